What follows belongs to an exercise in optimizing a design on an open flow for small area; a production flow would make more cautious choices.
Where RTL was checked, it was by simulation tests only, not by an equivalence proof against the original.
Order is by start time. A run may have started before the one above it ended, and the first run may already hold edits.
Some runs may be left out. An edit can pass the tests and still lose a function that they never use.
The RTL of runs 1 to 5 and 10 to 13 was laid out without a check of its function.
Power figures rest on the tool's default switching activity, not on a simulated workload.

==> run.sh <==
#!/bin/bash
# synth_recipe.tcl (not shown) runs the flow's synth.tcl, then flattens the netlist and writes it again
# the make line also repeats each setting of config.mk as NAME=value (left out here)
make -C /OpenROAD-flow-scripts/flow DESIGN_CONFIG=/design/flow/config.mk WORK_HOME=/design/flow/orfs CLKGATE_MAP_FILE= SYNTH_SCRIPT=/design/flow/synth_recipe.tcl finish
==> design.v <==
`timescale 1ns/1ps
module ram_single_port(
    input clk,
    input write_en,
    input reset,
    input [6:0] addr,
    input [7:0] data_in,
    output reg [7:0] data_out    
);
integer i;
reg [7:0] memory [63:0];
reg [7:0] temp;
reg [7:0] op_buff;
always@(posedge clk) 
begin
    if (reset == 1'b1)
    begin
        for (i=0;i<64;i=i+1) 
            memory[i] <= 8'h00;
        temp<=8'h00;
    end
    else
    begin
        if (write_en == 1)
        begin
            temp <= data_in;
            memory[addr[5:0]] <= data_in;
        end
        else
        begin
            temp <= memory[addr[5:0]];
            data_out <= memory[addr[5:0]];
        end
    end  
end
endmodule
==> config.mk <==
export PLATFORM = sky130hd
export DESIGN_NAME = ram_single_port
export DESIGN_NICKNAME = ram_single_port
export VERILOG_FILES = /design/flow/design.v
export SDC_FILE = /design/flow/constraint.sdc
export NUM_CORES = 4
export LEC_CHECK = 0
export CAP_MARGIN = 20
export CORE_MARGIN = 2
export CORE_UTILIZATION = 45
export SLEW_MARGIN = 20
==> constraint.sdc <==
create_clock -name core_clock -period 5.0 [get_ports {clk}]
set_input_delay 1.0000 -clock core_clock [delete_from_list [all_inputs] [get_ports {clk}]]
set_output_delay 1.0000 -clock core_clock [all_outputs]
set_load 0.01 [all_outputs]
==> impl_metrics.csv, run 1 <==
group,metric,value,unit
status,outcome,"no timing/DRC/antenna violations",
synth,synth_compound_area_share,8.60,%
timing,fin_tns_setup,0,ps
global_route,grt_pass1_vias,15363,
pwr,power.total,9.72,mW
place,dp_slack,995,ps
worst_setup_path,worst_setup_path_end_kind,"flop",
pwr,power_per_cell_area,362,nW/um2
floorplan,die-area,55900,um2
worst_setup_path,startpoint_type,"primary input",
floorplan,die_w,236,um
synth,yosys.area_share.simple,19.5,%
timing,max_clock_freq,285,MHz
timing,hold_viol_final,0,
floorplan,core_area,53600,um2
detailed_routing,drc,0,
cts,cts_sinks,520,
cts,cts_buffers,54,
floorplan,start_util,45.4,%
worst_setup_path,reg2reg_from,"memory[54][1]",
place,placed_area,25200,um2
detailed_routing,drtPass1Iterations,5,
hold_path,hold_path_end,"data_out[0]",
cts,hold_buffers,0,
timing,rsz0062_at_grt,"no",
timing,maxSlewHeadroom,18.8,%
worst_setup_path,slowest_delay,710,ps
synth,yosysWarningCount,1,
worst_setup_path,critPathMaxFanout,9,
detailed_routing,viasPerCell,6.02,
cts,htree_num_levels,2,
layout,synthToLayoutAreaGrowth,10.5,%
cts,cts_tree,"yes",
synth,ys_seq_area_share,64.2,%
cts,clk_latency,610,ps
synth,ys_async_sr_fraction,0,%
run,maxCapViolations,0,
pwr,leakagePower,9.30,nW
timing,setup_viol,0,
detailed_routing,dr.first_iter.drc_count,1695,
layout,drive_gt1_share,14.5,%
synth,synth_seq_cells,520,
worst_setup_path,r2r_slack,2740,ps
timing,worst_slew_pin_slew,1220,ps
timing,skew,16.3,ps
cts,clk_pin_slew,60,ps
hold_path,worstHoldStart,"memory[10][0]",
layout,fill_cells,4700,
synth,synth_top_family_by_area,"simple AND/OR/NAND/NOR gates",
worst_setup_path,worstPathCellList,"clkdlybuf4s50_1 -> nor3b_1 -> nand2_1 -> nor2_1 -> or2_2",
global_route,grt_max_degree,67,
detailed_routing,wl_per_cell,27.7,um
global_route,grt_overflow_total,0,
layout,fin_util,50.1,%
detailed_routing,num_vias,15359,
synth,synth_edf_count,520,
timing,holdWs,854,ps
timing,final_max_slew_viol_count,0,
place,io_buffer_count,24,
synth,synth_nets,1849,
timing,setup_ws,1490,ps
timing,period_needed,3510,ps
cts,cts_root_buf,"clkbuf_16",
place,hpwl,44700,um
hold_path,hold_depth,4,
global_route,antenna_found_initial,4,
worst_setup_path,criticalPathCategory,"in2reg",
synth,synthXorXnorAreaFrac,0,%
synth,muxShareOfSynthArea,4.96,%
worst_setup_path,crit_path_top_delay_cell,"nor2_1",
synth,synth_cell_types,60,
timing,period_share,70.2,%
cts,clock_path_buffers,3,
synth,avgSynthCellArea,13.3,um2
layout,antenna_cells,0,
detailed_routing,wl,70800,um
floorplan,rows,85,
floorplan,io_pins,26,
worst_setup_path,r2r_cells,5,
layout,nets,1834,
layout,finalNonFillerCells,2553,
worst_setup_path,critPathRequiredTime,5290,ps
synth,ys.flop_type,"edfxtp_1",
global_route,grt_pass1_wl,104000,um
hold_path,hold_path_class,"reg2reg",
cts,cts_resized,0,
global_route,grt_usage,25.4,%
layout,fin_area,26900,um2
worst_setup_path,cp.arrival,3800,ps
detailed_routing,final_antenna_net_count,0,
cts,cts_setup_buffers,0,
synth,postSynthCellCount,1831,
synth,synthAdderAreaFrac,0,%
worst_setup_path,r2r-end,"data_out[1]",
synth,netlist_area,24300,um2
pwr,vdd_drop_max,0.254,mV
place,routabilityCongestion,0.869,
floorplan,die_h,236,um
place,dp.cells,2456,
## cell type report
cell class / instances / area (um2) / share of cell area, %
inverter: 5 / 18.8 / 0.0698
multi-input combinational: 1153 / 8060 / 30.0
clock inverter: 26 / 186 / 0.694
clock buffer: 71 / 1480 / 5.50
timing repair buffer: 82 / 642 / 2.39
sequential: 520 / 15600 / 58.1
tap: 696 / 871 / 3.24
## layer usage
metal	GRT usage, %	part of all wire, %	vias to the layer above
met1	35.0	42	7841
li1	-	-	6756
met3	4.48	7.8	130
met5	0	0.025	-
met2	40.8	47	628
met4	8.55	3.1	4
## worst max-delay path by stage
stage	from	endpoint	slack (ps)	cells past startpoint
after global placement	addr[2]	memory[13][3]	1020	7
after global routing	addr[2]	memory[61][1]	1460	7
after detailed placement	addr[2]	memory[13][3]	990	7
after floorplan	addr[4]	memory[12][0]	2090	7
final	write_en	memory[19][1]	1490	5
after CTS	addr[2]	memory[13][5]	1650	7
## flip-flops by register name, indices dropped and copies added (netlist names)
signal,cells
data_out,8
memory,512
## Yosys cell counts, types with 9 or more instances
cell / instances / share of area (%)
a21oi_1: 25 / 0.51
a221o_1: 16 / 0.66
or2_2: 68 / 1.7
buf_1: 18 / 0.28
nand3_1: 16 / 0.33
nand2_1: 28 / 0.43
mux2i_1: 44 / 1.8
o221ai_1: 18 / 0.65
or3b_2: 9 / 0.32
o21ai_0: 15 / 0.31
mux4_2: 21 / 1.9
buf_2: 47 / 0.97
nand3b_1: 14 / 0.43
o22ai_1: 15 / 0.39
a221oi_1: 55 / 2.0
nor2_1: 74 / 1.1
a22o_1: 11 / 0.40
and3_1: 11 / 0.28
edfxtp_1: 520 / 64
a22oi_1: 62 / 1.9
clkbuf_1: 84 / 1.3
nor3b_1: 10 / 0.31
and2_1: 516 / 13
nand2b_1: 13 / 0.33
mux2_2: 26 / 1.2
## power breakdown
part / switching, mW / leakage, nW / internal, mW / total (mW)
clock: 1.67 / 0.816 / 2.21 / 3.89
combinational: 0.516 / 3.55 / 0.227 / 0.743
sequential: 0.0749 / 4.94 / 5.02 / 5.09
total: 2.26 / 9.30 / 7.46 / 9.72
## cells in the final DEF (no fill, tap or decap), types with 18 or more instances in the layout
cell and instances:
mux2_2 26, mux4_2 21, or2_2 68, edfxtp_1 520
a21oi_1 25, buf_4 60, a221oi_1 55, and2_1 516
mux2i_1 44, o221ai_1 18, a22oi_1 62, nor2_1 72
clkbuf_16 57, nand2_1 28
## worst max-delay path, delay by kind of cell
family        cells  cell delay [ps]
buf+inv           1              570
simple gates      4             2220
## cell families after synthesis
kind of cell | Yosys count
AO/OA/AOI/OAI | 270
buffers and inverters | 158
flip-flops | 520
multiplexers | 91
AND/OR/NAND/NOR | 792
==> inputs of run 2 (changes only) <==
==> design.v (replaced) <==
`timescale 1ns/1ps
module ram_single_port(
    input clk,
    input write_en,
    input reset,
    input [6:0] addr,
    input [7:0] data_in,
    output reg [7:0] data_out
);
reg [7:0] memory [63:0];
wire [2:0] lo = addr[2:0];
wire [2:0] hi = addr[5:3];
wire [7:0] wdata = data_in & {8{~reset}};
wire [7:0] col = 8'd1 << lo;               
wire [7:0] wcol = reset ? 8'hff : (write_en ? col : 8'h00);
wire [7:0] row = reset ? 8'hff : (8'd1 << hi);
integer i;
always @(posedge clk) begin
    for (i = 0; i < 64; i = i + 1)
        if (wcol[i % 8] & row[i / 8])
            memory[i] <= wdata;
end
wire [7:0] rdata;
genvar b, h;
generate
    for (b = 0; b < 8; b = b + 1) begin : bitg
        wire [7:0] rowbit;
        for (h = 0; h < 8; h = h + 1) begin : rowg
            ram_ao8 u_col (
                .d({memory[8*h+7][b], memory[8*h+6][b], memory[8*h+5][b], memory[8*h+4][b],
                    memory[8*h+3][b], memory[8*h+2][b], memory[8*h+1][b], memory[8*h+0][b]}),
                .s(col), .y(rowbit[h]));
        end
        ram_ao8 u_row (.d(rowbit), .s(row), .y(rdata[b]));
    end
endgenerate
always @(posedge clk) begin
    if (!reset && !write_en)
        data_out <= rdata;
end
endmodule
module ram_ao8(
    input [7:0] d,
    input [7:0] s,
    output y
);
assign y = |(d & s);
endmodule
--- a/config.mk
+++ b/config.mk
@@ -11 +11,3 @@
 export SLEW_MARGIN = 20
+export SYNTH_HIERARCHICAL = 1
+export SYNTH_MINIMUM_KEEP_SIZE = 0
==> impl_metrics.csv, run 2 <==
group,metric,value,unit
pwr,power.total,9.48,mW
worst_setup_path,worst_setup_path_end_kind,"flop",
place,hpwl,27300,um
synth,yosysWarningCount,8,
synth,synth_top_cell_by_area,"edfxtp_1",
cts,clock_path_buffers,3,
cts,htree_num_levels,2,
synth,synth_edf_count,520,
global_route,antenna_found_initial,0,
hold_path,hold_path_end,"data_out[7]",
detailed_routing,drc,0,
hold_path,hold_path_class,"reg2reg",
worst_setup_path,reg2reg_from,"memory[26][0]",
detailed_routing,drtPass1Iterations,6,
pwr,vdd_drop_max,0.276,mV
synth,synth_nets,1025,
layout,largestRegisters,"memory x512, data_out x8",
place,io_buffer_count,24,
synth,synth_cell_types,28,
cts,cts_root_buf,"clkbuf_16",
layout,antenna_cells,0,
timing,hold_viol_final,0,
place,placed_area,20500,um2
global_route,grt_max_degree,65,
cts,clk_pin_slew,60,ps
layout,drive_gt1_share,14.8,%
timing,period_needed,3650,ps
synth,synthXorXnorAreaFrac,0,%
synth,ys_seq_area_share,82.3,%
timing,skew,18.2,ps
detailed_routing,num_vias,10488,
detailed_routing,dr.first_iter.drc_count,1271,
layout,regMostFlops,"memory",
global_route,grt_pass1_wl,67600,um
global_route,grt_usage,21.0,%
synth,netlist_area,19000,um2
timing,maxSlewHeadroom,28.2,%
detailed_routing,final_antenna_net_count,0,
timing,max_clock_freq,274,MHz
place,routabilityCongestion,0.870,
worst_setup_path,criticalPathCategory,"in2reg",
timing,period_share,73.0,%
global_route,grt_overflow_total,0,
worst_setup_path,critPathMaxFanout,50,
synth,synthAdderAreaFrac,0,%
global_route,grt_pass1_vias,10195,
timing,rsz0062_at_grt,"no",
timing,final_max_slew_viol_count,0,
layout,largest_register_ffs,512,
synth,synth_seq_cells,520,
floorplan,die_w,209,um
run,maxCapViolations,0,
floorplan,die-area,43800,um2
place,dp.cells,1626,
synth,synth_compound_area_share,13.3,%
layout,final_cell_mix,"520 x edfxtp_1, 288 x a22oi_1, 74 x buf_4",
cts,clk_latency,570,ps
layout,nets,1156,
worst_setup_path,r2r_cells,4,
timing,worst_slew_pin_slew,1080,ps
timing,holdWs,788,ps
floorplan,core_area,41800,um2
detailed_routing,wl_per_cell,26.6,um
synth,synthTopCellsByCount,"520 x edfxtp_1, 288 x a22oi_1, 72 x nand4_1",
synth,ys_async_sr_fraction,0,%
synth,muxShareOfSynthArea,0,%
detailed_routing,wl,45800,um
cts,cts_resized,0,
worst_setup_path,startpoint_type,"primary input",
hold_path,worstHoldStart,"memory[52][7]",
layout,layout_commonest_cell,"edfxtp_1",
cts,cts_sinks,520,
cts,cts_tree,"yes",
floorplan,io_pins,26,
synth,synth_top_family_by_area,"compound AO/OA/AOI/OAI gates",
synth,avgSynthCellArea,18.8,um2
cts,hold_buffers,0,
detailed_routing,viasPerCell,6.10,
synth,yosys.area_share.simple,3.79,%
layout,synthToLayoutAreaGrowth,16.2,%
worst_setup_path,critPathRequiredTime,5410,ps
pwr,leakagePower,7.02,nW
synth,ys.flop_type,"edfxtp_1",
timing,setup_viol,0,
pwr,power_per_cell_area,430,nW/um2
layout,finalNonFillerCells,1718,
synth,post-synth-top-count-cell,"edfxtp_1",
timing,fin_tns_setup,0,ps
cts,cts_setup_buffers,0,
status,outcome,"no timing/DRC/antenna violations",
hold_path,hold_depth,4,
layout,fin_area,22000,um2
worst_setup_path,cp.arrival,4060,ps
worst_setup_path,r2r_slack,3110,ps
floorplan,start_util,45.4,%
floorplan,die_h,209,um
floorplan,rows,75,
synth,postSynthCellCount,1007,
synth,synthTopCellsByArea,"edfxtp_1 82%, a22oi_1 11%, nand4_1 2.4%",
synth,yosysTopAreaCellShare,82.3,%
worst_setup_path,r2r-end,"data_out[0]",
cts,cts_buffers,49,
-- run 2: changes by cell type after synthesis, moves of 44 or more --
cell / before / now
and2_1: 516 / 0
mux2i_1: 44 / 0
nand4_1: 5 / 72
a221oi_1: 55 / 0
clkbuf_1: 84 / 7
or2_2: 68 / 0
a22oi_1: 62 / 288
nor2_1: 74 / 3
-- run 2: where the power goes --
part           internal, mW  total [mW]  switching (mW)  leakage (nW)
registers              5.20        5.29          0.0896          4.91
logic                 0.178       0.627           0.449          1.34
clock network          2.02        3.56            1.54         0.770
total                  7.40        9.48            2.07          7.02
-- run 2: cells by family (layout without fill, tap and decap cells) --
kind of cell,after synthesis,count (layout)
DFF,520,520
AOI/OAI and AO/OA,353,353
and+or+nand+nor,112,112
buffers and inverters,22,194
-- run 2: how the worst max path moves through the flow --
stage               startpoint     endpoint  depth (start not counted)
finish                 addr[2]  data_out[3]                          8
global route           addr[2]  data_out[0]                          8
CTS                    addr[2]  data_out[3]                          8
detailed placement     addr[2]  data_out[3]                          8
global placement       addr[2]  data_out[0]                          8
floorplan              addr[2]  data_out[0]                          7
-- run 2: modules after synthesis, one instance, submodules excluded --
module,cells,times used,area [um2]
ram_single_port,647,1,16400
ram_ao8,5,72,36.3
-- run 2: area by class of cell --
class	count	area, um2
Fill cell	3274	19700
Sequential cell	520	15600
Tap cell	539	674
Inverter	2	7.51
Multi-Input combinational cell	465	3370
Timing Repair Buffer	100	836
Clock buffer	62	1320
Clock inverter	30	221
-- run 2: layer usage --
layer | wire length (um) | share of wire [%] | global-route usage, % | up-vias
met2 | 21600 | 47 | 32.7 | 409
met4 | 1350 | 3.0 | 7.39 | 0
met5 | 0 | 0 | 0 | -
met3 | 3260 | 7.1 | 4.00 | 81
li1 | - | - | - | 4676
met1 | 19600 | 43 | 29.8 | 5322
-- run 2: through the flow --
stage	setup WS, ps	util, %
after floorplan	1160	-
after global placement	885	49.1
after detailed placement	888	49.1
after CTS	1470	52.8
after global routing	1250	52.8
final	1350	52.8
-- run 2: critical path, stage by stage --
cell	delay, ps
clkdlybuf4s50_1	580
buf_4	270
nor3b_4	720
buf_4	680
a22oi_1	140
nand4_1	200
a22oi_1	210
nand4_1	210
==> inputs of run 3 (changes only) <==
--- a/config.mk
+++ b/config.mk
@@ -9,3 +9,4 @@
 export CORE_MARGIN = 2
-export CORE_UTILIZATION = 45
+export CORE_UTILIZATION = 70
+export CTS_BUF_LIST = sky130_fd_sc_hd__clkbuf_4
 export SLEW_MARGIN = 20
==> impl_metrics.csv, run 3 <==
group,metric,value,unit
detailed_routing,drtPass1Iterations,8,
detailed_routing,drc,0,
synth,synthAdderAreaFrac,0,%
worst_setup_path,startpoint_type,"primary input",
run,maxCapViolations,0,
layout,synthToLayoutAreaGrowth,15.2,%
worst_setup_path,crit_path_top_delay_cell,"clkdlybuf4s50_1",
timing,rsz0062_at_grt,"no",
timing,setup_viol,0,
synth,avgSynthCellArea,18.8,um2
global_route,grt_max_degree,65,
floorplan,die_w,169,um
layout,final_cell_mix,"520 x edfxtp_1, 288 x a22oi_1, 180 x clkbuf_4",
cts,cts_resized,0,
synth,yosysTopAreaCellShare,82.3,%
synth,netlist_area,19000,um2
worst_setup_path,critPathRequiredTime,5610,ps
floorplan,die_h,169,um
synth,muxShareOfSynthArea,0,%
worst_setup_path,worstPathCellList,"clkdlybuf4s50_1 -> and3b_4 -> buf_4 -> a22oi_1 -> nand4_1 -> a22oi_1 -> nand4_1",
cts,cts_root_buf,"clkbuf_4",
synth,synth_cell_types,28,
synth,ys_seq_area_share,82.3,%
timing,setup_ws,1730,ps
synth,yosysWarningCount,8,
synth,synthTopCellsByArea,"edfxtp_1 82%, a22oi_1 11%, nand4_1 2.4%",
synth,ys_async_sr_fraction,0,%
layout,regMostFlops,"memory",
synth,yosys.area_share.simple,3.79,%
synth,postSynthCellCount,1007,
cts,clk_pin_slew,70,ps
pwr,vdd_drop_max,0.312,mV
place,hpwl,26000,um
cts,clk_latency,770,ps
place,io_buffer_count,24,
status,outcome,"no timing/DRC/antenna violations",
worst_setup_path,critPathTopFamily,"buffers and inverters",
cts,htree_num_levels,3,
worst_setup_path,worst_setup_path_end_kind,"flop",
worst_setup_path,criticalPathCategory,"in2reg",
detailed_routing,num_vias,11365,
cts,clock_path_buffers,3,
place,dp_slack,1030,ps
place,routabilityCongestion,0.875,
hold_path,hold_path_class,"reg2reg",
layout,largestRegisters,"memory x512, data_out x8",
timing,hold_viol_final,0,
layout,layout_commonest_cell,"edfxtp_1",
synth,ys.flop_type,"edfxtp_1",
synth,synth_nets,1025,
global_route,grt_pass1_vias,11265,
global_route,grt_usage,33.3,%
global_route,grt_pass1_wl,68100,um
pwr,power_per_cell_area,419,nW/um2
cts,cts_sinks,520,
timing,worst_slew_pin_slew,1090,ps
timing,holdWs,722,ps
timing,final_max_slew_viol_count,0,
floorplan,io_pins,26,
worst_setup_path,crit_buf_inv,2,
worst_setup_path,cp.arrival,3880,ps
layout,nets,1233,
floorplan,rows,60,
detailed_routing,final_antenna_net_count,0,
layout,largest_register_ffs,512,
timing,maxSlewHeadroom,26.9,%
synth,synthTopCellsByCount,"520 x edfxtp_1, 288 x a22oi_1, 72 x nand4_1",
worst_setup_path,critPathMaxFanout,39,
floorplan,start_util,70.8,%
detailed_routing,viasPerCell,6.87,
timing,max_clock_freq,306,MHz
global_route,grt_overflow_total,0,
detailed_routing,wl_per_cell,27.9,um
synth,synth_compound_area_share,13.3,%
timing,period_share,65.5,%
layout,drive_gt1_share,22.8,%
cts,cts_setup_buffers,0,
cts,hold_buffers,0,
worst_setup_path,slowest_delay,940,ps
floorplan,die-area,28400,um2
synth,post-synth-top-count-cell,"edfxtp_1",
cts,cts_tree,"yes",
timing,skew,47.5,ps
synth,synth_edf_count,520,
cts,cts_buffers,117,
global_route,antenna_found_initial,1,
synth,synth_top_family_by_area,"compound AO/OA/AOI/OAI gates",
synth,synth_seq_cells,520,
detailed_routing,wl,46200,um
timing,fin_tns_setup,0,ps
detailed_routing,dr.first_iter.drc_count,2040,
synth,synth_top_cell_by_area,"edfxtp_1",
synth,synthXorXnorAreaFrac,0,%
pwr,leakagePower,7.20,nW
floorplan,core_area,26800,um2
timing,period_needed,3270,ps
[run 3: worst paths after layout]
check | start | end | depth (start not counted) | slack [ps]
setup / recovery | addr[1] | data_out[7] | 7 | 1730
hold / removal | memory[22][1] | data_out[1] | 4 | 720
setup reg to reg | memory[11][1] | data_out[1] | 4 | 3320
hold reg to reg | memory[22][1] | data_out[1] | 4 | 720
[run 3: report_power, final]
part           internal, mW  leakage (nW)  switching (mW)
logic                 0.187          1.38           0.452
clock network          1.65         0.908            1.58
registers              5.20          4.91          0.0974
[run 3: logic make-up (layout without fill, tap and decap cells)]
family	count (synthesis)	count (layout)
AO/OA/AOI/OAI	353	353
AND/OR/NAND/NOR	112	112
flip-flops	520	520
other	0	1
buffers and inverters	22	328
[run 3: cell type report]
class,count,area [um2]
diodes,1,2.50
clock buffers,180,1350
clock inverters,37,165
fillers,1388,4940
inverters,2,7.51
multi-input cells,465,3370
flip-flops and latches,520,15600
well taps,341,427
repair buffers,109,916
[run 3: through the flow]
stage | util, % | std cells | instance area (um2) | power (mW)
global route | 81.6 | 1655 | 21900 | 9.48
global placement | 75.8 | 1436 | 20300 | 5.98
finish | 81.6 | 1655 | 21900 | 9.17
floorplan | - | 1007 | 19000 | 5.69
CTS | 81.5 | 1653 | 21800 | 9.19
detailed placement | 75.8 | 1436 | 20300 | 6.02
[run 3: per-module statistics from Yosys (local to each module, per instance)]
module	flops+latches	times used
ram_single_port	520	1
ram_ao8	0	72
[run 3: tightest hold or removal path, cell delays in order (launching register included)]
cell and delay [ps]:
edfxtp_1 320, a22oi_1 60, nand4_1 70, a22oi_1 80
nand4_1 80
[run 3: layer usage]
| metal | GRT usage, % | part of all wire [%] |
|---|---|---|
| met1 | 46.5 | 37 |
| met2 | 51.9 | 48 |
| met3 | 8.28 | 12 |
| met4 | 13.5 | 3.2 |
| met5 | 0 | 0 |
==> inputs of run 4 (changes only) <==
--- a/design.v
+++ b/design.v
@@ -10,8 +10,9 @@
 reg [7:0] memory [63:0];
-wire [2:0] lo = addr[2:0];
-wire [2:0] hi = addr[5:3];
-wire [7:0] wdata = data_in & {8{~reset}};
-wire [7:0] col = 8'd1 << lo;               
-wire [7:0] wcol = reset ? 8'hff : (write_en ? col : 8'h00);
-wire [7:0] row = reset ? 8'hff : (8'd1 << hi);
+wire [63:0] s, sn;
+wire [7:0] wd, col, row;
+wire rd;
+ram_ctrl u_ctrl (
+    .write_en(write_en), .reset(reset), .addr(addr[5:0]), .data_in(data_in),
+    .s(s), .sn(sn), .wd(wd), .col(col), .row(row), .rd(rd)
+);
 integer i;
@@ -19,4 +20,3 @@
     for (i = 0; i < 64; i = i + 1)
-        if (wcol[i % 8] & row[i / 8])
-            memory[i] <= wdata;
+        memory[i] <= (memory[i] & {8{sn[i]}}) | (wd & {8{s[i]}});
 end
@@ -37,5 +37,31 @@
 always @(posedge clk) begin
-    if (!reset && !write_en)
+    if (rd)
         data_out <= rdata;
 end
+endmodule
+module ram_ctrl(
+    input write_en,
+    input reset,
+    input [5:0] addr,
+    input [7:0] data_in,
+    output [63:0] s,
+    output [63:0] sn,
+    output [7:0] wd,
+    output [7:0] col,
+    output [7:0] row,
+    output rd
+);
+wire [7:0] wcol;
+assign col = 8'd1 << addr[2:0];
+assign wcol = reset ? 8'hff : (write_en ? col : 8'h00);
+assign row = reset ? 8'hff : (8'd1 << addr[5:3]);
+genvar w;
+generate
+    for (w = 0; w < 64; w = w + 1) begin : wg
+        assign s[w] = wcol[w % 8] & row[w / 8];
+    end
+endgenerate
+assign sn = ~s;
+assign wd = data_in & {8{~reset}};
+assign rd = ~reset & ~write_en;
 endmodule
@@ -46,3 +72,14 @@
 );
-assign y = |(d & s);
+wire y0, y1, y2;
+ram_ao3n u0 (.d(d[2:0]), .s(s[2:0]), .y(y0));
+ram_ao3n u1 (.d(d[5:3]), .s(s[5:3]), .y(y1));
+assign y2 = ~((d[6] & s[6]) | (d[7] & s[7]));
+assign y = ~(y0 & y1 & y2);
 endmodule
+module ram_ao3n(
+    input [2:0] d,
+    input [2:0] s,
+    output y
+);
+assign y = ~|(d & s);
+endmodule
==> impl_metrics.csv, run 4 <==
group,metric,value,unit
timing,setup_viol,0,
layout,finalNonFillerCells,2185,
place,io_buffer_count,24,
timing,hold_viol_final,0,
worst_setup_path,r2r_cells,4,
timing,period_needed,3380,ps
pwr,vdd_drop_max,0.320,mV
cts,htree_num_levels,4,
cts,clk_latency,830,ps
detailed_routing,dr.first_iter.drc_count,2637,
hold_path,hold_path_class,"reg2reg",
synth,synth_edf_count,8,
global_route,grt_usage,41.1,%
synth,synthTopCellsByArea,"dfxtp_1 52%, a22o_1 23%, a222oi_1 7.3%",
synth,yosysWarningCount,8,
layout,synthToLayoutAreaGrowth,8.43,%
global_route,grt_max_degree,76,
layout,largest_register_ffs,512,
worst_setup_path,critPathMaxFanout,33,
synth,synth_seq_cells,520,
synth,ys_async_sr_fraction,0,%
synth,yosysTopAreaCellShare,51.9,%
timing,rsz0062_at_grt,"no",
worst_setup_path,critPathRequiredTime,5500,ps
place,hpwl,36600,um
cts,clock_path_buffers,3,
layout,largestRegisters,"memory x512, data_out x8",
detailed_routing,drc,0,
worst_setup_path,cp.arrival,3880,ps
cts,cts_root_buf,"clkbuf_4",
detailed_routing,final_antenna_net_count,0,
synth,synthTopCellsByCount,"512 x a22o_1, 512 x dfxtp_1, 144 x a222oi_1",
floorplan,rows,61,
layout,nets,1740,
pwr,leakagePower,8.64,nW
worst_setup_path,r2r_slack,3050,ps
global_route,use_met2,61.0,%
cts,cts_sinks,520,
place,routabilityCongestion,0.914,
cts,cts_setup_buffers,0,
timing,period_share,67.6,%
synth,postSynthCellCount,1729,
layout,regMostFlops,"memory",
synth,ys_seq_area_share,53.1,%
detailed_routing,wl_per_cell,28.1,um
global_route,grt_most_used_layer,"met2",
worst_setup_path,worst_setup_path_end_kind,"flop",
timing,max_clock_freq,296,MHz
place,dp.cells,1966,
detailed_routing,viasPerCell,7.63,
status,outcome,"no timing/DRC/antenna violations",
cts,cts_buffers,131,
pwr,power.total,9.43,mW
detailed_routing,num_vias,16667,
synth,avgSynthCellArea,11.4,um2
global_route,grt_overflow_total,0,
layout,final_cell_mix,"512 x a22o_1, 512 x dfxtp_1, 178 x clkbuf_4",
synth,synth_cell_types,42,
global_route,grt_pass1_vias,15904,
synth,ys.flop_type,"dfxtp_1",
floorplan,io_pins,26,
run,maxCapViolations,0,
global_route,grtUsageMet3,11.2,%
worst_setup_path,criticalPathCategory,"in2reg",
floorplan,core_area,27800,um2
worst_setup_path,reg2reg_from,"memory[32][7]",
floorplan,start_util,71.1,%
layout,drive_gt1_share,15.8,%
cts,hold_buffers,0,
floorplan,die_h,172,um
timing,fin_tns_setup,0,ps
timing,maxSlewHeadroom,22.2,%
timing,final_max_slew_viol_count,0,
pwr,power_per_cell_area,440,nW/um2
detailed_routing,wl,61400,um
global_route,antenna_found_initial,1,
worst_setup_path,r2r-end,"data_out[7]",
cts,clk_pin_slew,60,ps
worst_setup_path,crit_end,"data_out[6]",
cts,cts_tree,"yes",
synth,netlist_area,19800,um2
timing,worst_slew_pin_slew,1160,ps
global_route,grt_pass1_wl,93000,um
synth,synth_nets,1747,
floorplan,die_w,172,um
timing,skew,58.0,ps
cts,cts_resized,0,
worst_setup_path,startpoint_type,"primary input",
global_route,grt_use_met1,54.2,%
detailed_routing,drtPass1Iterations,10,
synth,synth_top_cell_by_area,"dfxtp_1",
floorplan,die-area,29600,um2
worst_setup_path,cp-startpoint,"addr[2]",
[run 4: how the worst min path moves through the flow]
stage,startpoint,endpoint,slack (ps),depth (start not counted)
5_1_grt,memory[8][3],memory[8][3],480,1
4_1_cts,memory[43][1],memory[43][1],470,1
2_1_floorplan,memory[11][7],memory[11][7],440,1
3_3_place_gp,memory[48][7],memory[48][7],450,1
3_5_place_dp,memory[27][3],memory[27][3],450,1
6_report,memory[27][1],memory[27][1],470,1
[run 4: stage by stage]
step | setup slack (ps) | instance area [um2] | hold slack (ps) | util, %
after global placement | 1010 | 19800 | 451 | 71.1
after CTS | 1760 | 21400 | 473 | 77.0
final | 1620 | 21400 | 469 | 77.1
after floorplan | 1000 | 19800 | 439 | -
after global routing | 1590 | 21400 | 479 | 77.1
after detailed placement | 914 | 19800 | 452 | 71.1
[run 4: cell type report]
class,instances,area [um2]
antenna,3,7.51
clock buffer,178,1340
clock inverter,37,298
fill,1939,6360
inverter,2,7.51
multi-input combinational,984,8080
sequential,520,10500
tap,378,473
timing repair buffer,83,736
[run 4: logic make-up (layout without fill, tap and decap cells)]
family	after synthesis	after routing	share of synthesized area, %
DFF	520	520	53.1
buffers and inverters	225	300	6.72
other	0	3	0
AOI/OAI and AO/OA	857	857	36.1
and+or+nand+nor	127	127	4.07
[run 4: power by group]
group | leakage (nW) | switching [mW] | internal (mW)
combinational | 3.36 | 0.619 | 0.434
clock | 0.949 | 1.71 | 1.90
sequential | 4.33 | 0.219 | 4.55
total | 8.64 | 2.55 | 6.89
[run 4: worst max-delay path: stages]
cell and delay (ps):
clkdlybuf4s50_1 710, and3b_2 540, buf_4 390, a222oi_1 430, nand3_1 230, a22oi_1 430
nand3_1 120
[run 4: layer usage]
metal | part of all wire, % | routed length, um
met1 | 38 | 23600
met2 | 43 | 26500
met3 | 12 | 7660
met4 | 6.0 | 3660
met5 | 0 | 0
[run 4: Yosys stat by module (local to each module, per instance)]
module	cells inside	cell area, um2
ram_ctrl	225	1340
ram_ao3n	1	10.0
ram_single_port	1216	16100
ram_ao8	2	12.5
==> inputs of run 5 (changes only) <==
--- a/design.v
+++ b/design.v
@@ -11,3 +11,3 @@
 wire [63:0] s, sn;
-wire [7:0] wd, col, row;
+wire [7:0] wd, col, row, wcol, wcoln, wrow, wrown;
 wire rd;
@@ -15,4 +15,11 @@
     .write_en(write_en), .reset(reset), .addr(addr[5:0]), .data_in(data_in),
-    .s(s), .sn(sn), .wd(wd), .col(col), .row(row), .rd(rd)
+    .wcol(wcol), .wcoln(wcoln), .wrow(wrow), .wrown(wrown), .wd(wd), .col(col), .row(row), .rd(rd)
 );
+genvar w;
+generate
+    for (w = 0; w < 64; w = w + 1) begin : wordg
+        ram_wsel u_wsel (.col(wcol[w % 8]), .coln(wcoln[w % 8]), .row(wrow[w / 8]), .rown(wrown[w / 8]),
+                         .s(s[w]), .sn(sn[w]));
+    end
+endgenerate
 integer i;
@@ -46,4 +53,6 @@
     input [7:0] data_in,
-    output [63:0] s,
-    output [63:0] sn,
+    output [7:0] wcol,
+    output [7:0] wcoln,
+    output [7:0] wrow,
+    output [7:0] wrown,
     output [7:0] wd,
@@ -53,15 +62,21 @@
 );
-wire [7:0] wcol;
 assign col = 8'd1 << addr[2:0];
+assign row = 8'd1 << addr[5:3];
 assign wcol = reset ? 8'hff : (write_en ? col : 8'h00);
-assign row = reset ? 8'hff : (8'd1 << addr[5:3]);
-genvar w;
-generate
-    for (w = 0; w < 64; w = w + 1) begin : wg
-        assign s[w] = wcol[w % 8] & row[w / 8];
-    end
-endgenerate
-assign sn = ~s;
+assign wcoln = ~wcol;
+assign wrow = reset ? 8'hff : row;
+assign wrown = ~wrow;
 assign wd = data_in & {8{~reset}};
 assign rd = ~reset & ~write_en;
+endmodule
+module ram_wsel(
+    input col,
+    input coln,
+    input row,
+    input rown,
+    output s,
+    output sn
+);
+assign s = ~(coln | rown);
+assign sn = ~(col & row);
 endmodule
==> flow/run.sh (new file) <==
#!/bin/bash
# Standard ORFS layout (standard.sh) with two changes:
# - clock tree: no dummy loads, clkbuf_4/clkbuf_8 buffers, larger sink clusters
# - port buffers: buf_1 instead of the default choice
# ORFS writes each step's log under orfs/logs/; make's own output goes to
# standard.log here.
set -euo pipefail
export CTS_ARGS="-sink_clustering_enable -repair_clock_nets -dont_use_dummy_load -buf_list {sky130_fd_sc_hd__clkbuf_4 sky130_fd_sc_hd__clkbuf_8} -sink_clustering_size 20 -sink_clustering_max_diameter 60"
export BUFFER_PORTS_ARGS="-buffer_cell sky130_fd_sc_hd__buf_1"
bash standard.sh > standard.log 2>&1
==> standard.sh (new file) <==
#!/bin/bash
# synth_recipe.tcl (not shown) runs the flow's synth.tcl, then flattens the netlist and writes it again
# the make line also repeats each setting of config.mk as NAME=value (left out here)
make -C /OpenROAD-flow-scripts/flow DESIGN_CONFIG=/design/flow/config.mk WORK_HOME=/design/flow/orfs CLKGATE_MAP_FILE= SYNTH_SCRIPT=/design/flow/synth_recipe.tcl "${@:-finish}"
--- a/config.mk
+++ b/config.mk
@@ -9,4 +9,3 @@
 export CORE_MARGIN = 2
-export CORE_UTILIZATION = 70
-export CTS_BUF_LIST = sky130_fd_sc_hd__clkbuf_4
+export CORE_UTILIZATION = 55
 export SLEW_MARGIN = 20
removed: run.sh
==> impl_metrics.csv, run 5 <==
group,metric,value,unit
synth,synth_edf_count,8,
cts,cts_buffers,37,
pwr,leakagePower,7.96,nW
synth,synthAdderAreaFrac,0,%
run,maxCapViolations,0,
worst_setup_path,reg2reg_from,"memory[3][6]",
pwr,vdd_drop_max,0.303,mV
worst_setup_path,crit_path_top_delay_cell,"and2_2",
pwr,p_comb_share,14.1,%
timing,hold_viol_final,0,
timing,rsz0062_at_grt,"no",
detailed_routing,final_antenna_net_count,0,
detailed_routing,wl,59300,um
pwr,clock_power_share,24.4,%
floorplan,start_util,55.9,%
timing,fin_tns_setup,0,ps
worst_setup_path,startpoint_type,"primary input",
synth,yosysWarningCount,8,
synth,synthTopCellsByCount,"512 x a22o_1, 512 x dfxtp_1, 144 x a222oi_1",
floorplan,core_area,34600,um2
pwr,power_frac_seq,61.5,%
detailed_routing,drc,0,
timing,setup_viol,0,
place,dp.cells,2029,
global_route,grt_overflow_total,0,
detailed_routing,viasPerCell,7.30,
synth,avgSynthCellArea,11.4,um2
pwr,switching_share,27.6,%
synth,synthTopCellsByArea,"dfxtp_1 53%, a22o_1 23%, a222oi_1 7.4%",
synth,netlist_area,19400,um2
synth,muxShareOfSynthArea,0,%
timing,period_share,72.3,%
global_route,antenna_found_initial,0,
place,hpwl,36900,um
pwr,internal_power,5.80,mW
place,routabilityCongestion,0.853,
layout,synthToLayoutAreaGrowth,2.48,%
detailed_routing,dr.first_iter.drc_count,2242,
synth,postSynthCellCount,1703,
hold_path,hold_path_class,"reg2reg",
cts,clk_latency,650,ps
layout,largestRegisters,"memory x512, data_out x8",
synth,synth_cell_types,31,
timing,final_max_slew_viol_count,0,
global_route,grt_usage,32.0,%
cts,clock_path_buffers,3,
timing,worst_slew_pin_slew,1160,ps
synth,yosysTopAreaCellShare,52.9,%
floorplan,rows,68,
layout,final_cell_mix,"512 x a22o_1, 512 x dfxtp_1, 144 x a222oi_1",
cts,clk_pin_slew,90,ps
worst_setup_path,slowest_delay,580,ps
synth,ys_seq_area_share,54.2,%
worst_setup_path,worst_setup_path_end_kind,"flop",
cts,cts_tree,"yes",
layout,largest_register_ffs,512,
global_route,grt_pass1_vias,14060,
synth,synth_seq_cells,520,
global_route,grt_max_degree,65,
pwr,power_per_cell_area,403,nW/um2
cts,cts_root_buf,"clkbuf_8",
worst_setup_path,critPathTopFamily,"simple AND/OR/NAND/NOR gates",
timing,maxSlewHeadroom,23.0,%
detailed_routing,wl_per_cell,28.7,um
cts,htree_num_levels,2,
cts,hold_buffers,0,
detailed_routing,drtPass1Iterations,9,
worst_setup_path,critPathMaxFanout,47,
synth,yosys.area_share.simple,5.88,%
timing,max_clock_freq,277,MHz
cts,cts_resized,0,
cts,cts_sinks,520,
floorplan,die-area,36700,um2
status,outcome,"no timing/DRC/antenna violations",
worst_setup_path,cp.arrival,3970,ps
timing,period_needed,3610,ps
layout,finalNonFillerCells,2067,
worst_setup_path,crit_buf_inv,2,
hold_path,worstHoldStart,"memory[9][7]",
cts,cts_setup_buffers,0,
layout,regMostFlops,"memory",
synth,synth_top_family_by_area,"compound AO/OA/AOI/OAI gates",
global_route,grt_pass1_wl,88900,um
synth,synthXorXnorAreaFrac,0,%
detailed_routing,num_vias,15093,
timing,holdWs,473,ps
worst_setup_path,criticalPathCategory,"in2reg",
worst_setup_path,critPathRequiredTime,5350,ps
floorplan,io_pins,26,
pwr,power_switching,2.21,mW
timing,skew,84.9,ps
synth,ys_async_sr_fraction,0,%
place,io_buffer_count,24,
floorplan,die_w,192,um
floorplan,die_h,192,um
synth,synth_compound_area_share,33.9,%
synth,synth_nets,1721,
worst_setup_path,cp-startpoint,"addr[1]",
layout,drive_gt1_share,6.83,%
worst_setup_path,worstPathCellList,"buf_1 -> nor2b_2 -> and2_2 -> buf_4 -> a222oi_1 -> nand3_1 -> a222oi_1 -> nand3_1",
synth,synth_top_cell_by_area,"dfxtp_1",
layout,nets,1631,
synth,ys.flop_type,"dfxtp_1",
run 5: Yosys stat by module (local to each module, per instance):
module	cells inside	times used
ram_single_port	1216	1
ram_ao3n	1	144
ram_wsel	2	64
ram_ctrl	71	1
ram_ao8	2	72
run 5: logic make-up after synthesis:
logic type             Yosys count
AO/OA/AOI/OAI                  743
flip-flops                     520
AND/OR/NAND/NOR                246
buffers and inverters          194
run 5: layer usage:
layer	track usage [%]	vias up	wire, um
li1	-	6639	-
met1	47.5	7489	25900
met2	44.8	835	25000
met3	7.14	130	6110
met4	12.3	0	2220
met5	0	-	0
run 5: layout make-up:
class,instances,area (um2)
Fill cell,2905,14800
Sequential cell,520,10500
Timing Repair Buffer,64,437
Inverter,1,3.75
Tap cell,455,569
Antenna cell,1,2.50
Clock buffer,37,509
Multi-Input combinational cell,989,7840
run 5: stage by stage:
stage	power, mW	setup slack [ps]	utilization, %	cell area [um2]
5_1_grt	8.34	1280	57.3	19800
3_5_place_dp	6.11	816	55.8	19300
2_1_floorplan	5.78	822	-	19400
6_report	8.00	1390	57.3	19900
3_3_place_gp	6.08	887	55.8	19300
4_1_cts	8.03	1520	57.3	19800
run 5: power groups by stage:
stage | logic (mW) | clock network, mW | registers, mW
2_1_floorplan | 0.849 | 0 | 4.93
3_3_place_gp | 1.08 | 0 | 5.00
3_5_place_dp | 1.11 | 0 | 5.00
4_1_cts | 1.11 | 2.00 | 4.91
5_1_grt | 1.21 | 2.15 | 4.98
6_report | 1.13 | 1.95 | 4.92
run 5: worst paths after layout:
check                      end  slack, ps  cells after the start
setup reg to reg   data_out[6]       2890                      4
hold / removal    memory[9][7]        470                      1
setup / recovery   data_out[7]       1390                      8
hold reg to reg   memory[9][7]        470                      1
==> inputs of run 6 (changes only) <==
--- a/design.v
+++ b/design.v
@@ -11,7 +11,8 @@
 wire [63:0] s, sn;
-wire [7:0] wd, col, row, wcol, wcoln, wrow, wrown;
-wire rd;
+wire [7:0] wd, col, wcol, wcoln, wrow, wrown;
+wire rd, rdn;
 ram_ctrl u_ctrl (
     .write_en(write_en), .reset(reset), .addr(addr[5:0]), .data_in(data_in),
-    .wcol(wcol), .wcoln(wcoln), .wrow(wrow), .wrown(wrown), .wd(wd), .col(col), .row(row), .rd(rd)
+    .wcol(wcol), .wcoln(wcoln), .wrow(wrow), .wrown(wrown), .wd(wd), .col(col),
+    .rd(rd), .rdn(rdn)
 );
@@ -35,8 +36,8 @@
         for (h = 0; h < 8; h = h + 1) begin : rowg
-            ram_ao8 u_col (
+            ram_rowsel u_row (
                 .d({memory[8*h+7][b], memory[8*h+6][b], memory[8*h+5][b], memory[8*h+4][b],
                     memory[8*h+3][b], memory[8*h+2][b], memory[8*h+1][b], memory[8*h+0][b]}),
-                .s(col), .y(rowbit[h]));
+                .col(col), .rown(wrown[h]), .y(rowbit[h]));
         end
-        ram_ao8 u_row (.d(rowbit), .s(row), .y(rdata[b]));
+        ram_or8 u_or (.d(rowbit), .y(rdata[b]));
     end
@@ -44,4 +45,3 @@
 always @(posedge clk) begin
-    if (rd)
-        data_out <= rdata;
+    data_out <= (data_out & {8{rdn}}) | (rdata & {8{rd}});
 end
@@ -59,10 +59,9 @@
     output [7:0] col,
-    output [7:0] row,
-    output rd
+    output rd,
+    output rdn
 );
 assign col = 8'd1 << addr[2:0];
-assign row = 8'd1 << addr[5:3];
 assign wcol = reset ? 8'hff : (write_en ? col : 8'h00);
 assign wcoln = ~wcol;
-assign wrow = reset ? 8'hff : row;
+assign wrow = reset ? 8'hff : (8'd1 << addr[5:3]);
 assign wrown = ~wrow;
@@ -70,2 +69,3 @@
 assign rd = ~reset & ~write_en;
+assign rdn = reset | write_en;
 endmodule
@@ -82,5 +82,6 @@
 endmodule
-module ram_ao8(
+module ram_rowsel(
     input [7:0] d,
-    input [7:0] s,
+    input [7:0] col,
+    input rown,
     output y
@@ -88,6 +89,6 @@
 wire y0, y1, y2;
-ram_ao3n u0 (.d(d[2:0]), .s(s[2:0]), .y(y0));
-ram_ao3n u1 (.d(d[5:3]), .s(s[5:3]), .y(y1));
-assign y2 = ~((d[6] & s[6]) | (d[7] & s[7]));
-assign y = ~(y0 & y1 & y2);
+ram_ao3n u0 (.d(d[2:0]), .s(col[2:0]), .y(y0));
+ram_ao3n u1 (.d(d[5:3]), .s(col[5:3]), .y(y1));
+assign y2 = ~((d[6] & col[6]) | (d[7] & col[7]));
+assign y = ~((y0 & y1 & y2) | rown);
 endmodule
@@ -100 +101,7 @@
 endmodule
+module ram_or8(
+    input [7:0] d,
+    output y
+);
+assign y = |d;
+endmodule
==> flow/run.sh (replaced) <==
#!/bin/bash
# Standard ORFS layout (standard.sh) with two changes:
# - clock tree: no dummy loads, clkbuf_8 buffers, sink clusters of up to 16
#   flip-flops within 60 um
# - port buffers: buf_1 instead of the default choice
# ORFS writes each step's log under orfs/logs/; make's own output goes to
# standard.log here.
set -euo pipefail
export CTS_ARGS="-sink_clustering_enable -repair_clock_nets -dont_use_dummy_load -buf_list sky130_fd_sc_hd__clkbuf_8 -sink_clustering_size 16 -sink_clustering_max_diameter 60"
export BUFFER_PORTS_ARGS="-buffer_cell sky130_fd_sc_hd__buf_1"
bash standard.sh > standard.log 2>&1
==> impl_metrics.csv, run 6 <==
group,metric,value,unit
global_route,grt_max_degree,65,
worst_setup_path,r2r-end,"data_out[5]",
timing,skew,45.4,ps
pwr,power_per_cell_area,414,nW/um2
detailed_routing,drtPass1Iterations,11,
global_route,use_met2,47.5,%
layout,drive_gt1_share,7.01,%
synth,synth_top_cell_by_area,"dfxtp_1",
timing,rsz0062_at_grt,"no",
global_route,antenna_found_initial,1,
synth,synth_edf_count,0,
synth,synthTopCellsByArea,"dfxtp_1 54%, a22o_1 24%, a222oi_1 6.6%",
worst_setup_path,slowest_delay,750,ps
cts,cts_resized,0,
worst_setup_path,critPathTopFamily,"simple AND/OR/NAND/NOR gates",
detailed_routing,drc,0,
status,outcome,"no timing/DRC/antenna violations",
floorplan,rows,68,
global_route,grt_pass1_vias,14352,
global_route,grt_most_used_layer,"met1",
layout,fill_cells,2967,
timing,setup_viol,0,
worst_setup_path,critPathRequiredTime,5530,ps
timing,hold_viol_final,0,
floorplan,start_util,55.8,%
worst_setup_path,startpoint_type,"primary input",
layout,final_cell_mix,"520 x a22o_1, 520 x dfxtp_1, 128 x a222oi_1",
cts,cts_setup_buffers,0,
worst_setup_path,r2r_slack,2840,ps
place,hpwl,37000,um
hold_path,worstHoldStart,"memory[27][1]",
cts,htree_num_levels,2,
global_route,grt_usage,33.6,%
pwr,leakagePower,7.71,nW
synth,ys_seq_area_share,53.8,%
timing,maxSlewHeadroom,22.2,%
timing,holdWs,476,ps
place,routabilityCongestion,0.868,
global_route,grt_overflow_total,0,
layout,largest_register_ffs,512,
layout,regArea,10400,um2
timing,period_needed,3620,ps
cts,hold_buffers,0,
worst_setup_path,cp.arrival,4150,ps
cts,clock_path_buffers,3,
synth,synth_nets,1725,
synth,yosysTopAreaCellShare,53.8,%
cts,clk_pin_slew,100,ps
synth,avgSynthCellArea,11.3,um2
worst_setup_path,criticalPathCategory,"in2reg",
worst_setup_path,reg2reg_from,"memory[11][5]",
cts,cts_tree,"yes",
global_route,grt_use_met1,50.0,%
synth,postSynthCellCount,1707,
worst_setup_path,r2r_cells,5,
hold_path,hold_path_class,"reg2reg",
floorplan,io_pins,26,
cts,cts_buffers,39,
detailed_routing,wl_per_cell,30.2,um
detailed_routing,viasPerCell,7.42,
timing,max_clock_freq,276,MHz
global_route,grt_pass1_wl,92600,um
floorplan,core_area,34600,um2
detailed_routing,wl,62500,um
hold_path,hold_path_end,"memory[27][1]",
layout,nets,1632,
floorplan,die-area,36700,um2
worst_setup_path,worstPathCellList,"buf_1 -> and2b_4 -> a222oi_1 -> a31oi_1 -> nor4_1 -> nand2_1 -> a22o_1",
timing,fin_tns_setup,0,ps
worst_setup_path,critPathMaxFanout,64,
detailed_routing,final_antenna_net_count,0,
synth,synth_cell_types,30,
worst_setup_path,crit_buf_inv,1,
worst_setup_path,crit_path_top_delay_cell,"buf_1",
layout,synthToLayoutAreaGrowth,2.28,%
synth,ys_async_sr_fraction,0,%
synth,yosysWarningCount,8,
synth,ys.flop_type,"dfxtp_1",
cts,cts_root_buf,"clkbuf_8",
floorplan,die_h,192,um
timing,period_share,72.5,%
synth,netlist_area,19300,um2
place,io_buffer_count,24,
cts,clk_latency,630,ps
synth,synth_seq_cells,520,
pwr,vdd_drop_max,0.299,mV
detailed_routing,dr.first_iter.drc_count,2039,
timing,final_max_slew_viol_count,0,
run,maxCapViolations,0,
synth,synthTopCellsByCount,"520 x a22o_1, 520 x dfxtp_1, 128 x a222oi_1",
detailed_routing,num_vias,15343,
layout,regMostFlops,"memory",
layout,largestRegisters,"memory x512, data_out x8",
worst_setup_path,path_depth,7,
floorplan,die_w,192,um
cts,cts_sinks,520,
layout,multi_input_area,7850,um2
global_route,grtUsageMet3,6.70,%
timing,worst_slew_pin_slew,1170,ps
hold_path,hold_depth,1,
worst_setup_path,worst_setup_path_end_kind,"flop",
==> run 6: cell count changes after synthesis, sizes merged, moves of 9 or more <==
cell / delta
nor4: +16
a31oi: +66
nand3: -72
a222oi: -16
nand2: +9
==> run 6: modules after synthesis (local to each module, per instance) <==
module | cell area [um2] | flops+latches | cells | times used
ram_ao3n | 10.0 | 0 | 1 | 128
ram_ctrl | 488 | 0 | 73 | 1
ram_or8 | 16.3 | 0 | 3 | 8
ram_rowsel | 13.8 | 0 | 2 | 64
ram_single_port | 16100 | 520 | 1226 | 1
ram_wsel | 7.51 | 0 | 2 | 64
==> run 6: report_power, final <==
group | switching [mW] | total (mW) | internal, mW
logic | 0.715 | 1.21 | 0.498
registers | 0.293 | 4.95 | 4.65
clock network | 1.32 | 2.02 | 0.704
total | 2.32 | 8.18 | 5.86
==> run 6: metal layers <==
layer	vias to the layer above	routed length [um]	part of all wire, %
li1	6674	-	-
met1	7673	27200	44
met2	870	26500	42
met3	126	6490	10
met4	0	2290	3.7
met5	-	0	0
==> run 6: logic make-up after synthesis <==
kind of cell | synth area share, %
AO/OA/AOI/OAI | 35.7
flip-flops | 53.8
AND/OR/NAND/NOR | 4.15
buffers and inverters | 6.30
==> run 6: worst max path at each step <==
stage / slack, ps / end / start
floorplan: 920 / data_out[0] / addr[1]
global placement: 990 / data_out[5] / addr[0]
detailed placement: 940 / data_out[5] / addr[0]
CTS: 1630 / data_out[5] / addr[0]
global route: 1310 / data_out[6] / addr[0]
finish: 1380 / data_out[0] / addr[0]
==> run 6: worst register-to-register path, cell delays in order, from the launching register on <==
cell      delay [ps]
dfxtp_1          330
a222oi_1         480
a31oi_1          320
nor4_1           660
nand2_1          110
a22o_1           190
==> run 6: layout make-up <==
class / count / share of cell area [%]
Tap cell: 455 / 2.88
Sequential cell: 520 / 52.6
Timing Repair Buffer: 63 / 2.01
Multi-Input combinational cell: 985 / 39.7
Inverter: 5 / 0.0949
Clock buffer: 39 / 2.71
Antenna cell: 2 / 0.0253
==> run 6: stage by stage <==
stage / cells / setup slack [ps] / instance area (um2) / util [%] / total power [mW]
after CTS: 2067 / 1630 / 19800 / 57.1 / 8.18
after global placement: 2028 / 988 / 19200 / 55.5 / 6.18
final: 2069 / 1380 / 19800 / 57.1 / 8.18
after global routing: 2067 / 1310 / 19800 / 57.1 / 8.49
after detailed placement: 2028 / 945 / 19200 / 55.5 / 6.21
after floorplan: 1707 / 923 / 19300 / - / 5.83
==> inputs of run 7 (changes only) <==
==> run.sh (new file) <==
#!/bin/bash
# synth_recipe.tcl (not shown) runs the flow's synth.tcl, then flattens the netlist and writes it again
# the make line also repeats each setting of config.mk as NAME=value (left out here)
make -C /OpenROAD-flow-scripts/flow DESIGN_CONFIG=/design/flow/config.mk WORK_HOME=/design/flow/orfs CLKGATE_MAP_FILE= SYNTH_SCRIPT=/design/flow/synth_recipe.tcl finish
--- a/config.mk
+++ b/config.mk
@@ -10,2 +10,5 @@
 export CORE_UTILIZATION = 55
+export CTS_BUF_LIST = sky130_fd_sc_hd__clkbuf_8
+export CTS_CLUSTER_DIAMETER = 60
+export CTS_CLUSTER_SIZE = 16
 export SLEW_MARGIN = 20
removed: flow/run.sh
removed: standard.sh
==> impl_metrics.csv, run 7 <==
group,metric,value,unit
detailed_routing,final_antenna_net_count,0,
cts,clock_path_buffers,3,
cts,htree_num_levels,2,
timing,period_needed,3800,ps
detailed_routing,dr_wl_met2,26300,um
cts,cts_setup_buffers,0,
global_route,grt_pass1_wl,91300,um
run,maxCapViolations,0,
detailed_routing,top_layer,"met4",
worst_setup_path,critPathMaxFanout,64,
timing,skew,20.9,ps
synth,ys_seq_area_share,53.8,%
pwr,vdd_drop_max,0.298,mV
floorplan,io_pins,26,
timing,fin_tns_setup,0,ps
synth,postSynthCellCount,1707,
detailed_routing,viasPerCell,7.34,
hold_path,hold_path_class,"reg2reg",
detailed_routing,drtPass1Iterations,11,
layout,finalNonFillerCells,2085,
global_route,antenna_found_initial,0,
synth,synth_seq_cells,520,
pwr,power_per_cell_area,420,nW/um2
layout,antenna_cells,0,
detailed_routing,wl,61300,um
cts,hold_buffers,0,
layout,regMostFlops,"memory",
layout,nets,1635,
synth,netlist_area,19300,um2
detailed_routing,dr.first_iter.drc_count,2131,
synth,synth_edf_count,0,
timing,period_share,76.0,%
timing,final_max_slew_viol_count,0,
layout,drive_gt1_share,7.42,%
synth,ys_async_sr_fraction,0,%
cts,clk_pin_slew,100,ps
detailed_routing,drc,0,
cts,cts_resized,0,
synth,synth_cell_types,30,
status,outcome,"no timing/DRC/antenna violations",
floorplan,die_w,192,um
place,routabilityCongestion,0.848,
worst_setup_path,critPathRequiredTime,5490,ps
synth,avgSynthCellArea,11.3,um2
synth,synthTopCellsByArea,"dfxtp_1 54%, a22o_1 24%, a222oi_1 6.6%",
synth,yosysTopAreaCellShare,53.8,%
synth,synth_top_cell_by_area,"dfxtp_1",
timing,setup_viol,0,
worst_setup_path,startpoint_type,"primary input",
pwr,leakagePower,7.90,nW
detailed_routing,num_vias,15313,
place,dp.cells,2029,
worst_setup_path,criticalPathCategory,"in2reg",
floorplan,start_util,55.8,%
layout,synthToLayoutAreaGrowth,4.18,%
timing,maxSlewHeadroom,26.8,%
detailed_routing,met3_length,5500,um
cts,cts_root_buf,"clkbuf_8",
detailed_routing,wl_per_cell,29.4,um
synth,synth_nets,1725,
synth,yosysWarningCount,8,
place,io_buffer_count,24,
layout,largest_register_ffs,512,
floorplan,die_h,192,um
cts,clk_latency,600,ps
timing,worst_slew_pin_slew,1100,ps
layout,final_cell_mix,"520 x a22o_1, 520 x dfxtp_1, 128 x a222oi_1",
global_route,grt_max_degree,65,
synth,ys.flop_type,"dfxtp_1",
place,hpwl,37300,um
cts,cts_tree,"yes",
global_route,grt_pass1_vias,14351,
floorplan,die-area,36700,um2
detailed_routing,met1Wirelength,27200,um
floorplan,rows,68,
layout,largestRegisters,"memory x512, data_out x8",
cts,cts_buffers,41,
worst_setup_path,r2r_slack,2850,ps
global_route,grt_usage,32.9,%
timing,rsz0062_at_grt,"no",
timing,max_clock_freq,263,MHz
synth,synthTopCellsByCount,"520 x a22o_1, 520 x dfxtp_1, 128 x a222oi_1",
timing,hold_viol_final,0,
worst_setup_path,cp.arrival,4290,ps
worst_setup_path,worst_setup_path_end_kind,"flop",
cts,cts_sinks,520,
floorplan,core_area,34600,um2
global_route,grt_overflow_total,0,
[run 7: worst paths after layout]
check	from	endpoint	cells after the start
hold / removal	memory[59][0]	memory[59][0]	1
setup / recovery	addr[0]	data_out[3]	7
hold reg to reg	memory[59][0]	memory[59][0]	1
setup reg to reg	memory[3][3]	data_out[3]	5
[run 7: final cells by class]
class | count | area [um2]
repair buffers | 64 | 611
well taps | 455 | 569
flip-flops and latches | 520 | 10400
clock buffers | 44 | 606
fillers | 2918 | 14500
inverters | 5 | 18.8
multi-input cells | 985 | 7810
clock inverters | 12 | 128
[run 7: power by group]
part	leakage, nW	internal [mW]	switching (mW)
clock network	0.390	0.922	1.37
registers	4.32	4.65	0.290
logic	3.19	0.531	0.703
total	7.90	6.11	2.36
[run 7: metrics by stage]
| stage | power [mW] | cell area [um2] | setup slack [ps] | util, % | hold slack (ps) |
|---|---|---|---|---|---|
| after floorplan | 5.83 | 19300 | 923 | - | 439 |
| after CTS | 8.47 | 20100 | 1350 | 58.2 | 480 |
| after detailed placement | 6.23 | 19400 | 723 | 56.1 | 452 |
| after global placement | 6.21 | 19400 | 730 | 56.1 | 451 |
| final | 8.46 | 20100 | 1200 | 58.2 | 479 |
| after global routing | 8.78 | 20100 | 1160 | 58.2 | 487 |
[run 7: cells by family after synthesis]
logic type / Yosys count / synth area share [%]
AND/OR/NAND/NOR: 181 / 4.15
AO/OA/AOI/OAI: 804 / 35.7
flip-flops: 520 / 53.8
buffers and inverters: 202 / 6.30
[run 7: per-module statistics from Yosys (local to each module, per instance)]
module	cells	cell area (um2)
ram_rowsel	2	13.8
ram_ctrl	73	488
ram_ao3n	1	10.0
ram_single_port	1226	16100
ram_or8	3	16.3
ram_wsel	2	7.51
[run 7: worst max-delay path, stage by stage]
cell and delay, ps:
clkdlybuf4s50_1 960, and2b_4 570, a222oi_1 550, a31oi_1 240, nor4_1 630, nand2_1 120, a22o_1 190
[run 7: metal layers]
metal	vias up	global-route usage, %
met5	-	0
met4	0	12.0
met3	142	5.29
met2	816	48.9
met1	7657	48.0
li1	6698	-
==> inputs of run 8 (changes only) <==
==> flow/run.sh (new file) <==
#!/bin/bash
# Standard ORFS layout (standard.sh) with two changes:
# - clock tree: no dummy loads, clkbuf_8 buffers, sink clusters of up to 16
#   flip-flops within 60 um
# - port buffers: buf_1 instead of the default choice
# ORFS writes each step's log under orfs/logs/; make's own output goes to
# standard.log here.
set -euo pipefail
export CTS_ARGS="-sink_clustering_enable -repair_clock_nets -dont_use_dummy_load -buf_list sky130_fd_sc_hd__clkbuf_8 -sink_clustering_size 16 -sink_clustering_max_diameter 60"
export BUFFER_PORTS_ARGS="-buffer_cell sky130_fd_sc_hd__buf_1"
bash standard.sh > standard.log 2>&1
==> standard.sh (new file) <==
#!/bin/bash
# synth_recipe.tcl (not shown) runs the flow's synth.tcl, then flattens the netlist and writes it again
# the make line also repeats each setting of config.mk as NAME=value (left out here)
make -C /OpenROAD-flow-scripts/flow DESIGN_CONFIG=/design/flow/config.mk WORK_HOME=/design/flow/orfs CLKGATE_MAP_FILE= SYNTH_SCRIPT=/design/flow/synth_recipe.tcl "${@:-finish}"
--- a/config.mk
+++ b/config.mk
@@ -10,5 +10,3 @@
 export CORE_UTILIZATION = 55
-export CTS_BUF_LIST = sky130_fd_sc_hd__clkbuf_8
-export CTS_CLUSTER_DIAMETER = 60
-export CTS_CLUSTER_SIZE = 16
+export GPL_TIMING_DRIVEN = 0
 export SLEW_MARGIN = 20
removed: run.sh
==> impl_metrics.csv, run 8 <==
group,metric,value,unit
worst_setup_path,crit_path_top_delay_cell,"nor4_1",
worst_setup_path,critPathTopFamily,"buffers and inverters",
worst_setup_path,slowest_delay,850,ps
cts,clock_path_buffers,3,
pwr,leakagePower,8.20,nW
timing,setup_viol,0,
synth,yosysTopAreaCellShare,53.8,%
worst_setup_path,crit_buf_inv,5,
timing,fin_tns_setup,0,ps
worst_setup_path,critPathRequiredTime,5530,ps
floorplan,die_w,192,um
worst_setup_path,path_depth,11,
layout,fin_util,60.8,%
layout,nets,1809,
synth,synth_nets,1725,
worst_setup_path,startpoint_type,"primary input",
cts,cts_resized,0,
global_route,grt_pass1_vias,14938,
detailed_routing,wl,64000,um
pwr,power_per_cell_area,394,nW/um2
cts,cts_buffers,40,
timing,final_max_slew_viol_count,0,
synth,netlist_area,19300,um2
timing,max_clock_freq,269,MHz
synth,synthAdderAreaFrac,0,%
layout,fill_cells,2899,
worst_setup_path,critPathMaxFanout,17,
cts,clk_latency,630,ps
place,io_buffer_count,18,
worst_setup_path,worstPathCellList,"buf_1 -> buf_4 -> nor3_4 -> buf_8 -> buf_8 -> buf_16 -> a222oi_1 -> a31oi_1 -> nor4_1 -> nand2_1 -> a22o_1",
layout,largestRegisters,"memory x512, data_out x8",
floorplan,die-area,36700,um2
synth,synth_compound_area_share,35.7,%
synth,muxShareOfSynthArea,0,%
cts,clk_pin_slew,100,ps
place,placed_area,20500,um2
synth,synth_seq_cells,520,
layout,regMostFlops,"memory",
layout,fin_area,21000,um2
layout,synthToLayoutAreaGrowth,8.83,%
worst_setup_path,cp.arrival,4250,ps
worst_setup_path,critical_path.most_common_cell,"buf_8",
global_route,grt_max_degree,41,
synth,synth_top_cell_by_area,"dfxtp_1",
detailed_routing,final_antenna_net_count,0,
timing,period_needed,3720,ps
synth,postSynthCellCount,1707,
detailed_routing,num_vias,15914,
detailed_routing,dr.first_iter.drc_count,2608,
place,routabilityCongestion,0.859,
timing,setup_ws,1280,ps
synth,synth_cell_types,30,
worst_setup_path,criticalPathCategory,"in2reg",
layout,drive_gt1_share,9.33,%
timing,skew,33.8,ps
synth,avgSynthCellArea,11.3,um2
worst_setup_path,r2r_slack,2540,ps
cts,cts_sinks,520,
place,dp_slack,739,ps
floorplan,io_pins,26,
floorplan,die_h,192,um
global_route,grt_overflow_total,0,
hold_path,hold_depth,1,
floorplan,rows,68,
synth,synthTopCellsByArea,"dfxtp_1 54%, a22o_1 24%, a222oi_1 6.6%",
global_route,grt_pass1_wl,94300,um
synth,synth_top_family_by_area,"compound AO/OA/AOI/OAI gates",
synth,ys.flop_type,"dfxtp_1",
synth,ys_async_sr_fraction,0,%
layout,final_cell_mix,"520 x a22o_1, 520 x dfxtp_1, 130 x buf_1",
synth,ys_seq_area_share,53.8,%
synth,yosys.area_share.simple,4.15,%
floorplan,core_area,34600,um2
pwr,vdd_drop_max,0.316,mV
run,maxCapViolations,0,
synth,synth_edf_count,0,
timing,maxSlewHeadroom,32.6,%
global_route,grt_usage,34.3,%
cts,hold_buffers,0,
detailed_routing,drc,0,
synth,yosysWarningCount,8,
worst_setup_path,worst_setup_path_end_kind,"flop",
detailed_routing,drtPass1Iterations,9,
cts,cts_setup_buffers,0,
timing,hold_viol_final,0,
layout,largest_register_ffs,512,
cts,cts_root_buf,"clkbuf_8",
synth,synthTopCellsByCount,"520 x a22o_1, 520 x dfxtp_1, 128 x a222oi_1",
floorplan,start_util,55.8,%
timing,worst_slew_pin_slew,1000,ps
hold_path,hold_path_class,"reg2reg",
detailed_routing,wl_per_cell,28.5,um
timing,rsz0062_at_grt,"no",
global_route,antenna_found_initial,1,
synth,synthXorXnorAreaFrac,0,%
cts,cts_tree,"yes",
status,outcome,"no timing/DRC/antenna violations",
timing,period_share,74.4,%
worst_setup_path,r2r_cells,5,
place,hpwl,41500,um
detailed_routing,viasPerCell,7.09,
cts,htree_num_levels,2,
## run 8: cell types whose count changed in the layout (fill, tap and decap cells not counted), moves of 18 or more
| cell | before | now |
|---|---|---|
| buf_1 | 0 | 130 |
| buf_6 | 0 | 68 |
| buf_4 | 34 | 3 |
| clkdlybuf4s50_1 | 23 | 0 |
| clkbuf_1 | 0 | 18 |
## run 8: worst paths after layout
kind / startpoint / endpoint
setup / recovery: addr[0] / data_out[1]
hold / removal: memory[17][2] / memory[17][2]
setup reg to reg: memory[0][2] / data_out[2]
hold reg to reg: memory[17][2] / memory[17][2]
## run 8: power breakdown
group | switching (mW) | total, mW | leakage (nW) | internal, mW
clock network | 1.32 | 2.04 | 0.288 | 0.721
registers | 0.280 | 4.93 | 4.32 | 4.65
logic | 0.755 | 1.33 | 3.59 | 0.576
total | 2.35 | 8.30 | 8.20 | 5.95
## run 8: final cells by class
cell class | count | area, um2 | share of cell area [%]
Inverter | 5 | 18.8 | 0.0892
Timing Repair Buffer | 42 | 467 | 2.22
Tap cell | 455 | 569 | 2.70
Sequential cell | 520 | 10400 | 49.5
Antenna cell | 1 | 2.50 | 0.0119
Clock buffer | 40 | 551 | 2.62
Multi-Input combinational cell | 985 | 7830 | 37.2
Buffer | 197 | 1200 | 5.70
## run 8: routing by layer
| layer | up-vias | track usage, % | wire length [um] |
|---|---|---|---|
| met1 | 7894 | 49.5 | 27600 |
| met5 | - | 0 | 0 |
| li1 | 7027 | - | - |
| met4 | 0 | 13.5 | 2580 |
| met2 | 849 | 49.8 | 27400 |
| met3 | 144 | 7.45 | 6390 |
## run 8: logic make-up (layout without fill, tap and decap cells)
logic type | count (synthesis) | in the layout
flops | 520 | 520
other cells | 0 | 1
simple gates | 181 | 181
compound gates | 804 | 804
buf+inv | 202 | 284
## run 8: worst register-to-register path, cell delays in order, from the launching register on
cell      delay (ps)
dfxtp_1          330
a222oi_1         540
a31oi_1          200
nor4_1           890
nand2_1          190
a22o_1           220
## run 8: stage by stage
stage                     std cells  hold WS, ps  total power, mW
after floorplan                1707          439             5.83
after global placement         2180          451             6.25
after detailed placement       2204          453             6.31
after CTS                      2244          475             8.30
after global routing           2244          488             8.60
final                          2245          474             8.30
## run 8: Yosys stat by module, one instance, submodules excluded
module | area (um2) | copies in the design
ram_or8 | 16.3 | 8
ram_rowsel | 13.8 | 64
ram_wsel | 7.51 | 64
ram_ctrl | 488 | 1
ram_ao3n | 10.0 | 128
ram_single_port | 16100 | 1
==> inputs of run 9 (changes only) <==
--- a/config.mk
+++ b/config.mk
@@ -9,4 +9,3 @@
 export CORE_MARGIN = 2
-export CORE_UTILIZATION = 55
-export GPL_TIMING_DRIVEN = 0
+export CORE_UTILIZATION = 65
 export SLEW_MARGIN = 20
==> impl_metrics.csv, run 9 <==
group,metric,value,unit
timing,fin_tns_setup,0,ps
worst_setup_path,cp.arrival,3880,ps
place,dp.cells,1955,
cts,cts_setup_buffers,0,
cts,cts_buffers,39,
pwr,internal_power,5.85,mW
detailed_routing,drtPass1Iterations,13,
pwr,p_comb_share,14.7,%
synth,netlist_area,19300,um2
floorplan,die_w,176,um
place,routabilityCongestion,0.940,
synth,ys_seq_area_share,53.8,%
floorplan,die_h,176,um
detailed_routing,viasPerCell,7.70,
layout,regMostFlops,"memory",
worst_setup_path,startpoint_type,"primary input",
cts,hold_buffers,0,
cts,clk_pin_slew,100,ps
synth,synth_nets,1725,
worst_setup_path,critPathRequiredTime,5480,ps
pwr,power_switching,2.24,mW
cts,cts_sinks,520,
timing,rsz0062_at_grt,"no",
worst_setup_path,r2r-end,"data_out[4]",
synth,ys.flop_type,"dfxtp_1",
timing,final_max_slew_viol_count,0,
worst_setup_path,cp-startpoint,"addr[2]",
worst_setup_path,crit_end,"data_out[3]",
place,placed_area,19200,um2
cts,cts_resized,0,
worst_setup_path,criticalPathCategory,"in2reg",
worst_setup_path,r2r_cells,5,
worst_setup_path,worst_setup_path_end_kind,"flop",
global_route,antenna_found_initial,0,
floorplan,io_pins,26,
layout,final_cell_mix,"520 x a22o_1, 520 x dfxtp_1, 128 x a222oi_1",
layout,largestRegisters,"memory x512, data_out x8",
timing,holdWs,471,ps
timing,period_share,68.1,%
layout,nets,1624,
pwr,vdd_drop_max,0.282,mV
synth,synthTopCellsByArea,"dfxtp_1 54%, a22o_1 24%, a222oi_1 6.6%",
global_route,grt_pass1_vias,14284,
timing,maxSlewHeadroom,22.3,%
global_route,grt_pass1_wl,87500,um
floorplan,start_util,65.6,%
timing,max_clock_freq,294,MHz
pwr,power_frac_seq,61.1,%
detailed_routing,num_vias,15351,
floorplan,rows,63,
cts,clk_latency,570,ps
global_route,grt_overflow_total,0,
worst_setup_path,reg2reg_from,"memory[24][4]",
layout,antenna_cells,0,
pwr,switching_share,27.7,%
cts,clock_path_buffers,3,
synth,synth_edf_count,0,
pwr,clock_power_share,24.2,%
detailed_routing,wl,58500,um
cts,cts_tree,"yes",
floorplan,core_area,29500,um2
detailed_routing,drc,0,
run,maxCapViolations,0,
layout,fill_cells,2364,
timing,period_needed,3400,ps
synth,synth_cell_types,30,
detailed_routing,wl_per_cell,29.3,um
layout,largest_register_ffs,512,
synth,synthTopCellsByCount,"520 x a22o_1, 520 x dfxtp_1, 128 x a222oi_1",
global_route,grt_usage,36.5,%
status,outcome,"no timing/DRC/antenna violations",
detailed_routing,final_antenna_net_count,0,
detailed_routing,dr.first_iter.drc_count,2194,
global_route,grt_max_degree,65,
synth,yosysWarningCount,8,
pwr,leakagePower,7.69,nW
place,io_buffer_count,24,
timing,hold_viol_final,0,
timing,worst_slew_pin_slew,1160,ps
hold_path,hold_path_class,"reg2reg",
place,hpwl,35300,um
cts,cts_root_buf,"clkbuf_8",
synth,yosysTopAreaCellShare,53.8,%
cts,htree_num_levels,2,
timing,skew,51.4,ps
layout,synthToLayoutAreaGrowth,1.85,%
timing,setup_viol,0,
synth,ys_async_sr_fraction,0,%
worst_setup_path,r2r_slack,2950,ps
synth,synth_seq_cells,520,
synth,synth_top_cell_by_area,"dfxtp_1",
pwr,power_per_cell_area,411,nW/um2
layout,fin_area,19700,um2
synth,avgSynthCellArea,11.3,um2
synth,postSynthCellCount,1707,
floorplan,die-area,31100,um2
layout,drive_gt1_share,6.48,%
worst_setup_path,critPathMaxFanout,48,
layout,finalNonFillerCells,1994,
[run 9: cell counts after synthesis]
No cell type changed its count.
[run 9: kinds of logic after synthesis]
logic type             Yosys count  synth area share, %
AOI/OAI and AO/OA              804                 35.7
buffers and inverters          202                 6.30
DFF                            520                 53.8
and+or+nand+nor                181                 4.15
[run 9: final cells by class]
class	instances	area (um2)	share of cell area, %
inverter	5	18.8	0.0953
sequential	520	10400	52.8
timing repair buffer	55	412	2.09
multi-input combinational	985	7830	39.8
clock buffer	39	537	2.73
tap	390	488	2.48
[run 9: worst max-delay path: stages]
cell	delay (ps)
buf_1	450
nor2b_4	130
and2_2	380
buf_12	250
a222oi_1	610
a31oi_1	240
nor4_1	480
nand2_1	100
a22o_1	190
[run 9: metal layers]
layer	up-vias	track usage [%]	wire length, um
met5	-	0	0
met4	0	18.4	3240
met3	187	6.24	5870
met2	956	53.7	25600
met1	7565	52.0	23700
li1	6643	-	-
[run 9: through the flow]
stage / setup WS [ps] / total power, mW / util, %
floorplan: 923 / 5.83 / -
global placement: 1190 / 6.14 / 65.0
detailed placement: 1130 / 6.18 / 65.0
CTS: 1740 / 8.09 / 66.8
global route: 1570 / 8.40 / 66.8
finish: 1600 / 8.09 / 66.8
[run 9: worst min-delay path by stage]
stage / startpoint / to / cells after the start
finish: memory[33][1] / memory[33][1] / 1
global route: memory[33][0] / memory[33][0] / 1
CTS: memory[33][1] / memory[33][1] / 1
detailed placement: memory[19][0] / memory[19][0] / 1
global placement: memory[32][5] / memory[32][5] / 1
floorplan: memory[11][7] / memory[11][7] / 1
[run 9: per-module statistics from Yosys (local to each module, per instance)]
module	copies in the design	area (um2)	flip-flops and latches	cells
ram_single_port	1	16100	520	1226
ram_ctrl	1	488	0	73
ram_or8	8	16.3	0	3
ram_rowsel	64	13.8	0	2
ram_ao3n	128	10.0	0	1
ram_wsel	64	7.51	0	2
[run 9: power groups by stage]
stage | Clock (mW) | Sequential [mW] | Combinational, mW
2_1_floorplan | 0 | 4.95 | 0.880
3_3_place_gp | 0 | 5.01 | 1.13
3_5_place_dp | 0 | 5.02 | 1.16
4_1_cts | 2.00 | 4.93 | 1.16
5_1_grt | 2.15 | 4.99 | 1.26
6_report | 1.96 | 4.94 | 1.19
==> inputs of run 10 (changes only) <==
--- a/design.v
+++ b/design.v
@@ -11,9 +11,14 @@
 wire [63:0] s, sn;
-wire [7:0] wd, col, wcol, wcoln, wrow, wrown;
+wire [7:0] wcol, wcoln, wrow, wrown;
+wire [7:0] col_lo, col_hi, wd_lo, wd_hi;
 wire rd, rdn;
 ram_ctrl u_ctrl (
-    .write_en(write_en), .reset(reset), .addr(addr[5:0]), .data_in(data_in),
-    .wcol(wcol), .wcoln(wcoln), .wrow(wrow), .wrown(wrown), .wd(wd), .col(col),
+    .write_en(write_en), .reset(reset), .addr(addr[5:0]),
+    .wcol(wcol), .wcoln(wcoln), .wrow(wrow), .wrown(wrown),
     .rd(rd), .rdn(rdn)
 );
+ram_coldec u_col_lo (.addr(addr[2:0]), .col(col_lo));
+ram_coldec u_col_hi (.addr(addr[2:0]), .col(col_hi));
+ram_wdata u_wd_lo (.reset(reset), .data_in(data_in), .wd(wd_lo));
+ram_wdata u_wd_hi (.reset(reset), .data_in(data_in), .wd(wd_hi));
 genvar w;
@@ -28,3 +33,3 @@
     for (i = 0; i < 64; i = i + 1)
-        memory[i] <= (memory[i] & {8{sn[i]}}) | (wd & {8{s[i]}});
+        memory[i] <= (memory[i] & {8{sn[i]}}) | ((i < 32 ? wd_lo : wd_hi) & {8{s[i]}});
 end
@@ -39,3 +44,3 @@
                     memory[8*h+3][b], memory[8*h+2][b], memory[8*h+1][b], memory[8*h+0][b]}),
-                .col(col), .rown(wrown[h]), .y(rowbit[h]));
+                .col(b < 4 ? col_lo : col_hi), .rown(wrown[h]), .y(rowbit[h]));
         end
@@ -52,3 +57,2 @@
     input [5:0] addr,
-    input [7:0] data_in,
     output [7:0] wcol,
@@ -57,4 +61,2 @@
     output [7:0] wrown,
-    output [7:0] wd,
-    output [7:0] col,
     output rd,
@@ -62,3 +64,3 @@
 );
-assign col = 8'd1 << addr[2:0];
+wire [7:0] col = 8'd1 << addr[2:0];
 assign wcol = reset ? 8'hff : (write_en ? col : 8'h00);
@@ -67,5 +69,17 @@
 assign wrown = ~wrow;
-assign wd = data_in & {8{~reset}};
 assign rd = ~reset & ~write_en;
 assign rdn = reset | write_en;
+endmodule
+module ram_coldec(
+    input [2:0] addr,
+    output [7:0] col
+);
+assign col = 8'd1 << addr;
+endmodule
+module ram_wdata(
+    input reset,
+    input [7:0] data_in,
+    output [7:0] wd
+);
+assign wd = data_in & {8{~reset}};
 endmodule
--- a/config.mk
+++ b/config.mk
@@ -9,3 +9,3 @@
 export CORE_MARGIN = 2
-export CORE_UTILIZATION = 65
+export CORE_UTILIZATION = 55
 export SLEW_MARGIN = 20
==> impl_metrics.csv, run 10 <==
group,metric,value,unit
synth,yosysWarningCount,8,
detailed_routing,final_antenna_net_count,0,
cts,cts_tree,"yes",
layout,regMostFlops,"memory",
worst_setup_path,critPathMaxFanout,32,
floorplan,core_area,34600,um2
timing,maxSlewHeadroom,20.0,%
global_route,grt_overflow_total,0,
layout,largestRegisters,"memory x512, data_out x8",
synth,synth_edf_count,0,
hold_path,hold_path_class,"reg2reg",
place,io_buffer_count,24,
pwr,vdd_drop_max,0.254,mV
worst_setup_path,worst_setup_path_end_kind,"flop",
global_route,grt_use_met1,46.0,%
floorplan,die_w,192,um
worst_setup_path,crit_buf_inv,1,
synth,avgSynthCellArea,11.3,um2
pwr,leakagePower,7.73,nW
worst_setup_path,critPathRequiredTime,5520,ps
synth,synth_seq_cells,520,
place,dp_slack,685,ps
detailed_routing,num_vias,15123,
layout,synthToLayoutAreaGrowth,2.54,%
cts,clk_pin_slew,100,ps
cts,cts_resized,0,
timing,hold_viol_final,0,
global_route,antenna_found_initial,0,
place,hpwl,38000,um
timing,fin_tns_setup,0,ps
worst_setup_path,slowest_delay,780,ps
pwr,power.total,8.16,mW
timing,setup_ws,1340,ps
floorplan,rows,68,
synth,synthTopCellsByArea,"dfxtp_1 54%, a22o_1 23%, a222oi_1 6.6%",
global_route,grt_pass1_wl,89800,um
worst_setup_path,worstPathCellList,"buf_1 -> and3b_2 -> a222oi_1 -> a31oi_1 -> nor4_1 -> nand2_1 -> a22o_1",
layout,fin_area,19900,um2
synth,post-synth-top-count-cell,"dfxtp_1",
timing,setup_viol,0,
worst_setup_path,critPathTopFamily,"simple AND/OR/NAND/NOR gates",
layout,largest_register_ffs,512,
timing,period_needed,3660,ps
synth,ys_async_sr_fraction,0,%
synth,ys_seq_area_share,53.7,%
worst_setup_path,crit_path_top_delay_cell,"nor4_1",
status,outcome,"no timing/DRC/antenna violations",
worst_setup_path,startpoint_type,"primary input",
global_route,grt_usage,32.5,%
synth,synthTopCellsByCount,"520 x dfxtp_1, 516 x a22o_1, 128 x a222oi_1",
synth,synth_nets,1727,
detailed_routing,viasPerCell,7.27,
synth,synth_top_cell_by_area,"dfxtp_1",
timing,final_max_slew_viol_count,0,
timing,skew,71.7,ps
timing,worst_slew_pin_slew,1200,ps
cts,cts_setup_buffers,0,
floorplan,die-area,36700,um2
layout,antenna_cells,0,
place,routabilityCongestion,0.860,
place,placed_area,19300,um2
layout,layout_commonest_cell,"dfxtp_1",
layout,nets,1644,
worst_setup_path,criticalPathCategory,"in2reg",
global_route,use_met2,48.5,%
cts,clock_path_buffers,3,
run,maxCapViolations,0,
detailed_routing,drtPass1Iterations,6,
cts,cts_buffers,40,
timing,period_share,73.2,%
synth,postSynthCellCount,1709,
synth,yosysTopAreaCellShare,53.7,%
floorplan,start_util,55.9,%
synth,netlist_area,19400,um2
detailed_routing,drc,0,
detailed_routing,wl_per_cell,29.1,um
timing,rsz0062_at_grt,"no",
cts,clk_latency,610,ps
global_route,grt_most_used_layer,"met2",
layout,drive_gt1_share,7.94,%
cts,cts_root_buf,"clkbuf_8",
cts,cts_sinks,520,
global_route,grt_max_degree,33,
synth,ys.flop_type,"dfxtp_1",
cts,hold_buffers,0,
detailed_routing,dr.first_iter.drc_count,2031,
detailed_routing,wl,60500,um
cts,htree_num_levels,2,
floorplan,die_h,192,um
pwr,power_per_cell_area,411,nW/um2
floorplan,io_pins,26,
layout,final_cell_mix,"520 x dfxtp_1, 516 x a22o_1, 128 x a222oi_1",
timing,max_clock_freq,273,MHz
synth,synth_cell_types,31,
worst_setup_path,cp.arrival,4180,ps
global_route,grtUsageMet3,6.05,%
global_route,grt_pass1_vias,14056,
[run 10: cell type report]
class / instances / area (um2)
sequential: 520 / 10400
fill: 2998 / 14800
multi-input combinational: 1000 / 7960
inverter: 4 / 15.0
timing repair buffer: 60 / 363
tap: 455 / 569
clock buffer: 40 / 551
[run 10: where the power goes]
| part | leakage (nW) | total [mW] | switching (mW) | internal (mW) |
|---|---|---|---|---|
| sequential | 4.32 | 4.95 | 0.299 | 4.65 |
| clock | 0.288 | 2.02 | 1.30 | 0.721 |
| combinational | 3.12 | 1.19 | 0.690 | 0.497 |
| total | 7.73 | 8.16 | 2.29 | 5.87 |
[run 10: cell families after synthesis]
kind of cell / count (synthesis) / share of synthesized area, %
flip-flops: 520 / 53.7
AO/OA/AOI/OAI: 804 / 35.7
AND/OR/NAND/NOR: 196 / 4.82
buffers and inverters: 189 / 5.77
[run 10: worst paths after layout]
path                                    start           end  slack [ps]  cells after the start
worst max-delay path                  addr[1]   data_out[2]        1340                      7
worst min-delay path             memory[8][4]  memory[8][4]         470                      1
worst max register to register  memory[56][2]   data_out[2]        2740                      5
worst min register to register   memory[8][4]  memory[8][4]         470                      1
[run 10: worst reg2reg max path, delay by kind of cell (launching register included)]
family / cells / cell delay (ps)
and+or+nand+nor: 2 / 880
DFF: 1 / 330
AOI/OAI and AO/OA: 3 / 940
[run 10: stage by stage]
stage | util (%) | std cells | hold slack (ps)
floorplan | - | 1709 | 439
global placement | 55.8 | 2039 | 451
detailed placement | 55.8 | 2039 | 453
CTS | 57.4 | 2079 | 474
global route | 57.4 | 2079 | 483
finish | 57.4 | 2079 | 473
[run 10: Yosys stat by module, one instance, submodules excluded]
module,cells inside,flip-flops and latches
ram_wdata,8,0
ram_rowsel,2,0
ram_coldec,8,0
ram_single_port,1218,520
ram_ctrl,51,0
ram_or8,3,0
ram_ao3n,1,0
ram_wsel,2,0
[run 10: routing by layer]
| layer | wire [um] | vias to the layer above |
|---|---|---|
| met2 | 26100 | 730 |
| met5 | 0 | - |
| met4 | 2710 | 0 |
| met1 | 26800 | 7538 |
| met3 | 4860 | 145 |
| li1 | - | 6710 |
==> inputs of run 11 (changes only) <==
==> design.v (replaced) <==
`timescale 1ns/1ps
module ram_single_port(
    input clk,
    input write_en,
    input reset,
    input [6:0] addr,
    input [7:0] data_in,
    output reg [7:0] data_out
);
reg [7:0] memory [63:0];
wire [31:0] wcol;
wire [1:0] whalf;
wire [7:0] wdh [1:0];
wire [63:0] sn;
wire [7:0] col, rown;
wire rd, rdn;
ram_ctrl u_ctrl (
    .write_en(write_en), .reset(reset), .addr(addr[5:0]), .data_in(data_in),
    .wcol(wcol), .whalf(whalf), .wdh0(wdh[0]), .wdh1(wdh[1]),
    .col(col), .rown(rown), .rd(rd), .rdn(rdn)
);
genvar w;
generate
    for (w = 0; w < 64; w = w + 1) begin : wordg
        ram_hold u_hold (.col(wcol[w % 32]), .half(whalf[w / 32]), .sn(sn[w]));
    end
endgenerate
integer i;
always @(posedge clk) begin
    for (i = 0; i < 64; i = i + 1)
        memory[i] <= (memory[i] & {8{sn[i]}}) | (wdh[i / 32] & {8{wcol[i % 32]}});
end
wire [7:0] rdata;
genvar b, r;
generate
    for (b = 0; b < 8; b = b + 1) begin : bitg
        wire [7:0] rowbit;
        for (r = 0; r < 8; r = r + 1) begin : rowg
            ram_rowsel u_row (
                .d({memory[8*r+7][b], memory[8*r+6][b], memory[8*r+5][b], memory[8*r+4][b],
                    memory[8*r+3][b], memory[8*r+2][b], memory[8*r+1][b], memory[8*r+0][b]}),
                .col(col), .rown(rown[r]), .y(rowbit[r]));
        end
        ram_or8 u_or (.d(rowbit), .y(rdata[b]));
    end
endgenerate
always @(posedge clk) begin
    data_out <= (data_out & {8{rdn}}) | (rdata & {8{rd}});
end
endmodule
module ram_ctrl(
    input write_en,
    input reset,
    input [5:0] addr,
    input [7:0] data_in,
    output [31:0] wcol,
    output [1:0] whalf,
    output [7:0] wdh0,
    output [7:0] wdh1,
    output [7:0] col,
    output [7:0] rown,
    output rd,
    output rdn
);
wire [3:0] plon = ~(reset ? 4'hf : (write_en ? (4'd1 << addr[1:0]) : 4'd0));
wire [7:0] phin = ~(reset ? 8'hff : (8'd1 << addr[4:2]));
genvar c;
generate
    for (c = 0; c < 32; c = c + 1) begin : colg
        ram_nor2 u_col (.a(plon[c % 4]), .b(phin[c / 4]), .y(wcol[c]));
    end
endgenerate
assign whalf = reset ? 2'b11 : (2'd1 << addr[5]);
assign wdh0 = data_in & {8{~reset & ~addr[5]}};
assign wdh1 = data_in & {8{~reset & addr[5]}};
assign col = 8'd1 << addr[2:0];
assign rown = ~(8'd1 << addr[5:3]);
assign rd = ~reset & ~write_en;
assign rdn = reset | write_en;
endmodule
module ram_nor2(
    input a,
    input b,
    output y
);
assign y = ~(a | b);
endmodule
module ram_hold(
    input col,
    input half,
    output sn
);
assign sn = ~(col & half);
endmodule
module ram_rowsel(
    input [7:0] d,
    input [7:0] col,
    input rown,
    output y
);
wire y0, y1, y2;
ram_ao3n u0 (.d(d[2:0]), .s(col[2:0]), .y(y0));
ram_ao3n u1 (.d(d[5:3]), .s(col[5:3]), .y(y1));
assign y2 = ~((d[6] & col[6]) | (d[7] & col[7]));
assign y = ~((y0 & y1 & y2) | rown);
endmodule
module ram_ao3n(
    input [2:0] d,
    input [2:0] s,
    output y
);
assign y = ~|(d & s);
endmodule
module ram_or8(
    input [7:0] d,
    output y
);
assign y = |d;
endmodule
==> impl_metrics.csv, run 11 <==
group,metric,value,unit
status,outcome,"no timing/DRC/antenna violations",
global_route,grt_usage,29.8,%
cts,clock_path_buffers,3,
detailed_routing,drtPass1Iterations,10,
synth,ys_seq_area_share,53.4,%
synth,ys.flop_type,"dfxtp_1",
layout,drive_gt1_share,7.83,%
floorplan,rows,68,
pwr,clock_power_share,25.5,%
layout,multi_input_area,7600,um2
timing,period_share,75.5,%
synth,synthTopCellsByArea,"dfxtp_1 53%, a22o_1 23%, a222oi_1 6.6%",
worst_setup_path,criticalPathCategory,"in2reg",
pwr,p_comb_share,12.8,%
layout,layout_commonest_cell,"dfxtp_1",
place,io_buffer_count,24,
global_route,grt_overflow_total,0,
timing,maxSlewHeadroom,28.1,%
layout,largest_register_ffs,512,
hold_path,worstHoldStart,"memory[35][2]",
timing,hold_viol_final,0,
floorplan,die_h,192,um
hold_path,hold_path_class,"reg2reg",
layout,regMostFlops,"memory",
timing,rsz0062_at_grt,"no",
synth,synthXorXnorAreaFrac,0,%
pwr,power_per_cell_area,396,nW/um2
synth,synth_top_cell_by_area,"dfxtp_1",
worst_setup_path,cp.arrival,4280,ps
layout,fin_util,57.2,%
detailed_routing,wl,56000,um
synth,synth_compound_area_share,34.8,%
layout,nets,1629,
worst_setup_path,r2r_cells,5,
cts,clk_latency,600,ps
floorplan,start_util,56.2,%
layout,final_cell_mix,"520 x dfxtp_1, 518 x a22o_1, 128 x a222oi_1",
worst_setup_path,critPathRequiredTime,5500,ps
floorplan,die_w,192,um
synth,synth_edf_count,0,
detailed_routing,dr.first_iter.drc_count,1841,
worst_setup_path,critPathMaxFanout,49,
cts,cts_tree,"yes",
cts,cts_setup_buffers,0,
detailed_routing,wl_per_cell,27.1,um
worst_setup_path,r2r-end,"data_out[6]",
cts,htree_num_levels,2,
synth,synth_cell_types,25,
cts,cts_root_buf,"clkbuf_8",
synth,muxShareOfSynthArea,0,%
layout,synthToLayoutAreaGrowth,1.91,%
detailed_routing,num_vias,14674,
synth,synth_top_family_by_area,"compound AO/OA/AOI/OAI gates",
floorplan,io_pins,26,
layout,regArea,10400,um2
synth,synthAdderAreaFrac,0,%
pwr,leakagePower,7.56,nW
floorplan,core_area,34700,um2
worst_setup_path,worst_setup_path_end_kind,"flop",
global_route,grt_pass1_wl,84700,um
timing,worst_slew_pin_slew,1070,ps
timing,skew,49.1,ps
global_route,grt_pass1_vias,13663,
global_route,grt_max_degree,65,
synth,synthTopCellsByCount,"520 x dfxtp_1, 518 x a22o_1, 128 x a222oi_1",
timing,fin_tns_setup,0,ps
synth,ys_async_sr_fraction,0,%
pwr,vdd_drop_max,0.297,mV
cts,clk_pin_slew,100,ps
pwr,power_switching,2.10,mW
global_route,antenna_found_initial,0,
layout,largestRegisters,"memory x512, data_out x8",
synth,post-synth-top-count-cell,"dfxtp_1",
synth,postSynthCellCount,1656,
worst_setup_path,cp-startpoint,"addr[0]",
timing,setup_viol,0,
pwr,power_frac_seq,61.7,%
layout,fill_cells,2953,
floorplan,die-area,37000,um2
synth,avgSynthCellArea,11.8,um2
timing,final_max_slew_viol_count,0,
detailed_routing,final_antenna_net_count,0,
cts,cts_sinks,520,
synth,synth_seq_cells,520,
synth,yosys.area_share.simple,3.75,%
cts,hold_buffers,0,
pwr,internal_power,5.76,mW
place,routabilityCongestion,0.967,
detailed_routing,drc,0,
place,hpwl,36300,um
worst_setup_path,reg2reg_from,"memory[0][6]",
synth,netlist_area,19500,um2
worst_setup_path,r2r_slack,2470,ps
timing,max_clock_freq,265,MHz
cts,cts_resized,0,
timing,period_needed,3770,ps
synth,yosysTopAreaCellShare,53.4,%
cts,cts_buffers,40,
pwr,switching_share,26.7,%
synth,synth_nets,1674,
synth,yosysWarningCount,9,
run,maxCapViolations,0,
layout,antenna_cells,0,
detailed_routing,viasPerCell,7.11,
worst_setup_path,crit_end,"data_out[7]",
worst_setup_path,startpoint_type,"primary input",
## run 11: cell types whose count changed after synthesis, sizes merged, moves of 4 or more
cell | before | now
nor3b | 6 | 0
and3b | 6 | 0
a31o | 4 | 0
a21o | 8 | 0
nor2 | 67 | 36
nor2b | 20 | 3
and2 | 0 | 16
## run 11: Yosys stat by module, one instance, submodules excluded
module           cells  cell area (um2)
ram_rowsel           2             13.8
ram_ao3n             1             10.0
ram_single_port   1218            16500
ram_nor2             1             3.75
ram_hold             1             3.75
ram_or8              3             16.3
ram_ctrl            62              363
## run 11: power by group through the flow
stage / clock network (mW) / registers [mW] / logic (mW)
2_1_floorplan: 0 / 4.87 / 0.811
3_3_place_gp: 0 / 4.93 / 0.969
3_5_place_dp: 0 / 4.93 / 0.992
4_1_cts: 2.07 / 4.85 / 0.993
5_1_grt: 2.19 / 4.90 / 1.09
6_report: 2.01 / 4.85 / 1.01
## run 11: stage by stage
| step | worst slack, ps | instances | area, um2 | hold WS, ps | power (mW) |
|---|---|---|---|---|---|
| 6_report | 1230 | 2064 | 19900 | 474 | 7.87 |
| 5_1_grt | 1340 | 2064 | 19900 | 488 | 8.18 |
| 4_1_cts | 1590 | 2064 | 19900 | 475 | 7.91 |
| 3_5_place_dp | 969 | 2024 | 19300 | 453 | 5.92 |
| 3_3_place_gp | 994 | 2024 | 19300 | 451 | 5.90 |
| 2_1_floorplan | 888 | 1656 | 19500 | 439 | 5.68 |
## run 11: how the worst min path moves through the flow
stage,to,slack (ps),cells after the start
detailed placement,memory[35][1],450,1
finish,memory[35][2],470,1
floorplan,memory[32][0],440,1
global route,memory[54][2],490,1
CTS,memory[8][5],480,1
global placement,memory[11][7],450,1
## run 11: metal layers
layer	global-route usage [%]	routed length, um	vias up
li1	-	-	6613
met2	41.3	22800	703
met5	0	0	-
met1	45.7	26000	7240
met4	11.7	2340	0
met3	5.16	4820	118
## run 11: cell type report
type,instances,area share [%]
well taps,455,2.86
clock buffers,40,2.77
multi-input cells,947,38.3
flip-flops and latches,520,52.4
inverters,6,0.113
repair buffers,96,3.61
## run 11: critical path: stages
cell      delay (ps)
buf_1            520
nor3_4           240
buf_4            390
a222oi_1         530
a31oi_1          280
nor4_1           930
nand2_1          120
a22o_1           210
## run 11: cells by family (layout without fill, tap and decap cells)
group,count (synthesis),count (layout)
AND/OR/NAND/NOR,159,159
buffers and inverters,189,142
flip-flops,520,520
AO/OA/AOI/OAI,788,788
==> inputs of run 12 (changes only) <==
--- a/design.v
+++ b/design.v
@@ -64,8 +64,10 @@
 );
-wire [3:0] plon = ~(reset ? 4'hf : (write_en ? (4'd1 << addr[1:0]) : 4'd0));
-wire [7:0] phin = ~(reset ? 8'hff : (8'd1 << addr[4:2]));
-genvar c;
+wire [3:0] plo = reset ? 4'hf : (write_en ? (4'd1 << addr[1:0]) : 4'd0);
+wire [7:0] phi = reset ? 8'hff : (8'd1 << addr[4:2]);
+genvar c, b;
 generate
     for (c = 0; c < 32; c = c + 1) begin : colg
-        ram_nor2 u_col (.a(plon[c % 4]), .b(phin[c / 4]), .y(wcol[c]));
+        wire n;
+        ram_nand2 u_nand (.a(plo[c % 4]), .b(phi[c / 4]), .y(n));
+        ram_inv u_inv (.a(n), .y(wcol[c]));
     end
@@ -73,4 +75,12 @@
 assign whalf = reset ? 2'b11 : (2'd1 << addr[5]);
-assign wdh0 = data_in & {8{~reset & ~addr[5]}};
-assign wdh1 = data_in & {8{~reset & addr[5]}};
+wire [1:0] hsel = reset ? 2'b00 : (2'd1 << addr[5]);
+generate
+    for (b = 0; b < 8; b = b + 1) begin : wdg
+        wire n0, n1;
+        ram_nand2 u_nand0 (.a(data_in[b]), .b(hsel[0]), .y(n0));
+        ram_inv u_inv0 (.a(n0), .y(wdh0[b]));
+        ram_nand2 u_nand1 (.a(data_in[b]), .b(hsel[1]), .y(n1));
+        ram_inv u_inv1 (.a(n1), .y(wdh1[b]));
+    end
+endgenerate
 assign col = 8'd1 << addr[2:0];
@@ -80,3 +90,3 @@
 endmodule
-module ram_nor2(
+module ram_nand2(
     input a,
@@ -85,3 +95,9 @@
 );
-assign y = ~(a | b);
+assign y = ~(a & b);
+endmodule
+module ram_inv(
+    input a,
+    output y
+);
+assign y = ~a;
 endmodule
==> impl_metrics.csv, run 12 <==
group,metric,value,unit
status,outcome,"no timing/DRC/antenna violations",
floorplan,core_area,35400,um2
cts,clock_path_buffers,3,
synth,postSynthCellCount,1702,
cts,cts_resized,0,
cts,cts_buffers,41,
timing,skew,33.3,ps
pwr,leakagePower,7.85,nW
worst_setup_path,crit_end,"data_out[3]",
timing,hold_viol_final,0,
floorplan,io_pins,26,
worst_setup_path,critPathRequiredTime,5530,ps
synth,synth_top_cell_by_area,"dfxtp_1",
timing,fin_tns_setup,0,ps
worst_setup_path,r2r_slack,2630,ps
layout,nets,1655,
layout,regMostFlops,"memory",
floorplan,die_w,193,um
place,io_buffer_count,24,
floorplan,rows,69,
synth,synth_cell_types,27,
layout,finalNonFillerCells,2097,
hold_path,hold_depth,1,
detailed_routing,final_antenna_net_count,0,
global_route,grt_pass1_vias,13894,
synth,netlist_area,19700,um2
place,dp.cells,2054,
hold_path,hold_path_class,"reg2reg",
timing,setup_ws,1230,ps
worst_setup_path,worst_setup_path_end_kind,"flop",
cts,cts_setup_buffers,0,
detailed_routing,wl_per_cell,28.5,um
run,maxCapViolations,0,
layout,largest_register_ffs,512,
timing,max_clock_freq,266,MHz
worst_setup_path,startpoint_type,"primary input",
floorplan,start_util,55.5,%
floorplan,die_h,193,um
cts,cts_tree,"yes",
worst_setup_path,criticalPathCategory,"in2reg",
timing,setup_viol,0,
worst_setup_path,cp-startpoint,"addr[0]",
worst_setup_path,r2r-end,"data_out[3]",
cts,clk_latency,630,ps
pwr,power_per_cell_area,399,nW/um2
detailed_routing,viasPerCell,7.17,
cts,cts_sinks,520,
timing,maxSlewHeadroom,21.9,%
detailed_routing,wl,59700,um
synth,ys.flop_type,"dfxtp_1",
global_route,grt_pass1_wl,88600,um
layout,drive_gt1_share,6.67,%
timing,worst_slew_pin_slew,1170,ps
detailed_routing,drc,0,
synth,post-synth-top-count-cell,"dfxtp_1",
timing,final_max_slew_viol_count,0,
synth,yosysTopAreaCellShare,53.0,%
place,hpwl,37800,um
synth,synthTopCellsByArea,"dfxtp_1 53%, a22o_1 23%, a222oi_1 6.5%",
worst_setup_path,critPathMaxFanout,26,
global_route,grt_overflow_total,0,
timing,rsz0062_at_grt,"no",
synth,yosysWarningCount,9,
synth,synth_edf_count,0,
global_route,grt_usage,31.6,%
layout,fin_area,19800,um2
worst_setup_path,cp.arrival,4300,ps
cts,cts_root_buf,"clkbuf_8",
place,routabilityCongestion,0.876,
synth,ys_seq_area_share,53.0,%
detailed_routing,dr.first_iter.drc_count,2339,
detailed_routing,drtPass1Iterations,10,
layout,layout_commonest_cell,"dfxtp_1",
floorplan,die-area,37300,um2
timing,period_needed,3770,ps
place,dp_slack,760,ps
synth,avgSynthCellArea,11.5,um2
synth,synth_seq_cells,520,
timing,period_share,75.3,%
place,placed_area,19300,um2
synth,synthTopCellsByCount,"520 x dfxtp_1, 518 x a22o_1, 128 x a222oi_1",
synth,synth_nets,1720,
global_route,antenna_found_initial,4,
worst_setup_path,r2r_cells,5,
cts,clk_pin_slew,100,ps
layout,synthToLayoutAreaGrowth,1.01,%
synth,ys_async_sr_fraction,0,%
detailed_routing,num_vias,15034,
cts,hold_buffers,0,
pwr,vdd_drop_max,0.273,mV
worst_setup_path,reg2reg_from,"memory[51][3]",
global_route,grt_max_degree,41,
layout,final_cell_mix,"520 x dfxtp_1, 518 x a22o_1, 128 x a222oi_1",
cts,htree_num_levels,2,
layout,largestRegisters,"memory x512, data_out x8",
==> run 12: where the power goes <==
part | total, mW | internal [mW] | switching, mW | leakage, nW
clock | 2.06 | 0.738 | 1.32 | 0.295
sequential | 4.85 | 4.60 | 0.252 | 4.28
combinational | 1.01 | 0.424 | 0.590 | 3.27
==> run 12: metal layers <==
layer	vias up	routed length, um	track usage, %
li1	6665	-	-
met1	7493	27200	47.6
met2	764	24900	44.5
met3	106	5730	7.00
met4	6	1830	10.3
met5	-	43	0
==> run 12: worst min path at each step <==
stage	endpoint	start	slack [ps]
2_1_floorplan	memory[32][0]	memory[32][0]	440
3_3_place_gp	memory[35][2]	memory[35][2]	450
3_5_place_dp	memory[11][7]	memory[11][7]	450
4_1_cts	memory[46][4]	memory[46][4]	480
5_1_grt	memory[54][5]	memory[54][5]	480
6_report	memory[46][4]	memory[46][4]	470
==> run 12: cells by family after synthesis <==
logic type,Yosys count,share of synthesized area (%)
AOI/OAI and AO/OA,788,34.7
DFF,520,53.0
buffers and inverters,235,8.86
and+or+nand+nor,159,3.49
==> run 12: final cells by class <==
type                       instances  area, um2
multi-input combinational        947       7590
antenna                            1       2.50
fill                            3088      15500
clock buffer                      41        564
sequential                       520      10400
timing repair buffer              73        503
tap                              461        577
inverter                          54        203
==> run 12: worst max-delay path: stages <==
cell	delay [ps]
buf_1	260
inv_1	400
nor3_4	90
buf_4	260
buf_4	280
a222oi_1	480
a31oi_1	240
nor4_1	930
nand2_1	100
a22o_1	220
==> run 12: per-module statistics from Yosys, one instance, submodules excluded <==
module / cell area [um2] / cells inside
ram_ctrl: 274 / 44
ram_hold: 3.75 / 1
ram_inv: 3.75 / 1
ram_rowsel: 13.8 / 2
ram_or8: 16.3 / 3
ram_nand2: 3.75 / 1
ram_ao3n: 10.0 / 1
ram_single_port: 16500 / 1218
==> run 12: stage by stage <==
| step | hold slack [ps] | power, mW | util (%) |
|---|---|---|---|
| after CTS | 476 | 7.93 | 56.0 |
| after global routing | 485 | 8.23 | 56.1 |
| final | 472 | 7.92 | 56.1 |
| after detailed placement | 453 | 5.92 | 54.4 |
| after global placement | 451 | 5.90 | 54.4 |
| after floorplan | 439 | 5.69 | - |
==> inputs of run 13 (changes only) <==
==> design.v (replaced) <==
`timescale 1ns/1ps
module ram_single_port(
    input clk,
    input write_en,
    input reset,
    input [6:0] addr,
    input [7:0] data_in,
    output reg [7:0] data_out
);
reg [7:0] memory [63:0];
wire [63:0] s, sn;
wire [7:0] wd, col, wcol, wcoln, wrow, wrown;
wire rd, rdn;
ram_ctrl u_ctrl (
    .write_en(write_en), .reset(reset), .addr(addr[5:0]), .data_in(data_in),
    .wcol(wcol), .wcoln(wcoln), .wrow(wrow), .wrown(wrown), .wd(wd), .col(col),
    .rd(rd), .rdn(rdn)
);
genvar w;
generate
    for (w = 0; w < 64; w = w + 1) begin : wordg
        ram_wsel u_wsel (.col(wcol[w % 8]), .coln(wcoln[w % 8]), .row(wrow[w / 8]), .rown(wrown[w / 8]),
                         .s(s[w]), .sn(sn[w]));
    end
endgenerate
integer i;
always @(posedge clk) begin
    for (i = 0; i < 64; i = i + 1)
        memory[i] <= (memory[i] & {8{sn[i]}}) | (wd & {8{s[i]}});
end
wire [7:0] rdata;
genvar b, h;
generate
    for (b = 0; b < 8; b = b + 1) begin : bitg
        wire [7:0] rowbit;
        for (h = 0; h < 8; h = h + 1) begin : rowg
            ram_rowsel u_row (
                .d({memory[8*h+7][b], memory[8*h+6][b], memory[8*h+5][b], memory[8*h+4][b],
                    memory[8*h+3][b], memory[8*h+2][b], memory[8*h+1][b], memory[8*h+0][b]}),
                .col(col), .rown(wrown[h]), .y(rowbit[h]));
        end
        ram_or8 u_or (.d(rowbit), .y(rdata[b]));
    end
endgenerate
always @(posedge clk) begin
    data_out <= (data_out & {8{rdn}}) | (rdata & {8{rd}});
end
endmodule
module ram_ctrl(
    input write_en,
    input reset,
    input [5:0] addr,
    input [7:0] data_in,
    output [7:0] wcol,
    output [7:0] wcoln,
    output [7:0] wrow,
    output [7:0] wrown,
    output [7:0] wd,
    output [7:0] col,
    output rd,
    output rdn
);
wire [2:0] an = ~addr[2:0];
genvar l, b;
generate
    for (l = 0; l < 8; l = l + 1) begin : rcolg
        wire n;
        ram_nand3 u_nand (.a(l & 1 ? addr[0] : an[0]), .b(l & 2 ? addr[1] : an[1]),
                          .c(l & 4 ? addr[2] : an[2]), .y(n));
        ram_inv u_inv (.a(n), .y(col[l]));
    end
    for (b = 0; b < 8; b = b + 1) begin : wdg
        wire n;
        ram_nand2 u_nand (.a(data_in[b]), .b(~reset), .y(n));
        ram_inv u_inv (.a(n), .y(wd[b]));
    end
endgenerate
assign wcol = reset ? 8'hff : (write_en ? (8'd1 << addr[2:0]) : 8'h00);
assign wcoln = ~wcol;
assign wrow = reset ? 8'hff : (8'd1 << addr[5:3]);
assign wrown = ~wrow;
assign rd = ~reset & ~write_en;
assign rdn = reset | write_en;
endmodule
module ram_wsel(
    input col,
    input coln,
    input row,
    input rown,
    output s,
    output sn
);
assign s = ~(coln | rown);
assign sn = ~(col & row);
endmodule
module ram_nand2(
    input a,
    input b,
    output y
);
assign y = ~(a & b);
endmodule
module ram_nand3(
    input a,
    input b,
    input c,
    output y
);
assign y = ~(a & b & c);
endmodule
module ram_inv(
    input a,
    output y
);
assign y = ~a;
endmodule
module ram_rowsel(
    input [7:0] d,
    input [7:0] col,
    input rown,
    output y
);
wire y0, y1, y2;
ram_ao3n u0 (.d(d[2:0]), .s(col[2:0]), .y(y0));
ram_ao3n u1 (.d(d[5:3]), .s(col[5:3]), .y(y1));
assign y2 = ~((d[6] & col[6]) | (d[7] & col[7]));
assign y = ~((y0 & y1 & y2) | rown);
endmodule
module ram_ao3n(
    input [2:0] d,
    input [2:0] s,
    output y
);
assign y = ~|(d & s);
endmodule
module ram_or8(
    input [7:0] d,
    output y
);
assign y = |d;
endmodule
--- a/flow/run.sh
+++ b/flow/run.sh
@@ -1,3 +1,5 @@
 #!/bin/bash
-# Standard ORFS layout (standard.sh) with two changes:
+# Standard ORFS layout (standard.sh) with three changes:
+# - before global placement, flow/upsize.tcl removes the synthesis buffers
+#   and gives high-fanout drivers a stronger size of the same cell family
 # - clock tree: no dummy loads, clkbuf_8 buffers, sink clusters of up to 16
@@ -8,2 +10,3 @@
 set -euo pipefail
+export PRE_GLOBAL_PLACE_TCL="$PWD/flow/upsize.tcl"
 export CTS_ARGS="-sink_clustering_enable -repair_clock_nets -dont_use_dummy_load -buf_list sky130_fd_sc_hd__clkbuf_8 -sink_clustering_size 16 -sink_clustering_max_diameter 60"
==> flow/upsize.tcl (new file) <==
# Before global placement: remove synthesis buffers (as the standard step
# does next anyway), then give each high-fanout combinational driver the
# smallest drive strength of its family that can carry its estimated load,
# so that placement's repair does not have to split the net with buffers.
remove_buffers
set per_load 0.0075
set margin 1.3
array set maxcap {inv_1 0.1813 inv_2 0.3314 inv_4 0.5631 inv_6 0.7828 inv_8 1.0355 and2_1 0.1584 and2_2 0.3030 and2_4 0.5393 and3_1 0.1575 and3_2 0.3095 and3_4 0.5328 and4_1 0.1611 and4_2 0.3003 and4_4 0.5319 nand2_1 0.1666 nand2_2 0.2957 nand2_4 0.5301 nand2_8 0.9338 nand3_1 0.1465 nand3_2 0.2600 nand3_4 0.4697 nor2_1 0.0861 nor2_2 0.1419 nor2_4 0.2518 nor2_8 0.4331 nor3_1 0.0522 nor3_2 0.0925 nor3_4 0.1538 or2_1 0.1648 or2_2 0.2994 or2_4 0.5145 or3_1 0.1676 or3_2 0.3104 or3_4 0.5319}
set block [ord::get_db_block]
set n_resized 0
foreach inst [$block getInsts] {
  set mname [[$inst getMaster] getName]
  if { ![regexp {^sky130_fd_sc_hd__([a-z0-9]+)_(\d+)$} $mname -> fam size] } {
    continue
  }
  if { ![info exists maxcap(${fam}_$size)] } { continue }
  set net ""
  foreach it [$inst getITerms] {
    if { [$it isOutputSignal] } { set net [$it getNet] }
  }
  if { $net == "" || $net == "NULL" } { continue }
  set fanout 0
  foreach it [$net getITerms] {
    if { [$it isInputSignal] } { incr fanout }
  }
  if { $fanout < 12 } { continue }
  set need [expr { $fanout * $per_load * $margin }]
  if { $maxcap(${fam}_$size) >= $need } { continue }
  foreach s {1 2 4 6 8} {
    if { $s <= $size || ![info exists maxcap(${fam}_$s)] } { continue }
    if { $maxcap(${fam}_$s) >= $need } {
      puts "upsize [$inst getName] $mname -> sky130_fd_sc_hd__${fam}_$s (fanout $fanout)"
      replace_cell [$inst getName] sky130_fd_sc_hd__${fam}_$s
      incr n_resized
      break
    }
  }
}
puts "upsized $n_resized drivers"
==> impl_metrics.csv, run 13 <==
group,metric,value,unit
detailed_routing,drc,0,
timing,hold_viol_final,0,
synth,synthTopCellsByCount,"520 x a22o_1, 520 x dfxtp_1, 128 x a222oi_1",
global_route,grtUsageMet3,7.99,%
layout,largestRegisters,"memory x512, data_out x8",
global_route,grt_overflow_total,0,
synth,synth_nets,1740,
timing,worst_slew_pin_slew,1170,ps
hold_path,hold_path_class,"reg2reg",
timing,period_needed,3260,ps
pwr,vdd_drop_max,0.332,mV
layout,final_cell_mix,"520 x a22o_1, 520 x dfxtp_1, 128 x a222oi_1",
worst_setup_path,criticalPathCategory,"in2reg",
worst_setup_path,cp.arrival,3750,ps
timing,rsz0062_at_grt,"no",
place,io_buffer_count,24,
layout,nets,1624,
detailed_routing,viasPerCell,7.41,
floorplan,die-area,36700,um2
synth,synthTopCellsByArea,"dfxtp_1 54%, a22o_1 24%, a222oi_1 6.6%",
layout,fin_area,19600,um2
cts,cts_buffers,40,
global_route,use_met2,48.5,%
timing,period_share,65.2,%
global_route,grt_pass1_wl,91100,um
place,routabilityCongestion,0.806,
synth,ys_seq_area_share,53.8,%
floorplan,die_h,191,um
detailed_routing,wl,61400,um
timing,skew,72.6,ps
floorplan,core_area,34500,um2
worst_setup_path,critPathRequiredTime,5490,ps
worst_setup_path,worst_setup_path_end_kind,"flop",
pwr,leakagePower,7.58,nW
detailed_routing,drtPass1Iterations,9,
synth,ys_async_sr_fraction,0,%
hold_path,worstHoldStart,"memory[52][2]",
cts,cts_sinks,520,
floorplan,start_util,56.0,%
cts,hold_buffers,0,
detailed_routing,dr.first_iter.drc_count,2075,
synth,yosysWarningCount,8,
floorplan,die_w,191,um
timing,maxSlewHeadroom,21.5,%
status,outcome,"no timing/DRC/antenna violations",
place,hpwl,34700,um
global_route,grt_use_met1,47.5,%
cts,clk_latency,610,ps
detailed_routing,final_antenna_net_count,0,
cts,cts_root_buf,"clkbuf_8",
global_route,grt_usage,33.0,%
layout,largest_register_ffs,512,
global_route,grt_pass1_vias,14278,
timing,setup_viol,0,
layout,regMostFlops,"memory",
run,maxCapViolations,0,
worst_setup_path,reg2reg_from,"memory[59][1]",
worst_setup_path,startpoint_type,"primary input",
global_route,grt_most_used_layer,"met2",
floorplan,rows,68,
synth,postSynthCellCount,1722,
detailed_routing,wl_per_cell,29.8,um
synth,synth_edf_count,0,
cts,clk_pin_slew,100,ps
cts,cts_tree,"yes",
synth,ys.flop_type,"dfxtp_1",
pwr,power_per_cell_area,416,nW/um2
layout,fin_util,56.7,%
cts,clock_path_buffers,3,
synth,yosysTopAreaCellShare,53.8,%
cts,htree_num_levels,2,
floorplan,io_pins,26,
synth,synth_top_cell_by_area,"dfxtp_1",
synth,synth_seq_cells,520,
global_route,grt_max_degree,65,
synth,avgSynthCellArea,11.2,um2
synth,synth_cell_types,30,
place,placed_area,19000,um2
detailed_routing,num_vias,15256,
worst_setup_path,cp-startpoint,"addr[1]",
layout,drive_gt1_share,5.36,%
timing,final_max_slew_viol_count,0,
layout,synthToLayoutAreaGrowth,1.31,%
synth,netlist_area,19300,um2
timing,max_clock_freq,307,MHz
worst_setup_path,critPathMaxFanout,64,
timing,fin_tns_setup,0,ps
cts,cts_setup_buffers,0,
global_route,antenna_found_initial,1,
cts,cts_resized,0,
layout,antenna_cells,0,
-- run 13: cell count changes in the layout (fill, tap and decap cells not counted), sizes merged, moves of 2 or more --
| cell | change |
|---|---|
| o21bai | -2 |
| a31oi | +6 |
| nand2 | -43 |
| inv | -30 |
| nor2 | +66 |
| buf | -38 |
| o21ai | +3 |
| nand3 | +7 |
| nor3 | -7 |
| a21oi | +8 |
-- run 13: modules after synthesis, one instance, submodules excluded --
module / flip-flops and latches / cell area, um2 / cells
ram_ctrl: 0 / 350 / 56
ram_wsel: 0 / 7.51 / 2
ram_single_port: 520 / 16100 / 1226
ram_or8: 0 / 16.3 / 3
ram_rowsel: 0 / 13.8 / 2
ram_nand3: 0 / 5.00 / 1
ram_inv: 0 / 3.75 / 1
ram_ao3n: 0 / 10.0 / 1
ram_nand2: 0 / 3.75 / 1
-- run 13: logic make-up (layout without fill, tap and decap cells) --
logic type      count (synthesis)  after routing  synth area share, %
simple gates                  181            181                 3.97
flops                         520            520                 53.8
buf+inv                       217             99                 6.49
compound gates                804            804                 35.7
-- run 13: path summary, 6_finish.rpt --
kind / endpoint / slack [ps] / cells after the start
max: data_out[1] / 1740 / 9
min: memory[52][2] / 470 / 1
max reg2reg: data_out[1] / 2850 / 5
min reg2reg: memory[52][2] / 470 / 1
-- run 13: final cells by class --
| cell class | count | area [um2] |
|---|---|---|
| Timing Repair Buffer | 35 | 173 |
| Tap cell | 455 | 569 |
| Multi-Input combinational cell | 985 | 7710 |
| Clock buffer | 40 | 551 |
| Sequential cell | 520 | 10400 |
| Inverter | 24 | 170 |
| Fill cell | 2976 | 15000 |
-- run 13: critical path: stages --
cell and delay, ps:
buf_1 380, inv_1 170, nand3_1 180, inv_6 220, a222oi_1 480, a31oi_1 300, nor4_1 670, nand2_1 100
a22o_1 200
-- run 13: through the flow --
| step | cells | setup slack (ps) | power, mW | hold WS (ps) |
|---|---|---|---|---|
| 2_1_floorplan | 1722 | 1980 | 5.82 | 439 |
| 3_3_place_gp | 2019 | 1230 | 6.15 | 452 |
| 3_5_place_dp | 2019 | 1210 | 6.18 | 453 |
| 4_1_cts | 2059 | 1850 | 8.15 | 478 |
| 5_1_grt | 2059 | 1610 | 8.46 | 484 |
| 6_report | 2059 | 1740 | 8.15 | 473 |
-- run 13: layer usage --
metal	wire (um)	up-vias
met5	13	-
met4	2000	2
met3	6770	132
met2	26400	872
met1	26200	7589
li1	-	6661
-- run 13: report_power, final --
part / switching [mW] / total, mW / internal [mW]
combinational: 0.706 / 1.19 / 0.480
clock: 1.31 / 2.03 / 0.720
sequential: 0.285 / 4.94 / 4.65
total: 2.30 / 8.15 / 5.85
==> inputs of run 14 (changes only) <==
==> design.v (replaced) <==
`timescale 1ns/1ps
module ram_single_port(
    input clk,
    input write_en,
    input reset,
    input [6:0] addr,
    input [7:0] data_in,
    output reg [7:0] data_out
);
reg [7:0] memory [63:0];
wire [31:0] wcol;
wire [1:0] whalf;
wire [7:0] wdh [1:0];
wire [63:0] sn;
wire [7:0] col, rown;
wire rd, rdn;
ram_ctrl u_ctrl (
    .write_en(write_en), .reset(reset), .addr(addr[5:0]), .data_in(data_in),
    .wcol(wcol), .whalf(whalf), .wdh0(wdh[0]), .wdh1(wdh[1]),
    .col(col), .rown(rown), .rd(rd), .rdn(rdn)
);
genvar w;
generate
    for (w = 0; w < 64; w = w + 1) begin : wordg
        ram_hold u_hold (.col(wcol[w % 32]), .half(whalf[w / 32]), .sn(sn[w]));
    end
endgenerate
integer i;
always @(posedge clk) begin
    for (i = 0; i < 64; i = i + 1)
        memory[i] <= (memory[i] & {8{sn[i]}}) | (wdh[i / 32] & {8{wcol[i % 32]}});
end
wire [7:0] rdata;
genvar b, r;
generate
    for (b = 0; b < 8; b = b + 1) begin : bitg
        wire [7:0] rowbit;
        for (r = 0; r < 8; r = r + 1) begin : rowg
            ram_rowsel u_row (
                .d({memory[8*r+7][b], memory[8*r+6][b], memory[8*r+5][b], memory[8*r+4][b],
                    memory[8*r+3][b], memory[8*r+2][b], memory[8*r+1][b], memory[8*r+0][b]}),
                .col(col), .rown(rown[r]), .y(rowbit[r]));
        end
        ram_or8 u_or (.d(rowbit), .y(rdata[b]));
    end
endgenerate
always @(posedge clk) begin
    data_out <= (data_out & {8{rdn}}) | (rdata & {8{rd}});
end
endmodule
module ram_ctrl(
    input write_en,
    input reset,
    input [5:0] addr,
    input [7:0] data_in,
    output [31:0] wcol,
    output [1:0] whalf,
    output [7:0] wdh0,
    output [7:0] wdh1,
    output [7:0] col,
    output [7:0] rown,
    output rd,
    output rdn
);
wire [3:0] plo = reset ? 4'hf : (write_en ? (4'd1 << addr[1:0]) : 4'd0);
wire [7:0] phi = reset ? 8'hff : (8'd1 << addr[4:2]);
genvar c, b;
generate
    for (c = 0; c < 32; c = c + 1) begin : colg
        wire n;
        ram_nand2 u_nand (.a(plo[c % 4]), .b(phi[c / 4]), .y(n));
        ram_inv u_inv (.a(n), .y(wcol[c]));
    end
endgenerate
assign whalf = reset ? 2'b11 : (2'd1 << addr[5]);
wire [1:0] hsel = reset ? 2'b00 : (2'd1 << addr[5]);
generate
    for (b = 0; b < 8; b = b + 1) begin : wdg
        wire n0, n1;
        ram_nand2 u_nand0 (.a(data_in[b]), .b(hsel[0]), .y(n0));
        ram_inv u_inv0 (.a(n0), .y(wdh0[b]));
        ram_nand2 u_nand1 (.a(data_in[b]), .b(hsel[1]), .y(n1));
        ram_inv u_inv1 (.a(n1), .y(wdh1[b]));
    end
endgenerate
wire [2:0] an = ~addr[2:0];
genvar l;
generate
    for (l = 0; l < 8; l = l + 1) begin : rcolg
        wire n;
        ram_nand3 u_nand (.a(l & 1 ? addr[0] : an[0]), .b(l & 2 ? addr[1] : an[1]),
                          .c(l & 4 ? addr[2] : an[2]), .y(n));
        ram_inv u_inv (.a(n), .y(col[l]));
    end
endgenerate
assign rown = ~(8'd1 << addr[5:3]);
assign rd = ~reset & ~write_en;
assign rdn = reset | write_en;
endmodule
module ram_nand2(
    input a,
    input b,
    output y
);
assign y = ~(a & b);
endmodule
module ram_nand3(
    input a,
    input b,
    input c,
    output y
);
assign y = ~(a & b & c);
endmodule
module ram_inv(
    input a,
    output y
);
assign y = ~a;
endmodule
module ram_hold(
    input col,
    input half,
    output sn
);
assign sn = ~(col & half);
endmodule
module ram_rowsel(
    input [7:0] d,
    input [7:0] col,
    input rown,
    output y
);
wire y0, y1, y2;
ram_ao3n u0 (.d(d[2:0]), .s(col[2:0]), .y(y0));
ram_ao3n u1 (.d(d[5:3]), .s(col[5:3]), .y(y1));
assign y2 = ~((d[6] & col[6]) | (d[7] & col[7]));
assign y = ~((y0 & y1 & y2) | rown);
endmodule
module ram_ao3n(
    input [2:0] d,
    input [2:0] s,
    output y
);
assign y = ~|(d & s);
endmodule
module ram_or8(
    input [7:0] d,
    output y
);
assign y = |d;
endmodule
==> impl_metrics.csv, run 14 <==
group,metric,value,unit
status,outcome,"no timing/DRC/antenna violations",
timing,period_share,66.7,%
worst_setup_path,criticalPathCategory,"in2reg",
worst_setup_path,slowest_delay,750,ps
pwr,leakagePower,7.64,nW
layout,nets,1627,
layout,regMostFlops,"memory",
cts,cts_sinks,520,
floorplan,die_h,193,um
layout,fin_area,19500,um2
layout,layout_commonest_cell,"dfxtp_1",
pwr,power.total,7.90,mW
synth,netlist_area,19700,um2
floorplan,io_pins,26,
layout,drive_gt1_share,5.35,%
floorplan,die-area,37300,um2
synth,yosysTopAreaCellShare,52.9,%
synth,synth_nets,1728,
global_route,grtUsageMet3,6.97,%
worst_setup_path,worstPathCellList,"buf_1 -> inv_1 -> nand3_1 -> inv_6 -> a222oi_1 -> a31oi_1 -> nor4_1 -> nand2_1 -> a22o_1",
cts,cts_buffers,41,
global_route,antenna_found_initial,3,
place,io_buffer_count,24,
place,routabilityCongestion,0.872,
worst_setup_path,startpoint_type,"primary input",
timing,setup_ws,1670,ps
synth,postSynthCellCount,1710,
place,hpwl,34400,um
global_route,grt_usage,31.3,%
synth,ys.flop_type,"dfxtp_1",
cts,clk_pin_slew,100,ps
synth,ys_seq_area_share,52.9,%
place,dp_slack,1210,ps
timing,hold_viol_final,0,
detailed_routing,wl_per_cell,28.9,um
detailed_routing,num_vias,15003,
worst_setup_path,critPathRequiredTime,5530,ps
cts,cts_resized,0,
detailed_routing,final_antenna_net_count,0,
worst_setup_path,crit_path_top_delay_cell,"nor4_1",
synth,synth_seq_cells,520,
floorplan,core_area,35400,um2
detailed_routing,dr.first_iter.drc_count,1770,
cts,cts_root_buf,"clkbuf_8",
layout,largestRegisters,"memory x512, data_out x8",
layout,fill_cells,3088,
timing,setup_viol,0,
timing,fin_tns_setup,0,ps
global_route,use_met2,45.6,%
run,maxCapViolations,0,
timing,rsz0062_at_grt,"no",
global_route,grt_pass1_vias,13561,
timing,max_clock_freq,300,MHz
layout,synthToLayoutAreaGrowth,-0.846,%
pwr,power_per_cell_area,405,nW/um2
timing,worst_slew_pin_slew,1010,ps
layout,largest_register_ffs,512,
cts,cts_tree,"yes",
global_route,grt_overflow_total,0,
floorplan,start_util,55.6,%
floorplan,rows,69,
cts,clk_latency,630,ps
timing,maxSlewHeadroom,32.6,%
synth,synth_edf_count,0,
global_route,grt_most_used_layer,"met1",
synth,synth_cell_types,25,
detailed_routing,wl,59800,um
hold_path,hold_path_class,"reg2reg",
detailed_routing,drc,0,
worst_setup_path,worst_setup_path_end_kind,"flop",
layout,final_cell_mix,"520 x dfxtp_1, 518 x a22o_1, 128 x a222oi_1",
place,placed_area,18900,um2
timing,holdWs,473,ps
synth,synthTopCellsByArea,"dfxtp_1 53%, a22o_1 23%, a222oi_1 6.5%",
global_route,grt_pass1_wl,87700,um
synth,ys_async_sr_fraction,0,%
global_route,grt_max_degree,65,
timing,period_needed,3330,ps
synth,yosysWarningCount,9,
cts,cts_setup_buffers,0,
cts,htree_num_levels,2,
synth,synthTopCellsByCount,"520 x dfxtp_1, 518 x a22o_1, 128 x a222oi_1",
detailed_routing,viasPerCell,7.25,
timing,skew,48.0,ps
worst_setup_path,cp.arrival,3860,ps
timing,final_max_slew_viol_count,0,
cts,hold_buffers,0,
synth,synth_top_cell_by_area,"dfxtp_1",
cts,clock_path_buffers,3,
worst_setup_path,r2r_slack,2750,ps
worst_setup_path,critPathMaxFanout,64,
detailed_routing,drtPass1Iterations,9,
synth,post-synth-top-count-cell,"dfxtp_1",
synth,avgSynthCellArea,11.5,um2
global_route,grt_use_met1,46.1,%
floorplan,die_w,193,um
pwr,vdd_drop_max,0.257,mV
run 14: cell types whose count changed in the layout (fill, tap and decap cells not counted), moves of 3 or more:
cell and change:
a21o_1 +3, nor2_1 -65, a21o_2 -3, inv_2 +17, a31oi_2 -4, a21oi_1 -5, inv_1 +29, a21oi_2 -3
nand2_1 +44, o21bai_1 +4, inv_6 -8
run 14: per-module statistics from Yosys (local to each module, per instance):
module / flip-flops and latches / times used
ram_ao3n: 0 / 128
ram_ctrl: 0 / 1
ram_hold: 0 / 64
ram_inv: 0 / 56
ram_nand2: 0 / 48
ram_nand3: 0 / 8
ram_or8: 0 / 8
ram_rowsel: 0 / 64
ram_single_port: 520 / 1
run 14: cells by family after synthesis:
kind of cell	synth area share (%)
AOI/OAI and AO/OA	34.6
DFF	52.9
buffers and inverters	8.97
and+or+nand+nor	3.50
run 14: power by group:
part	internal, mW	switching (mW)
Sequential	4.60	0.253
Combinational	0.408	0.584
Clock	0.738	1.31
run 14: through the flow:
stage,utilization [%],instances
6_report,55.1,2069
5_1_grt,55.1,2068
4_1_cts,55.1,2068
3_5_place_dp,53.5,2027
3_3_place_gp,53.5,2027
2_1_floorplan,-,1710
run 14: area by class of cell:
class	count	area (um2)	area share, %
antenna	1	2.50	0.0128
clock buffer	41	564	2.89
inverter	62	273	1.40
multi-input combinational	948	7500	38.5
sequential	520	10400	53.4
tap	461	577	2.96
timing repair buffer	36	180	0.923
run 14: path summary, 6_finish.rpt:
| kind | cells after the start | startpoint | to |
|---|---|---|---|
| min reg2reg | 1 | memory[32][5] | memory[32][5] |
| max reg2reg | 5 | memory[11][2] | data_out[2] |
| min | 1 | memory[32][5] | memory[32][5] |
| max | 9 | addr[0] | data_out[6] |
run 14: routing by layer:
metal	part of all wire [%]	vias to the layer above
met5	0.043	-
met4	2.6	4
met3	9.4	95
met2	43	740
met1	45	7550
li1	-	6614
run 14: critical path, delay by kind of cell:
family	cells	cell delay, ps
AND/OR/NAND/NOR	3	1080
AO/OA/AOI/OAI	3	1010
buffers and inverters	3	760
==> inputs of run 15 (changes only) <==
--- a/flow/upsize.tcl
+++ b/flow/upsize.tcl
@@ -4,2 +4,3 @@
 # so that placement's repair does not have to split the net with buffers.
+# An inv_1 driving 8 or more loads becomes at least an inv_2 (same area).
 remove_buffers
@@ -25,4 +26,10 @@
   }
-  if { $fanout < 12 } { continue }
-  set need [expr { $fanout * $per_load * $margin }]
+  if { $mname == "sky130_fd_sc_hd__inv_1" && $fanout >= 8 } {
+    # inv_2 has the same area as inv_1
+    set need [expr { max($fanout * $per_load * $margin, 0.2) }]
+  } elseif { $fanout < 12 } {
+    continue
+  } else {
+    set need [expr { $fanout * $per_load * $margin }]
+  }
   if { $maxcap(${fam}_$size) >= $need } { continue }
==> impl_metrics.csv, run 15 <==
group,metric,value,unit
status,outcome,"no timing/DRC/antenna violations",
timing,period_needed,3470,ps
timing,worst_slew_pin_slew,1140,ps
worst_setup_path,critPathRequiredTime,5500,ps
cts,cts_buffers,40,
synth,synth_cell_types,25,
floorplan,core_area,35400,um2
global_route,grt_pass1_vias,13672,
timing,setup_viol,0,
worst_setup_path,slowest_delay,880,ps
floorplan,die_w,193,um
place,dp.cells,2015,
cts,hold_buffers,0,
synth,yosysTopAreaCellShare,52.9,%
detailed_routing,wl,58900,um
place,routabilityCongestion,0.866,
synth,synthTopCellsByCount,"520 x dfxtp_1, 518 x a22o_1, 128 x a222oi_1",
timing,skew,31.1,ps
synth,synthTopCellsByArea,"dfxtp_1 53%, a22o_1 23%, a222oi_1 6.5%",
cts,cts_setup_buffers,0,
timing,maxSlewHeadroom,23.7,%
layout,largest_register_ffs,512,
detailed_routing,dr.first_iter.drc_count,1597,
timing,fin_tns_setup,0,ps
global_route,grt_pass1_wl,86800,um
worst_setup_path,r2r_cells,5,
layout,largestRegisters,"memory x512, data_out x8",
worst_setup_path,cp.arrival,3970,ps
floorplan,die_h,193,um
timing,period_share,69.4,%
cts,clk_pin_slew,80,ps
global_route,antenna_found_initial,8,
cts,htree_num_levels,2,
hold_path,hold_path_class,"reg2reg",
floorplan,die-area,37300,um2
hold_path,hold_depth,1,
worst_setup_path,startpoint_type,"primary input",
cts,cts_resized,0,
timing,final_max_slew_viol_count,0,
worst_setup_path,crit_buf_inv,3,
timing,setup_ws,1530,ps
synth,ys.flop_type,"dfxtp_1",
worst_setup_path,criticalPathCategory,"in2reg",
synth,postSynthCellCount,1710,
hold_path,hold_path_end,"memory[51][3]",
layout,regMostFlops,"memory",
detailed_routing,drtPass1Iterations,9,
detailed_routing,viasPerCell,7.24,
floorplan,start_util,55.6,%
synth,synth_top_cell_by_area,"dfxtp_1",
synth,synth_edf_count,0,
synth,yosysWarningCount,9,
layout,nets,1614,
hold_path,worstHoldStart,"memory[51][3]",
timing,hold_viol_final,0,
layout,fill_cells,3128,
place,io_buffer_count,24,
synth,netlist_area,19700,um2
worst_setup_path,critPathTopFamily,"simple AND/OR/NAND/NOR gates",
detailed_routing,drc,0,
pwr,power_per_cell_area,404,nW/um2
worst_setup_path,r2r-end,"data_out[2]",
pwr,leakagePower,7.51,nW
layout,layout_commonest_cell,"dfxtp_1",
worst_setup_path,worst_setup_path_end_kind,"flop",
timing,max_clock_freq,288,MHz
global_route,grt_usage,31.0,%
place,dp_slack,1090,ps
cts,cts_root_buf,"clkbuf_8",
cts,clock_path_buffers,3,
pwr,vdd_drop_max,0.259,mV
cts,cts_sinks,520,
detailed_routing,final_antenna_net_count,0,
synth,avgSynthCellArea,11.5,um2
place,hpwl,34200,um
worst_setup_path,crit_path_top_delay_cell,"nor4_1",
detailed_routing,num_vias,14927,
worst_setup_path,worstPathCellList,"buf_1 -> inv_2 -> nand3_1 -> inv_6 -> a222oi_1 -> a31oi_1 -> nor4_1 -> nand2_1 -> a22o_1",
detailed_routing,wl_per_cell,28.6,um
layout,drive_gt1_share,6.78,%
synth,post-synth-top-count-cell,"dfxtp_1",
layout,synthToLayoutAreaGrowth,-1.31,%
worst_setup_path,critPathMaxFanout,64,
worst_setup_path,r2r_slack,2640,ps
cts,cts_tree,"yes",
synth,synth_nets,1728,
synth,synth_seq_cells,520,
cts,clk_latency,630,ps
run,maxCapViolations,0,
pwr,power.total,7.85,mW
floorplan,rows,69,
layout,final_cell_mix,"520 x dfxtp_1, 518 x a22o_1, 128 x a222oi_1",
timing,rsz0062_at_grt,"no",
layout,finalNonFillerCells,2061,
worst_setup_path,reg2reg_from,"memory[0][2]",
global_route,grt_max_degree,65,
global_route,grt_overflow_total,0,
floorplan,io_pins,26,
synth,ys_async_sr_fraction,0,%
synth,ys_seq_area_share,52.9,%
run 15: metrics by stage:
step           utilization (%)  cell area (um2)  hold slack [ps]
3_3_place_gp              53.3            18900              452
6_report                  54.9            19400              475
3_5_place_dp              53.3            18900              453
4_1_cts                   54.8            19400              478
2_1_floorplan                -            19700              439
5_1_grt                   54.8            19400              488
run 15: cells by family after synthesis:
family / synth area share, %
DFF: 52.9
and+or+nand+nor: 3.50
buffers and inverters: 8.97
AOI/OAI and AO/OA: 34.6
run 15: power breakdown:
group / switching (mW) / internal, mW
Combinational: 0.579 / 0.401
Clock: 1.30 / 0.721
Sequential: 0.252 / 4.60
run 15: Yosys stat by module (local to each module, per instance):
module,area [um2],times used
ram_nand3,5.00,8
ram_inv,3.75,56
ram_nand2,3.75,48
ram_rowsel,13.8,64
ram_or8,16.3,8
ram_hold,3.75,64
ram_single_port,16500,1
ram_ao3n,10.0,128
ram_ctrl,230,1
run 15: layer usage:
metal	wire [um]	share of wire [%]	GRT usage, %	vias to the layer above
met5	30	0.051	0	-
met4	2040	3.5	12.0	4
met3	5630	9.5	6.66	111
met2	25300	43	45.0	762
met1	25900	44	44.9	7470
li1	-	-	-	6580
run 15: layout make-up:
type / count / area (um2) / area share (%)
flip-flops and latches: 520 / 10400 / 53.6
multi-input cells: 948 / 7500 / 38.6
well taps: 461 / 577 / 2.97
clock buffers: 40 / 551 / 2.84
inverters: 62 / 273 / 1.40
repair buffers: 24 / 90.1 / 0.464
diodes: 6 / 15.0 / 0.0773
run 15: how the worst max path moves through the flow:
stage            start          end  slack, ps  depth (start not counted)
2_1_floorplan  addr[2]  data_out[0]       2110                          8
3_3_place_gp   addr[2]  data_out[2]       1070                          9
3_5_place_dp   addr[2]  data_out[2]       1090                          9
4_1_cts        addr[2]  data_out[2]       1720                          9
5_1_grt        addr[2]  data_out[2]       1380                          9
6_report       addr[2]  data_out[2]       1530                          9
==> inputs of run 16 (changes only) <==
--- a/flow/run.sh
+++ b/flow/run.sh
@@ -5,3 +5,3 @@
 # - clock tree: no dummy loads, clkbuf_8 buffers, sink clusters of up to 16
-#   flip-flops within 60 um
+#   flip-flops within 80 um
 # - port buffers: buf_1 instead of the default choice
@@ -11,3 +11,3 @@
 export PRE_GLOBAL_PLACE_TCL="$PWD/flow/upsize.tcl"
-export CTS_ARGS="-sink_clustering_enable -repair_clock_nets -dont_use_dummy_load -buf_list sky130_fd_sc_hd__clkbuf_8 -sink_clustering_size 16 -sink_clustering_max_diameter 60"
+export CTS_ARGS="-sink_clustering_enable -repair_clock_nets -dont_use_dummy_load -buf_list sky130_fd_sc_hd__clkbuf_8 -sink_clustering_size 16 -sink_clustering_max_diameter 80"
 export BUFFER_PORTS_ARGS="-buffer_cell sky130_fd_sc_hd__buf_1"
==> impl_metrics.csv, run 16 <==
group,metric,value,unit
timing,period_needed,3530,ps
timing,final_max_slew_viol_count,0,
global_route,grt_pass1_vias,13616,
detailed_routing,wl_per_cell,28.7,um
detailed_routing,dr.first_iter.drc_count,1651,
layout,layout_commonest_cell,"dfxtp_1",
place,routabilityCongestion,0.866,
place,io_buffer_count,24,
cts,clock_path_buffers,3,
global_route,grt_pass1_wl,86600,um
synth,synthTopCellsByArea,"dfxtp_1 53%, a22o_1 23%, a222oi_1 6.5%",
synth,yosysWarningCount,9,
synth,ys_seq_area_share,52.9,%
worst_setup_path,r2r_slack,2610,ps
synth,post-synth-top-count-cell,"dfxtp_1",
layout,drive_gt1_share,6.66,%
synth,ys_async_sr_fraction,0,%
cts,cts_root_buf,"clkbuf_8",
synth,synth_edf_count,0,
layout,final_cell_mix,"520 x dfxtp_1, 518 x a22o_1, 128 x a222oi_1",
floorplan,die_h,193,um
global_route,grt_overflow_total,0,
global_route,grt_usage,30.8,%
synth,synth_cell_types,25,
layout,regMostFlops,"memory",
pwr,power_per_cell_area,403,nW/um2
synth,avgSynthCellArea,11.5,um2
synth,synthTopCellsByCount,"520 x dfxtp_1, 518 x a22o_1, 128 x a222oi_1",
cts,clk_pin_slew,110,ps
place,placed_area,18900,um2
hold_path,hold_path_class,"reg2reg",
cts,cts_sinks,520,
floorplan,rows,69,
cts,hold_buffers,0,
detailed_routing,drtPass1Iterations,9,
place,hpwl,34200,um
synth,netlist_area,19700,um2
cts,htree_num_levels,2,
layout,fin_area,19400,um2
status,outcome,"no timing/DRC/antenna violations",
worst_setup_path,criticalPathCategory,"in2reg",
detailed_routing,final_antenna_net_count,0,
run,maxCapViolations,0,
timing,setup_viol,0,
synth,synth_nets,1728,
timing,max_clock_freq,283,MHz
worst_setup_path,critPathMaxFanout,64,
cts,cts_resized,0,
global_route,grt_max_degree,65,
timing,period_share,70.6,%
cts,clk_latency,600,ps
floorplan,die-area,37300,um2
synth,postSynthCellCount,1710,
worst_setup_path,critPathRequiredTime,5510,ps
floorplan,start_util,55.6,%
layout,nets,1612,
synth,synth_top_cell_by_area,"dfxtp_1",
synth,synth_seq_cells,520,
floorplan,core_area,35400,um2
layout,largestRegisters,"memory x512, data_out x8",
layout,fill_cells,3135,
layout,finalNonFillerCells,2058,
pwr,leakagePower,7.50,nW
timing,fin_tns_setup,0,ps
cts,cts_buffers,38,
detailed_routing,num_vias,14783,
timing,rsz0062_at_grt,"no",
layout,synthToLayoutAreaGrowth,-1.46,%
global_route,antenna_found_initial,7,
synth,ys.flop_type,"dfxtp_1",
layout,largest_register_ffs,512,
timing,worst_slew_pin_slew,1120,ps
floorplan,die_w,193,um
cts,cts_tree,"yes",
detailed_routing,viasPerCell,7.18,
worst_setup_path,cp.arrival,4040,ps
timing,maxSlewHeadroom,24.9,%
detailed_routing,drc,0,
detailed_routing,wl,59100,um
timing,hold_viol_final,0,
timing,holdWs,475,ps
worst_setup_path,worst_setup_path_end_kind,"flop",
synth,yosysTopAreaCellShare,52.9,%
place,dp.cells,2015,
floorplan,io_pins,26,
timing,skew,38.9,ps
pwr,vdd_drop_max,0.264,mV
worst_setup_path,startpoint_type,"primary input",
cts,cts_setup_buffers,0,
-- run 16: cell counts after synthesis --
No cell type changed its count.
-- run 16: cell type report --
type / instances / area, um2 / share of cell area (%)
flip-flops and latches: 520 / 10400 / 53.7
multi-input cells: 948 / 7500 / 38.7
well taps: 461 / 577 / 2.97
clock buffers: 38 / 523 / 2.70
inverters: 62 / 273 / 1.41
repair buffers: 24 / 90.1 / 0.465
diodes: 5 / 12.5 / 0.0645
-- run 16: final timing paths --
path | endpoint | start | depth (start not counted)
setup / recovery | data_out[2] | addr[2] | 9
hold / removal | memory[36][0] | memory[36][0] | 1
setup reg to reg | data_out[2] | memory[0][2] | 5
hold reg to reg | memory[36][0] | memory[36][0] | 1
-- run 16: worst max-delay path, stage by stage --
cell and delay, ps:
buf_1 350, inv_2 170, nand3_1 200, inv_6 230, a222oi_1 520, a31oi_1 260, nor4_1 940, nand2_1 120
a22o_1 200
-- run 16: per-layer routing --
metal	track usage, %	wire, um
met3	6.75	6030
met5	0	27
met1	45.0	25800
met2	45.0	25400
met4	10.1	1810
-- run 16: cell families (layout without fill, tap and decap cells) --
| group | after synthesis | count (layout) | share of synthesized area, % |
|---|---|---|---|
| other cells | 0 | 5 | 0 |
| buf+inv | 242 | 124 | 8.97 |
| simple gates | 160 | 160 | 3.50 |
| compound gates | 788 | 788 | 34.6 |
| flops | 520 | 520 | 52.9 |
-- run 16: per-module statistics from Yosys (local to each module, per instance), a selection --
module,cells,flops+latches
ram_inv,1,0
ram_nand2,1,0
ram_hold,1,0
ram_rowsel,2,0
ram_single_port,1218,520
ram_nand3,1,0
ram_ao3n,1,0
ram_or8,3,0
-- run 16: per-stage QoR --
step / util (%) / power (mW) / worst slack [ps]
final: 54.8 / 7.81 / 1470
after global routing: 54.7 / 8.11 / 1390
after CTS: 54.7 / 7.82 / 1710
after detailed placement: 53.3 / 5.90 / 1090
after global placement: 53.3 / 5.87 / 1070
after floorplan: - / 5.69 / 2110
-- run 16: power breakdown --
group	internal, mW	total, mW	switching, mW
Clock	0.688	1.97	1.28
Sequential	4.60	4.85	0.253
Combinational	0.401	0.981	0.580
Total	5.69	7.81	2.12
==> inputs of run 17 (changes only) <==
==> design.v (replaced) <==
`timescale 1ns/1ps
module ram_single_port(
    input clk,
    input write_en,
    input reset,
    input [6:0] addr,
    input [7:0] data_in,
    output reg [7:0] data_out
);
reg [7:0] memory [63:0];
wire [31:0] wcol;
wire [1:0] whalf, rhalf;
wire [7:0] wdh [1:0];
wire [63:0] sn;
wire rd, rdn;
ram_ctrl u_ctrl (
    .write_en(write_en), .reset(reset), .addr(addr[5:0]), .data_in(data_in),
    .wcol(wcol), .whalf(whalf), .wdh0(wdh[0]), .wdh1(wdh[1]),
    .rhalf(rhalf), .rd(rd), .rdn(rdn)
);
genvar w;
generate
    for (w = 0; w < 64; w = w + 1) begin : wordg
        ram_nand2 u_hold (.a(wcol[w % 32]), .b(whalf[w / 32]), .y(sn[w]));
    end
endgenerate
integer i;
always @(posedge clk) begin
    for (i = 0; i < 64; i = i + 1)
        memory[i] <= (memory[i] & {8{sn[i]}}) | (wdh[i / 32] & {8{wcol[i % 32]}});
end
wire [7:0] rdata;
genvar b, h, k;
generate
    for (b = 0; b < 8; b = b + 1) begin : bitg
        wire [2:0] hp [1:0];
        for (h = 0; h < 2; h = h + 1) begin : halfg
            wire [31:0] d;
            for (k = 0; k < 32; k = k + 1) begin : dg
                assign d[k] = memory[32*h+k][b];
            end
            ram_half u_half (.d(d), .col(wcol), .p(hp[h]));
        end
        ram_out u_out (.p0(hp[0]), .p1(hp[1]), .sel(rhalf), .y(rdata[b]));
    end
endgenerate
always @(posedge clk) begin
    data_out <= (data_out & {8{rdn}}) | (rdata & {8{rd}});
end
endmodule
module ram_ctrl(
    input write_en,
    input reset,
    input [5:0] addr,
    input [7:0] data_in,
    output [31:0] wcol,
    output [1:0] whalf,
    output [7:0] wdh0,
    output [7:0] wdh1,
    output [1:0] rhalf,
    output rd,
    output rdn
);
wire [3:0] plo = reset ? 4'hf : (4'd1 << addr[1:0]);
wire [7:0] phi = reset ? 8'hff : (8'd1 << addr[4:2]);
genvar c, b;
generate
    for (c = 0; c < 32; c = c + 1) begin : colg
        wire n;
        ram_nand2 u_nand (.a(plo[c % 4]), .b(phi[c / 4]), .y(n));
        ram_inv u_inv (.a(n), .y(wcol[c]));
    end
endgenerate
assign whalf = reset ? 2'b11 : (write_en ? (2'd1 << addr[5]) : 2'b00);
assign rhalf = 2'd1 << addr[5];
wire [1:0] hsel = (reset | ~write_en) ? 2'b00 : (2'd1 << addr[5]);
generate
    for (b = 0; b < 8; b = b + 1) begin : wdg
        wire n0, n1;
        ram_nand2 u_nand0 (.a(data_in[b]), .b(hsel[0]), .y(n0));
        ram_inv u_inv0 (.a(n0), .y(wdh0[b]));
        ram_nand2 u_nand1 (.a(data_in[b]), .b(hsel[1]), .y(n1));
        ram_inv u_inv1 (.a(n1), .y(wdh1[b]));
    end
endgenerate
assign rd = ~reset & ~write_en;
assign rdn = reset | write_en;
endmodule
module ram_half(
    input [31:0] d,
    input [31:0] col,
    output [2:0] p
);
wire [9:0] z;
genvar g;
generate
    for (g = 0; g < 10; g = g + 1) begin : g3
        ram_ao3n u_ao (.d(d[3*g+2:3*g]), .s(col[3*g+2:3*g]), .y(z[g]));
    end
endgenerate
ram_nand4 u_p0 (.a(z[3:0]), .y(p[0]));
ram_nand4 u_p1 (.a(z[7:4]), .y(p[1]));
ram_tail u_p2 (.z(z[9:8]), .d(d[31:30]), .s(col[31:30]), .y(p[2]));
endmodule
module ram_tail(
    input [1:0] z,
    input [1:0] d,
    input [1:0] s,
    output y
);
assign y = ~(z[0] & z[1] & ~|(d & s));
endmodule
module ram_out(
    input [2:0] p0,
    input [2:0] p1,
    input [1:0] sel,
    output y
);
assign y = (|p0 & sel[0]) | (|p1 & sel[1]);
endmodule
module ram_nand4(
    input [3:0] a,
    output y
);
assign y = ~&a;
endmodule
module ram_nand2(
    input a,
    input b,
    output y
);
assign y = ~(a & b);
endmodule
module ram_inv(
    input a,
    output y
);
assign y = ~a;
endmodule
module ram_ao3n(
    input [2:0] d,
    input [2:0] s,
    output y
);
assign y = ~|(d & s);
endmodule
==> impl_metrics.csv, run 17 <==
group,metric,value,unit
status,outcome,"no timing/DRC/antenna violations",
cts,cts_tree,"yes",
pwr,leakagePower,7.54,nW
place,dp_slack,964,ps
floorplan,die-area,36800,um2
layout,regArea,10400,um2
place,io_buffer_count,24,
global_route,grtUsageMet3,4.57,%
synth,yosysTopAreaCellShare,53.6,%
detailed_routing,dr.first_iter.drc_count,1654,
detailed_routing,drc,0,
layout,synthToLayoutAreaGrowth,-1.28,%
cts,cts_setup_buffers,0,
timing,period_share,71.7,%
global_route,grt_most_used_layer,"met1",
layout,largest_register_ffs,512,
layout,fill_cells,2964,
cts,cts_buffers,38,
hold_path,worstHoldStart,"memory[41][4]",
synth,ys_async_sr_fraction,0,%
worst_setup_path,cp-startpoint,"reset",
detailed_routing,wl,51100,um
global_route,grt_pass1_wl,78500,um
cts,clk_pin_slew,100,ps
timing,period_needed,3590,ps
detailed_routing,viasPerCell,6.96,
synth,yosysWarningCount,9,
global_route,grt_pass1_vias,12690,
timing,max_clock_freq,279,MHz
global_route,grt_max_degree,35,
global_route,grt_usage,27.5,%
synth,ys.flop_type,"dfxtp_1",
synth,synth_cell_types,24,
worst_setup_path,startpoint_type,"primary input",
worst_setup_path,critPathMaxFanout,34,
timing,setup_ws,1410,ps
floorplan,core_area,34600,um2
pwr,vdd_drop_max,0.250,mV
layout,finalNonFillerCells,1995,
global_route,use_met2,38.7,%
synth,synth_nets,1673,
synth,post-synth-top-count-cell,"dfxtp_1",
pwr,power_per_cell_area,405,nW/um2
floorplan,die_w,192,um
layout,layout_commonest_cell,"dfxtp_1",
layout,nets,1559,
synth,synth_seq_cells,520,
layout,regMostFlops,"memory",
floorplan,start_util,56.1,%
synth,ys_seq_area_share,53.6,%
floorplan,die_h,192,um
synth,synthTopCellsByCount,"520 x dfxtp_1, 518 x a22o_1, 160 x a222oi_1",
synth,synthTopCellsByArea,"dfxtp_1 54%, a22o_1 23%, a222oi_1 8.3%",
place,routabilityCongestion,0.851,
timing,setup_viol,0,
synth,synth_top_cell_by_area,"dfxtp_1",
detailed_routing,num_vias,13882,
place,hpwl,31800,um
synth,postSynthCellCount,1655,
worst_setup_path,r2r_slack,2750,ps
timing,maxSlewHeadroom,30.1,%
cts,clock_path_buffers,3,
place,dp.cells,1956,
hold_path,hold_path_class,"reg2reg",
timing,fin_tns_setup,0,ps
floorplan,rows,68,
cts,clk_latency,570,ps
synth,synth_edf_count,0,
layout,largestRegisters,"memory x512, data_out x8",
synth,netlist_area,19400,um2
timing,skew,25.6,ps
timing,final_max_slew_viol_count,0,
hold_path,hold_depth,1,
worst_setup_path,criticalPathCategory,"in2reg",
global_route,antenna_found_initial,2,
detailed_routing,final_antenna_net_count,0,
detailed_routing,wl_per_cell,25.6,um
timing,worst_slew_pin_slew,1040,ps
cts,cts_sinks,520,
worst_setup_path,cp.arrival,4060,ps
synth,avgSynthCellArea,11.7,um2
timing,rsz0062_at_grt,"no",
worst_setup_path,r2r-end,"data_out[1]",
cts,cts_resized,0,
timing,hold_viol_final,0,
worst_setup_path,critPathRequiredTime,5480,ps
hold_path,hold_path_end,"memory[41][4]",
floorplan,io_pins,26,
run,maxCapViolations,0,
worst_setup_path,r2r_cells,5,
cts,cts_root_buf,"clkbuf_8",
cts,hold_buffers,0,
cts,htree_num_levels,2,
layout,final_cell_mix,"520 x dfxtp_1, 518 x a22o_1, 160 x a222oi_1",
detailed_routing,drtPass1Iterations,7,
global_route,grt_overflow_total,0,
timing,holdWs,478,ps
worst_setup_path,reg2reg_from,"memory[50][1]",
global_route,grt_use_met1,43.1,%
layout,multi_input_area,7270,um2
worst_setup_path,worst_setup_path_end_kind,"flop",
layout,drive_gt1_share,6.30,%
## run 17: per-stage QoR
stage | cell area [um2] | total power, mW | utilization, %
after floorplan | 19400 | 5.58 | -
after global placement | 18600 | 5.86 | 53.8
after detailed placement | 18600 | 5.88 | 53.8
after CTS | 19200 | 7.81 | 55.3
after global routing | 19200 | 8.11 | 55.3
final | 19200 | 7.76 | 55.3
## run 17: per-layer routing
layer	up-vias	share of wire, %
li1	6391	-
met1	6910	49
met4	2	2.2
met3	65	7.3
met5	-	0.025
met2	514	41
## run 17: layout make-up
class / instances / share of cell area, %
inverters: 54 / 1.48
flip-flops and latches: 520 / 54.3
multi-input cells: 901 / 37.9
well taps: 455 / 2.97
diodes: 1 / 0.0131
clock buffers: 38 / 2.73
repair buffers: 26 / 0.548
## run 17: where the power goes
group          total (mW)  switching, mW  leakage (nW)  internal, mW
sequential           4.69          0.196          4.25          4.50
combinational        1.11          0.702          3.02         0.413
clock                1.96           1.27         0.273         0.688
total                7.76           2.17          7.54          5.60
## run 17: logic make-up (layout without fill, tap and decap cells)
family | after synthesis | count (layout) | synth area share [%]
other | 0 | 1 | 0
buffers and inverters | 234 | 118 | 8.95
AOI/OAI and AO/OA | 723 | 723 | 33.4
and+or+nand+nor | 178 | 178 | 4.00
DFF | 520 | 520 | 53.6
## run 17: how the worst max path moves through the flow
stage,end,depth (start not counted)
after global placement,data_out[1],10
after global routing,data_out[1],10
final,data_out[1],10
after detailed placement,data_out[1],10
after floorplan,data_out[0],10
after CTS,data_out[1],10
## run 17: per-module statistics from Yosys (local to each module, per instance), a selection
module,cell area (um2),flops+latches
ram_out,18.8,0
ram_tail,12.5,0
ram_single_port,16500,520
ram_ctrl,174,0
ram_ao3n,10.0,0
ram_nand2,3.75,0
## run 17: critical path, cell delays in order
cell and delay (ps):
buf_1 180, inv_2 200, o21ai_0 400, nand2_1 260, inv_4 180, a222oi_1 580, nand4_1 230, o31ai_1 640
nand2_1 170, a22o_1 200
==> inputs of run 18 (changes only) <==
--- a/flow/upsize.tcl
+++ b/flow/upsize.tcl
@@ -7,3 +7,3 @@
 set per_load 0.0075
-set margin 1.3
+set margin 1.2
 array set maxcap {inv_1 0.1813 inv_2 0.3314 inv_4 0.5631 inv_6 0.7828 inv_8 1.0355 and2_1 0.1584 and2_2 0.3030 and2_4 0.5393 and3_1 0.1575 and3_2 0.3095 and3_4 0.5328 and4_1 0.1611 and4_2 0.3003 and4_4 0.5319 nand2_1 0.1666 nand2_2 0.2957 nand2_4 0.5301 nand2_8 0.9338 nand3_1 0.1465 nand3_2 0.2600 nand3_4 0.4697 nor2_1 0.0861 nor2_2 0.1419 nor2_4 0.2518 nor2_8 0.4331 nor3_1 0.0522 nor3_2 0.0925 nor3_4 0.1538 or2_1 0.1648 or2_2 0.2994 or2_4 0.5145 or3_1 0.1676 or3_2 0.3104 or3_4 0.5319}
==> impl_metrics.csv, run 18 <==
group,metric,value,unit
global_route,antenna_found_initial,0,
timing,period_share,73.4,%
worst_setup_path,worst_setup_path_end_kind,"flop",
floorplan,core_area,34600,um2
layout,regMostFlops,"memory",
cts,cts_buffers,38,
timing,rsz0062_at_grt,"no",
synth,ys_seq_area_share,53.6,%
timing,setup_ws,1330,ps
timing,holdWs,474,ps
pwr,leakagePower,7.53,nW
run,maxCapViolations,0,
pwr,power_per_cell_area,405,nW/um2
timing,maxSlewHeadroom,26.6,%
detailed_routing,final_antenna_net_count,0,
worst_setup_path,crit_buf_inv,3,
layout,final_cell_mix,"520 x dfxtp_1, 518 x a22o_1, 160 x a222oi_1",
hold_path,hold_path_class,"reg2reg",
synth,yosysTopAreaCellShare,53.6,%
cts,cts_tree,"yes",
synth,postSynthCellCount,1655,
cts,cts_root_buf,"clkbuf_8",
synth,post-synth-top-count-cell,"dfxtp_1",
global_route,grt_overflow_total,0,
synth,avgSynthCellArea,11.7,um2
worst_setup_path,crit_path_top_delay_cell,"o31ai_1",
detailed_routing,wl,49900,um
layout,largestRegisters,"memory x512, data_out x8",
detailed_routing,viasPerCell,6.89,
timing,worst_slew_pin_slew,1090,ps
cts,cts_setup_buffers,0,
worst_setup_path,r2r_slack,2710,ps
global_route,grt_pass1_vias,12580,
synth,synthTopCellsByCount,"520 x dfxtp_1, 518 x a22o_1, 160 x a222oi_1",
worst_setup_path,slowest_delay,680,ps
place,io_buffer_count,24,
place,hpwl,30900,um
place,placed_area,18500,um2
worst_setup_path,criticalPathCategory,"in2reg",
timing,hold_viol_final,0,
synth,synth_nets,1673,
cts,clk_latency,600,ps
cts,clock_path_buffers,3,
cts,htree_num_levels,2,
floorplan,die_h,192,um
floorplan,die_w,192,um
synth,ys.flop_type,"dfxtp_1",
synth,yosysWarningCount,9,
timing,period_needed,3670,ps
synth,synthTopCellsByArea,"dfxtp_1 54%, a22o_1 23%, a222oi_1 8.3%",
layout,fin_util,55.1,%
layout,nets,1558,
detailed_routing,drtPass1Iterations,10,
layout,synthToLayoutAreaGrowth,-1.77,%
synth,netlist_area,19400,um2
detailed_routing,dr.first_iter.drc_count,1957,
layout,largest_register_ffs,512,
worst_setup_path,critPathTopFamily,"compound AO/OA/AOI/OAI gates",
floorplan,io_pins,26,
layout,layout_commonest_cell,"dfxtp_1",
cts,cts_resized,0,
worst_setup_path,startpoint_type,"primary input",
layout,antenna_cells,0,
cts,hold_buffers,0,
timing,setup_viol,0,
global_route,grt_usage,27.0,%
floorplan,die-area,36800,um2
detailed_routing,num_vias,13741,
timing,fin_tns_setup,0,ps
place,dp_slack,860,ps
detailed_routing,drc,0,
synth,synth_seq_cells,520,
place,dp.cells,1955,
synth,synth_edf_count,0,
layout,drive_gt1_share,6.24,%
detailed_routing,wl_per_cell,25.0,um
synth,ys_async_sr_fraction,0,%
cts,clk_pin_slew,100,ps
global_route,grt_max_degree,35,
floorplan,rows,68,
global_route,grt_pass1_wl,77200,um
timing,final_max_slew_viol_count,0,
layout,fill_cells,2970,
timing,max_clock_freq,273,MHz
place,routabilityCongestion,0.918,
synth,synth_cell_types,24,
layout,fin_area,19100,um2
pwr,vdd_drop_max,0.229,mV
cts,cts_sinks,520,
floorplan,start_util,56.1,%
pwr,power.total,7.73,mW
timing,skew,24.0,ps
status,outcome,"no timing/DRC/antenna violations",
worst_setup_path,worstPathCellList,"buf_1 -> inv_2 -> o21ai_0 -> nand2_1 -> inv_2 -> a222oi_1 -> nand4_1 -> o31ai_1 -> nand2_1 -> a22o_1",
worst_setup_path,critPathMaxFanout,34,
synth,synth_top_cell_by_area,"dfxtp_1",
layout,finalNonFillerCells,1993,
worst_setup_path,cp.arrival,4150,ps
worst_setup_path,critPathRequiredTime,5480,ps
[run 18: routing by layer]
metal / vias up / GRT usage [%] / routed length (um)
met3: 68 / 4.81 / 3930
met5: - / 0 / 0
met2: 541 / 37.8 / 20500
li1: 6399 / - / -
met4: 0 / 7.16 / 1150
met1: 6733 / 42.2 / 24300
[run 18: final cells by class]
cell class | count | area, um2 | share of cell area [%]
Sequential cell | 520 | 10400 | 54.6
Multi-Input combinational cell | 901 | 7260 | 38.1
Timing Repair Buffer | 25 | 97.6 | 0.512
Inverter | 54 | 203 | 1.06
Clock buffer | 38 | 523 | 2.74
Tap cell | 455 | 569 | 2.99
[run 18: cells by family after synthesis]
group | count (synthesis) | share of synthesized area, %
buffers and inverters | 234 | 8.95
DFF | 520 | 53.6
and+or+nand+nor | 178 | 4.00
AOI/OAI and AO/OA | 723 | 33.4
[run 18: path summary, 6_finish.rpt]
check | cells past startpoint | to | start
worst max-delay path | 10 | data_out[4] | reset
worst min-delay path | 1 | memory[54][1] | memory[54][1]
worst max register to register | 5 | data_out[4] | memory[50][4]
worst min register to register | 1 | memory[54][1] | memory[54][1]
[run 18: worst reg2reg max path, delay by kind of cell, from the launching register on]
kind,cells,cell delay (ps)
compound gates,3,1420
simple gates,2,420
flops,1,320
[run 18: where the power goes]
group	total (mW)	internal [mW]	switching (mW)
clock network	1.95	0.687	1.26
registers	4.69	4.50	0.195
logic	1.09	0.408	0.680
total	7.73	5.59	2.14
[run 18: Yosys stat by module, one instance, submodules excluded, a selection]
module / flip-flops and latches / area (um2) / copies in the design
ram_ao3n: 0 / 10.0 / 160
ram_ctrl: 0 / 174 / 1
ram_inv: 0 / 3.75 / 48
ram_nand2: 0 / 3.75 / 112
ram_nand4: 0 / 6.26 / 32
ram_out: 0 / 18.8 / 8
ram_single_port: 520 / 16500 / 1
ram_tail: 0 / 12.5 / 16

-- what the ideal ports hide --
The flow's constraints put no driver on any port. The routed layouts listed below were extracted and timed again, unchanged, in two steps. Step 1 assumes that a clkbuf_16 drives the clock port and a buf_2 every other input. Step 2 also shifts input and output timing later by t, the mid clock arrival at the registers, as if the neighbouring blocks saw the same clock. Slacks: no drivers / after step 1 / after step 2; pairs: no drivers / after step 1.
run | t, ns | setup WS [ns] | worst hold slack (ns) | worst setup path at the end | clock arrival spread, ns
run 1 | 0.663 | 1.488 / 1.515 / 0.852 | 0.854 / 0.854 / 0.854 | input to register | 0.019 / 0.018
run 2 | 0.614 | 1.348 / 1.371 / 0.757 | 0.788 / 0.788 / 0.788 | input to register | 0.028 / 0.028
run 3 | 0.797 | 1.727 / 1.739 / 0.942 | 0.722 / 0.722 / 0.722 | input to register | 0.053 / 0.053
run 4 | 0.847 | 1.619 / 1.642 / 0.796 | 0.469 / 0.469 / 0.469 | input to register | 0.069 / 0.069
run 5 | 0.659 | 1.386 / 1.408 / 0.749 | 0.473 / 0.473 / 0.473 | input to register | 0.096 / 0.096
run 6 | 0.658 | 1.377 / 1.391 / 0.733 | 0.476 / 0.476 / 0.476 | input to register | 0.051 / 0.050
run 7 | 0.637 | 1.198 / 1.229 / 0.591 | 0.479 / 0.479 / 0.479 | input to register | 0.030 / 0.029
run 8 | 0.666 | 1.282 / 1.307 / 0.641 | 0.474 / 0.474 / 0.474 | input to register | 0.034 / 0.034
run 9 | 0.605 | 1.596 / 1.613 / 1.008 | 0.471 / 0.471 / 0.471 | input to register | 0.064 / 0.064
run 10 | 0.631 | 1.341 / 1.359 / 0.728 | 0.473 / 0.473 / 0.473 | input to register | 0.074 / 0.074
run 11 | 0.627 | 1.225 / 1.246 / 0.619 | 0.474 / 0.474 / 0.474 | input to register | 0.049 / 0.049
run 12 | 0.673 | 1.234 / 1.218 / 0.545 | 0.472 / 0.472 / 0.472 | input to register | 0.036 / 0.036
run 13 | 0.630 | 1.741 / 1.768 / 1.138 | 0.473 / 0.473 / 0.473 | input to register | 0.076 / 0.076
run 14 | 0.667 | 1.665 / 1.681 / 1.014 | 0.473 / 0.473 / 0.473 | input to register | 0.068 / 0.068
run 15 | 0.670 | 1.529 / 1.482 / 0.812 | 0.475 / 0.475 / 0.475 | input to register | 0.033 / 0.032
run 16 | 0.634 | 1.471 / 1.433 / 0.799 | 0.475 / 0.475 / 0.475 | input to register | 0.040 / 0.040
run 17 | 0.607 | 1.414 / 1.408 / 0.801 | 0.478 / 0.478 / 0.478 | input to register | 0.028 / 0.028
run 18 | 0.631 | 1.331 / 1.348 / 0.717 | 0.474 / 0.474 / 0.474 | input to register | 0.038 / 0.038
After both steps every run listed still meets setup and hold. The setup slack of run 4, which loses most, moves by +0.023 ns with the drivers and by -0.823 ns with both steps.
